Background: an optimization exercise with open tools, aiming at small area and a short achievable clock period. Do not read the settings as production practice. Where RTL was checked, it was by simulation tests only, not by an equivalence proof against the original. Order is by start time. A run may have started before the one above it ended, and the first run may already hold edits. Some runs may be left out. An edit can pass the tests and still lose a function that they never use. No functional check of the RTL was part of runs 4, 5 and 7 to 12.

==> flow/config.mk <==
export PLATFORM = sky130hd
export DESIGN_NAME = Router
export DESIGN_NICKNAME = Router
export VERILOG_FILES = /design/flow/design.v
export SDC_FILE = /design/flow/constraint.sdc
export NUM_CORES = 4
export LEC_CHECK = 0
export CAP_MARGIN = 20
export CORE_MARGIN = 2
export CORE_UTILIZATION = 40
export SLEW_MARGIN = 20
==> flow/constraint.sdc <==
create_clock -name core_clock -period 8.0 [get_ports {clk}]
set_input_delay 1.6000 -clock core_clock [delete_from_list [all_inputs] [get_ports {clk}]]
set_output_delay 1.6000 -clock core_clock [all_outputs]
set_load 0.01 [all_outputs]
==> flow/design.v <==
module Router #(
	parameter LINK_WIDTH = 8,
	parameter PORTS = 5,
	parameter BUFFER_DEPTH = 4,
	parameter MESH_DIM = 4,
	parameter ROUTER_ID = 5
)(
	input clk,
	input rst,
	output router_out_wr_en_0,
	output router_out_wr_en_1,
	output router_out_wr_en_2,
	output router_out_wr_en_3,
	output router_out_wr_en_4,
	input [LINK_WIDTH-1:0] router_in_flit_0,
	input [LINK_WIDTH-1:0] router_in_flit_1,
	input [LINK_WIDTH-1:0] router_in_flit_2,
	input [LINK_WIDTH-1:0] router_in_flit_3,
	input [LINK_WIDTH-1:0] router_in_flit_4,
	output [LINK_WIDTH-1:0] router_out_flit_0,
	output [LINK_WIDTH-1:0] router_out_flit_1,
	output [LINK_WIDTH-1:0] router_out_flit_2,
	output [LINK_WIDTH-1:0] router_out_flit_3,
	output [LINK_WIDTH-1:0] router_out_flit_4,
	input router_in_wr_en_0,
	input router_in_wr_en_1,
	input router_in_wr_en_2,
	input router_in_wr_en_3,
	input router_in_wr_en_4,
	output reg router_out_full_0,
	output reg router_out_full_1,
	output reg router_out_full_2,
	output reg router_out_full_3,
	output reg router_out_full_4,
	input router_in_ON_OFF_0,
	input router_in_ON_OFF_1,
	input router_in_ON_OFF_2,
	input router_in_ON_OFF_3,
	input router_in_ON_OFF_4
);
localparam MY_X = ROUTER_ID % MESH_DIM;
localparam MY_Y = ROUTER_ID / MESH_DIM;
wire [7:0] in_flit [0:4];
assign in_flit[0] = router_in_flit_0;
assign in_flit[1] = router_in_flit_1;
assign in_flit[2] = router_in_flit_2;
assign in_flit[3] = router_in_flit_3;
assign in_flit[4] = router_in_flit_4;
wire [4:0] in_wr = {router_in_wr_en_4, router_in_wr_en_3, router_in_wr_en_2,
                    router_in_wr_en_1, router_in_wr_en_0};
wire [4:0] on_off = {router_in_ON_OFF_4, router_in_ON_OFF_3, router_in_ON_OFF_2,
                     router_in_ON_OFF_1, router_in_ON_OFF_0};
reg [7:0] F  [0:4];
reg [7:0] B0 [0:4];
reg [7:0] B1 [0:4];
reg [7:0] B2 [0:4];
reg [4:1] t  [0:4];           
wire [4:0] rd;                
reg  [4:0] hreq [0:4];        
wire [4:0] fv;
genvar k, o;
generate
for (k = 0; k < 5; k = k + 1) begin : q
	wire [7:0] f = F[k];
	wire [2:0] dx = f[4:2];
	wire [2:0] dy = f[7:5];
	wire head = fv[k] && (f[1:0] == 2'b00);
	wire xeq = (dx == MY_X);
	wire yeq = (dy == MY_Y);
	assign fv[k] = t[k][1];
	always @* begin
		hreq[0][k] = head && xeq && !yeq && (dy > MY_Y);
		hreq[1][k] = head && !xeq && (dx > MY_X);
		hreq[2][k] = head && xeq && !yeq && !(dy > MY_Y);
		hreq[3][k] = head && !xeq && !(dx > MY_X);
		hreq[4][k] = head && xeq && yeq;
	end
	wire [4:1] tt = t[k];
	always @(posedge clk) begin
		if (rst)
			t[k] <= 4'b0000;
		else if (in_wr[k] && !rd[k])
			t[k] <= {tt[3:1], 1'b1};
		else if (rd[k] && !in_wr[k])
			t[k] <= {1'b0, tt[4:2]};
	end
	always @(posedge clk) begin
		if (rd[k] || !tt[1]) F[k]  <= tt[2] ? B0[k] : in_flit[k];
		if (rd[k] || !tt[2]) B0[k] <= tt[3] ? B1[k] : in_flit[k];
		if (rd[k] || !tt[3]) B1[k] <= tt[4] ? B2[k] : in_flit[k];
		if (rd[k] || !tt[4]) B2[k] <= in_flit[k];
	end
end
endgenerate
always @(posedge clk) begin
	router_out_full_0 <= !rst && t[0][3];
	router_out_full_1 <= !rst && t[1][3];
	router_out_full_2 <= !rst && t[2][3];
	router_out_full_3 <= !rst && t[3][3];
	router_out_full_4 <= !rst && t[4][3];
end
reg [4:0] last [0:4];         
reg [1:0] cnt  [0:4];         
reg [4:0] g    [0:4];         
wire [4:0] send;
generate
for (o = 0; o < 5; o = o + 1) begin : arb
	integer i, d;
	reg found;
	wire done = (cnt[o] == 2'b11);
	always @* begin
		g[o] = 5'b00000;
		found = 1'b0;
		if (!done) begin
			g[o] = last[o] & fv;
		end else begin
			for (i = 0; i < 5; i = i + 1)
				if (last[o][i])
					for (d = 1; d <= 5; d = d + 1)
						if (!found && hreq[o][(i + d) % 5]) begin
							g[o][(i + d) % 5] = 1'b1;
							found = 1'b1;
						end
		end
	end
	assign send[o] = (|g[o]) && !on_off[o] && !rst;
	always @(posedge clk) begin
		if (rst) begin
			last[o] <= 5'b10000;
			cnt[o] <= 2'b11;
		end else if (!on_off[o]) begin
			if (done) begin
				last[o] <= (|g[o]) ? g[o] : 5'b10000;
				if (|g[o]) cnt[o] <= 2'b00;
			end else if (|g[o]) begin
				cnt[o] <= cnt[o] + 2'b01;
			end
		end
	end
end
endgenerate
assign rd[0] = |{g[4][0] & send[4], g[3][0] & send[3], g[2][0] & send[2], g[1][0] & send[1], g[0][0] & send[0]};
assign rd[1] = |{g[4][1] & send[4], g[3][1] & send[3], g[2][1] & send[2], g[1][1] & send[1], g[0][1] & send[0]};
assign rd[2] = |{g[4][2] & send[4], g[3][2] & send[3], g[2][2] & send[2], g[1][2] & send[1], g[0][2] & send[0]};
assign rd[3] = |{g[4][3] & send[4], g[3][3] & send[3], g[2][3] & send[2], g[1][3] & send[1], g[0][3] & send[0]};
assign rd[4] = |{g[4][4] & send[4], g[3][4] & send[3], g[2][4] & send[2], g[1][4] & send[1], g[0][4] & send[0]};
function [7:0] xbar(input [4:0] s, input [7:0] f0, input [7:0] f1, input [7:0] f2,
                    input [7:0] f3, input [7:0] f4);
	xbar = ({8{s[0]}} & f0) | ({8{s[1]}} & f1) | ({8{s[2]}} & f2) |
	       ({8{s[3]}} & f3) | ({8{s[4]}} & f4);
endfunction
assign router_out_flit_0 = xbar(g[0], F[0], F[1], F[2], F[3], F[4]);
assign router_out_flit_1 = xbar(g[1], F[0], F[1], F[2], F[3], F[4]);
assign router_out_flit_2 = xbar(g[2], F[0], F[1], F[2], F[3], F[4]);
assign router_out_flit_3 = xbar(g[3], F[0], F[1], F[2], F[3], F[4]);
assign router_out_flit_4 = xbar(g[4], F[0], F[1], F[2], F[3], F[4]);
assign router_out_wr_en_0 = send[0];
assign router_out_wr_en_1 = send[1];
assign router_out_wr_en_2 = send[2];
assign router_out_wr_en_3 = send[3];
assign router_out_wr_en_4 = send[4];
endmodule
==> flow/run.sh <==
#!/bin/bash
# synth_recipe.tcl (not shown) runs the flow's synth.tcl, then flattens the netlist and writes it again
# the make line also repeats each setting of config.mk as NAME=value (left out here)
make -C /OpenROAD-flow-scripts/flow DESIGN_CONFIG=/design/flow/config.mk WORK_HOME=/design/flow/orfs CLKGATE_MAP_FILE= SYNTH_SCRIPT=/design/flow/synth_recipe.tcl finish
==> impl_metrics.ini, run 1 <==
[layout]
drive_gt1_share_pct = 17.7
num-fill-cells = 2811
multiInputGateArea_um2 = 5820
seq_area_um2 = 6010
design.final.nets = 1272
syn_to_final_growth_pct = 16.7
fin_util_pct = 47.1
num_antenna_cells = 0

[floorplanning]
rows = 64
core_um2 = 30400
start_util_pct = 40.4
die_h_um = 179
ioPinCount = 102
die_area_um2 = 32100
die_x_um = 179

[timing]
rsz0062_at_grt = no
max_freq_mhz = 163
tightest_slew_ps = 1130
finalHoldViolCount = 0
finalMaxSlewViolations = 0
fin_setup_tns_ps = 0
finClkSkew_ps = 18.9
min_period_over_period_pct = 76.6
setup_viol = 0
min_period_ps = 6130
slew-limit-headroom_pct = 24.5

[worst_setup_path]
start_kind = flip-flop
slowest_delay_ps = 950
cp.arrival_ps = 4530
crit_buf_inv = 1
path_cells = nor4bb_2 -> nand3_1 -> a32oi_1 -> o31ai_1 -> a31o_1 -> nor4b_4 -> a21o_1 -> nor2_1 -> clkdlybuf4s50_1
cpMaxStageDelayCell = nor4bb_2
cp_max_fo = 12
cp.required_ps = 6400
end_kind = output pin
worstSetupPathType = flip-flop to output pin
crit_family = simple AND/OR/NAND/NOR gates

[detailed_routing]
drt_iter0_markers = 1457
post_drt_wl_per_cell_um = 23.6
drcViolationCount = 0
via_per_inst = 6.21
ant_nets = 0
vias = 10066
drtPass1Iterations = 10
routed_wl_um = 38300

[grt]
gr-total-overflow = 0
grt_antenna_before_repair = 0
grt_pass1_vias = 9794
grt_usage_pct = 23.8
grt_max_degree = 36
grt_pass1_wl_um = 58300

[clock_tree]
numCtsBuffers = 26
cts.hold.buffers_added = 0
ctsResizeCount = 0
ctsRootBufferMaster = clkbuf_16
cts_setup_buffers = 0
cts_max_level = 1
cts.clk_slew.worst_paths_ps = 60
cts_sinks = 220
cts.path.max_buffers = 3
cts_tree = built
clk_latency_ps = 540

[synth]
async_reset_ff_share_pct = 0
yosysUniqueCellTypes = 87
synth_ff_type = edfxtp_1
yosysSeqAreaShare_pct = 48.9
syn_nets = 1217
netlist_area_um2 = 12300
synth-edff-count = 160
synth_area_per_cell_um2 = 10.7
yosysWarnings = 10
ys_seq_elements = 220
netlist_instances = 1151

[run]
cap_viol_max_count = 0

[placed_design]
portBuffers = 101
place_hpwl_um = 26800
gp_congestion = 0.963

[min_path]
holdCritPathClass = flip-flop to flip-flop

[run_status]
status = no timing/DRC/antenna violations
-- stage by stage --
step           cell area [um2]  std cells  setup WS (ps)  hold slack [ps]
4_1_cts                  14300       1622           1970              499
3_5_place_dp             13500       1574           2530              480
3_3_place_gp             13500       1574           2620              478
5_1_grt                  14300       1622           1600              529
2_1_floorplan            12300       1151           3900              461
6_report                 14300       1622           1870              498
-- registers in the layout (all words and copies together) (netlist names), 10 cells and up --
register	cells
F	40
t	20
B1	40
B2	40
last	25
cnt	10
B0	40
-- path summary, 6_finish.rpt --
kind	cells past startpoint	startpoint	endpoint	slack (ps)
worst max register to register	11	t[2][1]$_SDFFE_PP0P_	t[4][3]$_SDFFE_PP0P_	3540
worst min register to register	1	cnt[2][0]$_SDFFE_PP1N_	cnt[2][0]$_SDFFE_PP1N_	500
worst min-delay path	1	cnt[2][0]$_SDFFE_PP1N_	cnt[2][0]$_SDFFE_PP1N_	500
worst max-delay path	9	t[2][1]$_SDFFE_PP0P_	router_out_wr_en_4	1870
-- area by class of cell --
type | count | share of cell area (%)
Sequential cell | 220 | 41.9
Multi-Input combinational cell | 827 | 40.6
Timing Repair Buffer | 109 | 7.43
Clock buffer | 35 | 5.20
Tap cell | 396 | 3.45
Clock inverter | 13 | 0.846
Inverter | 22 | 0.576
-- kinds of logic (layout without fill, tap and decap cells) --
kind of cell / Yosys count / after routing / share of synthesized area [%]
multiplexers: 133 / 133 / 12.1
AND/OR/NAND/NOR: 407 / 407 / 16.7
buffers and inverters: 104 / 179 / 3.88
flip-flops: 220 / 220 / 48.9
adder cells (fa/ha/maj): 14 / 14 / 1.43
AO/OA/AOI/OAI: 273 / 273 / 17.1
-- synth_stat cells, drive strengths merged, types with 11 or more instances --
cell type,instances,area [um2]
a222oi,43,430
and3,13,86.3
dfxtp,60,1200
mux2,120,1350
a41oi,11,104
mux2i,13,130
a21oi,60,308
a21o,19,145
buf,33,185
nor2,120,450
edfxtp,160,4800
nor2b,14,87.6
inv,21,78.8
a31oi,13,111
clkbuf,48,199
nor3,22,110
ha,14,175
nand2,117,439
nand3,47,235
a22oi,31,233
nand4,13,81.3
o21ai,23,123
-- placed cells by master, fill, tap and decap left out, drive strengths merged, types with 9 or more instances in the layout --
master and count:
clkbuf 35, a21o 19, dfxtp 60, a41oi 11, a222oi 43, clkdlybuf4s50 100
and3 13, nand2 117, a22oi 31, nand4 13, buf 9, a21oi 60
clkinv 11, edfxtp 160, nor2b 14, nor2 120, nand3 47, mux2 120
mux2i 13, ha 14, a31oi 13, nor3 22, inv 22, nor4 10
o21ai 23
-- per-layer routing --
layer,global-route usage [%],vias to the layer above,routed length (um)
li1,-,4576,-
met1,32.3,4822,16000
met2,36.5,537,16800
met3,5.05,131,3650
met4,10.4,0,1860
met5,0,-,0
-- worst reg2reg max path: cells and delay by family, from the launching register on --
kind | cells | cell delay [ps]
and+or+nand+nor | 4 | 1390
adders and majority gates | 1 | 310
muxes | 1 | 200
AOI/OAI and AO/OA | 5 | 1710
DFF | 1 | 710
Power of run 1 is not shown: the default activity estimate is doubtful for this run.
==> run 2, diff against run 1 <==
--- a/flow/config.mk
+++ b/flow/config.mk
@@ -9,3 +9,4 @@
 export CORE_MARGIN = 2
 export CORE_UTILIZATION = 40
+export SETUP_SLACK_MARGIN = 4.4
 export SLEW_MARGIN = 20
==> impl_metrics.ini, run 2 <==
[run_status]
status = no timing/DRC/antenna violations

[layout]
final_common_cell = buf_4
syn_to_final_growth_pct = 41.5
num_antenna_cells = 0
design.final.nets = 1501
layout_common_cells = 167 x buf_4, 160 x edfxtp_1, 120 x mux2_2, 103 x nor2_1, 99 x nand2_1
drive_gt1_share_pct = 43.1

[detailed_routing]
drt_iter0_markers = 1959
post_drt_wl_per_cell_um = 23.8
ant_nets = 0
via_per_inst = 6.24
routed_wl_um = 44000
drcViolationCount = 0
vias = 11536
drtPass1Iterations = 17

[synth]
yosysSeqAreaShare_pct = 48.9
netlist_instances = 1151
syn_nets = 1217
synth_top_area_share_pct = 39.1
synth-edff-count = 160
netlist_area_um2 = 12300
netlist_top_cells_area = edfxtp_1 39%, mux2_2 11%, dfxtp_1 9.8%
ys_seq_elements = 220
synth_common_cells = 160 x edfxtp_1, 120 x mux2_2, 120 x nor2_1, 117 x nand2_1, 60 x dfxtp_1
yosysUniqueCellTypes = 87
synth_area_per_cell_um2 = 10.7
yosys.area.top_type = edfxtp_1
async_reset_ff_share_pct = 0
yosysWarnings = 10
yosysMostFrequentCell = edfxtp_1
synth_ff_type = edfxtp_1

[grt]
grt_usage_pct = 26.2
grt_antenna_before_repair = 0
grt_pass1_vias = 10937
gr-total-overflow = 0
grt_max_degree = 36
grt_pass1_wl_um = 64100

[clock_tree]
ctsRootBufferMaster = clkbuf_16
cts.clk_slew.worst_paths_ps = 60
cts_sinks = 220
cts_max_level = 1
cts.hold.buffers_added = 0
cts.path.max_buffers = 3
clk_latency_ps = 550
numCtsBuffers = 25
cts_tree = built

[timing]
max_freq_mhz = 203
finClkSkew_ps = 15.5
setup_viol = 0
rsz0062_at_grt = yes
min_period_ps = 4930
slew-limit-headroom_pct = 36.5
finalMaxSlewViolations = 0
fin_setup_tns_ps = 0
tightest_slew_ps = 952
min_period_over_period_pct = 61.6
finalHoldViolCount = 0

[placed_design]
gp_congestion = 0.922
place_hpwl_um = 26400
portBuffers = 101

[worst_setup_path]
cp.arrival_ps = 3330
cp_max_fo = 6
cp.required_ps = 6400
worstSetupPathType = flip-flop to output pin
end_kind = output pin
start_kind = flip-flop

[floorplanning]
die_x_um = 179
ioPinCount = 102
start_util_pct = 40.4
die_h_um = 179
die_area_um2 = 32100
rows = 64
core_um2 = 30400

[min_path]
holdCritPathClass = flip-flop to flip-flop

[run]
cap_viol_max_count = 0
run 2: cell counts after synthesis:
Identical to the previous run, type by type.
run 2: per-layer routing:
layer / GRT usage, % / vias up / wire length (um)
met4: 13.6 / 0 / 2980
li1: - / 5053 / -
met1: 34.6 / 5467 / 17600
met3: 6.55 / 269 / 4420
met2: 39.6 / 747 / 19000
met5: 0 / - / 0
run 2: what timing repair did:
item / 4_1_cts / 5_1_grt
pin swaps: 125 / 117
cloned: 6 / 4
setup buffers: 166 / 56
setup endpoints to repair: 193 / 208
gates resized for setup: 319 / 124
run 2: path summary, 6_finish.rpt:
path | startpoint | endpoint | slack, ps | cells past startpoint
worst min-delay path | cnt[2][0]$_SDFFE_PP1N_ | cnt[2][0]$_SDFFE_PP1N_ | 500 | 1
worst min register to register | cnt[2][0]$_SDFFE_PP1N_ | cnt[2][0]$_SDFFE_PP1N_ | 500 | 1
worst max register to register | F[3][0]$_DFFE_PP_ | B2[3][1]$_DFFE_PP_ | 4060 | 15
worst max-delay path | F[3][0]$_DFFE_PP_ | router_out_flit_4[3] | 3070 | 13
run 2: cell families (layout without fill, tap and decap cells):
group | count (synthesis) | after routing | share of synthesized area, %
AND/OR/NAND/NOR | 407 | 408 | 16.7
multiplexers | 133 | 133 | 12.1
adder cells (fa/ha/maj) | 14 | 14 | 1.43
buffers and inverters | 104 | 400 | 3.88
AO/OA/AOI/OAI | 273 | 279 | 17.1
flip-flops | 220 | 220 | 48.9
run 2: final cells by class:
type | count | area, um2
clock buffer | 35 | 713
tap | 396 | 495
multi-input combinational | 834 | 7070
fill | 2547 | 13000
clock inverter | 11 | 131
inverter | 22 | 82.6
sequential | 220 | 6020
timing repair buffer | 332 | 2870
run 2: critical path, cell delays in order, from the launching register on:
cell      delay [ps]
edfxtp_1         430
buf_4            170
buf_6            140
and4bb_2         310
buf_6            110
nand3_4          100
buf_12           170
nand3_1           80
a211oi_2         100
buf_4            150
a21o_1           250
a222oi_1         340
nand3_1          240
buf_2            200
run 2: metrics by stage:
step,setup WS [ps],std cells,hold slack (ps),utilization (%),instance area (um2)
floorplan,3950,1151,461,-,12500
global placement,2890,1572,475,44.8,13600
detailed placement,2860,1572,489,44.8,13600
CTS,3060,1790,504,53.8,16400
global route,2990,1850,523,57.1,17400
finish,3070,1850,505,57.1,17400
Power of run 2 is not shown: the default activity estimate is doubtful for this run.
==> run 3, diff against run 2 <==
--- a/flow/config.mk
+++ b/flow/config.mk
@@ -6,4 +6,5 @@
 export NUM_CORES = 4
 export LEC_CHECK = 0
+export ABC_AREA = 1
 export CAP_MARGIN = 20
 export CORE_MARGIN = 2
==> impl_metrics.ini, run 3 <==
[timing]
rsz0062_at_grt = yes
finalHoldViolCount = 0
slew-limit-headroom_pct = 55.2
min_period_ps = 4810
max_freq_mhz = 208
min_period_over_period_pct = 60.1
finClkSkew_ps = 13.5
fin_setup_tns_ps = 0
setup_viol = 0
finalMaxSlewViolations = 0
tightest_slew_ps = 670

[detailed_routing]
routed_wl_um = 44400
ant_nets = 0
drt_iter0_markers = 1518
drcViolationCount = 0
vias = 12261
drtPass1Iterations = 12
post_drt_wl_per_cell_um = 20.4
via_per_inst = 5.63

[worst_setup_path]
slowest_delay_ps = 480
crit_family = simple AND/OR/NAND/NOR gates
cp.arrival_ps = 3210
end_kind = output pin
cp.required_ps = 6400
crit_buf_inv = 6
path_cells = nor2_2 -> nand2_2 -> inv_4 -> buf_12 -> nand3_2 -> nand2_2 -> inv_2 -> nand2_4 -> o41ai_4 -> nand2_1 -> nand2_2 -> nand4_1 -> nand3_2 -> nand2_4 -> clkinvlp_4 -> buf_6 -> a21oi_4 -> o221ai_4 -> buf_6
cpMaxStageDelayCell = edfxtp_1
cp_max_fo = 3
crit_top_cell = nand2_2
worstSetupPathType = flip-flop to output pin
start_kind = flip-flop

[floorplanning]
ioPinCount = 102
rows = 63
die_x_um = 179
core_um2 = 29800
die_area_um2 = 31900
die_h_um = 179
start_util_pct = 40.9

[min_path]
holdCritPathClass = flip-flop to flip-flop

[synth]
synth-edff-count = 160
yosysWarnings = 10
netlist_instances = 1465
synth_ff_type = edfxtp_1
yosysUniqueCellTypes = 50
yosysMostFrequentCell = nand2_1
synth_common_cells = 305 x nand2_1, 183 x o21ai_0, 163 x inv_1, 160 x edfxtp_1, 98 x nor2_1
syn_nets = 1531
yosysSeqAreaShare_pct = 49.2
netlist_top_cells_area = edfxtp_1 39%, dfxtp_1 9.8%, nand2_1 9.4%
netlist_area_um2 = 12200
ys_seq_elements = 220
async_reset_ff_share_pct = 0
synth_top_area_share_pct = 39.4
synth_area_per_cell_um2 = 8.32
yosys.area.top_type = edfxtp_1

[run]
cap_viol_max_count = 0

[clock_tree]
cts_tree = built
cts.clk_slew.worst_paths_ps = 60
cts_sinks = 220
clk_latency_ps = 520
cts_max_level = 1
numCtsBuffers = 25
ctsRootBufferMaster = clkbuf_16
cts.path.max_buffers = 3

[layout]
num-fill-cells = 2502
syn_to_final_growth_pct = 47.1
num_antenna_cells = 0
drive_gt1_share_pct = 38.3
layout_common_cells = 246 x nand2_1, 169 x buf_4, 164 x o21ai_0, 160 x edfxtp_1, 124 x inv_1
design.final.nets = 1836
final_common_cell = nand2_1

[grt]
grt_usage_pct = 27.0
gr-total-overflow = 0
grt_pass1_vias = 11421
grt_antenna_before_repair = 0
grt_pass1_wl_um = 65800
grt_max_degree = 46

[placed_design]
place_hpwl_um = 29500
gp_congestion = 1.03
portBuffers = 101

[run_status]
status = no timing/DRC/antenna violations
## run 3: cell count changes after synthesis, moves of 27 or more
cell,previous run,this run
nand3_1,47,85
a222oi_1,43,0
inv_1,21,163
nand2_2,0,27
mux2_2,120,1
nand2_1,117,305
o21ai_0,17,183
## run 3: cells by family after synthesis
| family | after synthesis | synth area share (%) |
|---|---|---|
| simple gates | 611 | 23.4 |
| compound gates | 372 | 18.0 |
| mux | 3 | 0.256 |
| flops | 220 | 49.2 |
| buf+inv | 245 | 7.66 |
| fa+ha+maj | 14 | 1.44 |
## run 3: cell type report
cell class | count | area [um2] | area share, %
well taps | 390 | 488 | 2.72
clock inverters | 12 | 83.8 | 0.467
clock buffers | 33 | 676 | 3.77
flip-flops and latches | 220 | 6020 | 33.5
inverters | 193 | 833 | 4.64
repair buffers | 328 | 2840 | 15.8
multi-input cells | 1002 | 7010 | 39.1
## run 3: per-layer routing
metal	vias up	track usage (%)	routed length [um]
li1	5712	-	-
met1	5764	37.7	18700
met2	627	41.7	19600
met3	158	4.24	3770
met4	0	11.6	2330
met5	-	0	0
## run 3: worst reg2reg max path, cell delays in order, from the launching register on
cell	delay (ps)
edfxtp_1	480
nor2_2	170
nand2_2	120
inv_4	140
buf_12	120
nand3_2	80
nand2_2	110
inv_2	50
nand2_4	90
o41ai_4	80
nand2_1	100
nand2_2	100
o21ai_4	180
nand2_4	120
buf_4	160
buf_6	110
nor2_4	90
nand4_4	100
buf_4	150
buf_4	150
nand4_1	140
nand2_2	150
nor3_4	280
ha_2	250
buf_4	110
nor3_2	30
a211oi_1	170
## run 3: path summary, 6_finish.rpt
check	startpoint	slack [ps]	depth (start not counted)	end
worst max-delay path	F[4][1]$_DFFE_PP_	3190	19	router_out_flit_2[3]
worst min-delay path	cnt[1][1]$_SDFFE_PP1N_	460	2	cnt[1][1]$_SDFFE_PP1N_
worst max register to register	F[4][1]$_DFFE_PP_	4100	26	t[2][1]$_SDFFE_PP0P_
worst min register to register	cnt[1][1]$_SDFFE_PP1N_	460	2	cnt[1][1]$_SDFFE_PP1N_
## run 3: through the flow
| step | worst slack (ps) | utilization (%) | instance area (um2) | hold slack, ps | cells |
|---|---|---|---|---|---|
| floorplan | 4230 | - | 12500 | 433 | 1465 |
| global placement | 2870 | 46.0 | 13700 | 442 | 1905 |
| detailed placement | 2820 | 46.0 | 13700 | 452 | 1905 |
| CTS | 3290 | 56.5 | 16800 | 467 | 2128 |
| global route | 3110 | 60.2 | 17900 | 490 | 2178 |
| finish | 3190 | 60.2 | 17900 | 462 | 2178 |
## run 3: timing repair
item                                    CTS  global route
buffers inserted                        176            50
pin swaps                               110           109
endpoints found under the setup margin  225           211
gates cloned                              2             0
gates resized for setup                 453           165
hold buffers                              0             0
Power of run 3 is not shown: the default activity estimate is doubtful for this run.
==> run 4, diff against run 3 <==
--- a/flow/design.v
+++ b/flow/design.v
@@ -57,24 +57,35 @@
 reg [4:1] t  [0:4];           
 wire [4:0] rd;                
-reg  [4:0] hreq [0:4];        
+reg  [4:0] hr   [0:4];        
+wire [4:0] hreq [0:4];        
 wire [4:0] fv;
 genvar k, o;
 generate
 for (k = 0; k < 5; k = k + 1) begin : q
-	wire [7:0] f = F[k];
-	wire [2:0] dx = f[4:2];
-	wire [2:0] dy = f[7:5];
-	wire head = fv[k] && (f[1:0] == 2'b00);
+	wire [4:1] tt = t[k];
+	assign fv[k] = tt[1];
+	wire reload = rd[k] || !tt[1];
+	wire [7:0] nf = tt[2] ? B0[k] : in_flit[k];
+	wire nv = tt[2] || in_wr[k];
+	wire [2:0] dx = nf[4:2];
+	wire [2:0] dy = nf[7:5];
+	wire head = nv && (nf[1:0] == 2'b00);
 	wire xeq = (dx == MY_X);
 	wire yeq = (dy == MY_Y);
-	assign fv[k] = t[k][1];
-	always @* begin
-		hreq[0][k] = head && xeq && !yeq && (dy > MY_Y);
-		hreq[1][k] = head && !xeq && (dx > MY_X);
-		hreq[2][k] = head && xeq && !yeq && !(dy > MY_Y);
-		hreq[3][k] = head && !xeq && !(dx > MY_X);
-		hreq[4][k] = head && xeq && yeq;
+	wire [4:0] nhr;
+	assign nhr[0] = head && xeq && !yeq && (dy > MY_Y);
+	assign nhr[1] = head && !xeq && (dx > MY_X);
+	assign nhr[2] = head && xeq && !yeq && !(dy > MY_Y);
+	assign nhr[3] = head && !xeq && !(dx > MY_X);
+	assign nhr[4] = head && xeq && yeq;
+	always @(posedge clk) begin
+		if (rst)
+			hr[k] <= 5'b00000;
+		else if (reload)
+			hr[k] <= nhr;
 	end
-	wire [4:1] tt = t[k];
+	for (o = 0; o < 5; o = o + 1) begin : tr
+		assign hreq[o][k] = hr[k][o];
+	end
 	always @(posedge clk) begin
 		if (rst)
@@ -86,5 +97,5 @@
 	end
 	always @(posedge clk) begin
-		if (rd[k] || !tt[1]) F[k]  <= tt[2] ? B0[k] : in_flit[k];
+		if (reload) F[k] <= nf;
 		if (rd[k] || !tt[2]) B0[k] <= tt[3] ? B1[k] : in_flit[k];
 		if (rd[k] || !tt[3]) B1[k] <= tt[4] ? B2[k] : in_flit[k];
@@ -102,27 +113,20 @@
 reg [4:0] last [0:4];         
 reg [1:0] cnt  [0:4];         
-reg [4:0] g    [0:4];         
+wire [4:0] g   [0:4];         
+wire [4:0] sel [0:4];         
 wire [4:0] send;
 generate
 for (o = 0; o < 5; o = o + 1) begin : arb
-	integer i, d;
-	reg found;
+	wire [4:0] l = last[o];
+	wire [4:0] h = hreq[o];
 	wire done = (cnt[o] == 2'b11);
-	always @* begin
-		g[o] = 5'b00000;
-		found = 1'b0;
-		if (!done) begin
-			g[o] = last[o] & fv;
-		end else begin
-			for (i = 0; i < 5; i = i + 1)
-				if (last[o][i])
-					for (d = 1; d <= 5; d = d + 1)
-						if (!found && hreq[o][(i + d) % 5]) begin
-							g[o][(i + d) % 5] = 1'b1;
-							found = 1'b1;
-						end
-		end
-	end
-	assign send[o] = (|g[o]) && !on_off[o] && !rst;
+	wire [4:0] m  = {|l[3:0], |l[2:0], |l[1:0], l[0], 1'b0};
+	wire [4:0] hi = h & m;
+	wire [4:0] r  = (|hi) ? hi : h;
+	wire [4:0] w  = r & ~{|r[3:0], |r[2:0], |r[1:0], r[0], 1'b0};
+	assign g[o] = done ? w : (l & fv);
+	assign sel[o] = done ? w : l;
+	wire any = done ? (|h) : (|(l & fv));
+	assign send[o] = any && !on_off[o] && !rst;
 	always @(posedge clk) begin
 		if (rst) begin
@@ -131,7 +135,7 @@
 		end else if (!on_off[o]) begin
 			if (done) begin
-				last[o] <= (|g[o]) ? g[o] : 5'b10000;
-				if (|g[o]) cnt[o] <= 2'b00;
-			end else if (|g[o]) begin
+				last[o] <= (|h) ? w : 5'b10000;
+				if (|h) cnt[o] <= 2'b00;
+			end else if (any) begin
 				cnt[o] <= cnt[o] + 2'b01;
 			end
@@ -150,9 +154,9 @@
 	       ({8{s[3]}} & f3) | ({8{s[4]}} & f4);
 endfunction
-assign router_out_flit_0 = xbar(g[0], F[0], F[1], F[2], F[3], F[4]);
-assign router_out_flit_1 = xbar(g[1], F[0], F[1], F[2], F[3], F[4]);
-assign router_out_flit_2 = xbar(g[2], F[0], F[1], F[2], F[3], F[4]);
-assign router_out_flit_3 = xbar(g[3], F[0], F[1], F[2], F[3], F[4]);
-assign router_out_flit_4 = xbar(g[4], F[0], F[1], F[2], F[3], F[4]);
+assign router_out_flit_0 = xbar(sel[0], F[0], F[1], F[2], F[3], F[4]);
+assign router_out_flit_1 = xbar(sel[1], F[0], F[1], F[2], F[3], F[4]);
+assign router_out_flit_2 = xbar(sel[2], F[0], F[1], F[2], F[3], F[4]);
+assign router_out_flit_3 = xbar(sel[3], F[0], F[1], F[2], F[3], F[4]);
+assign router_out_flit_4 = xbar(sel[4], F[0], F[1], F[2], F[3], F[4]);
 assign router_out_wr_en_0 = send[0];
 assign router_out_wr_en_1 = send[1];
--- a/flow/config.mk
+++ b/flow/config.mk
@@ -6,8 +6,7 @@
 export NUM_CORES = 4
 export LEC_CHECK = 0
-export ABC_AREA = 1
 export CAP_MARGIN = 20
 export CORE_MARGIN = 2
 export CORE_UTILIZATION = 40
-export SETUP_SLACK_MARGIN = 4.4
+export SETUP_SLACK_MARGIN = 4
 export SLEW_MARGIN = 20
==> impl_metrics.ini, run 4 <==
[run_status]
status = no timing/DRC/antenna violations

[floorplanning]
rows = 65
die_h_um = 184
start_util_pct = 40.8
die_area_um2 = 33700
ioPinCount = 102
die_x_um = 184
core_um2 = 31600

[worst_setup_path]
r2r_start = last[2][1]$_SDFFE_PP0P_
crit_buf_inv = 4
start_kind = flip-flop
cp_max_fo = 6
reg2reg_depth = 12
end_kind = output pin
regToRegSetupSlack_ps = 4260
path_cells = buf_6 -> o41ai_4 -> o311ai_4 -> o211ai_1 -> nor3_2 -> mux2_4 -> buf_6 -> buf_6 -> a22oi_2 -> nand2_2 -> buf_6
timing.rr.end = t[4][4]$_SDFFE_PP0P_
crit_family = compound AO/OA/AOI/OAI gates
cp.required_ps = 6400
cp.arrival_ps = 2890
crit_top_cell = buf_6
slowest_delay_ps = 400
worstSetupPathType = flip-flop to output pin
cpMaxStageDelayCell = o41ai_4

[timing]
setup_viol = 0
tightest_slew_ps = 1180
finalHoldViolCount = 0
min_period_ps = 4490
max_freq_mhz = 223
hold-worst-slack_ps = 472
fin_setup_tns_ps = 0
min_period_over_period_pct = 56.1
finalMaxSlewViolations = 0
rsz0062_at_grt = yes
finClkSkew_ps = 34.4
slew-limit-headroom_pct = 20.3

[synth]
yosysSeqAreaShare_pct = 50.4
netlist_top_cells_area = edfxtp_1 37%, dfxtp_1 13%, mux2_2 11%
netlist_area_um2 = 12900
yosysMostFrequentCell = edfxtp_1
syn_nets = 1242
synth_common_cells = 160 x edfxtp_1, 125 x mux2_2, 113 x nand2_1, 92 x nor2_1, 85 x dfxtp_1
netlist_instances = 1178
synth_top_area_share_pct = 37.2
async_reset_ff_share_pct = 0
yosysUniqueCellTypes = 77
synth-edff-count = 160
yosys.area.top_type = edfxtp_1
synth_area_per_cell_um2 = 11.0
synth_ff_type = edfxtp_1
ys_seq_elements = 245
yosysWarnings = 9

[detailed_routing]
drcViolationCount = 0
post_drt_wl_per_cell_um = 23.2
ant_nets = 0
drt_iter0_markers = 1049
drtPass1Iterations = 9
via_per_inst = 6.19
vias = 10902
routed_wl_um = 40900

[run]
cap_viol_max_count = 0

[clock_tree]
clk_latency_ps = 580
numCtsBuffers = 28
cts_sinks = 245
ctsRootBufferMaster = clkbuf_16
cts.hold.buffers_added = 0
cts_max_level = 1
cts.clk_slew.worst_paths_ps = 60
cts.path.max_buffers = 3
cts_tree = built

[grt]
busiest_layer = met2
grt_pass1_vias = 10453
grt_max_degree = 39
grtUsageMet3_pct = 4.34
use_met2_pct = 37.5
gr-total-overflow = 0
grt_antenna_before_repair = 0
grt_usage_pct = 23.7
met1_usage_pct = 32.2
grt_pass1_wl_um = 61900

[layout]
drive_gt1_share_pct = 35.7
num_antenna_cells = 0
syn_to_final_growth_pct = 30.5
design.final.nets = 1402
layout_common_cells = 160 x edfxtp_1, 121 x mux2_2, 101 x nand2_1, 89 x nor2_1, 75 x buf_4
num-fill-cells = 2703
final_common_cell = edfxtp_1

[min_path]
holdPathEnd = cnt[0][1]$_SDFFE_PP1P_
holdCritPathClass = flip-flop to flip-flop
hold_start = cnt[0][1]$_SDFFE_PP1P_
hold_path_depth = 1

[placed_design]
gp_congestion = 0.936
portBuffers = 101
place_hpwl_um = 27800
-- run 4: cell count changes in the layout (fill, tap and decap cells not counted), moves of 26 or more --
cell | previous run | this run
a21oi_2 | 26 | 0
a222oi_1 | 0 | 40
buf_4 | 169 | 75
inv_1 | 124 | 28
inv_2 | 36 | 5
mux2_2 | 1 | 121
mux2i_1 | 2 | 32
nand2_1 | 246 | 101
nand2_2 | 53 | 12
nand2_4 | 35 | 0
nand2b_1 | 0 | 32
nand3_1 | 57 | 18
nor2_4 | 38 | 2
o21ai_0 | 164 | 11
-- run 4: worst max-delay path by stage --
stage / startpoint / endpoint / cells past startpoint
3_3_place_gp: router_in_ON_OFF_3 / router_out_wr_en_3 / 5
3_5_place_dp: router_in_ON_OFF_3 / router_out_wr_en_3 / 5
6_report: last[4][0]$_SDFFE_PP0P_ / router_out_flit_4[0] / 11
2_1_floorplan: rst / router_out_wr_en_3 / 3
5_1_grt: last[4][0]$_SDFFE_PP0P_ / router_out_flit_4[6] / 11
4_1_cts: last[0][3]$_SDFFE_PP0P_ / router_out_flit_0[0] / 7
-- run 4: final cells by class --
type	count	area [um2]	share of cell area (%)
Sequential cell	245	6590	39.1
Inverter	34	129	0.765
Timing Repair Buffer	197	1810	10.7
Tap cell	402	503	2.99
Clock buffer	33	749	4.45
Multi-Input combinational cell	832	6780	40.3
Clock inverter	19	283	1.68
-- run 4: timing repair --
item / 4_1_cts / 5_1_grt
pin swaps: 90 / 42
gates resized for setup: 420 / 40
setup endpoints to repair: 73 / 44
setup buffers: 77 / 16
cloned: 2 / 0
-- run 4: worst reg2reg max path, stage by stage (launching register included) --
cell and delay, ps:
dfxtp_4 380, buf_4 140, buf_4 130, nand4bb_1 190, a21oi_1 290, o221ai_4 170
buf_4 170, nor4_1 970, a211oi_1 370, ha_1 550, nor2_1 80, a21oi_1 120
nor2_1 60
-- run 4: routing by layer --
layer	vias to the layer above	part of all wire, %
met4	0	3.9
met5	-	0
li1	4894	-
met3	119	8.3
met1	5343	42
met2	546	46
-- run 4: stage by stage --
stage,cell area [um2],std cells,worst slack [ps],utilization (%)
2_1_floorplan,12900,1178,4040,-
3_3_place_gp,14200,1615,3020,44.7
3_5_place_dp,14200,1615,3010,44.7
4_1_cts,16600,1746,3580,52.4
5_1_grt,16800,1762,3430,53.2
6_report,16800,1762,3510,53.2
-- run 4: logic make-up (layout without fill, tap and decap cells) --
kind of cell,Yosys count,in the layout,share of synthesized area [%]
and+or+nand+nor,388,388,15.4
AOI/OAI and AO/OA,272,272,16.3
DFF,245,245,50.4
muxes,160,160,13.6
buffers and inverters,101,283,3.08
adders and majority gates,12,12,1.16
Power of run 4 is not shown: the default activity estimate is doubtful for this run.
==> run 5, diff against run 4 <==
--- a/flow/config.mk
+++ b/flow/config.mk
@@ -9,4 +9,4 @@
 export CORE_MARGIN = 2
 export CORE_UTILIZATION = 40
-export SETUP_SLACK_MARGIN = 4
+export SETUP_SLACK_MARGIN = 3
 export SLEW_MARGIN = 20
==> impl_metrics.ini, run 5 <==
[run_status]
status = no timing/DRC/antenna violations

[grt]
busiest_layer = met2
grt_pass1_vias = 9480
met1_usage_pct = 31.2
use_met2_pct = 34.7
grt_usage_pct = 22.0
grt_max_degree = 70
grt_antenna_before_repair = 0
grt_pass1_wl_um = 57400
grtUsageMet3_pct = 3.59
gr-total-overflow = 0

[worst_setup_path]
crit_buf_inv = 1
path_cells = or2_1 -> o311ai_4 -> o211ai_1 -> nor3_2 -> mux2_2 -> a22oi_1 -> nand2_1 -> clkdlybuf4s50_1
cp_max_fo = 13
cp.arrival_ps = 3320
start_kind = flip-flop
end_kind = output pin
slowest_delay_ps = 570
cp.required_ps = 6400
crit_family = compound AO/OA/AOI/OAI gates
cpMaxStageDelayCell = clkdlybuf4s50_1
worstSetupPathType = flip-flop to output pin

[clock_tree]
cts_tree = built
cts_sinks = 245
cts.clk_slew.worst_paths_ps = 60
cts.path.max_buffers = 3
ctsRootBufferMaster = clkbuf_16
clk_latency_ps = 580
numCtsBuffers = 28
cts.hold.buffers_added = 0
cts_max_level = 1

[layout]
design.final.nets = 1310
syn_to_final_growth_pct = 19.6
num_antenna_cells = 0
final_common_cell = edfxtp_1
drive_gt1_share_pct = 19.5
layout_common_cells = 160 x edfxtp_1, 126 x mux2_2, 113 x nand2_1, 98 x clkdlybuf4s50_1, 91 x nor2_1

[floorplanning]
rows = 65
core_um2 = 31600
die_x_um = 184
start_util_pct = 40.8
die_h_um = 184
ioPinCount = 102
die_area_um2 = 33700

[detailed_routing]
drt_iter0_markers = 1047
drtPass1Iterations = 6
post_drt_wl_per_cell_um = 22.6
via_per_inst = 6.12
drcViolationCount = 0
routed_wl_um = 37800
ant_nets = 0
vias = 10215

[timing]
finalMaxSlewViolations = 0
min_period_over_period_pct = 61.5
fin_setup_tns_ps = 0
finClkSkew_ps = 34.5
slew-limit-headroom_pct = 24.1
rsz0062_at_grt = yes
setup_viol = 0
finalHoldViolCount = 0
max_freq_mhz = 203
min_period_ps = 4920
tightest_slew_ps = 1130

[synth]
synth_top_family_by_area = compound AO/OA/AOI/OAI gates
synth_top_area_share_pct = 37.2
netlist_top_cells_area = edfxtp_1 37%, dfxtp_1 13%, mux2_2 11%
synth_ff_type = edfxtp_1
synthSimpleGateAreaFrac_pct = 15.4
netlist_instances = 1178
yosysSeqAreaShare_pct = 50.4
ys_seq_elements = 245
async_reset_ff_share_pct = 0
synth-edff-count = 160
yosysMostFrequentCell = edfxtp_1
yosysUniqueCellTypes = 77
synth_area_per_cell_um2 = 11.0
syn_nets = 1242
synthMuxAreaShare_pct = 13.6
yosysWarnings = 9
netlist_area_um2 = 12900
synthAdderAreaFrac_pct = 1.16
yosys.area.top_type = edfxtp_1
synth_compound_area_share_pct = 16.3
synth_xor_area_share_pct = 0
synth_common_cells = 160 x edfxtp_1, 125 x mux2_2, 113 x nand2_1, 92 x nor2_1, 85 x dfxtp_1

[run]
cap_viol_max_count = 0

[min_path]
holdCritPathClass = flip-flop to flip-flop

[placed_design]
place_hpwl_um = 27800
gp_congestion = 0.936
portBuffers = 101
[run 5: cell counts after synthesis]
No cell type changed its count.
[run 5: repair_timing]
| item | CTS | global route |
|---|---|---|
| setup endpoints to repair | 33 | 43 |
| pin swaps | 0 | 7 |
| hold endpoints to repair | 0 | 0 |
| buffers inserted | 0 | 3 |
| resized for setup | 17 | 31 |
[run 5: final cells by class]
cell class / count / area [um2]
inverter: 34 / 128
tap: 402 / 503
multi-input combinational: 832 / 6220
clock buffer: 33 / 749
fill: 2835 / 16200
timing repair buffer: 105 / 1040
sequential: 245 / 6520
clock inverter: 19 / 283
[run 5: cells by family (layout without fill, tap and decap cells)]
group                      count (synthesis)  in the layout
and+or+nand+nor                          388            388
DFF                                      245            245
adders and majority gates                 12             12
muxes                                    160            160
AOI/OAI and AO/OA                        272            272
buffers and inverters                    101            191
[run 5: path summary, 6_finish.rpt]
kind	start	endpoint	slack, ps	depth (start not counted)
worst max-delay path	last[4][0]$_SDFFE_PP0P_	router_out_flit_4[5]	3080	8
worst min-delay path	cnt[0][1]$_SDFFE_PP1P_	cnt[0][1]$_SDFFE_PP1P_	470	1
worst max register to register	cnt[0][0]$_SDFFE_PP1P_	t[4][3]$_SDFFE_PP0P_	4280	11
worst min register to register	cnt[0][1]$_SDFFE_PP1P_	cnt[0][1]$_SDFFE_PP1P_	470	1
[run 5: stage by stage]
stage                     cell area (um2)  setup WS [ps]  utilization (%)  cells  hold WS, ps
after floorplan                     12900           4040                -   1178          440
after global placement              14200           3020             44.7   1615          448
after detailed placement            14200           3010             44.7   1615          462
after CTS                           15300           3000             48.3   1667          476
after global routing                15400           2980             48.8   1670          508
final                               15400           3080             48.8   1670          465
[run 5: worst register-to-register path, cell delays in order, from the launching register on]
cell	delay, ps
dfxtp_1	350
ha_1	670
nor3b_1	410
a2111oi_0	230
nand4_2	190
o2111ai_4	170
a211oi_1	790
ha_1	400
mux2i_1	200
nor2_1	50
a21oi_1	120
nor2_1	50
[run 5: layer usage]
| layer | share of wire (%) | vias up |
|---|---|---|
| met3 | 7.4 | 62 |
| met2 | 46 | 452 |
| met5 | 0 | - |
| met4 | 2.8 | 0 |
| li1 | - | 4714 |
| met1 | 44 | 4987 |
Power of run 5 is not shown: the default activity estimate is doubtful for this run.
==> run 6, diff against run 5 <==
--- a/flow/design.v
+++ b/flow/design.v
@@ -58,5 +58,6 @@
 wire [4:0] rd;                
 reg  [4:0] hr   [0:4];        
-wire [4:0] hreq [0:4];        
+wire [4:0] hr_n [0:4];        
+wire [4:0] hreq_n [0:4];      
 wire [4:0] fv;
 genvar k, o;
@@ -79,12 +80,9 @@
 	assign nhr[3] = head && !xeq && !(dx > MY_X);
 	assign nhr[4] = head && xeq && yeq;
-	always @(posedge clk) begin
-		if (rst)
-			hr[k] <= 5'b00000;
-		else if (reload)
-			hr[k] <= nhr;
-	end
+	assign hr_n[k] = rst ? 5'b00000 : reload ? nhr : hr[k];
+	always @(posedge clk)
+		hr[k] <= hr_n[k];
 	for (o = 0; o < 5; o = o + 1) begin : tr
-		assign hreq[o][k] = hr[k][o];
+		assign hreq_n[o][k] = hr_n[k][o];
 	end
 	always @(posedge clk) begin
@@ -111,34 +109,43 @@
 	router_out_full_4 <= !rst && t[4][3];
 end
-reg [4:0] last [0:4];         
-reg [1:0] cnt  [0:4];         
-wire [4:0] g   [0:4];         
-wire [4:0] sel [0:4];         
+reg  [4:0] last [0:4];        
+reg  [1:0] cnt  [0:4];        
+reg  [4:0] sel  [0:4];
+wire [4:0] g    [0:4];        
 wire [4:0] send;
 generate
 for (o = 0; o < 5; o = o + 1) begin : arb
 	wire [4:0] l = last[o];
-	wire [4:0] h = hreq[o];
+	wire [4:0] s = sel[o];
 	wire done = (cnt[o] == 2'b11);
-	wire [4:0] m  = {|l[3:0], |l[2:0], |l[1:0], l[0], 1'b0};
+	assign g[o] = done ? s : (s & fv);
+	wire any = |g[o];
+	assign send[o] = any && !on_off[o] && !rst;
+	reg [4:0] l_n;
+	reg [1:0] c_n;
+	always @* begin
+		l_n = l;
+		c_n = cnt[o];
+		if (rst) begin
+			l_n = 5'b10000;
+			c_n = 2'b11;
+		end else if (!on_off[o]) begin
+			if (done) begin
+				l_n = any ? s : 5'b10000;
+				if (any) c_n = 2'b00;
+			end else if (any) begin
+				c_n = cnt[o] + 2'b01;
+			end
+		end
+	end
+	wire [4:0] h  = hreq_n[o];
+	wire [4:0] m  = {|l_n[3:0], |l_n[2:0], |l_n[1:0], l_n[0], 1'b0};
 	wire [4:0] hi = h & m;
 	wire [4:0] r  = (|hi) ? hi : h;
 	wire [4:0] w  = r & ~{|r[3:0], |r[2:0], |r[1:0], r[0], 1'b0};
-	assign g[o] = done ? w : (l & fv);
-	assign sel[o] = done ? w : l;
-	wire any = done ? (|h) : (|(l & fv));
-	assign send[o] = any && !on_off[o] && !rst;
 	always @(posedge clk) begin
-		if (rst) begin
-			last[o] <= 5'b10000;
-			cnt[o] <= 2'b11;
-		end else if (!on_off[o]) begin
-			if (done) begin
-				last[o] <= (|h) ? w : 5'b10000;
-				if (|h) cnt[o] <= 2'b00;
-			end else if (any) begin
-				cnt[o] <= cnt[o] + 2'b01;
-			end
-		end
+		last[o] <= l_n;
+		cnt[o] <= c_n;
+		sel[o] <= (c_n == 2'b11) ? w : l_n;
 	end
 end
==> flow/flow/run.sh (new file) <==
#!/bin/bash
# Standard ORFS layout (standard.sh), with the port buffers set to a
# plain buffer cell. Each tool's output goes to standard.log.
export BUFFER_PORTS_ARGS="-buffer_cell sky130_fd_sc_hd__buf_2"
bash standard.sh > standard.log 2>&1
==> flow/standard.sh (new file) <==
#!/bin/bash
# synth_recipe.tcl (not shown) runs the flow's synth.tcl, then flattens the netlist and writes it again
# the make line also repeats each setting of config.mk as NAME=value (left out here)
make -C /OpenROAD-flow-scripts/flow DESIGN_CONFIG=/design/flow/config.mk WORK_HOME=/design/flow/orfs CLKGATE_MAP_FILE= SYNTH_SCRIPT=/design/flow/synth_recipe.tcl "${@:-finish}"
--- a/flow/config.mk
+++ b/flow/config.mk
@@ -9,4 +9,4 @@
 export CORE_MARGIN = 2
 export CORE_UTILIZATION = 40
-export SETUP_SLACK_MARGIN = 3
+export SETUP_SLACK_MARGIN = 4
 export SLEW_MARGIN = 20
removed: flow/run.sh
==> impl_metrics.ini, run 6 <==
[run_status]
status = no timing/DRC/antenna violations

[timing]
rsz0062_at_grt = yes
max_freq_mhz = 251
finalHoldViolCount = 0
min_period_ps = 3990
worst_slack_ps = 4010
fin_setup_tns_ps = 0
min_period_over_period_pct = 49.8
finClkSkew_ps = 21.1
tightest_slew_ps = 949
finalMaxSlewViolations = 0
setup_viol = 0
slew-limit-headroom_pct = 36.1

[detailed_routing]
vias = 10092
ant_nets = 0
routed_wl_um = 36800
via_per_inst = 5.83
drt_iter0_markers = 1112
post_drt_wl_per_cell_um = 21.3
drcViolationCount = 0
drtPass1Iterations = 12

[worst_setup_path]
end_kind = output pin
worstSetupPathType = primary input to output pin
start_kind = primary input
cp.required_ps = 6400
cp_max_fo = 37
cp.arrival_ps = 2390

[clock_tree]
numCtsBuffers = 30
ctsRootBufferMaster = clkbuf_16
cts_sinks = 270
clk_latency_ps = 570
cts.clk_slew.worst_paths_ps = 60
cts_tree = built
cts.path.max_buffers = 3
cts_max_level = 1

[synth]
synth_ff_type = edfxtp_1
netlist_top_cells_area = edfxtp_1 36%, dfxtp_1 16%, mux2_2 10%
async_reset_ff_share_pct = 0
synth_common_cells = 160 x edfxtp_1, 125 x mux2_2, 124 x nor2_1, 110 x dfxtp_1, 97 x nand2_1
yosysMostFrequentCell = edfxtp_1
ys_seq_elements = 270
netlist_area_um2 = 13400
yosysSeqAreaShare_pct = 52.2
yosys.area.top_type = edfxtp_1
synth-edff-count = 160
synth_area_per_cell_um2 = 11.1
netlist_instances = 1203
yosysUniqueCellTypes = 81
yosysWarnings = 10
syn_nets = 1270
synth_top_area_share_pct = 35.8

[floorplanning]
rows = 67
die_x_um = 187
ioPinCount = 102
core_um2 = 33300
start_util_pct = 40.3
die_area_um2 = 35000
die_h_um = 187

[min_path]
holdCritPathClass = flip-flop to flip-flop

[grt]
grt_usage_pct = 20.6
grt_max_degree = 38
grt_pass1_wl_um = 57300
gr-total-overflow = 0
grt_antenna_before_repair = 0
grt_pass1_vias = 9737

[layout]
num_antenna_cells = 0
syn_to_final_growth_pct = 14.3
design.final.nets = 1325
layout_common_cells = 160 x edfxtp_1, 125 x mux2_2, 122 x nor2_1, 110 x dfxtp_1, 100 x buf_2
final_common_cell = edfxtp_1
drive_gt1_share_pct = 25.7

[run]
cap_viol_max_count = 0

[placed_design]
gp_congestion = 0.933
place_hpwl_um = 27000
portBuffers = 101
pre_cts_slack_ps = 3020
[run 6: cell count changes in the layout (fill, tap and decap cells not counted), sizes merged, moves of 14 or more]
cell | previous run | this run
a211o | 15 | 1
a21oi | 57 | 37
buf | 5 | 109
clkdlybuf4s50 | 98 | 0
dfxtp | 85 | 110
mux2i | 32 | 47
nand2 | 113 | 97
nand2b | 34 | 10
nor2 | 92 | 124
[run 6: cells by family after synthesis]
group	share of synthesized area, %
flip-flops	52.2
multiplexers	14.2
adder cells (fa/ha/maj)	1.40
buffers and inverters	3.72
AO/OA/AOI/OAI	15.3
AND/OR/NAND/NOR	13.2
[run 6: cell type report]
type | count | area [um2]
fill | 3085 | 17900
timing repair buffer | 110 | 633
clock inverter | 15 | 129
sequential | 270 | 7010
tap | 448 | 561
inverter | 36 | 135
clock buffer | 41 | 878
multi-input combinational | 810 | 5990
[run 6: final timing paths]
kind | startpoint | to | slack [ps] | depth (start not counted)
setup reg to reg | cnt[3][0]$_DFF_P_ | sel[2][4]$_DFF_P_ | 4560 | 11
setup / recovery | rst | router_out_wr_en_0 | 4010 | 4
hold / removal | hr[0][4]$_DFF_P_ | hr[0][4]$_DFF_P_ | 520 | 2
hold reg to reg | hr[0][4]$_DFF_P_ | hr[0][4]$_DFF_P_ | 520 | 2
[run 6: layer usage]
layer	vias to the layer above	routed length (um)	global-route usage, %
li1	4709	-	-
met1	4914	16800	29.2
met2	401	16500	32.3
met3	68	2720	3.81
met4	0	856	5.56
met5	-	0	0
[run 6: through the flow]
| step | hold WS [ps] | cells | instance area [um2] | utilization, % |
|---|---|---|---|---|
| after floorplan | 450 | 1203 | 13500 | - |
| after global placement | 508 | 1667 | 14200 | 42.5 |
| after detailed placement | 504 | 1667 | 14200 | 42.5 |
| after CTS | 522 | 1726 | 15300 | 45.9 |
| after global routing | 536 | 1730 | 15300 | 46.1 |
| final | 519 | 1730 | 15300 | 46.1 |
[run 6: timing repair]
item	CTS	global route
endpoints found under the setup margin	29	7
endpoints found under the hold margin	0	0
pin swaps	2	1
buffers inserted	2	4
hold buffers	0	0
resized for setup	13	9
gates cloned	1	0
[run 6: worst max-delay path, cell delays in order]
cell and delay, ps:
buf_16 150, or2_4 300, nor2_4 150, buf_2 160
Power of run 6 is not shown: the default activity estimate is doubtful for this run.
==> run 7, diff against run 6 <==
--- a/flow/design.v
+++ b/flow/design.v
@@ -57,8 +57,23 @@
 reg [4:1] t  [0:4];           
 wire [4:0] rd;                
-reg  [4:0] hr   [0:4];        
 wire [4:0] hr_n [0:4];        
 wire [4:0] hreq_n [0:4];      
 wire [4:0] fv;
+function [4:0] route(input [7:0] f);
+	reg [2:0] dx, dy;
+	reg head, xeq, yeq;
+	begin
+		dx = f[4:2];
+		dy = f[7:5];
+		head = (f[1:0] == 2'b00);
+		xeq = (dx == MY_X);
+		yeq = (dy == MY_Y);
+		route[0] = head && xeq && !yeq && (dy > MY_Y);
+		route[1] = head && !xeq && (dx > MY_X);
+		route[2] = head && xeq && !yeq && !(dy > MY_Y);
+		route[3] = head && !xeq && !(dx > MY_X);
+		route[4] = head && xeq && yeq;
+	end
+endfunction
 genvar k, o;
 generate
@@ -69,18 +84,7 @@
 	wire [7:0] nf = tt[2] ? B0[k] : in_flit[k];
 	wire nv = tt[2] || in_wr[k];
-	wire [2:0] dx = nf[4:2];
-	wire [2:0] dy = nf[7:5];
-	wire head = nv && (nf[1:0] == 2'b00);
-	wire xeq = (dx == MY_X);
-	wire yeq = (dy == MY_Y);
-	wire [4:0] nhr;
-	assign nhr[0] = head && xeq && !yeq && (dy > MY_Y);
-	assign nhr[1] = head && !xeq && (dx > MY_X);
-	assign nhr[2] = head && xeq && !yeq && !(dy > MY_Y);
-	assign nhr[3] = head && !xeq && !(dx > MY_X);
-	assign nhr[4] = head && xeq && yeq;
-	assign hr_n[k] = rst ? 5'b00000 : reload ? nhr : hr[k];
-	always @(posedge clk)
-		hr[k] <= hr_n[k];
+	wire [4:0] r_new = nv ? route(nf) : 5'b00000;
+	wire [4:0] r_cur = tt[1] ? route(F[k]) : 5'b00000;
+	assign hr_n[k] = rst ? 5'b00000 : reload ? r_new : r_cur;
 	for (o = 0; o < 5; o = o + 1) begin : tr
 		assign hreq_n[o][k] = hr_n[k][o];
@@ -118,5 +122,5 @@
 	wire [4:0] l = last[o];
 	wire [4:0] s = sel[o];
-	wire done = (cnt[o] == 2'b11);
+	wire done = (cnt[o] == 2'b10);
 	assign g[o] = done ? s : (s & fv);
 	wire any = |g[o];
@@ -129,5 +133,5 @@
 		if (rst) begin
 			l_n = 5'b10000;
-			c_n = 2'b11;
+			c_n = 2'b10;
 		end else if (!on_off[o]) begin
 			if (done) begin
@@ -135,5 +139,5 @@
 				if (any) c_n = 2'b00;
 			end else if (any) begin
-				c_n = cnt[o] + 2'b01;
+				c_n = {cnt[o][0], !cnt[o][1]};
 			end
 		end
@@ -147,5 +151,5 @@
 		last[o] <= l_n;
 		cnt[o] <= c_n;
-		sel[o] <= (c_n == 2'b11) ? w : l_n;
+		sel[o] <= (c_n == 2'b10) ? w : l_n;
 	end
 end
--- a/flow/config.mk
+++ b/flow/config.mk
@@ -9,4 +9,7 @@
 export CORE_MARGIN = 2
 export CORE_UTILIZATION = 40
-export SETUP_SLACK_MARGIN = 4
+export CTS_BUF_LIST = sky130_fd_sc_hd__clkbuf_8
+export CTS_CLUSTER_DIAMETER = 60
+export CTS_CLUSTER_SIZE = 16
+export SETUP_SLACK_MARGIN = 4.4
 export SLEW_MARGIN = 20
==> impl_metrics.ini, run 7 <==
[run_status]
status = no timing/DRC/antenna violations

[clock_tree]
ctsRootBufferMaster = clkbuf_8
cts_tree = built
clk_latency_ps = 580
cts.hold.buffers_added = 0
cts.path.max_buffers = 3
numCtsBuffers = 23
cts_max_level = 1
cts.clk_slew.worst_paths_ps = 90
cts_sinks = 245

[synth]
netlist_top_cells_area = edfxtp_1 37%, dfxtp_1 13%, mux2_2 10%
netlist_area_um2 = 12900
yosysMostFrequentCell = edfxtp_1
yosysWarnings = 9
yosysUniqueCellTypes = 91
synth_top_area_share_pct = 37.2
ys_seq_elements = 245
synth_ff_type = edfxtp_1
yosysSeqAreaShare_pct = 50.4
synth_area_per_cell_um2 = 10.7
netlist_instances = 1210
yosys.area.top_type = edfxtp_1
syn_nets = 1267
synth-edff-count = 160
synth_common_cells = 160 x edfxtp_1, 140 x nor2_1, 132 x nand2_1, 119 x mux2_2, 85 x dfxtp_1
async_reset_ff_share_pct = 0

[floorplanning]
die_x_um = 184
die_area_um2 = 33700
die_h_um = 184
start_util_pct = 40.8
rows = 65
ioPinCount = 102
core_um2 = 31600

[timing]
max_freq_mhz = 267
finClkSkew_ps = 33.8
finalMaxSlewViolations = 0
finalHoldViolCount = 0
min_period_ps = 3740
slew-limit-headroom_pct = 46.3
min_period_over_period_pct = 46.8
tightest_slew_ps = 801
hold-worst-slack_ps = 493
fin_setup_tns_ps = 0
rsz0062_at_grt = yes
setup_viol = 0

[detailed_routing]
ant_nets = 0
via_per_inst = 6.18
routed_wl_um = 39500
drt_iter0_markers = 1584
vias = 10575
post_drt_wl_per_cell_um = 23.1
drtPass1Iterations = 8
drcViolationCount = 0

[worst_setup_path]
crit_family = buffers and inverters
slowest_delay_ps = 260
cp.required_ps = 6400
end_kind = output pin
cp.arrival_ps = 2140
path_cells = bufbuf_16 -> nor3_4 -> buf_2
cpMaxStageDelayCell = bufbuf_16
start_kind = primary input
worstSetupPathType = primary input to output pin
crit_buf_inv = 2
cp_max_fo = 5

[layout]
drive_gt1_share_pct = 28.2
final_common_cell = edfxtp_1
layout_common_cells = 160 x edfxtp_1, 132 x nand2_1, 131 x nor2_1, 119 x mux2_2, 98 x buf_2
num-fill-cells = 2942
final_area_um2 = 14700
syn_to_final_growth_pct = 13.5
design.final.nets = 1347

[min_path]
holdCritPathClass = flip-flop to flip-flop

[grt]
grt_max_degree = 30
grt_pass1_vias = 10015
grt_pass1_wl_um = 59800
gr-total-overflow = 0
grt_antenna_before_repair = 1
grt_usage_pct = 23.0

[placed_design]
place_hpwl_um = 27300
portBuffers = 101
place_area_um2 = 13600
gp_congestion = 0.957

[run]
cap_viol_max_count = 0
## run 7: cell count changes after synthesis, moves of 7 or more
cell | previous run | this run
a21oi_1 | 37 | 52
buf_2 | 18 | 3
dfxtp_1 | 110 | 85
ha_1 | 15 | 5
inv_1 | 34 | 15
nand2_1 | 97 | 132
nor2_1 | 124 | 140
nor4_1 | 6 | 13
o211ai_1 | 6 | 20
o21ai_0 | 25 | 35
or3b_1 | 7 | 0
## run 7: per-layer routing
metal  vias up  GRT usage (%)  share of wire (%)
met1      5006           31.4                 42
met2       585           35.6                 43
met4         2           9.89                5.4
met3       148           4.58                9.8
li1       4834              -                  -
met5         -          0.444               0.16
## run 7: per-stage QoR
stage	instances	setup slack, ps	util (%)
2_1_floorplan	1210	3610	-
3_3_place_gp	1640	3240	43.1
3_5_place_dp	1640	3180	43.1
4_1_cts	1700	4260	45.8
5_1_grt	1709	4240	46.3
6_report	1710	4260	46.4
## run 7: repair_timing
action	4_1_cts	5_1_grt
gates resized for setup	41	33
pin swaps	9	5
setup buffers	13	9
setup endpoints to repair	36	31
gates cloned	5	0
## run 7: kinds of logic (layout without fill, tap and decap cells)
| kind of cell | after synthesis | count (layout) | synth area share [%] |
|---|---|---|---|
| XOR/XNOR | 3 | 3 | 0.203 |
| flip-flops | 245 | 245 | 50.4 |
| adder cells (fa/ha/maj) | 5 | 5 | 0.484 |
| buffers and inverters | 91 | 188 | 3.23 |
| AO/OA/AOI/OAI | 280 | 280 | 16.0 |
| multiplexers | 163 | 163 | 13.9 |
| AND/OR/NAND/NOR | 423 | 423 | 15.8 |
| other | 0 | 1 | 0 |
## run 7: path summary, 6_finish.rpt
check	slack (ps)	cells past startpoint	start	to
worst max-delay path	4260	3	rst	router_out_wr_en_2
worst min-delay path	490	2	last[1][3]$_DFF_P_	last[1][3]$_DFF_P_
worst max register to register	4700	10	t[4][2]$_SDFFE_PP0P_	sel[2][4]$_DFF_P_
worst min register to register	490	2	last[1][3]$_DFF_P_	last[1][3]$_DFF_P_
## run 7: layout make-up
cell class	count	area, um2	area share (%)
clock inverter	18	120	0.819
antenna	1	2.50	0.0171
tap	402	503	3.43
inverter	16	60.1	0.410
sequential	245	6530	44.5
timing repair buffer	130	903	6.16
multi-input combinational	874	6210	42.4
clock buffer	24	330	2.25
## run 7: worst register-to-register path, delay by kind of cell, from the launching register on
kind | cells | cell delay [ps]
flops | 1 | 790
buf+inv | 1 | 170
compound gates | 5 | 1320
simple gates | 3 | 790
mux | 1 | 180
Power of run 7 is not shown: the default activity estimate is doubtful for this run.
==> run 8, diff against run 7 <==
--- a/flow/design.v
+++ b/flow/design.v
@@ -117,5 +117,5 @@
 reg  [4:0] sel  [0:4];
 wire [4:0] g    [0:4];        
-wire [4:0] send;
+wire [4:0] send;              
 generate
 for (o = 0; o < 5; o = o + 1) begin : arb
@@ -155,9 +155,9 @@
 end
 endgenerate
-assign rd[0] = |{g[4][0] & send[4], g[3][0] & send[3], g[2][0] & send[2], g[1][0] & send[1], g[0][0] & send[0]};
-assign rd[1] = |{g[4][1] & send[4], g[3][1] & send[3], g[2][1] & send[2], g[1][1] & send[1], g[0][1] & send[0]};
-assign rd[2] = |{g[4][2] & send[4], g[3][2] & send[3], g[2][2] & send[2], g[1][2] & send[1], g[0][2] & send[0]};
-assign rd[3] = |{g[4][3] & send[4], g[3][3] & send[3], g[2][3] & send[2], g[1][3] & send[1], g[0][3] & send[0]};
-assign rd[4] = |{g[4][4] & send[4], g[3][4] & send[3], g[2][4] & send[2], g[1][4] & send[1], g[0][4] & send[0]};
+assign rd[0] = |{g[4][0] & !on_off[4], g[3][0] & !on_off[3], g[2][0] & !on_off[2], g[1][0] & !on_off[1], g[0][0] & !on_off[0]};
+assign rd[1] = |{g[4][1] & !on_off[4], g[3][1] & !on_off[3], g[2][1] & !on_off[2], g[1][1] & !on_off[1], g[0][1] & !on_off[0]};
+assign rd[2] = |{g[4][2] & !on_off[4], g[3][2] & !on_off[3], g[2][2] & !on_off[2], g[1][2] & !on_off[1], g[0][2] & !on_off[0]};
+assign rd[3] = |{g[4][3] & !on_off[4], g[3][3] & !on_off[3], g[2][3] & !on_off[2], g[1][3] & !on_off[1], g[0][3] & !on_off[0]};
+assign rd[4] = |{g[4][4] & !on_off[4], g[3][4] & !on_off[3], g[2][4] & !on_off[2], g[1][4] & !on_off[1], g[0][4] & !on_off[0]};
 function [7:0] xbar(input [4:0] s, input [7:0] f0, input [7:0] f1, input [7:0] f2,
                     input [7:0] f3, input [7:0] f4);
==> impl_metrics.ini, run 8 <==
[worst_setup_path]
timing.rr.end = sel[1][4]$_DFF_P_
cp.required_ps = 6400
cp_max_fo = 4
regToRegSetupSlack_ps = 4900
cp.arrival_ps = 2210
start_kind = primary input
worstSetupPathType = primary input to output pin
reg2reg_depth = 9
r2r_start = sel[2][4]$_DFF_P_
end_kind = output pin

[detailed_routing]
vias = 10985
drcViolationCount = 0
drtPass1Iterations = 8
drt_iter0_markers = 1497
post_drt_wl_per_cell_um = 22.8
ant_nets = 0
via_per_inst = 6.12
routed_wl_um = 41000

[floorplanning]
ioPinCount = 102
die_h_um = 186
rows = 66
core_um2 = 32600
die_x_um = 186
die_area_um2 = 34700
start_util_pct = 40.7

[synth]
yosysWarnings = 9
yosysSeqAreaShare_pct = 49.0
synth_common_cells = 160 x edfxtp_1, 129 x nor2_1, 121 x mux2_2, 108 x nand2_1, 85 x dfxtp_1
async_reset_ff_share_pct = 0
netlist_area_um2 = 13300
netlist_top_cells_area = edfxtp_1 36%, dfxtp_1 13%, mux2_2 10%
ys_seq_elements = 245
synthSimpleGateAreaFrac_pct = 16.5
synth-edff-count = 160
synth_area_per_cell_um2 = 10.5
synth_top_area_share_pct = 36.2
synth_compound_area_share_pct = 16.3
yosysMostFrequentCell = edfxtp_1
synth_ff_type = edfxtp_1
yosys.area.top_type = edfxtp_1
synth_xor_area_share_pct = 0.264
synth_top_family_by_area = simple AND/OR/NAND/NOR gates
netlist_instances = 1259
synthMuxAreaShare_pct = 14.3
syn_nets = 1316
yosysUniqueCellTypes = 95
synthAdderAreaFrac_pct = 0.471

[layout]
num-fill-cells = 3054
layout_common_cells = 160 x edfxtp_1, 129 x nor2_1, 121 x mux2_2, 108 x nand2_1, 92 x buf_2
design.final.nets = 1390
syn_to_final_growth_pct = 14.5
drive_gt1_share_pct = 27.4
final_common_cell = edfxtp_1

[min_path]
holdCritPathClass = flip-flop to flip-flop
holdPathEnd = last[4][4]$_DFF_P_
hold_start = last[4][4]$_DFF_P_
hold_path_depth = 2

[timing]
fin_setup_tns_ps = 0
finalMaxSlewViolations = 0
min_period_over_period_pct = 47.7
slew-limit-headroom_pct = 38.1
tightest_slew_ps = 917
setup_viol = 0
rsz0062_at_grt = yes
hold-worst-slack_ps = 502
finClkSkew_ps = 31.9
finalHoldViolCount = 0
max_freq_mhz = 262
min_period_ps = 3810

[grt]
grt_antenna_before_repair = 2
grt_pass1_wl_um = 62100
grt_pass1_vias = 10566
grt_max_degree = 35
gr-total-overflow = 0
grt_usage_pct = 23.4

[clock_tree]
cts.path.max_buffers = 3
clk_latency_ps = 590
cts.clk_slew.worst_paths_ps = 90
ctsRootBufferMaster = clkbuf_8
numCtsBuffers = 25
cts_sinks = 245
cts_max_level = 1
cts.hold.buffers_added = 0
cts_tree = built

[placed_design]
place_hpwl_um = 29200
gp_congestion = 0.934
portBuffers = 101

[run]
cap_viol_max_count = 0

[run_status]
status = no timing/DRC/antenna violations
-- run 8: cell count changes after synthesis, sizes merged, moves of 6 or more --
| cell | before | now |
|---|---|---|
| buf | 26 | 32 |
| and2 | 5 | 11 |
| o21ai | 40 | 53 |
| inv | 16 | 27 |
| nor2 | 142 | 130 |
| nand2 | 133 | 108 |
| a22oi | 49 | 42 |
| o211ai | 21 | 9 |
| nor2b | 14 | 25 |
| nand2b | 4 | 13 |
| mux2i | 41 | 51 |
-- run 8: worst max-delay path by stage --
stage / startpoint / end / slack (ps)
5_1_grt: rst / router_out_wr_en_1 / 4160
3_5_place_dp: rst / router_out_wr_en_4 / 3490
3_3_place_gp: rst / router_out_wr_en_4 / 3510
2_1_floorplan: rst / router_out_wr_en_3 / 3710
4_1_cts: rst / router_out_wr_en_1 / 4190
6_report: rst / router_out_wr_en_1 / 4190
-- run 8: critical path: stages --
cell,delay (ps)
buf_16,90
clkinvlp_4,90
buf_12,150
and2_4,150
buf_6,110
-- run 8: through the flow --
| stage | cell area, um2 | utilization, % | setup slack, ps | instances |
|---|---|---|---|---|
| after CTS | 15000 | 46.1 | 4190 | 1788 |
| final | 15200 | 46.6 | 4190 | 1796 |
| after detailed placement | 14100 | 43.3 | 3490 | 1728 |
| after global placement | 14100 | 43.3 | 3510 | 1728 |
| after floorplan | 13500 | - | 3710 | 1259 |
| after global routing | 15200 | 46.6 | 4160 | 1794 |
-- run 8: area by class of cell --
class | count | area, um2 | share of cell area (%)
Clock buffer | 25 | 344 | 2.26
Inverter | 27 | 108 | 0.708
Tap cell | 442 | 553 | 3.64
Antenna cell | 2 | 5.00 | 0.0329
Timing Repair Buffer | 125 | 855 | 5.62
Multi-Input combinational cell | 909 | 6580 | 43.3
Sequential cell | 245 | 6540 | 43.0
Clock inverter | 21 | 214 | 1.41
-- run 8: repair_timing --
action / in CTS / in global routing
gates resized for setup: 48 / 29
setup buffers: 11 / 6
pin swaps: 1 / 4
setup endpoints to repair: 24 / 23
gates cloned: 3 / 0
-- run 8: kinds of logic (layout without fill, tap and decap cells) --
| family | count (synthesis) | in the layout |
|---|---|---|
| buffers and inverters | 105 | 198 |
| DFF | 245 | 245 |
| muxes | 174 | 174 |
| xor gates and xnor gates | 4 | 4 |
| AOI/OAI and AO/OA | 291 | 291 |
| and+or+nand+nor | 435 | 435 |
| adders and majority gates | 5 | 5 |
| other | 0 | 2 |
-- run 8: layer usage --
layer,wire length [um],part of all wire [%],vias to the layer above,global-route usage [%]
li1,-,-,5014,-
met1,18100,44,5323,32.9
met2,17800,43,537,35.4
met3,3530,8.6,109,4.87
met4,1580,3.9,2,8.98
met5,39,0.095,-,0
Power of run 8 is not shown: the default activity estimate is doubtful for this run.
==> run 9, diff against run 8 <==
--- a/flow/config.mk
+++ b/flow/config.mk
@@ -8,5 +8,5 @@
 export CAP_MARGIN = 20
 export CORE_MARGIN = 2
-export CORE_UTILIZATION = 40
+export CORE_UTILIZATION = 60
 export CTS_BUF_LIST = sky130_fd_sc_hd__clkbuf_8
 export CTS_CLUSTER_DIAMETER = 60
==> impl_metrics.ini, run 9 <==
[placed_design]
portBuffers = 101
gp_congestion = 1.04
place_hpwl_um = 27800

[detailed_routing]
drcViolationCount = 0
drt_iter0_markers = 1508
routed_wl_um = 38900
via_per_inst = 6.79
post_drt_wl_per_cell_um = 24.0
vias = 11021
ant_nets = 0
drtPass1Iterations = 14

[layout]
num_antenna_cells = 0
final_common_cell = edfxtp_1
drive_gt1_share_pct = 26.0
syn_to_final_growth_pct = 11.4
design.final.nets = 1383
layout_common_cells = 160 x edfxtp_1, 129 x nor2_1, 121 x mux2_2, 107 x nand2_1, 93 x buf_2

[run]
cap_viol_max_count = 0

[timing]
fin_setup_tns_ps = 0
min_period_ps = 3800
rsz0062_at_grt = yes
min_period_over_period_pct = 47.5
finalMaxSlewViolations = 0
max_freq_mhz = 263
finalHoldViolCount = 0
tightest_slew_ps = 952
finClkSkew_ps = 51.5
slew-limit-headroom_pct = 35.7
setup_viol = 0

[worst_setup_path]
cpMaxStageDelayCell = buf_12
slowest_delay_ps = 150
cp.arrival_ps = 2200
end_kind = output pin
path_cells = buf_16 -> clkinvlp_4 -> buf_12 -> and2_4 -> buf_6
cp.required_ps = 6400
start_kind = primary input
crit_buf_inv = 4
worstSetupPathType = primary input to output pin
cp_max_fo = 3
crit_family = buffers and inverters

[floorplanning]
die_h_um = 153
rows = 54
die_x_um = 153
start_util_pct = 61.0
core_um2 = 21800
ioPinCount = 102
die_area_um2 = 23300

[grt]
grt_pass1_wl_um = 59700
grt_max_degree = 74
grt_antenna_before_repair = 0
grt_pass1_vias = 10439
grt_usage_pct = 32.5
gr-total-overflow = 0

[synth]
synth_area_per_cell_um2 = 10.5
synth_common_cells = 160 x edfxtp_1, 129 x nor2_1, 121 x mux2_2, 108 x nand2_1, 85 x dfxtp_1
syn_nets = 1316
yosysUniqueCellTypes = 95
yosysMostFrequentCell = edfxtp_1
synthMuxAreaShare_pct = 14.3
synthAdderAreaFrac_pct = 0.471
synth_ff_type = edfxtp_1
netlist_area_um2 = 13300
ys_seq_elements = 245
synth_compound_area_share_pct = 16.3
netlist_top_cells_area = edfxtp_1 36%, dfxtp_1 13%, mux2_2 10%
netlist_instances = 1259
async_reset_ff_share_pct = 0
synth-edff-count = 160
yosys.area.top_type = edfxtp_1
synth_top_family_by_area = simple AND/OR/NAND/NOR gates
synth_top_area_share_pct = 36.2
synthSimpleGateAreaFrac_pct = 16.5
yosysSeqAreaShare_pct = 49.0
yosysWarnings = 9
synth_xor_area_share_pct = 0.264

[run_status]
status = no timing/DRC/antenna violations

[min_path]
holdCritPathClass = flip-flop to flip-flop

[clock_tree]
clk_latency_ps = 570
ctsRootBufferMaster = clkbuf_8
numCtsBuffers = 23
cts_sinks = 245
cts_tree = built
cts.path.max_buffers = 3
cts_max_level = 1
cts.clk_slew.worst_paths_ps = 80
[run 9: cell counts after synthesis]
No cell type changed its count.
[run 9: worst min-delay path, delay by kind of cell, from the launching register on]
| family | cells | cell delay, ps |
|---|---|---|
| AND/OR/NAND/NOR | 1 | 80 |
| flip-flops | 1 | 320 |
| AO/OA/AOI/OAI | 1 | 80 |
[run 9: metrics by stage]
| stage | std cells | hold slack (ps) | utilization (%) | instance area [um2] | setup WS [ps] |
|---|---|---|---|---|---|
| floorplan | 1259 | 448 | - | 13500 | 3710 |
| global placement | 1566 | 474 | 64.0 | 13900 | 3640 |
| detailed placement | 1566 | 482 | 64.0 | 13900 | 3530 |
| CTS | 1619 | 503 | 67.4 | 14700 | 4200 |
| global route | 1622 | 529 | 68.0 | 14800 | 4180 |
| finish | 1622 | 509 | 68.0 | 14800 | 4200 |
[run 9: per-layer routing]
metal  track usage, %  up-vias  wire, um
met5                0        -         0
met4             12.7        0      1670
met3             6.85      122      4080
met2             48.8      643     17000
met1             46.3     5271     16200
li1                 -     4985         -
[run 9: cells by family after synthesis]
kind of cell	after synthesis
buffers and inverters	105
adder cells (fa/ha/maj)	5
AND/OR/NAND/NOR	435
multiplexers	174
AO/OA/AOI/OAI	291
flip-flops	245
XOR/XNOR	4
[run 9: path summary, 6_finish.rpt]
check | start | to | slack (ps) | cells past startpoint
hold / removal | last[4][4]$_DFF_P_ | last[4][4]$_DFF_P_ | 510 | 2
setup reg to reg | sel[1][3]$_DFF_P_ | sel[2][2]$_DFF_P_ | 5000 | 7
setup / recovery | rst | router_out_wr_en_1 | 4200 | 5
hold reg to reg | last[4][4]$_DFF_P_ | last[4][4]$_DFF_P_ | 510 | 2
[run 9: area by class of cell]
class | count | area [um2]
Fill cell | 1691 | 6960
Multi-Input combinational cell | 909 | 6580
Sequential cell | 245 | 6530
Timing Repair Buffer | 120 | 761
Tap cell | 280 | 350
Clock buffer | 23 | 317
Clock inverter | 18 | 154
Inverter | 27 | 108
[run 9: timing repair]
item / in CTS / in global routing
resized for setup: 44 / 26
gates cloned: 1 / 0
pin swaps: 1 / 3
endpoints found under the setup margin: 24 / 24
setup buffers: 11 / 3
hold buffers: 0 / 0
Power of run 9 is not shown: the default activity estimate is doubtful for this run.
==> run 10, diff against run 9 <==
--- a/flow/design.v
+++ b/flow/design.v
@@ -86,5 +86,5 @@
 	wire [4:0] r_new = nv ? route(nf) : 5'b00000;
 	wire [4:0] r_cur = tt[1] ? route(F[k]) : 5'b00000;
-	assign hr_n[k] = rst ? 5'b00000 : reload ? r_new : r_cur;
+	assign hr_n[k] = reload ? r_new : r_cur;
 	for (o = 0; o < 5; o = o + 1) begin : tr
 		assign hreq_n[o][k] = hr_n[k][o];
@@ -131,8 +131,5 @@
 		l_n = l;
 		c_n = cnt[o];
-		if (rst) begin
-			l_n = 5'b10000;
-			c_n = 2'b10;
-		end else if (!on_off[o]) begin
+		if (!on_off[o]) begin
 			if (done) begin
 				l_n = any ? s : 5'b10000;
@@ -143,13 +140,15 @@
 		end
 	end
+	wire done_n = (c_n == 2'b10);
+	wire idle_n = done && !on_off[o];
 	wire [4:0] h  = hreq_n[o];
-	wire [4:0] m  = {|l_n[3:0], |l_n[2:0], |l_n[1:0], l_n[0], 1'b0};
+	wire [4:0] m  = {|l[3:0], |l[2:0], |l[1:0], l[0], 1'b0} & {5{!idle_n}};
 	wire [4:0] hi = h & m;
 	wire [4:0] r  = (|hi) ? hi : h;
 	wire [4:0] w  = r & ~{|r[3:0], |r[2:0], |r[1:0], r[0], 1'b0};
 	always @(posedge clk) begin
-		last[o] <= l_n;
-		cnt[o] <= c_n;
-		sel[o] <= (c_n == 2'b10) ? w : l_n;
+		last[o] <= rst ? 5'b10000 : l_n;
+		cnt[o] <= rst ? 2'b10 : c_n;
+		sel[o] <= rst ? 5'b00000 : done_n ? w : l_n;
 	end
 end
--- a/flow/config.mk
+++ b/flow/config.mk
@@ -8,5 +8,5 @@
 export CAP_MARGIN = 20
 export CORE_MARGIN = 2
-export CORE_UTILIZATION = 60
+export CORE_UTILIZATION = 40
 export CTS_BUF_LIST = sky130_fd_sc_hd__clkbuf_8
 export CTS_CLUSTER_DIAMETER = 60
==> impl_metrics.ini, run 10 <==
[synth]
synth_top_family_by_area = compound AO/OA/AOI/OAI gates
async_reset_ff_share_pct = 0
synthAdderAreaFrac_pct = 0.484
ys_seq_elements = 245
synth-edff-count = 160
synth_xor_area_share_pct = 0.136
syn_nets = 1295
synth_common_cells = 160 x edfxtp_1, 149 x nand2_1, 120 x mux2_2, 116 x nor2_1, 85 x dfxtp_1
synth_compound_area_share_pct = 16.5
yosysWarnings = 9
yosysMostFrequentCell = edfxtp_1
synth_top_area_share_pct = 37.2
synth_ff_type = edfxtp_1
netlist_area_um2 = 12900
synthSimpleGateAreaFrac_pct = 16.4
synthMuxAreaShare_pct = 13.2
synth_area_per_cell_um2 = 10.4
netlist_top_cells_area = edfxtp_1 37%, dfxtp_1 13%, mux2_2 10%
yosysSeqAreaShare_pct = 50.4
yosysUniqueCellTypes = 74
yosys.area.top_type = edfxtp_1
netlist_instances = 1238

[timing]
finalHoldViolCount = 0
finClkSkew_ps = 38.1
min_period_ps = 3870
rsz0062_at_grt = yes
max_freq_mhz = 258
slew-limit-headroom_pct = 41.0
tightest_slew_ps = 877
min_period_over_period_pct = 48.4
fin_setup_tns_ps = 0
finalMaxSlewViolations = 0
setup_viol = 0

[run]
cap_viol_max_count = 0

[run_status]
status = no timing/DRC/antenna violations

[worst_setup_path]
slowest_delay_ps = 150
worstSetupPathType = primary input to output pin
cp.required_ps = 6400
start_kind = primary input
cpMaxStageDelayCell = o221a_4
end_kind = output pin
cp_max_fo = 4
path_cells = buf_12 -> nor2b_4 -> o21ai_4 -> o221a_4 -> nor2_4 -> buf_6
cp.arrival_ps = 2270

[grt]
grt_pass1_wl_um = 60300
grt_usage_pct = 23.1
gr-total-overflow = 0
grt_max_degree = 38
grt_antenna_before_repair = 0
grt_pass1_vias = 10140

[layout]
final_common_cell = edfxtp_1
syn_to_final_growth_pct = 16.4
final_area_um2 = 15000
num_antenna_cells = 0
design.final.nets = 1401
layout_common_cells = 160 x edfxtp_1, 147 x nand2_1, 120 x mux2_2, 113 x nor2_1, 94 x buf_2
drive_gt1_share_pct = 28.0
fin_util_pct = 47.4

[floorplanning]
rows = 65
ioPinCount = 102
die_x_um = 184
die_area_um2 = 33700
die_h_um = 184
core_um2 = 31700
start_util_pct = 40.7

[detailed_routing]
via_per_inst = 6.15
routed_wl_um = 39800
vias = 10854
ant_nets = 0
drt_iter0_markers = 1504
post_drt_wl_per_cell_um = 22.5
drtPass1Iterations = 10
drcViolationCount = 0

[clock_tree]
cts_tree = built
cts.path.max_buffers = 3
cts_sinks = 245
cts.hold.buffers_added = 0
numCtsBuffers = 24
ctsRootBufferMaster = clkbuf_8
cts_max_level = 1
clk_latency_ps = 590
cts.clk_slew.worst_paths_ps = 90

[placed_design]
place_area_um2 = 13700
place_hpwl_um = 28400
portBuffers = 101
gp_congestion = 0.941

[min_path]
holdCritPathClass = flip-flop to flip-flop
==> run 10: cell count changes in the layout (fill, tap and decap cells not counted), sizes merged, moves of 6 or more <==
| cell | before | now |
|---|---|---|
| a31oi | 3 | 11 |
| mux2i | 51 | 34 |
| o21ai | 53 | 44 |
| nor2 | 130 | 116 |
| nand2 | 108 | 149 |
| inv | 37 | 31 |
| buf | 119 | 150 |
| a21oi | 52 | 64 |
| nor4 | 12 | 19 |
| nor3 | 43 | 31 |
| o211ai | 9 | 17 |
| nand3 | 18 | 11 |
==> run 10: routing by layer <==
metal,up-vias,GRT usage (%),wire length (um)
li1,4984,-,-
met1,5238,32.0,16800
met2,532,36.5,17800
met3,100,4.46,3840
met4,0,7.33,1350
met5,-,0,0
==> run 10: cell families after synthesis <==
family          count (synthesis)
compound gates                296
buf+inv                        94
fa+ha+maj                       5
simple gates                  441
flops                         245
mux                           155
xor+xnor                        2
==> run 10: path summary, 6_finish.rpt <==
check	end	from	cells after the start	slack (ps)
max	router_out_wr_en_0	router_in_ON_OFF_0	6	4130
min	last[2][2]$_SDFF_PP0_	last[2][2]$_SDFF_PP0_	2	500
max reg2reg	sel[3][2]$_SDFF_PP0_	sel[0][4]$_SDFF_PP0_	10	4890
min reg2reg	last[2][2]$_SDFF_PP0_	last[2][2]$_SDFF_PP0_	2	500
==> run 10: through the flow <==
stage	hold WS, ps	instances	setup WS (ps)
final	498	1764	4130
after floorplan	450	1238	4170
after global placement	474	1673	3460
after detailed placement	482	1673	3440
after CTS	494	1738	4120
after global routing	512	1764	4100
==> run 10: area by class of cell <==
| cell class | instances | area [um2] |
|---|---|---|
| Clock buffer | 25 | 344 |
| Timing Repair Buffer | 151 | 1040 |
| Sequential cell | 245 | 6540 |
| Clock inverter | 19 | 235 |
| Fill cell | 2960 | 16700 |
| Inverter | 23 | 96.3 |
| Tap cell | 402 | 503 |
| Multi-Input combinational cell | 899 | 6290 |
==> run 10: timing repair <==
| action | in CTS | in global routing |
|---|---|---|
| buffers inserted | 20 | 26 |
| pin swaps | 4 | 6 |
| endpoints found under the setup margin | 22 | 27 |
| resized for setup | 66 | 27 |
| cloned | 1 | 0 |
==> run 10: critical path, delay by kind of cell <==
family / cells / cell delay, ps
AND/OR/NAND/NOR: 2 / 210
AO/OA/AOI/OAI: 2 / 230
buffers and inverters: 2 / 220
Power of run 10 is not shown: the default activity estimate is doubtful for this run.
==> run 11, diff against run 10 <==
--- a/flow/design.v
+++ b/flow/design.v
@@ -82,11 +82,27 @@
 	assign fv[k] = tt[1];
 	wire reload = rd[k] || !tt[1];
-	wire [7:0] nf = tt[2] ? B0[k] : in_flit[k];
-	wire nv = tt[2] || in_wr[k];
-	wire [4:0] r_new = nv ? route(nf) : 5'b00000;
-	wire [4:0] r_cur = tt[1] ? route(F[k]) : 5'b00000;
-	assign hr_n[k] = reload ? r_new : r_cur;
+	wire [7:0] ld_f  = {8{reload & tt[2]}};
+	wire [7:0] in_f  = {8{reload & !tt[2]}};
+	wire en0 = rd[k] || !tt[2];
+	wire [7:0] sh0 = {8{en0 & tt[3]}};
+	wire [7:0] in0 = {8{en0 & !tt[3]}};
+	wire en1 = rd[k] || !tt[3];
+	wire [7:0] sh1 = {8{en1 & tt[4]}};
+	wire [7:0] in1 = {8{en1 & !tt[4]}};
+	wire [7:0] fd;
+	sel3 #(8) fmux (.h(~(ld_f | in_f)), .s(ld_f), .l(in_f), .a(F[k]), .b(B0[k]), .c(in_flit[k]), .y(fd));
+	wire [7:0] b0d, b1d;
+	sel3 #(8) b0mux (.h(~(sh0 | in0)), .s(sh0), .l(in0), .a(B0[k]), .b(B1[k]), .c(in_flit[k]), .y(b0d));
+	sel3 #(8) b1mux (.h(~(sh1 | in1)), .s(sh1), .l(in1), .a(B1[k]), .b(B2[k]), .c(in_flit[k]), .y(b1d));
+	wire fv_n = reload ? (tt[2] || in_wr[k]) : tt[1];
+	assign hr_n[k] = fv_n ? route(fd) : 5'b00000;
 	for (o = 0; o < 5; o = o + 1) begin : tr
 		assign hreq_n[o][k] = hr_n[k][o];
+	end
+	always @(posedge clk) begin
+		F[k]  <= fd;
+		B0[k] <= b0d;
+		B1[k] <= b1d;
+		if (rd[k] || !tt[4]) B2[k] <= in_flit[k];
 	end
 	always @(posedge clk) begin
@@ -97,10 +113,4 @@
 		else if (rd[k] && !in_wr[k])
 			t[k] <= {1'b0, tt[4:2]};
-	end
-	always @(posedge clk) begin
-		if (reload) F[k] <= nf;
-		if (rd[k] || !tt[2]) B0[k] <= tt[3] ? B1[k] : in_flit[k];
-		if (rd[k] || !tt[3]) B1[k] <= tt[4] ? B2[k] : in_flit[k];
-		if (rd[k] || !tt[4]) B2[k] <= in_flit[k];
 	end
 end
@@ -175,2 +185,9 @@
 assign router_out_wr_en_4 = send[4];
 endmodule
+module sel3 #(parameter W = 8) (
+	input [W-1:0] h, s, l,
+	input [W-1:0] a, b, c,
+	output [W-1:0] y
+);
+assign y = (h & a) | (s & b) | (l & c);
+endmodule
--- a/flow/config.mk
+++ b/flow/config.mk
@@ -14,2 +14,4 @@
 export SETUP_SLACK_MARGIN = 4.4
 export SLEW_MARGIN = 20
+export SYNTH_HIERARCHICAL = 1
+export SYNTH_MINIMUM_KEEP_SIZE = 0
==> impl_metrics.ini, run 11 <==
[synth]
netlist_top_cells_area = dfxtp_1 36%, a222oi_1 14%, edfxtp_1 11%
async_reset_ff_share_pct = 0
yosysMostFrequentCell = dfxtp_1
yosys.area.top_type = dfxtp_1
netlist_area_um2 = 11400
synth_area_per_cell_um2 = 9.06
yosysSeqAreaShare_pct = 46.7
synth_top_area_share_pct = 36.1
syn_nets = 1312
synth_ff_type = dfxtp_1
ys_seq_elements = 245
synth-edff-count = 40
netlist_instances = 1255
yosysWarnings = 23
synth_common_cells = 205 x dfxtp_1, 161 x a222oi_1, 139 x inv_1, 138 x nor2_1, 119 x nand2_1
yosysUniqueCellTypes = 71

[worst_setup_path]
slowest_delay_ps = 460
path_cells = buf_12 -> nor2b_1 -> o21ai_1 -> nand4_1 -> buf_4 -> nor2_4 -> nor2b_4 -> a222oi_1 -> inv_1 -> nor2_2 -> nand2_2 -> o41ai_4 -> o21ai_2 -> o21ai_4 -> a211oi_4 -> nor4_4 -> a22o_1
cp_max_fo = 8
crit_buf_inv = 3
start_kind = primary input
cp.required_ps = 8520
end_kind = flip-flop
cpMaxStageDelayCell = o41ai_4
worstSetupPathType = primary input to flip-flop
crit_family = compound AO/OA/AOI/OAI gates
cp.arrival_ps = 4640

[timing]
tightest_slew_ps = 881
finalHoldViolCount = 0
fin_setup_tns_ps = 0
finClkSkew_ps = 24.5
worst_slack_ps = 3880
setup_viol = 0
min_period_over_period_pct = 51.5
slew-limit-headroom_pct = 40.8
min_period_ps = 4120
max_freq_mhz = 243
rsz0062_at_grt = yes
finalMaxSlewViolations = 0

[grt]
gr-total-overflow = 0
met1_usage_pct = 32.7
grt_max_degree = 34
grt_pass1_vias = 10353
busiest_layer = met2
grt_usage_pct = 24.8
grt_pass1_wl_um = 59100
grt_antenna_before_repair = 1
grtUsageMet3_pct = 3.63
use_met2_pct = 39.8

[layout]
final_common_cell = dfxtp_1
design.final.nets = 1462
seq_area_um2 = 5320
layout_common_cells = 192 x dfxtp_1, 161 x a222oi_1, 140 x inv_1, 117 x nor2_1, 115 x nand2_1
syn_to_final_growth_pct = 25.6
final_area_um2 = 14300
num-fill-cells = 2586
drive_gt1_share_pct = 24.2
multiInputGateArea_um2 = 6110

[detailed_routing]
ant_nets = 0
post_drt_wl_per_cell_um = 21.8
drt_iter0_markers = 1687
via_per_inst = 6.19
drtPass1Iterations = 13
vias = 11144
drcViolationCount = 0
routed_wl_um = 39200

[placed_design]
place_area_um2 = 12500
pre_cts_slack_ps = 2740
place_hpwl_um = 28400
gp_congestion = 0.966
portBuffers = 101

[min_path]
holdCritPathClass = flip-flop to flip-flop

[floorplanning]
ioPinCount = 102
die_area_um2 = 29800
start_util_pct = 40.8
core_um2 = 27900
die_h_um = 173
die_x_um = 173
rows = 61

[clock_tree]
ctsRootBufferMaster = clkbuf_8
cts_sinks = 245
numCtsBuffers = 23
cts.clk_slew.worst_paths_ps = 100
clk_latency_ps = 570
cts_max_level = 1
cts_tree = built
cts.path.max_buffers = 3
cts.hold.buffers_added = 0

[run_status]
status = no timing/DRC/antenna violations

[run]
cap_viol_max_count = 0
-- run 11: cell count changes in the layout (fill, tap and decap cells not counted), moves of 24 or more --
| cell | before | now |
|---|---|---|
| mux2_2 | 120 | 0 |
| dfxtp_1 | 70 | 192 |
| edfxtp_1 | 160 | 40 |
| inv_1 | 25 | 140 |
| o21ai_0 | 38 | 14 |
| nand2_1 | 147 | 115 |
| a222oi_1 | 41 | 161 |
-- run 11: final cells by class --
cell class | count | share of cell area (%)
timing repair buffer | 173 | 9.07
clock inverter | 16 | 1.32
antenna | 1 | 0.0175
sequential | 245 | 37.3
tap | 378 | 3.31
clock buffer | 26 | 2.51
multi-input combinational | 823 | 42.8
inverter | 139 | 3.68
-- run 11: worst reg2reg max path: cells and delay by family, from the launching register on --
kind / cells / cell delay (ps)
AO/OA/AOI/OAI: 7 / 1620
AND/OR/NAND/NOR: 6 / 910
flip-flops: 1 / 690
buffers and inverters: 3 / 510
-- run 11: logic make-up (layout without fill, tap and decap cells) --
logic type,count (synthesis),after routing,share of synthesized area [%]
compound gates,367,367,26.7
xor+xnor,4,4,0.308
fa+ha+maj,5,5,0.550
buf+inv,187,354,6.27
flops,245,245,46.7
mux,16,16,1.41
other cells,0,1,0
simple gates,431,431,18.1
-- run 11: what timing repair did --
action	in CTS	in global routing
gates resized for setup	91	68
gates cloned	2	0
setup buffers	49	20
pin swaps	46	39
endpoints found under the setup margin	30	47
-- run 11: metal layers --
layer,up-vias,wire (um)
li1,5119,-
met1,5343,16500
met2,562,17800
met3,118,2900
met4,2,2040
met5,-,13
-- run 11: worst paths after layout --
kind	start	endpoint	slack, ps	cells after the start
max	router_in_ON_OFF_1	sel[0][3]$_SDFF_PP0_	3880	17
min	B2[4][6]$_DFFE_PP_	B1[4][6]$_DFF_P_	460	2
max reg2reg	sel[0][3]$_SDFF_PP0_	sel[0][3]$_SDFF_PP0_	4240	16
min reg2reg	B2[4][6]$_DFFE_PP_	B1[4][6]$_DFF_P_	460	2
-- run 11: through the flow --
| stage | hold slack [ps] | instances | utilization, % |
|---|---|---|---|
| 6_report | 456 | 1801 | 51.3 |
| 3_5_place_dp | 435 | 1687 | 44.8 |
| 5_1_grt | 497 | 1800 | 51.2 |
| 3_3_place_gp | 427 | 1687 | 44.8 |
| 2_1_floorplan | 426 | 1255 | - |
| 4_1_cts | 460 | 1780 | 49.5 |
Power of run 11 is not shown: the default activity estimate is doubtful for this run.
==> run 12, diff against run 11 <==
--- a/flow/design.v
+++ b/flow/design.v
@@ -60,4 +60,5 @@
 wire [4:0] hreq_n [0:4];      
 wire [4:0] fv;
+wire [4:0] fvn;                
 function [4:0] route(input [7:0] f);
 	reg [2:0] dx, dy;
@@ -96,4 +97,5 @@
 	sel3 #(8) b1mux (.h(~(sh1 | in1)), .s(sh1), .l(in1), .a(B1[k]), .b(B2[k]), .c(in_flit[k]), .y(b1d));
 	wire fv_n = reload ? (tt[2] || in_wr[k]) : tt[1];
+	assign fvn[k] = fv_n;
 	assign hr_n[k] = fv_n ? route(fd) : 5'b00000;
 	for (o = 0; o < 5; o = o + 1) begin : tr
@@ -126,4 +128,5 @@
 reg  [1:0] cnt  [0:4];        
 reg  [4:0] sel  [0:4];
+reg  [4:0] anyq;              
 wire [4:0] g    [0:4];        
 wire [4:0] send;              
@@ -134,6 +137,6 @@
 	wire done = (cnt[o] == 2'b10);
 	assign g[o] = done ? s : (s & fv);
-	wire any = |g[o];
-	assign send[o] = any && !on_off[o] && !rst;
+	wire any = anyq[o];           
+	assign send[o] = anyq[o] && !on_off[o] && !rst;
 	reg [4:0] l_n;
 	reg [1:0] c_n;
@@ -161,4 +164,5 @@
 		cnt[o] <= rst ? 2'b10 : c_n;
 		sel[o] <= rst ? 5'b00000 : done_n ? w : l_n;
+		anyq[o] <= !rst && (done_n ? |h : |(l_n & fvn));
 	end
 end
==> impl_metrics.ini, run 12 <==
[clock_tree]
cts_tree = built
cts.path.max_buffers = 3
cts.clk_slew.worst_paths_ps = 100
clk_latency_ps = 590
cts_sinks = 250
cts_max_level = 1
ctsRootBufferMaster = clkbuf_8
numCtsBuffers = 25
cts.hold.buffers_added = 0

[timing]
tightest_slew_ps = 988
max_freq_mhz = 231
finClkSkew_ps = 21.3
worst_slack_ps = 3680
setup_viol = 0
fin_setup_tns_ps = 0
slew-limit-headroom_pct = 34.2
rsz0062_at_grt = yes
finalMaxSlewViolations = 0
min_period_ps = 4320
min_period_over_period_pct = 54.1
finalHoldViolCount = 0

[grt]
grt_usage_pct = 26.8
grt_max_degree = 33
grt_pass1_vias = 10720
grt_pass1_wl_um = 64500
gr-total-overflow = 0
grt_antenna_before_repair = 0

[synth]
yosysSeqAreaShare_pct = 46.1
synth-edff-count = 40
yosys.area.top_type = dfxtp_1
yosysMostFrequentCell = dfxtp_1
synth_top_area_share_pct = 35.9
synth_common_cells = 210 x dfxtp_1, 161 x a222oi_1, 153 x nor2_1, 133 x inv_1, 96 x nand2_1
synth_area_per_cell_um2 = 9.10
syn_nets = 1345
yosysUniqueCellTypes = 80
netlist_top_cells_area = dfxtp_1 36%, a222oi_1 14%, edfxtp_1 10%
yosysWarnings = 23
netlist_instances = 1288
async_reset_ff_share_pct = 0
synth_ff_type = dfxtp_1
netlist_area_um2 = 11700
ys_seq_elements = 250

[worst_setup_path]
path_cells = buf_12 -> and2b_1 -> o21ai_1 -> nand4_1 -> nor2_4 -> nor2_2 -> a222oi_1 -> inv_2 -> nor4_4 -> nand3_2 -> buf_4 -> nor4_2 -> nor3_2 -> or4b_4 -> a21oi_2
start_kind = primary input
cpMaxStageDelayCell = or4b_4
worstSetupPathType = primary input to flip-flop
cp.arrival_ps = 4850
end_kind = flip-flop
cp_max_fo = 8
slowest_delay_ps = 540
cp.required_ps = 8530

[detailed_routing]
drcViolationCount = 0
drt_iter0_markers = 2049
top_layer = met4
routed_wl_um = 42900
met3_length_um = 4300
met2_length_um = 19100
via_per_inst = 6.37
m1WireLength_um = 18000
ant_nets = 0
post_drt_wl_per_cell_um = 23.4
drtPass1Iterations = 12
vias = 11670

[floorplanning]
die_h_um = 175
rows = 62
die_x_um = 175
die_area_um2 = 30700
ioPinCount = 102
core_um2 = 28800
start_util_pct = 40.7

[layout]
final_common_cell = dfxtp_1
seq_area_um2 = 5410
design.final.nets = 1486
fin_util_pct = 50.1
num-fill-cells = 2744
layout_common_cells = 208 x dfxtp_1, 161 x a222oi_1, 132 x inv_1, 128 x nor2_1, 91 x buf_2
drive_gt1_share_pct = 24.6
syn_to_final_growth_pct = 23.1
num_antenna_cells = 0
multiInputGateArea_um2 = 6290

[placed_design]
place_hpwl_um = 30900
pre_cts_slack_ps = 2830
portBuffers = 101
gp_congestion = 1.08

[run_status]
status = no timing/DRC/antenna violations

[run]
cap_viol_max_count = 0

[min_path]
holdCritPathClass = flip-flop to flip-flop
-- run 12: cell types whose count changed in the layout (fill, tap and decap cells not counted), moves of 8 or more --
cell / before / now
dfxtp_2: 13 / 2
nor2b_1: 30 / 21
nand4_1: 11 / 3
nand2_1: 115 / 89
inv_1: 140 / 132
and3_1: 8 / 19
a31oi_1: 1 / 11
or2_2: 2 / 16
dfxtp_1: 192 / 208
nor3_1: 13 / 25
nor2_1: 117 / 128
-- run 12: layout make-up --
type	instances	area share, %
Tap cell	384	3.33
Clock inverter	19	1.20
Sequential cell	250	37.5
Inverter	134	3.64
Timing Repair Buffer	166	8.32
Clock buffer	26	2.48
Multi-Input combinational cell	852	43.6
-- run 12: critical path: cells and delay by family --
kind / cells / cell delay (ps)
buffers and inverters: 3 / 380
AO/OA/AOI/OAI: 3 / 510
AND/OR/NAND/NOR: 9 / 2340
-- run 12: metrics by stage --
step	instance area [um2]	std cells	hold WS, ps
after floorplan	12100	1288	426
after detailed placement	12800	1723	442
after global placement	12800	1723	431
after global routing	14400	1831	485
after CTS	14100	1814	467
final	14400	1831	464
-- run 12: kinds of logic after synthesis --
| kind of cell | share of synthesized area (%) |
|---|---|
| AND/OR/NAND/NOR | 19.9 |
| AO/OA/AOI/OAI | 26.1 |
| flip-flops | 46.1 |
| buffers and inverters | 6.29 |
| multiplexers | 1.12 |
| adder cells (fa/ha/maj) | 0.534 |
-- run 12: repair_timing --
| action | 4_1_cts | 5_1_grt |
|---|---|---|
| gates resized for setup | 80 | 45 |
| gates cloned | 3 | 0 |
| setup buffers | 43 | 17 |
| endpoints found under the setup margin | 50 | 69 |
| pin swaps | 29 | 22 |
-- run 12: final timing paths --
| check | from | to | slack (ps) | cells after the start |
|---|---|---|---|---|
| min | B2[3][6]$_DFFE_PP_ | B1[3][6]$_DFF_P_ | 460 | 2 |
| max | router_in_ON_OFF_3 | sel[2][2]$_SDFF_PP0_ | 3680 | 15 |
| min reg2reg | B2[3][6]$_DFFE_PP_ | B1[3][6]$_DFF_P_ | 460 | 2 |
| max reg2reg | sel[3][3]$_SDFF_PP0_ | sel[2][3]$_SDFF_PP0_ | 4060 | 15 |
-- run 12: metal layers --
metal | global-route usage, % | vias up
met3 | 4.72 | 114
met5 | 0 | -
li1 | - | 5245
met4 | 7.78 | 0
met1 | 37.2 | 5637
met2 | 42.7 | 674
Power of run 12 is not shown: the default activity estimate is doubtful for this run.
==> run 13, diff against run 12 <==
--- a/flow/design.v
+++ b/flow/design.v
@@ -60,5 +60,5 @@
 wire [4:0] hreq_n [0:4];      
 wire [4:0] fv;
-wire [4:0] fvn;                
+wire [4:0] fvn;               
 function [4:0] route(input [7:0] f);
 	reg [2:0] dx, dy;
@@ -83,28 +83,12 @@
 	assign fv[k] = tt[1];
 	wire reload = rd[k] || !tt[1];
-	wire [7:0] ld_f  = {8{reload & tt[2]}};
-	wire [7:0] in_f  = {8{reload & !tt[2]}};
-	wire en0 = rd[k] || !tt[2];
-	wire [7:0] sh0 = {8{en0 & tt[3]}};
-	wire [7:0] in0 = {8{en0 & !tt[3]}};
-	wire en1 = rd[k] || !tt[3];
-	wire [7:0] sh1 = {8{en1 & tt[4]}};
-	wire [7:0] in1 = {8{en1 & !tt[4]}};
-	wire [7:0] fd;
-	sel3 #(8) fmux (.h(~(ld_f | in_f)), .s(ld_f), .l(in_f), .a(F[k]), .b(B0[k]), .c(in_flit[k]), .y(fd));
-	wire [7:0] b0d, b1d;
-	sel3 #(8) b0mux (.h(~(sh0 | in0)), .s(sh0), .l(in0), .a(B0[k]), .b(B1[k]), .c(in_flit[k]), .y(b0d));
-	sel3 #(8) b1mux (.h(~(sh1 | in1)), .s(sh1), .l(in1), .a(B1[k]), .b(B2[k]), .c(in_flit[k]), .y(b1d));
-	wire fv_n = reload ? (tt[2] || in_wr[k]) : tt[1];
-	assign fvn[k] = fv_n;
-	assign hr_n[k] = fv_n ? route(fd) : 5'b00000;
+	wire [7:0] nf = tt[2] ? B0[k] : in_flit[k];
+	wire nv = tt[2] || in_wr[k];
+	assign fvn[k] = reload ? nv : tt[1];
+	wire [4:0] r_new = nv ? route(nf) : 5'b00000;
+	wire [4:0] r_cur = tt[1] ? route(F[k]) : 5'b00000;
+	assign hr_n[k] = reload ? r_new : r_cur;
 	for (o = 0; o < 5; o = o + 1) begin : tr
 		assign hreq_n[o][k] = hr_n[k][o];
-	end
-	always @(posedge clk) begin
-		F[k]  <= fd;
-		B0[k] <= b0d;
-		B1[k] <= b1d;
-		if (rd[k] || !tt[4]) B2[k] <= in_flit[k];
 	end
 	always @(posedge clk) begin
@@ -115,4 +99,19 @@
 		else if (rd[k] && !in_wr[k])
 			t[k] <= {1'b0, tt[4:2]};
+	end
+	wire en0 = rd[k] || !tt[2];
+	wire [7:0] sh0 = {8{en0 & tt[3]}};
+	wire [7:0] in0 = {8{en0 & !tt[3]}};
+	wire en1 = rd[k] || !tt[3];
+	wire [7:0] sh1 = {8{en1 & tt[4]}};
+	wire [7:0] in1 = {8{en1 & !tt[4]}};
+	wire [7:0] b0d, b1d;
+	sel3 #(8) b0mux (.h(~(sh0 | in0)), .s(sh0), .l(in0), .a(B0[k]), .b(B1[k]), .c(in_flit[k]), .y(b0d));
+	sel3 #(8) b1mux (.h(~(sh1 | in1)), .s(sh1), .l(in1), .a(B1[k]), .b(B2[k]), .c(in_flit[k]), .y(b1d));
+	always @(posedge clk) begin
+		if (reload) F[k] <= nf;
+		B0[k] <= b0d;
+		B1[k] <= b1d;
+		if (rd[k] || !tt[4]) B2[k] <= in_flit[k];
 	end
 end
==> impl_metrics.ini, run 13 <==
[run_status]
status = no timing/DRC/antenna violations

[run]
cap_viol_max_count = 0

[timing]
hold-worst-slack_ps = 469
setup_viol = 0
min_period_ps = 3660
finalHoldViolCount = 0
slew-limit-headroom_pct = 44.9
worst_slack_ps = 4340
fin_setup_tns_ps = 0
finClkSkew_ps = 44.9
rsz0062_at_grt = yes
min_period_over_period_pct = 45.8
finalMaxSlewViolations = 0
tightest_slew_ps = 823
max_freq_mhz = 273

[worst_setup_path]
slowest_delay_ps = 160
end_kind = output pin
cp.arrival_ps = 2060
start_kind = primary input
cp_max_fo = 8
path_cells = buf_12 -> nand2b_4 -> nor2_4 -> buf_6
cpMaxStageDelayCell = nand2b_4
worstSetupPathType = primary input to output pin
cp.required_ps = 6400

[detailed_routing]
drcViolationCount = 0
drt_iter0_markers = 1697
via_per_inst = 6.32
drtPass1Iterations = 10
routed_wl_um = 42500
post_drt_wl_per_cell_um = 23.2
ant_nets = 0
vias = 11592

[grt]
gr-total-overflow = 0
grt_usage_pct = 25.1
grt_pass1_wl_um = 64300
grt_max_degree = 25
grt_antenna_before_repair = 0
grt_pass1_vias = 10708

[synth]
syn_nets = 1377
synth_top_family_by_area = compound AO/OA/AOI/OAI gates
synth_ff_type = dfxtp_1
ys_seq_elements = 250
async_reset_ff_share_pct = 0
yosysSeqAreaShare_pct = 46.7
synthSimpleGateAreaFrac_pct = 17.7
synth_area_per_cell_um2 = 9.42
netlist_instances = 1320
synth_xor_area_share_pct = 0.0704
synth_common_cells = 170 x dfxtp_1, 133 x nor2_1, 122 x a222oi_1, 116 x inv_1, 107 x nand2_1
synthAdderAreaFrac_pct = 0.503
yosysWarnings = 23
netlist_area_um2 = 12400
yosysUniqueCellTypes = 81
netlist_top_cells_area = dfxtp_1 27%, edfxtp_1 19%, a222oi_1 9.8%
synth-edff-count = 80
synth_top_area_share_pct = 27.4
yosys.area.top_type = dfxtp_1
synth_compound_area_share_pct = 24.3
synthMuxAreaShare_pct = 5.00
yosysMostFrequentCell = dfxtp_1

[floorplanning]
die_h_um = 180
rows = 64
die_area_um2 = 32500
die_x_um = 180
core_um2 = 30600
ioPinCount = 102
start_util_pct = 40.6

[clock_tree]
cts.clk_slew.worst_paths_ps = 100
cts.path.max_buffers = 3
clk_latency_ps = 620
cts_max_level = 1
cts_tree = built
ctsRootBufferMaster = clkbuf_8
cts_sinks = 250
numCtsBuffers = 27
cts.hold.buffers_added = 0

[placed_design]
gp_congestion = 1.01
portBuffers = 101
place_hpwl_um = 30200
pre_cts_slack_ps = 3530

[layout]
layout_common_cells = 167 x dfxtp_1, 128 x nor2_1, 122 x a222oi_1, 116 x inv_1, 104 x nand2_1
multiInputGateArea_um2 = 6170
num-fill-cells = 2925
num_antenna_cells = 0
seq_area_um2 = 5810
syn_to_final_growth_pct = 17.0
final_common_cell = dfxtp_1
drive_gt1_share_pct = 19.6
design.final.nets = 1474

[min_path]
holdCritPathClass = flip-flop to flip-flop
## run 13: cell types whose count changed after synthesis, sizes merged, moves of 11 or more
cell	previous run	this run
a21oi	48	61
a222oi	161	122
buf	21	10
clkbuf	31	59
dfxtp	210	170
edfxtp	40	80
inv	134	117
mux2	1	33
mux2i	12	25
nor2	153	133
o211ai	4	15
or2	21	10
## run 13: per-stage QoR
stage | area (um2) | utilization, % | std cells
3_5_place_dp | 13300 | 43.5 | 1753
2_1_floorplan | 12600 | - | 1320
6_report | 14600 | 47.6 | 1834
5_1_grt | 14600 | 47.6 | 1834
3_3_place_gp | 13300 | 43.4 | 1753
4_1_cts | 14400 | 47.0 | 1826
## run 13: what timing repair did
| item | CTS | global route |
|---|---|---|
| cloned | 3 | 0 |
| endpoints found under the setup margin | 31 | 50 |
| pin swaps | 5 | 5 |
| resized for setup | 51 | 27 |
| buffers inserted | 20 | 8 |
## run 13: layer usage
layer / share of wire (%) / track usage (%) / vias up
met5: 0 / 0 / -
met2: 45 / 39.9 / 668
li1: - / - / 5288
met3: 10 / 6.49 / 113
met1: 40 / 32.8 / 5523
met4: 4.2 / 9.19 / 0
## run 13: area by class of cell
class	count	share of cell area [%]
multi-input cells	884	42.4
flip-flops and latches	250	39.9
repair buffers	137	6.85
well taps	396	3.40
inverters	117	3.19
clock buffers	30	2.84
clock inverters	20	1.42
## run 13: logic make-up after synthesis
logic type	after synthesis
xor gates and xnor gates	1
muxes	58
DFF	250
buffers and inverters	186
and+or+nand+nor	445
AOI/OAI and AO/OA	375
adders and majority gates	5
## run 13: path summary, 6_finish.rpt
| check | from | slack, ps | depth (start not counted) | to |
|---|---|---|---|---|
| setup / recovery | router_in_ON_OFF_1 | 4340 | 4 | router_out_wr_en_1 |
| hold reg to reg | B2[3][6]$_DFFE_PP_ | 470 | 2 | B1[3][6]$_DFF_P_ |
| hold / removal | B2[3][6]$_DFFE_PP_ | 470 | 2 | B1[3][6]$_DFF_P_ |
| setup reg to reg | sel[3][4]$_SDFF_PP0_ | 4770 | 8 | sel[3][4]$_SDFF_PP0_ |
## run 13: critical path: cells and delay by family
kind,cells,cell delay (ps)
simple gates,2,250
buf+inv,2,210
Power of run 13 is not shown: the default activity estimate is doubtful for this run.
==> run 14, diff against run 13 <==
--- a/flow/config.mk
+++ b/flow/config.mk
@@ -9,7 +9,7 @@
 export CORE_MARGIN = 2
 export CORE_UTILIZATION = 40
-export CTS_BUF_LIST = sky130_fd_sc_hd__clkbuf_8
-export CTS_CLUSTER_DIAMETER = 60
-export CTS_CLUSTER_SIZE = 16
+export CTS_BUF_LIST = sky130_fd_sc_hd__clkbuf_16
+export CTS_CLUSTER_DIAMETER = 80
+export CTS_CLUSTER_SIZE = 28
 export SETUP_SLACK_MARGIN = 4.4
 export SLEW_MARGIN = 20
==> impl_metrics.ini, run 14 <==
[run_status]
status = no timing/DRC/antenna violations

[placed_design]
placed_cells = 1753
portBuffers = 101
place_area_um2 = 13300
place_hpwl_um = 30200
gp_congestion = 1.01

[synth]
yosysMostFrequentCell = dfxtp_1
ys_seq_elements = 250
yosysUniqueCellTypes = 81
synth_ff_type = dfxtp_1
synth_common_cells = 170 x dfxtp_1, 133 x nor2_1, 122 x a222oi_1, 116 x inv_1, 107 x nand2_1
synth_top_family_by_area = compound AO/OA/AOI/OAI gates
synthMuxAreaShare_pct = 5.00
netlist_instances = 1320
netlist_top_cells_area = dfxtp_1 27%, edfxtp_1 19%, a222oi_1 9.8%
syn_nets = 1377
yosysWarnings = 23
yosys.area.top_type = dfxtp_1
synth-edff-count = 80
synth_xor_area_share_pct = 0.0704
synthSimpleGateAreaFrac_pct = 17.7
netlist_area_um2 = 12400
synth_top_area_share_pct = 27.4
async_reset_ff_share_pct = 0
synthAdderAreaFrac_pct = 0.503
yosysSeqAreaShare_pct = 46.7
synth_area_per_cell_um2 = 9.42
synth_compound_area_share_pct = 24.3

[detailed_routing]
drt_iter0_markers = 1707
vias = 11387
post_drt_wl_per_cell_um = 23.4
ant_nets = 0
drcViolationCount = 0
drtPass1Iterations = 7
via_per_inst = 6.33
routed_wl_um = 42100

[grt]
grt_usage_pct = 24.6
grt_pass1_wl_um = 63200
grt_pass1_vias = 10513
busiest_layer = met2
gr-total-overflow = 0
grt_antenna_before_repair = 0
met1_usage_pct = 32.5
grt_max_degree = 36
use_met2_pct = 39.4
grtUsageMet3_pct = 6.14

[worst_setup_path]
worstSetupPathType = primary input to output pin
cp_max_fo = 18
cp.required_ps = 6400
crit_family = buffers and inverters
cpMaxStageDelayCell = buf_16
end_kind = output pin
start_kind = primary input
slowest_delay_ps = 150
path_cells = buf_16 -> buf_16 -> nor2_4 -> buf_6
crit_top_cell = buf_16
crit_buf_inv = 3
cp.arrival_ps = 2100

[min_path]
holdCritPathClass = flip-flop to flip-flop

[timing]
fin_setup_tns_ps = 0
finalHoldViolCount = 0
min_period_ps = 3700
max_freq_mhz = 270
min_period_over_period_pct = 46.3
finalMaxSlewViolations = 0
setup_viol = 0
finClkSkew_ps = 24.4
tightest_slew_ps = 860
rsz0062_at_grt = yes
slew-limit-headroom_pct = 42.4

[clock_tree]
ctsRootBufferMaster = clkbuf_16
cts_sinks = 250
cts_tree = built
cts_max_level = 1
clk_latency_ps = 510
numCtsBuffers = 15
cts.path.max_buffers = 3
cts.clk_slew.worst_paths_ps = 100

[layout]
syn_to_final_growth_pct = 15.9
drive_gt1_share_pct = 18.2
layout_common_cells = 170 x dfxtp_1, 126 x nor2_1, 122 x a222oi_1, 114 x inv_1, 104 x nand2_1
final_common_cell = dfxtp_1
num_antenna_cells = 0
design.final.nets = 1453
final_area_um2 = 14400
finalNonFillerCells = 1800

[floorplanning]
ioPinCount = 102
rows = 64
die_x_um = 180
die_h_um = 180
die_area_um2 = 32500
core_um2 = 30600
start_util_pct = 40.6

[run]
cap_viol_max_count = 0
-- run 14: cell count changes in the layout (fill, tap and decap cells not counted), moves of 3 or more --
cell,delta
buf_4,-6
clkbuf_16,+17
clkbuf_8,-30
dfxtp_1,+3
dfxtp_2,-3
inv_6,-4
-- run 14: layer usage --
metal / share of wire (%) / wire length [um] / vias up
met5: 0 / 0 / -
met4: 3.9 / 1650 / 0
met3: 10 / 4310 / 102
met2: 45 / 19100 / 623
met1: 40 / 17100 / 5412
li1: - / - / 5250
-- run 14: layout make-up --
type	instances	area, um2
multi-input cells	884	6240
fillers	2915	16200
flip-flops and latches	250	5810
inverters	117	472
well taps	396	495
clock inverters	10	116
repair buffers	128	905
clock buffers	15	375
-- run 14: worst paths after layout --
path / startpoint / end / slack [ps] / depth (start not counted)
worst min register to register: B2[2][6]$_DFFE_PP_ / B1[2][6]$_DFF_P_ / 450 / 2
worst max register to register: sel[3][4]$_SDFF_PP0_ / anyq[4]$_DFF_P_ / 4770 / 7
worst max-delay path: rst / router_out_wr_en_3 / 4300 / 4
worst min-delay path: B2[2][6]$_DFFE_PP_ / B1[2][6]$_DFF_P_ / 450 / 2
-- run 14: cells by family (layout without fill, tap and decap cells) --
logic type / count (synthesis) / in the layout
buffers and inverters: 186 / 270
adders and majority gates: 5 / 5
AOI/OAI and AO/OA: 375 / 375
xor gates and xnor gates: 1 / 1
DFF: 250 / 250
and+or+nand+nor: 445 / 445
muxes: 58 / 58
-- run 14: worst register-to-register path: stages, from the launching register on --
cell and delay (ps):
dfxtp_1 770, inv_1 190, o221ai_1 650, nor2_1 220, nor3_2 590, o22ai_1 220, a2111oi_0 380, a211oi_1 90
-- run 14: what timing repair did --
action	in CTS	in global routing
setup endpoints to repair	44	73
resized for setup	44	47
pin swaps	2	8
gates cloned	1	2
setup buffers	7	12
hold buffers	0	0
-- run 14: stage by stage --
| step | utilization, % | setup slack [ps] | hold slack [ps] |
|---|---|---|---|
| 2_1_floorplan | - | 4280 | 426 |
| 3_3_place_gp | 43.4 | 3630 | 433 |
| 3_5_place_dp | 43.5 | 3530 | 441 |
| 4_1_cts | 45.9 | 4190 | 454 |
| 5_1_grt | 47.1 | 4280 | 493 |
| 6_report | 47.1 | 4300 | 452 |
Power of run 14 is not shown: the default activity estimate is doubtful for this run.
==> run 15, diff against run 14 <==
==> flow/flow/run.sh (replaced) <==
#!/bin/bash
# Standard ORFS layout (standard.sh), with the port buffers set to a
# plain buffer cell. Each tool's output goes to standard.log.
export BUFFER_PORTS_ARGS="-buffer_cell sky130_fd_sc_hd__buf_1"
bash standard.sh > standard.log 2>&1
--- a/flow/config.mk
+++ b/flow/config.mk
@@ -9,7 +9,7 @@
 export CORE_MARGIN = 2
 export CORE_UTILIZATION = 40
-export CTS_BUF_LIST = sky130_fd_sc_hd__clkbuf_16
-export CTS_CLUSTER_DIAMETER = 80
-export CTS_CLUSTER_SIZE = 28
+export CTS_BUF_LIST = sky130_fd_sc_hd__clkbuf_8
+export CTS_CLUSTER_DIAMETER = 60
+export CTS_CLUSTER_SIZE = 16
 export SETUP_SLACK_MARGIN = 4.4
 export SLEW_MARGIN = 20
==> impl_metrics.ini, run 15 <==
[clock_tree]
ctsRootBufferMaster = clkbuf_8
cts_sinks = 250
cts_tree = built
cts.path.max_buffers = 3
clk_latency_ps = 610
cts.clk_slew.worst_paths_ps = 100
cts_max_level = 1
numCtsBuffers = 26

[timing]
fin_setup_tns_ps = 0
setup_viol = 0
finClkSkew_ps = 28.4
slew-limit-headroom_pct = 25.3
rsz0062_at_grt = yes
min_period_ps = 3670
min_period_over_period_pct = 45.9
tightest_slew_ps = 1110
finalMaxSlewViolations = 0
max_freq_mhz = 272
finalHoldViolCount = 0

[synth]
netlist_instances = 1320
synth_top_area_share_pct = 27.4
synth_xor_area_share_pct = 0.0704
yosysUniqueCellTypes = 81
yosys.area.top_type = dfxtp_1
synth_ff_type = dfxtp_1
synthMuxAreaShare_pct = 5.00
synth_compound_area_share_pct = 24.3
synth-edff-count = 80
netlist_top_cells_area = dfxtp_1 27%, edfxtp_1 19%, a222oi_1 9.8%
yosysWarnings = 23
async_reset_ff_share_pct = 0
synth_area_per_cell_um2 = 9.42
netlist_area_um2 = 12400
ys_seq_elements = 250
synthAdderAreaFrac_pct = 0.503
synth_common_cells = 170 x dfxtp_1, 133 x nor2_1, 122 x a222oi_1, 116 x inv_1, 107 x nand2_1
yosysMostFrequentCell = dfxtp_1
yosysSeqAreaShare_pct = 46.7
synthSimpleGateAreaFrac_pct = 17.7
synth_top_family_by_area = compound AO/OA/AOI/OAI gates
syn_nets = 1377

[worst_setup_path]
end_kind = output pin
timing.critical_path.to = router_out_wr_en_1
crit_family = simple AND/OR/NAND/NOR gates
path_cells = buf_12 -> nand2b_4 -> nor2_4 -> buf_6
regToRegSetupSlack_ps = 4670
cp_max_fo = 3
cp.required_ps = 6400
timing.rr.end = anyq[4]$_DFF_P_
reg2reg_depth = 7
slowest_delay_ps = 150
cp.arrival_ps = 2070
cp_num_cells = 4
crit_buf_inv = 2
crit_path_start = router_in_ON_OFF_1
start_kind = primary input
cpMaxStageDelayCell = nand2b_4
r2r_start = sel[1][4]$_SDFF_PP0_
worstSetupPathType = primary input to output pin

[layout]
final_common_cell = dfxtp_1
fin_util_pct = 46.8
num_antenna_cells = 0
layout_common_cells = 168 x dfxtp_1, 127 x nor2_1, 122 x a222oi_1, 118 x inv_1, 104 x nand2_1
design.final.nets = 1470
drive_gt1_share_pct = 12.4
syn_to_final_growth_pct = 15.1

[grt]
grt_usage_pct = 24.7
grt_pass1_wl_um = 63000
grt_antenna_before_repair = 0
gr-total-overflow = 0
grt_pass1_vias = 10625
grt_max_degree = 25

[floorplanning]
die_x_um = 180
start_util_pct = 40.6
rows = 64
core_um2 = 30600
die_h_um = 180
die_area_um2 = 32500
ioPinCount = 102

[placed_design]
place_hpwl_um = 29800
portBuffers = 101
gp_congestion = 0.949

[run_status]
status = no timing/DRC/antenna violations

[detailed_routing]
drcViolationCount = 0
post_drt_wl_per_cell_um = 23.0
via_per_inst = 6.32
vias = 11558
drtPass1Iterations = 10
drt_iter0_markers = 1777
routed_wl_um = 42000
ant_nets = 0

[min_path]
holdCritPathClass = flip-flop to flip-flop

[run]
cap_viol_max_count = 0
run 15: cell counts after synthesis:
No cell type changed its count.
run 15: cells by family (layout without fill, tap and decap cells):
| family | after synthesis | after routing |
|---|---|---|
| AOI/OAI and AO/OA | 375 | 375 |
| xor gates and xnor gates | 1 | 1 |
| adders and majority gates | 5 | 5 |
| buffers and inverters | 186 | 298 |
| DFF | 250 | 250 |
| muxes | 58 | 58 |
| and+or+nand+nor | 445 | 445 |
run 15: area by class of cell:
type                    instances  area [um2]
fillers                      2961       16300
clock inverters                20         215
clock buffers                  27         372
well taps                     396         495
multi-input cells             884        6120
repair buffers                134         838
flip-flops and latches        250        5810
inverters                     117         459
run 15: tightest hold or removal path, stage by stage (launching register included):
cell and delay (ps):
edfxtp_1 330, a222oi_1 60, inv_1 50
run 15: per-layer routing:
layer	vias up	GRT usage (%)	part of all wire [%]
li1	5282	-	-
met4	0	9.61	4.5
met1	5532	32.4	41
met2	601	38.8	44
met3	143	6.55	10
met5	-	0	0
run 15: worst min path at each step:
stage / endpoint / startpoint / cells after the start / slack, ps
global placement: B1[4][6]$_DFF_P_ / B2[4][6]$_DFFE_PP_ / 2 / 430
floorplan: B1[0][6]$_DFF_P_ / B2[0][6]$_DFFE_PP_ / 2 / 430
finish: B1[2][6]$_DFF_P_ / B2[2][6]$_DFFE_PP_ / 2 / 460
detailed placement: B1[2][6]$_DFF_P_ / B2[2][6]$_DFFE_PP_ / 2 / 440
CTS: B1[2][6]$_DFF_P_ / B2[2][6]$_DFFE_PP_ / 2 / 460
global route: B1[2][6]$_DFF_P_ / B2[2][6]$_DFFE_PP_ / 2 / 490
run 15: stage by stage:
step	setup WS (ps)	instances	instance area, um2	hold WS [ps]
finish	4330	1828	14300	461
global route	4320	1828	14300	491
CTS	4320	1819	14100	463
detailed placement	3120	1751	13200	438
global placement	3350	1751	13200	432
floorplan	4280	1320	12600	426
run 15: timing repair:
action	in CTS	in global routing
gates cloned	3	0
resized for setup	52	25
setup buffers	18	9
hold buffers	0	0
setup endpoints to repair	70	58
pin swaps	6	5
Power of run 15 is not shown: the default activity estimate is doubtful for this run.
==> run 16, diff against run 15 <==
--- a/flow/design.v
+++ b/flow/design.v
@@ -124,5 +124,5 @@
 	router_out_full_4 <= !rst && t[4][3];
 end
-reg  [4:0] last [0:4];        
+reg  [2:0] last [0:4];        
 reg  [1:0] cnt  [0:4];        
 reg  [4:0] sel  [0:4];
@@ -132,5 +132,5 @@
 generate
 for (o = 0; o < 5; o = o + 1) begin : arb
-	wire [4:0] l = last[o];
+	wire [2:0] l = last[o];
 	wire [4:0] s = sel[o];
 	wire done = (cnt[o] == 2'b10);
@@ -138,30 +138,24 @@
 	wire any = anyq[o];           
 	assign send[o] = anyq[o] && !on_off[o] && !rst;
-	reg [4:0] l_n;
 	reg [1:0] c_n;
 	always @* begin
-		l_n = l;
 		c_n = cnt[o];
-		if (!on_off[o]) begin
-			if (done) begin
-				l_n = any ? s : 5'b10000;
-				if (any) c_n = 2'b00;
-			end else if (any) begin
-				c_n = {cnt[o][0], !cnt[o][1]};
-			end
-		end
+		if (!on_off[o] && any)
+			c_n = done ? 2'b00 : {cnt[o][0], !cnt[o][1]};
 	end
 	wire done_n = (c_n == 2'b10);
+	wire [2:0] enc = {s[4], s[3] | s[2], s[3] | s[1]};
+	wire [2:0] l_n = !done ? enc : on_off[o] ? l : 3'd4;
 	wire idle_n = done && !on_off[o];
 	wire [4:0] h  = hreq_n[o];
-	wire [4:0] m  = {|l[3:0], |l[2:0], |l[1:0], l[0], 1'b0} & {5{!idle_n}};
+	wire [4:0] m  = {l <= 3'd3, l <= 3'd2, l <= 3'd1, l == 3'd0, 1'b0} & {5{!idle_n}};
 	wire [4:0] hi = h & m;
 	wire [4:0] r  = (|hi) ? hi : h;
 	wire [4:0] w  = r & ~{|r[3:0], |r[2:0], |r[1:0], r[0], 1'b0};
 	always @(posedge clk) begin
-		last[o] <= rst ? 5'b10000 : l_n;
+		last[o] <= rst ? 3'd4 : l_n;
 		cnt[o] <= rst ? 2'b10 : c_n;
-		sel[o] <= rst ? 5'b00000 : done_n ? w : l_n;
-		anyq[o] <= !rst && (done_n ? |h : |(l_n & fvn));
+		sel[o] <= rst ? 5'b00000 : done_n ? w : s;
+		anyq[o] <= !rst && (done_n ? |h : |(s & fvn));
 	end
 end
==> flow/flow/run.sh (replaced) <==
#!/bin/bash
# Standard ORFS layout (standard.sh), with the port buffers set to a
# plain buffer cell. Each tool's output goes to standard.log.
export BUFFER_PORTS_ARGS="-buffer_cell sky130_fd_sc_hd__buf_2"
bash standard.sh > standard.log 2>&1
==> impl_metrics.ini, run 16 <==
[run_status]
status = no timing/DRC/antenna violations

[worst_setup_path]
cp_max_fo = 7
reg2reg_depth = 10
end_kind = output pin
worstSetupPathType = primary input to output pin
cp.required_ps = 6400
start_kind = primary input
cp.arrival_ps = 2090

[placed_design]
place_hpwl_um = 27900
placed_cells = 1706
gp_congestion = 0.954
portBuffers = 101

[synth]
synth-edff-count = 80
synth_compound_area_share_pct = 23.3
netlist_top_cells_area = dfxtp_1 26%, edfxtp_1 20%, a222oi_1 10%
netlist_instances = 1273
synth_area_per_cell_um2 = 9.51
async_reset_ff_share_pct = 0
synthSimpleGateAreaFrac_pct = 18.6
synth_ff_type = dfxtp_1
synth_top_family_by_area = compound AO/OA/AOI/OAI gates
synth_xor_area_share_pct = 0
yosysUniqueCellTypes = 77
ys_seq_elements = 240
netlist_area_um2 = 12100
synth_top_area_share_pct = 26.5
yosysMostFrequentCell = dfxtp_1
syn_nets = 1330
synthMuxAreaShare_pct = 6.16
yosysWarnings = 23
synth_common_cells = 160 x dfxtp_1, 130 x nor2_1, 121 x a222oi_1, 116 x nand2_1, 95 x inv_1
yosysSeqAreaShare_pct = 46.3
yosys.area.top_type = dfxtp_1
synthAdderAreaFrac_pct = 0.517

[detailed_routing]
drt_iter0_markers = 1564
post_drt_wl_per_cell_um = 21.7
drtPass1Iterations = 10
ant_nets = 0
routed_wl_um = 39100
drcViolationCount = 0
via_per_inst = 6.28
vias = 11331

[grt]
grt_max_degree = 28
grt_usage_pct = 24.1
grt_pass1_vias = 10584
gr-total-overflow = 0
grt_pass1_wl_um = 59800
grt_antenna_before_repair = 1

[timing]
slew-limit-headroom_pct = 50.1
finalMaxSlewViolations = 0
finalHoldViolCount = 0
min_period_over_period_pct = 46.1
min_period_ps = 3690
rsz0062_at_grt = yes
setup_viol = 0
hold-worst-slack_ps = 457
finClkSkew_ps = 45.6
fin_setup_tns_ps = 0
max_freq_mhz = 271
tightest_slew_ps = 747

[layout]
final_common_cell = dfxtp_1
fin_util_pct = 48.5
num_antenna_cells = 0
finalNonFillerCells = 1805
drive_gt1_share_pct = 22.4
layout_common_cells = 160 x dfxtp_1, 125 x nor2_1, 121 x a222oi_1, 112 x nand2_1, 95 x inv_1
syn_to_final_growth_pct = 19.1
design.final.nets = 1455

[clock_tree]
cts.hold.buffers_added = 0
numCtsBuffers = 25
cts_tree = built
ctsRootBufferMaster = clkbuf_8
cts_sinks = 240
cts_max_level = 1
clk_latency_ps = 590
cts.clk_slew.worst_paths_ps = 80
cts.path.max_buffers = 3

[floorplanning]
die_h_um = 178
rows = 63
ioPinCount = 102
die_area_um2 = 31700
core_um2 = 29700
start_util_pct = 40.7
die_x_um = 178

[run]
cap_viol_max_count = 0

[min_path]
hold_path_depth = 2
holdCritPathClass = flip-flop to flip-flop
[run 16: changes by cell type in the layout (fill, tap and decap cells not counted), sizes merged, moves of 7 or more]
cell	before	now
nor3	33	50
inv	127	105
and3	12	4
a31oi	15	6
nand2	107	116
o22ai	13	3
a211oi	11	2
dfxtp	170	160
a221o	1	8
buf	130	153
or2	10	20
[run 16: per-layer routing]
metal  wire (um)  track usage [%]  vias up
li1            -                -     5187
met1       16500             32.6     5401
met2       17300             37.5      625
met3        3650             4.67      116
met4        1700             10.2        2
met5          13                0        -
[run 16: what timing repair did]
item	in CTS	in global routing
pin swaps	15	15
buffers inserted	25	26
setup endpoints to repair	28	42
gates resized for setup	67	32
gates cloned	3	1
hold endpoints to repair	0	0
[run 16: layout make-up]
| type | instances | area (um2) |
|---|---|---|
| fillers | 2788 | 15300 |
| multi-input cells | 878 | 6190 |
| flip-flops and latches | 240 | 5610 |
| repair buffers | 157 | 1200 |
| well taps | 390 | 488 |
| inverters | 96 | 385 |
| clock buffers | 26 | 358 |
| clock inverters | 18 | 198 |
[run 16: cells by family (layout without fill, tap and decap cells)]
group | Yosys count | in the layout
AO/OA/AOI/OAI | 348 | 348
buffers and inverters | 155 | 297
multiplexers | 69 | 69
flip-flops | 240 | 240
AND/OR/NAND/NOR | 456 | 456
adder cells (fa/ha/maj) | 5 | 5
[run 16: final timing paths]
path	startpoint	to	slack, ps
setup / recovery	rst	router_out_wr_en_3	4310
hold / removal	B2[4][6]$_DFFE_PP_	B1[4][6]$_DFF_P_	460
setup reg to reg	t[3][2]$_SDFFE_PP0P_	sel[0][4]$_SDFFE_PP0P_	4810
hold reg to reg	B2[4][6]$_DFFE_PP_	B1[4][6]$_DFF_P_	460
[run 16: through the flow]
| step | setup slack [ps] | instance area [um2] |
|---|---|---|
| finish | 4310 | 14400 |
| global route | 4300 | 14400 |
| CTS | 4270 | 14100 |
| detailed placement | 3390 | 12900 |
| global placement | 3450 | 12900 |
| floorplan | 4100 | 12200 |
[run 16: worst max-delay path, stage by stage]
cell    delay [ps]
buf_16         140
buf_12         140
nor2_4         100
buf_6          100
Power of run 16 is not shown: the default activity estimate is doubtful for this run.
==> run 17, diff against run 16 <==
==> flow/flow/run.sh (replaced) <==
#!/bin/bash
# Standard ORFS layout (standard.sh), with the port buffers set to a
# plain buffer cell. Each tool's output goes to standard.log.
export BUFFER_PORTS_ARGS="-buffer_cell sky130_fd_sc_hd__buf_1"
bash standard.sh > standard.log 2>&1
==> impl_metrics.ini, run 17 <==
[timing]
fin_setup_tns_ps = 0
tightest_slew_ps = 697
max_freq_mhz = 273
rsz0062_at_grt = yes
finalHoldViolCount = 0
setup_viol = 0
finClkSkew_ps = 31.7
min_period_ps = 3660
finalMaxSlewViolations = 0
slew-limit-headroom_pct = 53.5
min_period_over_period_pct = 45.8

[synth]
netlist_instances = 1273
yosys.area.top_type = dfxtp_1
syn_nets = 1330
synth-edff-count = 80
synthSimpleGateAreaFrac_pct = 18.6
synthMuxAreaShare_pct = 6.16
synth_ff_type = dfxtp_1
yosysUniqueCellTypes = 77
synth_top_area_share_pct = 26.5
synth_xor_area_share_pct = 0
synth_area_per_cell_um2 = 9.51
async_reset_ff_share_pct = 0
synth_compound_area_share_pct = 23.3
synth_top_family_by_area = compound AO/OA/AOI/OAI gates
synthAdderAreaFrac_pct = 0.517
synth_common_cells = 160 x dfxtp_1, 130 x nor2_1, 121 x a222oi_1, 116 x nand2_1, 95 x inv_1
ys_seq_elements = 240
netlist_area_um2 = 12100
yosysSeqAreaShare_pct = 46.3
yosysWarnings = 23
yosysMostFrequentCell = dfxtp_1
netlist_top_cells_area = dfxtp_1 26%, edfxtp_1 20%, a222oi_1 10%

[clock_tree]
cts_sinks = 240
clk_latency_ps = 590
ctsRootBufferMaster = clkbuf_8
cts.clk_slew.worst_paths_ps = 110
numCtsBuffers = 25
cts_tree = built
cts.path.max_buffers = 3
cts_max_level = 1

[grt]
grt_usage_pct = 24.3
grt_antenna_before_repair = 1
gr-total-overflow = 0
grt_max_degree = 35
grt_pass1_wl_um = 60300
grt_pass1_vias = 10596

[layout]
final_common_cell = dfxtp_1
num_antenna_cells = 0
finalNonFillerCells = 1789
drive_gt1_share_pct = 15.2
layout_common_cells = 158 x dfxtp_1, 125 x nor2_1, 121 x a222oi_1, 111 x nand2_1, 97 x inv_1
syn_to_final_growth_pct = 16.3
design.final.nets = 1438

[worst_setup_path]
start_kind = primary input
cp.arrival_ps = 2060
reg2reg_depth = 10
cp.required_ps = 6400
timing.rr.end = sel[0][4]$_SDFFE_PP0P_
cp_max_fo = 2
worstSetupPathType = primary input to output pin
r2r_start = t[3][2]$_SDFFE_PP0P_
end_kind = output pin
regToRegSetupSlack_ps = 4750

[detailed_routing]
vias = 11287
drtPass1Iterations = 9
post_drt_wl_per_cell_um = 21.9
ant_nets = 0
drt_iter0_markers = 1937
via_per_inst = 6.31
routed_wl_um = 39200
drcViolationCount = 0

[min_path]
hold_start = B2[0][6]$_DFFE_PP_
hold_path_depth = 2
holdPathEnd = B1[0][6]$_DFF_P_
holdCritPathClass = flip-flop to flip-flop

[floorplanning]
start_util_pct = 40.7
die_x_um = 178
core_um2 = 29700
die_area_um2 = 31700
ioPinCount = 102
rows = 63
die_h_um = 178

[placed_design]
place_hpwl_um = 27800
gp_congestion = 1.01
placed_cells = 1706
portBuffers = 101

[run]
cap_viol_max_count = 0

[run_status]
status = no timing/DRC/antenna violations
-- run 17: cell counts after synthesis --
Identical to the previous run, type by type.
-- run 17: area by class of cell --
class	count	area [um2]
fillers	2820	15600
multi-input cells	879	6190
flip-flops and latches	240	5610
repair buffers	139	858
well taps	390	488
inverters	96	388
clock buffers	25	344
clock inverters	20	210
-- run 17: repair_timing --
item	4_1_cts	5_1_grt
setup endpoints to repair	37	52
gates cloned	2	1
hold buffers	0	0
pin swaps	16	10
gates resized for setup	79	31
setup buffers	22	13
-- run 17: critical path: stages --
cell and delay, ps:
buf_12 100, nand2b_4 140, nor2_4 100, buf_6 110
-- run 17: cell families after synthesis --
kind of cell               count (synthesis)
and+or+nand+nor                          456
AOI/OAI and AO/OA                        348
DFF                                      240
buffers and inverters                    155
muxes                                     69
adders and majority gates                  5
-- run 17: per-layer routing --
layer  global-route usage, %  wire length, um  vias up
met5                       0                9        -
met4                    9.53             1640        2
met3                    4.43             3920      124
met2                    37.2            17000      657
met1                    34.0            16700     5365
li1                        -                -     5139
-- run 17: metrics by stage --
stage / cell area, um2 / hold slack [ps] / util (%) / setup WS (ps)
CTS: 13800 / 448 / 46.5 / 4310
global route: 14100 / 450 / 47.4 / 4310
floorplan: 12200 / 426 / - / 4100
detailed placement: 12800 / 438 / 43.0 / 3200
global placement: 12800 / 427 / 43.0 / 3330
finish: 14100 / 440 / 47.4 / 4340
-- run 17: how the worst max path moves through the flow --
| stage | slack, ps | end | cells after the start | from |
|---|---|---|---|---|
| global placement | 3330 | sel[2][3]$_SDFFE_PP0P_ | 10 | router_in_ON_OFF_2 |
| floorplan | 4100 | sel[0][4]$_SDFFE_PP0P_ | 11 | router_in_ON_OFF_0 |
| detailed placement | 3200 | sel[2][2]$_SDFFE_PP0P_ | 10 | router_in_ON_OFF_0 |
| global route | 4310 | sel[2][3]$_SDFFE_PP0P_ | 13 | router_in_ON_OFF_4 |
| finish | 4340 | router_out_wr_en_2 | 4 | router_in_ON_OFF_2 |
| CTS | 4310 | router_out_wr_en_4 | 5 | router_in_ON_OFF_4 |
Power of run 17 is not shown: the default activity estimate is doubtful for this run.
==> run 18, diff against run 17 <==
--- a/flow/config.mk
+++ b/flow/config.mk
@@ -12,5 +12,5 @@
 export CTS_CLUSTER_DIAMETER = 60
 export CTS_CLUSTER_SIZE = 16
-export SETUP_SLACK_MARGIN = 4.4
+export SETUP_SLACK_MARGIN = 4.2
 export SLEW_MARGIN = 20
 export SYNTH_HIERARCHICAL = 1
==> impl_metrics.ini, run 18 <==
[synth]
ys_seq_elements = 240
yosys.area.top_type = dfxtp_1
yosysWarnings = 23
synth_common_cells = 160 x dfxtp_1, 130 x nor2_1, 121 x a222oi_1, 116 x nand2_1, 95 x inv_1
yosysMostFrequentCell = dfxtp_1
yosysSeqAreaShare_pct = 46.3
synth_area_per_cell_um2 = 9.51
synth_top_area_share_pct = 26.5
netlist_top_cells_area = dfxtp_1 26%, edfxtp_1 20%, a222oi_1 10%
netlist_instances = 1273
yosysUniqueCellTypes = 77
synth_ff_type = dfxtp_1
async_reset_ff_share_pct = 0
synth-edff-count = 80
syn_nets = 1330
netlist_area_um2 = 12100

[placed_design]
pre_cts_slack_ps = 3150
place_hpwl_um = 28300
gp_congestion = 0.960
place_area_um2 = 12800
portBuffers = 101

[detailed_routing]
drtPass1Iterations = 10
vias = 10856
via_per_inst = 6.18
routed_wl_um = 38600
drt_iter0_markers = 1557
drcViolationCount = 0
ant_nets = 0
post_drt_wl_per_cell_um = 21.9

[worst_setup_path]
cpMaxStageDelayCell = clkbuf_16
start_kind = primary input
crit_family = buffers and inverters
end_kind = output pin
cp.required_ps = 6400
worstSetupPathType = primary input to output pin
path_cells = clkbuf_16 -> buf_16 -> nor2_4 -> buf_6
crit_buf_inv = 3
r2r_start = t[3][2]$_SDFFE_PP0P_
crit_path_start = rst
cp_max_fo = 22
slowest_delay_ps = 180
cp.arrival_ps = 2180
regToRegSetupSlack_ps = 4800

[floorplanning]
rows = 63
die_h_um = 178
die_area_um2 = 31700
core_um2 = 29700
ioPinCount = 102
start_util_pct = 40.7
die_x_um = 178

[clock_tree]
cts.clk_slew.worst_paths_ps = 90
clk_latency_ps = 590
cts_sinks = 240
cts_max_level = 1
numCtsBuffers = 24
cts.hold.buffers_added = 0
ctsRootBufferMaster = clkbuf_8
cts_tree = built
cts.path.max_buffers = 3

[timing]
fin_setup_tns_ps = 0
rsz0062_at_grt = yes
min_period_over_period_pct = 47.3
worst_slack_ps = 4220
hold-worst-slack_ps = 462
finClkSkew_ps = 23.6
max_freq_mhz = 265
min_period_ps = 3780
finalHoldViolCount = 0
finalMaxSlewViolations = 0
tightest_slew_ps = 735
slew-limit-headroom_pct = 50.4
setup_viol = 0

[grt]
grt_antenna_before_repair = 0
gr-total-overflow = 0
grt_pass1_wl_um = 59200
grt_max_degree = 23
grt_usage_pct = 23.9
grt_pass1_vias = 10319

[run_status]
status = no timing/DRC/antenna violations

[layout]
design.final.nets = 1407
final_area_um2 = 13600
drive_gt1_share_pct = 11.6
num_antenna_cells = 0
syn_to_final_growth_pct = 12.4
layout_common_cells = 160 x dfxtp_1, 126 x nor2_1, 121 x a222oi_1, 112 x nand2_1, 97 x inv_1
final_common_cell = dfxtp_1

[min_path]
holdCritPathClass = flip-flop to flip-flop
hold_start = B2[4][6]$_DFFE_PP_

[run]
cap_viol_max_count = 0
[run 18: cell counts after synthesis]
Identical to the previous run, type by type.
[run 18: cell type report]
cell class	count	area, um2
well taps	390	488
inverters	96	365
multi-input cells	878	6040
fillers	2886	16100
flip-flops and latches	240	5610
clock inverters	17	184
repair buffers	110	546
clock buffers	27	372
[run 18: kinds of logic (layout without fill, tap and decap cells)]
group / after synthesis / after routing / share of synthesized area (%)
muxes: 69 / 69 / 6.16
adders and majority gates: 5 / 5 / 0.517
buffers and inverters: 155 / 250 / 5.05
and+or+nand+nor: 456 / 456 / 18.6
DFF: 240 / 240 / 46.3
AOI/OAI and AO/OA: 348 / 348 / 23.3
[run 18: repair_timing]
action	CTS	global route
pin swaps	1	1
resized for setup	29	19
setup endpoints to repair	32	22
gates cloned	2	0
buffers inserted	4	2
[run 18: metal layers]
layer	share of wire [%]	global-route usage, %
met1	43	32.6
met2	44	37.6
met3	9.9	4.84
met4	3.2	8.20
met5	0	0
[run 18: path summary, 6_finish.rpt]
kind                                  to  cells past startpoint
setup / recovery      router_out_wr_en_3                      4
hold / removal          B1[4][6]$_DFF_P_                      2
setup reg to reg  sel[2][3]$_SDFFE_PP0P_                      9
hold reg to reg         B1[4][6]$_DFF_P_                      2
[run 18: tightest hold or removal path, stage by stage, from the launching register on]
cell      delay, ps
edfxtp_1        330
a222oi_1         60
inv_1            50
[run 18: per-stage QoR]
stage	utilization (%)	cells
3_5_place_dp	43.0	1706
5_1_grt	45.8	1758
3_3_place_gp	43.0	1706
6_report	45.8	1758
2_1_floorplan	-	1273
4_1_cts	45.5	1756
Power of run 18 is not shown: the default activity estimate is doubtful for this run.
==> run 19, diff against run 18 <==
--- a/flow/config.mk
+++ b/flow/config.mk
@@ -12,5 +12,5 @@
 export CTS_CLUSTER_DIAMETER = 60
 export CTS_CLUSTER_SIZE = 16
-export SETUP_SLACK_MARGIN = 4.2
+export SETUP_SLACK_MARGIN = 4.0
 export SLEW_MARGIN = 20
 export SYNTH_HIERARCHICAL = 1
==> impl_metrics.ini, run 19 <==
[run_status]
status = no timing/DRC/antenna violations

[detailed_routing]
routed_wl_um = 37700
via_per_inst = 6.22
met3_length_um = 3410
vias = 10902
drtPass1Iterations = 15
met2_length_um = 16200
ant_nets = 0
top_layer = met4
drcViolationCount = 0
post_drt_wl_per_cell_um = 21.5
m1WireLength_um = 16800
drt_iter0_markers = 1522

[synth]
synthAdderAreaFrac_pct = 0.517
synth_ff_type = dfxtp_1
synth_common_cells = 160 x dfxtp_1, 130 x nor2_1, 121 x a222oi_1, 116 x nand2_1, 95 x inv_1
synth_top_area_share_pct = 26.5
synthSimpleGateAreaFrac_pct = 18.6
ys_seq_elements = 240
async_reset_ff_share_pct = 0
yosysWarnings = 23
netlist_area_um2 = 12100
synth_area_per_cell_um2 = 9.51
netlist_instances = 1273
synth_compound_area_share_pct = 23.3
yosys.area.top_type = dfxtp_1
netlist_top_cells_area = dfxtp_1 26%, edfxtp_1 20%, a222oi_1 10%
synth_xor_area_share_pct = 0
synthMuxAreaShare_pct = 6.16
yosysSeqAreaShare_pct = 46.3
syn_nets = 1330
synth_top_family_by_area = compound AO/OA/AOI/OAI gates
yosysMostFrequentCell = dfxtp_1
synth-edff-count = 80
yosysUniqueCellTypes = 77

[placed_design]
gp_congestion = 0.997
portBuffers = 101
place_hpwl_um = 28300
pre_cts_slack_ps = 3240

[clock_tree]
ctsRootBufferMaster = clkbuf_8
cts.clk_slew.worst_paths_ps = 90
cts_sinks = 240
cts_max_level = 1
cts.hold.buffers_added = 0
clk_latency_ps = 570
numCtsBuffers = 24
cts.path.max_buffers = 3
cts_tree = built

[layout]
syn_to_final_growth_pct = 9.97
drive_gt1_share_pct = 9.97
design.final.nets = 1403
final_common_cell = dfxtp_1
num_antenna_cells = 0
layout_common_cells = 160 x dfxtp_1, 129 x nor2_1, 121 x a222oi_1, 113 x nand2_1, 97 x buf_1

[floorplanning]
rows = 63
die_h_um = 178
die_x_um = 178
core_um2 = 29700
die_area_um2 = 31700
start_util_pct = 40.7
ioPinCount = 102

[timing]
rsz0062_at_grt = yes
worst_slack_ps = 4080
finClkSkew_ps = 29.0
tightest_slew_ps = 759
slew-limit-headroom_pct = 48.9
finalMaxSlewViolations = 0
finalHoldViolCount = 0
min_period_over_period_pct = 49.0
min_period_ps = 3920
max_freq_mhz = 255
hold-worst-slack_ps = 460
fin_setup_tns_ps = 0
setup_viol = 0

[grt]
grt_pass1_vias = 10077
gr-total-overflow = 0
grt_pass1_wl_um = 57500
grt_antenna_before_repair = 0
grt_max_degree = 39
grt_usage_pct = 23.1

[worst_setup_path]
cp.required_ps = 6400
end_kind = output pin
worstSetupPathType = primary input to output pin
cp.arrival_ps = 2320
start_kind = primary input
cp_max_fo = 6

[min_path]
holdCritPathClass = flip-flop to flip-flop

[run]
cap_viol_max_count = 0
## run 19: kinds of logic after synthesis
family | count (synthesis)
compound gates | 348
fa+ha+maj | 5
buf+inv | 155
flops | 240
mux | 69
simple gates | 456
## run 19: critical path, cell delays in order
cell,delay (ps)
buf_1,140
inv_2,150
nand2_2,120
nor2_2,140
buf_1,170
## run 19: path summary, 6_finish.rpt
path / from / to / slack, ps / cells after the start
worst min-delay path: B2[3][6]$_DFFE_PP_ / B1[3][6]$_DFF_P_ / 460 / 2
worst max-delay path: router_in_ON_OFF_3 / router_out_wr_en_3 / 4080 / 5
worst min register to register: B2[3][6]$_DFFE_PP_ / B1[3][6]$_DFF_P_ / 460 / 2
worst max register to register: cnt[4][1]$_SDFF_PP1_ / sel[3][4]$_SDFFE_PP0P_ / 4630 / 9
## run 19: area by class of cell
type | count | area [um2]
clock inverters | 19 | 170
repair buffers | 106 | 429
flip-flops and latches | 240 | 5610
fillers | 2926 | 16400
clock buffers | 25 | 344
inverters | 96 | 360
well taps | 390 | 488
multi-input cells | 878 | 5910
## run 19: routing by layer
layer,global-route usage [%],vias up
met3,3.96,105
met2,35.9,584
met4,7.48,0
met1,32.4,5152
met5,0,-
li1,-,5061
## run 19: timing repair
action	CTS	global route
pin swaps	0	1
setup endpoints to repair	16	10
buffers inserted	0	3
gates resized for setup	7	9
## run 19: through the flow
stage	instance area [um2]	cells	util (%)
floorplan	12100	1273	-
global placement	12700	1707	42.9
detailed placement	12700	1707	42.9
CTS	13300	1751	44.6
global route	13300	1754	44.8
finish	13300	1754	44.8
Power of run 19 is not shown: the default activity estimate is doubtful for this run.
==> run 20, diff against run 19 <==
--- a/flow/config.mk
+++ b/flow/config.mk
@@ -9,8 +9,8 @@
 export CORE_MARGIN = 2
 export CORE_UTILIZATION = 40
-export CTS_BUF_LIST = sky130_fd_sc_hd__clkbuf_8
-export CTS_CLUSTER_DIAMETER = 60
-export CTS_CLUSTER_SIZE = 16
-export SETUP_SLACK_MARGIN = 4.0
+export CTS_BUF_LIST = sky130_fd_sc_hd__clkbuf_16
+export CTS_CLUSTER_DIAMETER = 80
+export CTS_CLUSTER_SIZE = 28
+export SETUP_SLACK_MARGIN = 4.2
 export SLEW_MARGIN = 20
 export SYNTH_HIERARCHICAL = 1
==> impl_metrics.ini, run 20 <==
[synth]
async_reset_ff_share_pct = 0
yosys.area.top_type = dfxtp_1
synth_ff_type = dfxtp_1
yosysWarnings = 23
ys_seq_elements = 240
yosysUniqueCellTypes = 77
synth-edff-count = 80
synth_common_cells = 160 x dfxtp_1, 130 x nor2_1, 121 x a222oi_1, 116 x nand2_1, 95 x inv_1
synth_area_per_cell_um2 = 9.51
syn_nets = 1330
synth_top_area_share_pct = 26.5
yosysMostFrequentCell = dfxtp_1
netlist_area_um2 = 12100
netlist_top_cells_area = dfxtp_1 26%, edfxtp_1 20%, a222oi_1 10%
netlist_instances = 1273
yosysSeqAreaShare_pct = 46.3

[detailed_routing]
post_drt_wl_per_cell_um = 22.1
vias = 10881
via_per_inst = 6.23
drcViolationCount = 0
drtPass1Iterations = 10
routed_wl_um = 38700
ant_nets = 0
drt_iter0_markers = 1686

[timing]
finClkSkew_ps = 26.4
rsz0062_at_grt = yes
slew-limit-headroom_pct = 47.8
min_period_over_period_pct = 47.3
tightest_slew_ps = 775
finalMaxSlewViolations = 0
min_period_ps = 3780
max_freq_mhz = 264
fin_setup_tns_ps = 0
setup_viol = 0
finalHoldViolCount = 0

[floorplanning]
die_x_um = 178
ioPinCount = 102
start_util_pct = 40.7
core_um2 = 29700
die_h_um = 178
rows = 63
die_area_um2 = 31700

[clock_tree]
cts.path.max_buffers = 3
numCtsBuffers = 14
clk_latency_ps = 510
cts.hold.buffers_added = 0
ctsRootBufferMaster = clkbuf_16
cts.clk_slew.worst_paths_ps = 110
cts_max_level = 1
cts_tree = built
cts_sinks = 240

[worst_setup_path]
worstSetupPathType = primary input to output pin
cpMaxStageDelayCell = buf_1
cp_max_fo = 6
cp.arrival_ps = 2180
start_kind = primary input
end_kind = output pin
path_cells = buf_1 -> inv_2 -> nand2_4 -> nor2_4 -> buf_6
slowest_delay_ps = 180
cp.required_ps = 6400

[grt]
grt_pass1_wl_um = 58500
grt_usage_pct = 23.7
grt_max_degree = 30
grt_pass1_vias = 10120
grt_antenna_before_repair = 0
gr-total-overflow = 0

[run]
cap_viol_max_count = 0

[placed_design]
portBuffers = 101
gp_congestion = 0.960
place_hpwl_um = 28300

[layout]
num_antenna_cells = 0
syn_to_final_growth_pct = 12.4
layout_common_cells = 160 x dfxtp_1, 126 x nor2_1, 121 x a222oi_1, 112 x nand2_1, 96 x inv_1
drive_gt1_share_pct = 11.3
design.final.nets = 1406
final_common_cell = dfxtp_1

[min_path]
holdCritPathClass = flip-flop to flip-flop

[run_status]
status = no timing/DRC/antenna violations
run 20: worst paths after layout:
kind / end / cells after the start / startpoint / slack (ps)
setup reg to reg: sel[2][4]$_SDFFE_PP0P_ / 9 / t[3][2]$_SDFFE_PP0P_ / 4790
setup / recovery: router_out_wr_en_3 / 5 / router_in_ON_OFF_3 / 4220
hold reg to reg: B1[3][6]$_DFF_P_ / 2 / B2[3][6]$_DFFE_PP_ / 460
hold / removal: B1[3][6]$_DFF_P_ / 2 / B2[3][6]$_DFFE_PP_ / 460
run 20: kinds of logic after synthesis:
| logic type | share of synthesized area, % |
|---|---|
| AND/OR/NAND/NOR | 18.6 |
| multiplexers | 6.16 |
| adder cells (fa/ha/maj) | 0.517 |
| buffers and inverters | 5.05 |
| AO/OA/AOI/OAI | 23.3 |
| flip-flops | 46.3 |
run 20: worst max-delay path, delay by kind of cell:
kind | cells | cell delay [ps]
and+or+nand+nor | 2 | 160
buffers and inverters | 3 | 420
run 20: layout make-up:
cell class,instances,area (um2)
clock buffer,15,375
clock inverter,9,87.6
fill,2880,16100
inverter,96,365
multi-input combinational,878,6060
sequential,240,5610
tap,390,488
timing repair buffer,119,623
run 20: what timing repair did:
item	4_1_cts	5_1_grt
setup buffers	4	10
resized for setup	29	31
pin swaps	1	11
gates cloned	2	1
setup endpoints to repair	32	23
run 20: per-layer routing:
| metal | part of all wire (%) | global-route usage [%] | vias to the layer above |
|---|---|---|---|
| met4 | 3.1 | 7.62 | 0 |
| met5 | 0 | 0 | - |
| met3 | 9.1 | 4.05 | 75 |
| met2 | 44 | 37.4 | 565 |
| li1 | - | - | 5064 |
| met1 | 43 | 33.0 | 5177 |
run 20: per-stage QoR:
stage | setup slack (ps) | hold slack [ps] | utilization (%) | cell area (um2) | std cells
after floorplan | 4100 | 426 | - | 12200 | 1273
after global placement | 3270 | 428 | 43.0 | 12800 | 1706
after detailed placement | 3150 | 442 | 43.0 | 12800 | 1706
after CTS | 4160 | 460 | 45.1 | 13400 | 1736
after global routing | 4180 | 469 | 45.8 | 13600 | 1747
final | 4220 | 457 | 45.8 | 13600 | 1747
Power of run 20 is not shown: the default activity estimate is doubtful for this run.

## static timing again, ports no longer ideal
The flow's constraints put no driver on any port. The routed layouts listed below were extracted and timed again, unchanged, in two steps.
Step 1: set_driving_cell puts a clkbuf_16 on clk and a buf_2 on each other input, an assumption about the parent block.
Step 2 also shifts input and output timing later by t, the mid clock arrival at the registers, as if the neighbouring blocks saw the same clock.
a / b / c = ideal ports / drivers / drivers and shift; a / b = the first two.
| run | t (ns) | setup slack, ns | worst hold slack (ns) | slew at the worst register clock pin (ns) | worst slew at a driven data input, ns |
|---|---|---|---|---|---|
| run 1 | 0.583 | 1.873 / 1.824 / 2.408 | 0.498 / 0.498 / 0.498 | 0.06 / 0.06 | 0.04 |
| run 2 | 0.596 | 3.069 / 3.015 / 3.443 | 0.505 / 0.505 / 0.505 | 0.06 / 0.06 | 0.05 |
| run 3 | 0.565 | 3.190 / 3.137 / 3.376 | 0.462 / 0.462 / 0.462 | 0.06 / 0.06 | 0.04 |
| run 4 | 0.609 | 3.509 / 3.460 / 3.547 | 0.472 / 0.472 / 0.472 | 0.07 / 0.07 | 0.21 |
| run 5 | 0.607 | 3.079 / 3.031 / 3.091 | 0.465 / 0.465 / 0.465 | 0.06 / 0.06 | 0.05 |
| run 6 | 0.609 | 4.014 / 3.900 / 3.376 | 0.519 / 0.519 / 0.519 | 0.07 / 0.07 | 0.17 |
| run 7 | 0.610 | 4.256 / 4.113 / 3.709 | 0.493 / 0.493 / 0.493 | 0.10 / 0.10 | 0.23 |
| run 8 | 0.621 | 4.188 / 4.005 / 3.832 | 0.502 / 0.502 / 0.502 | 0.11 / 0.11 | 0.19 |
| run 9 | 0.590 | 4.201 / 4.049 / 3.821 | 0.509 / 0.509 / 0.509 | 0.11 / 0.11 | 0.15 |
| run 10 | 0.617 | 4.127 / 4.068 / 3.763 | 0.498 / 0.498 / 0.498 | 0.11 / 0.11 | 0.15 |
| run 11 | 0.608 | 3.882 / 3.820 / 3.212 | 0.456 / 0.456 / 0.456 | 0.11 / 0.11 | 0.11 |
| run 12 | 0.629 | 3.676 / 3.663 / 3.033 | 0.464 / 0.464 / 0.464 | 0.10 / 0.10 | 0.15 |
| run 13 | 0.643 | 4.339 / 4.262 / 3.840 | 0.469 / 0.469 / 0.469 | 0.11 / 0.11 | 0.15 |
| run 14 | 0.551 | 4.299 / 4.182 / 3.961 | 0.452 / 0.452 / 0.452 | 0.11 / 0.11 | 0.17 |
| run 15 | 0.643 | 4.329 / 4.262 / 3.773 | 0.461 / 0.461 / 0.461 | 0.11 / 0.11 | 0.12 |
| run 16 | 0.619 | 4.311 / 4.163 / 3.750 | 0.457 / 0.457 / 0.457 | 0.11 / 0.11 | 0.22 |
| run 17 | 0.621 | 4.338 / 4.236 / 3.761 | 0.440 / 0.440 / 0.440 | 0.11 / 0.11 | 0.18 |
| run 18 | 0.626 | 4.220 / 4.146 / 3.668 | 0.462 / 0.462 / 0.462 | 0.10 / 0.10 | 0.10 |
| run 19 | 0.601 | 4.081 / 4.026 / 3.511 | 0.460 / 0.460 / 0.460 | 0.10 / 0.10 | 0.07 |
| run 20 | 0.544 | 4.216 / 4.144 / 3.747 | 0.457 / 0.457 / 0.457 | 0.11 / 0.11 | 0.14 |
After both steps every run listed still meets setup and hold. The setup slack of run 11, which loses most, moves by -0.062 ns with the drivers and by -0.670 ns with both steps.
